What follows belongs to an exercise in optimizing a design on an open flow for small area, a short achievable clock period and few clock cycles; a production flow would make more cautious choices.
RTL that was checked went through simulation tests only; none was proved equivalent to the original.
Order is by start time. A run may have started before the one above it ended, and the first run may already hold edits.
The series may have gaps, and a smaller design here may also do less where the tests do not look.
The RTL of runs 3, 4, 7, 12, 15 to 17 and 23 to 28 was laid out without a check of its function.
No activity file was given, so power comes from the tool's default toggle rates.

==> design/flow/design.v <==
`timescale 1ns / 1ps
module projectCPU2020(
  clk,
  rst,
  wrEn,
  data_fromRAM,
  addr_toRAM,
  data_toRAM,
  PC,
  W
);
input clk, rst;
input wire[15:0] data_fromRAM;
output reg [15:0] data_toRAM;
output reg wrEn;
output reg [12:0] addr_toRAM;
output reg [12:0] PC;  
output reg [15:0] W;  
reg [2:0] state, stateNext;
reg [12:0] PCNext;
reg [2:0] inst, instNext;
reg [15:0] WNext;
always @(posedge clk) begin
	state <= stateNext;
	PC    <= PCNext;
	inst  <= instNext;
	W     <= WNext;
end
always @(*) begin
		stateNext  = state;
		PCNext     = PC;
		instNext   = inst;
		WNext      = W;
		wrEn       = 0;
		addr_toRAM = 0;
		data_toRAM = 0;
	if (rst) begin
		stateNext  = 0;
		PCNext     = 0;
		instNext   = 0;
		WNext      = 0;
		wrEn       = 0;
		addr_toRAM = 0;
		data_toRAM = 0;
	end else begin
		case (state)
			0: begin
				PCNext     = PC;
				instNext   = inst;
				addr_toRAM = PC;
				WNext      = W;
				wrEn       = 0;
				data_toRAM = 0;
				stateNext  = 1;
			end
			1: begin
				instNext   = data_fromRAM[15:13];
				addr_toRAM = data_fromRAM[12:0];
				WNext      = W;
				if (data_fromRAM[12:0] == 13'b0000000000000) begin
					addr_toRAM = 13'b0000000000010;
					data_toRAM = 0;
					wrEn       = 0;
					PCNext     = PC;
					stateNext  = 3;
				end else begin
					if (instNext == 3'b110) begin
						data_toRAM = W;
						wrEn       = 1;
						PCNext     = PC + 1;
						stateNext  = 0;
					end else begin
						data_toRAM = 0;
						wrEn       = 0;
						PCNext     = PC;
						stateNext  = 2;
					end
				end
			end
			2: begin
				stateNext  = 0;
				wrEn       = 0;
				data_toRAM = 0;
				addr_toRAM = 0;
				instNext   = inst;
				if (instNext == 3'b000) begin
					WNext      = W + data_fromRAM;
					PCNext     = PC + 1;
				end else if (instNext == 3'b001) begin
					WNext      = (~( W | data_fromRAM));
					PCNext     = PC + 1;
				end else if (instNext == 3'b010) begin
					if (data_fromRAM < 16) begin
						WNext = W >> data_fromRAM;
					end else if (data_fromRAM < 32) begin
						WNext = W << (data_fromRAM[3:0]);
					end else if (data_fromRAM < 48) begin
							WNext = ((W >> data_fromRAM[3:0]) | (W << (16- data_fromRAM[3:0])));
					end else begin
						WNext = ((W << data_fromRAM[3:0]) | (W >> (16- data_fromRAM[3:0])));
					end
					PCNext     = PC + 1;
				end else if (instNext == 3'b011) begin
					WNext  = (W > data_fromRAM) ? 1 : 0;
					PCNext = PC + 1;
				end else if (instNext == 3'b100) begin
					PCNext = (data_fromRAM == 0) ? (PC+2) : (PC+1);
					WNext  = W;
				end else if (instNext == 3'b101) begin
					WNext  = data_fromRAM;
					PCNext = PC + 1;
				end else if (instNext == 3'b111) begin
					PCNext = data_fromRAM[12:0];
					WNext  = W;
				end
			end
			3: begin
				addr_toRAM = data_fromRAM;
				instNext   = inst;
				WNext      = W;
				if (instNext == 3'b110) begin
					data_toRAM = W;
					wrEn       = 1;
					PCNext     = PC + 1;
					stateNext  = 0;
				end else begin
					PCNext     = PC;
					data_toRAM = 0;
					wrEn       = 0;
					stateNext = 2;
				end
			end
		endcase
end
end
endmodule
==> design/flow/run.sh <==
#!/bin/bash
# synth_recipe.tcl (not shown) runs the flow's synth.tcl, then flattens the netlist and writes it again
# the make line also repeats each setting of config.mk as NAME=value (left out here)
make -C /OpenROAD-flow-scripts/flow DESIGN_CONFIG=/design/flow/config.mk WORK_HOME=/design/flow/orfs CLKGATE_MAP_FILE= SYNTH_SCRIPT=/design/flow/synth_recipe.tcl finish
==> design/flow/config.mk <==
export PLATFORM = sky130hd
export DESIGN_NAME = projectCPU2020
export DESIGN_NICKNAME = projectCPU2020
export VERILOG_FILES = /design/flow/design.v
export SDC_FILE = /design/flow/constraint.sdc
export NUM_CORES = 4
export LEC_CHECK = 0
export CAP_MARGIN = 20
export CORE_MARGIN = 2
export CORE_UTILIZATION = 40
export PLACE_DENSITY = 0.6
export SLEW_MARGIN = 20
==> design/flow/constraint.sdc <==
create_clock -name core_clock -period 5.5 [get_ports {clk}]
set_input_delay 1.1000 -clock core_clock [delete_from_list [all_inputs] [get_ports {clk}]]
set_output_delay 1.1000 -clock core_clock [all_outputs]
set_load 0.01 [all_outputs]
==> impl_metrics.tcl, run 1 <==
set metrics [dict create \
    synth-seq-area-share_pct 9.86 \
    multiInputGateArea_mm2 0.00564 \
    synth_top_family_by_area "compound AO/OA/AOI/OAI gates" \
    power_frac_seq_pct 24.2 \
    yosys_register_bits 34 \
    ant_nets 0 \
    h-tree-depth 2 \
    cp_max_fo 17 \
    post-dp-hpwl_um 21300 \
    rsz0062_at_grt "false" \
    fin_util_pct 47.1 \
    tightest_slew_ns 1.11 \
    clock_latency_ns 0.30 \
    p_leak_nw 2.92 \
    core_mm2 0.0171 \
    r2r_end "W[12]" \
    setup_tns_ns 0 \
    die-width_um 135 \
    worstPathCellList "clkdlybuf4s50_1 -> inv_2 -> ha_1 -> nor3b_1 -> buf_4 -> nand4_1 -> nand3_1 -> o21ai_0 -> and3b_1 -> and2_1 -> clkdlybuf4s50_1" \
    netSwitchingFraction_pct 40.5 \
    rr_startpoint "W[5]" \
    clockBufferDepth 2 \
    netlist_area_mm2 0.00691 \
    yosys_warnings 1 \
    wl_per_cell_um 24.9 \
    status "finished clean" \
    synth-compound-area-share_pct 27.5 \
    antenna_cells 0 \
    synth_cell_types 81 \
    p_int_w 0.000747 \
    placementRows 48 \
    cpPeakStageDelay_ns 0.62 \
    hold_buffers 0 \
    stdcell_area_mm2 0.00803 \
    synth_ff_type "dfxtp_1" \
    syn_area_per_cell_um2 7.59 \
    relSlewSlack_pct 26.2 \
    endpoint "data_toRAM[6]" \
    drtPass1Iterations 6 \
    min_period_ns 5.05 \
    gr-total-overflow 0 \
    layout.nets 1018 \
    num_vias 7787 \
    synth_fa_ha_area_share_pct 9.53 \
    crit_path_frequent_cell "clkdlybuf4s50_1" \
    synthCells 910 \
    synth-xor-area-share_pct 2.55 \
    min_period_over_period_pct 91.8 \
    grt_pass1_wl_um 44700 \
    start_kind "input port" \
    synthArstFlopShare_pct 0 \
    crit_type "in2out" \
    p_comb_share_pct 44.7 \
    grt_max_degree 45 \
    reg2reg_slack_ns 1.93 \
    syn_to_final_growth_pct 16.3 \
    die_height_um 135 \
    clkPwrFrac_pct 31.1 \
    clock_skew_ns 0.00974 \
    cts_resized 0 \
    syn-num-nets 980 \
    finalHoldViolCount 0 \
    crit_slowest_cell "and3b_1" \
    vias_per_cell 6.63 \
    numCtsBuffers 5 \
    clk_pin_slew_worst_paths_ns 0.07 \
    power_density_mw_per_mm2 156 \
    io_pins 77 \
    r2r_cells 9 \
    cts.sinks 34 \
    end_kind "output pin" \
    setup_ws_ns 0.453 \
    io_buffer_count 76 \
    gp_congestion 1.01 \
    peakVddDrop_v 0.000103 \
    synth_area_leader_cell "dfxtp_1" \
    max-cap-violations 0 \
    drive_gt1_share_pct 11.3 \
    synth.area.mux_share_pct 20.9 \
    crit_required_ns 4.40 \
    switchingPower_w 0.000507 \
    antenna_found_initial 0 \
    place_ws_ns 0.492 \
    start_util_pct 40.5 \
    routed_wl_um 29300 \
    drt_iter0_markers 953 \
    setup_viol 0 \
    crit_start "data_fromRAM[1]" \
    worstPathArrival_ns 3.95 \
    grt_pass1_vias 7475 \
    root_buffer "clkbuf_16" \
    regArea_um2 681 \
    synthSimpleGateAreaFrac_pct 21.1 \
    hold_path.class "reg2reg" \
    synthTopCellsByArea "dfxtp_1 9.9%, mux4_2 9.5%, ha_1 9.2%, mux2i_1 7.8%, nor2_1 4.9%" \
    drc 0 \
    tritoncts "built" \
    track_usage_pct 31.7 \
    dieArea_mm2 0.0183 \
    post-cts-setup-buffers 0 \
    max_freq_ghz 0.198 \
    drv_slew 0 \
    synth_edf_count 0 \
    synth.top_cell.area_share_pct 9.86 \
    placed_area_mm2 0.00784 \
    nFillCells 1792 \
]
## state kept, by name, indices dropped and copies added (netlist names)
signal / flops
inst: 3
PC: 13
W: 16
state: 2
## worst max-delay path: cells and delay by family
| family | cells | cell delay [ns] |
|---|---|---|
| fa+ha+maj | 1 | 0.18 |
| compound gates | 1 | 0.12 |
| simple gates | 5 | 1.31 |
| buf+inv | 4 | 1.24 |
## cells by family after synthesis
logic type / count (synthesis)
adder cells (fa/ha/maj): 52
flip-flops: 34
multiplexers: 104
buffers and inverters: 134
AND/OR/NAND/NOR: 295
AO/OA/AOI/OAI: 273
XOR/XNOR: 18
## per-layer routing
metal | vias to the layer above | global-route usage, % | part of all wire (%)
li1 | 3511 | - | -
met1 | 3767 | 40.0 | 41
met2 | 411 | 54.3 | 47
met3 | 98 | 4.12 | 6.7
met4 | 0 | 13.4 | 4.9
met5 | - | 0 | 0
## power by group through the flow
stage	combinational [W]	sequential [W]	clock, W
after floorplan	0.000378	0.000284	0
after global placement	0.000548	0.000308	0
after detailed placement	0.000544	0.000308	0
after CTS	0.000548	0.000302	0.000394
after global routing	0.000599	0.000307	0.000398
final	0.000560	0.000304	0.000390
## layout make-up
type                            instances  area share [%]
Clock buffer                            5            1.56
Timing Repair Buffer                  114            13.0
Tap cell                              225            3.51
Clock inverter                          3           0.857
Sequential cell                        34            8.47
Multi-Input combinational cell        742            70.2
Inverter                               51            2.38
## cells in the mapped netlist, types with 5 or more instances
| cell | number |
|---|---|
| or3_1 | 5 |
| a22oi_1 | 18 |
| a221o_1 | 7 |
| o21ai_0 | 32 |
| a311oi_1 | 8 |
| nor2_1 | 91 |
| nor3b_1 | 7 |
| ha_1 | 51 |
| buf_2 | 10 |
| buf_1 | 8 |
| nand3_1 | 18 |
| dfxtp_1 | 34 |
| a2111oi_0 | 5 |
| o211ai_1 | 10 |
| mux2i_1 | 54 |
| nand4_1 | 9 |
| a31oi_1 | 19 |
| clkbuf_1 | 56 |
| nor3_1 | 26 |
| and3_1 | 7 |
| o31ai_1 | 5 |
| a221oi_1 | 10 |
| mux4_2 | 29 |
| a21oi_1 | 58 |
| nor4_1 | 15 |
| o221ai_1 | 11 |
| a21o_1 | 5 |
| a211oi_1 | 14 |
| o21ai_1 | 9 |
| o21a_1 | 9 |
| inv_1 | 49 |
| nand2b_1 | 6 |
| nand2_1 | 66 |
| o22ai_1 | 12 |
| xnor2_1 | 15 |
| mux2_2 | 13 |
| and2_1 | 18 |
| nor2b_1 | 10 |
## through the flow
| step | instances | hold WS, ns | power (W) |
|---|---|---|---|
| 4_1_cts | 1174 | 0.547 | 0.00124 |
| 3_5_place_dp | 1166 | 0.536 | 0.000851 |
| 5_1_grt | 1174 | 0.610 | 0.00130 |
| 3_3_place_gp | 1166 | 0.545 | 0.000856 |
| 2_1_floorplan | 910 | 0.533 | 0.000662 |
| 6_report | 1174 | 0.549 | 0.00125 |
## worst min path at each step
stage / startpoint / endpoint / cells after the start
after floorplan: PC[12] / PC[12] / 2
after global placement: PC[12] / PC[12] / 2
after detailed placement: PC[12] / PC[12] / 2
after CTS: PC[12] / PC[12] / 2
after global routing: PC[12] / PC[12] / 2
final: PC[12] / PC[12] / 2
## cell usage in the layout, fill, tap and decap left out, types with 5 or more instances in the layout
cell,instances
nor2b_1,10
dfxtp_1,34
or3_1,5
a21o_1,5
a221o_1,7
and2_1,18
o31ai_1,5
nand2_1,66
o211ai_1,10
o21ai_1,9
nor2_1,91
a31oi_1,19
o21a_1,9
and3_1,7
clkbuf_16,5
a211oi_1,14
a21oi_1,58
mux4_2,29
a311oi_1,8
nor3b_1,7
buf_4,39
o221ai_1,11
nand2b_1,6
clkdlybuf4s50_1,75
a221oi_1,10
nor3_1,25
mux2_2,13
o22ai_1,12
nor4_1,15
o21ai_0,32
a2111oi_0,5
nand3_1,18
nand4_1,9
xnor2_1,15
ha_1,51
mux2i_1,54
a22oi_1,18
inv_1,49
Testbench counts, summed over its fixed seeds: cycles 88,614.
==> run 2: changes to the inputs <==
==> design/flow/design.v (replaced) <==
`timescale 1ns / 1ps
module projectCPU2020(
  clk,
  rst,
  wrEn,
  data_fromRAM,
  addr_toRAM,
  data_toRAM,
  PC,
  W
);
input clk, rst;
input wire [15:0] data_fromRAM;
output reg [15:0] data_toRAM;
output reg wrEn;
output reg [12:0] addr_toRAM;
output reg [12:0] PC;
output reg [15:0] W;
localparam S_F = 2'd0;    
localparam S_D = 2'd1;    
localparam S_I = 2'd2;    
reg [1:0] state, stateNext;
reg [2:0] inst, instNext;
reg       pend, pendNext;      
reg [12:0] ind, indNext;       
reg       indV, indVNext;
reg [12:0] PCNext;
reg [15:0] WNext;
reg [12:0] ea;
reg [15:0] sh;
always @(posedge clk) begin
  state <= stateNext;
  inst  <= instNext;
  pend  <= pendNext;
  ind   <= indNext;
  indV  <= indVNext;
  PC    <= PCNext;
  W     <= WNext;
end
always @(*) begin
  case (data_fromRAM[15:4] == 12'd0 ? 2'd0 :
        data_fromRAM[15:4] == 12'd1 ? 2'd1 :
        data_fromRAM[15:4] == 12'd2 ? 2'd2 : 2'd3)
    2'd0: sh = W >> data_fromRAM[3:0];
    2'd1: sh = W << data_fromRAM[3:0];
    2'd2: sh = ({W, W} >> data_fromRAM[3:0]);
    default: sh = ({W, W} << data_fromRAM[3:0]) >> 16;
  endcase
end
always @(*) begin
  stateNext  = state;
  instNext   = inst;
  pendNext   = pend;
  indNext    = ind;
  indVNext   = indV;
  PCNext     = PC;
  WNext      = W;
  wrEn       = 1'b0;
  addr_toRAM = PC;
  data_toRAM = W;
  ea         = data_fromRAM[12:0];
  if (rst) begin
    stateNext = S_F;
    instNext  = 3'd0;
    pendNext  = 1'b0;
    indVNext  = 1'b0;
    PCNext    = 13'd0;
    WNext     = 16'd0;
  end else begin
    case (state)
      S_F: begin
        if (pend) begin
          case (inst)
            3'd0: WNext = W + data_fromRAM;
            3'd1: WNext = ~(W | data_fromRAM);
            3'd2: WNext = sh;
            3'd3: WNext = (W > data_fromRAM) ? 16'd1 : 16'd0;
            3'd5: WNext = data_fromRAM;
            default: WNext = W;
          endcase
          if (inst == 3'd7)
            PCNext = data_fromRAM[12:0];
          else if (inst == 3'd4 && data_fromRAM == 16'd0)
            PCNext = PC + 13'd2;
          else
            PCNext = PC + 13'd1;
        end
        addr_toRAM = PCNext;
        pendNext   = 1'b0;
        stateNext  = S_D;
      end
      default: begin  
        if (state == S_D) begin
          instNext = data_fromRAM[15:13];
          ea = (data_fromRAM[12:0] == 13'd0) ? ind : data_fromRAM[12:0];
        end else begin
          ea = data_fromRAM[12:0];
          indNext  = data_fromRAM[12:0];
          indVNext = 1'b1;
        end
        addr_toRAM = ea;
        if (state == S_D && data_fromRAM[12:0] == 13'd0 && !indV) begin
          addr_toRAM = 13'd2;
          stateNext  = S_I;
        end else if (instNext == 3'd6) begin
          wrEn      = 1'b1;
          PCNext    = PC + 13'd1;
          stateNext = S_F;
          if (ea == 13'd2) begin
            indNext  = W[12:0];
            indVNext = 1'b1;
          end
        end else begin
          pendNext  = 1'b1;
          stateNext = S_F;
        end
      end
    endcase
  end
end
endmodule
==> run 2 against run 1 <==
Clock skew fell by 0.0031 ns. Largest power group unchanged. Core utilization fell by 1.7 points. Synthesized area rose by 8.6%. Register-to-register slack improved by 0.03 ns.
==> impl_metrics.tcl, run 2 <==
set metrics [dict create \
    status "finished clean" \
    tightest_slew_ns 1.08 \
    track_usage_pct 29.4 \
    worstPathCellList "clkdlybuf4s50_1 -> nor4_4 -> nand4_4 -> buf_4 -> nor3_4 -> o22ai_4 -> a41o_1 -> a211oi_2 -> o22a_1 -> clkdlybuf4s50_1" \
    cpPeakStageDelay_ns 0.53 \
    cts.sinks 49 \
    synth-seq-area-share_pct 14.8 \
    synth.area.mux_share_pct 11.4 \
    start_kind "input port" \
    synth_area_leader_cell "dfxtp_1" \
    peakVddDrop_v 0.000107 \
    synthSimpleGateAreaFrac_pct 22.9 \
    synthCells 1033 \
    synthArstFlopShare_pct 0 \
    layout_common_cells "117 x nor2_1, 104 x a21oi_1, 75 x o21ai_0" \
    yosys_register_bits 49 \
    grt_pass1_vias 7467 \
    synth_fa_ha_area_share_pct 8.61 \
    whs_path_depth 2 \
    drt_iter0_markers 991 \
    die_height_um 141 \
    drc 0 \
    gr-total-overflow 0 \
    min_period_ns 5.25 \
    numCtsBuffers 5 \
    crit_required_ns 4.40 \
    layout.nets 1118 \
    largestRegisters "W x16, PC x13, ind x13" \
    post-cts-setup-buffers 0 \
    post-dp-hpwl_um 21300 \
    nFillCells 1897 \
    start_util_pct 40.4 \
    yosys-top-cells-count "118 x nor2_1, 104 x a21oi_1, 75 x o21ai_0" \
    largest_reg_flops 16 \
    antenna_cells 0 \
    netlist_area_mm2 0.00750 \
    setup_viol 0 \
    drive_gt1_share_pct 11.2 \
    dieArea_mm2 0.0199 \
    io_buffer_count 76 \
    root_buffer "clkbuf_16" \
    crit_slowest_cell "clkdlybuf4s50_1" \
    setup_tns_ns 0 \
    min_period_over_period_pct 95.5 \
    gp_congestion 0.988 \
    worstPathArrival_ns 4.15 \
    num_vias 8471 \
    io_pins 77 \
    top_register "W" \
    synth.top_cell.area_share_pct 9.61 \
    post-synth-top-count-cell "nor2_1" \
    syn-num-nets 1102 \
    max-cap-violations 0 \
    clk_pin_slew_worst_paths_ns 0.08 \
    vias_per_cell 6.60 \
    synth_ff_type "dfxtp_1" \
    h-tree-depth 2 \
    core_mm2 0.0186 \
    p_leak_nw 3.16 \
    synth_top_family_by_area "compound AO/OA/AOI/OAI gates" \
    power_density_mw_per_mm2 162 \
    drtPass1Iterations 5 \
    placementRows 50 \
    clockBufferDepth 2 \
    finalHoldViolCount 0 \
    clock_latency_ns 0.31 \
    r2r_cells 9 \
    clock_skew_ns 0.00666 \
    stdcell_area_mm2 0.00843 \
    max_freq_ghz 0.190 \
    grt_max_degree 56 \
    cts_resized 0 \
    drv_slew 0 \
    syn_area_per_cell_um2 7.26 \
    synth_edf_count 13 \
    die-width_um 141 \
    crit_type "in2out" \
    hold_path.class "reg2reg" \
    final_common_cell "nor2_1" \
    cp_max_fo 6 \
    end_kind "output pin" \
    crit_path_frequent_cell "clkdlybuf4s50_1" \
    yosys_warnings 1 \
    synth_cell_types 91 \
    placed_area_mm2 0.00825 \
    relSlewSlack_pct 27.9 \
    grt_pass1_wl_um 45600 \
    antenna_found_initial 0 \
    tritoncts "built" \
    synthTopCellsByArea "dfxtp_1 9.6%, ha_1 8.3%, a21oi_1 6.9%, nor2_1 5.9%, edfxtp_1 5.2%" \
    synth-compound-area-share_pct 30.5 \
    wl_per_cell_um 23.2 \
    syn_to_final_growth_pct 12.4 \
    routed_wl_um 29800 \
    synth-xor-area-share_pct 1.17 \
    ant_nets 0 \
    rsz0062_at_grt "false" \
    hold_buffers 0 \
]
run 2: cell count changes after synthesis, sizes merged, moves of 14 or more:
| cell | change |
|---|---|
| a21oi | +46 |
| a22oi | -16 |
| mux2i | -26 |
| mux4 | -15 |
| nand3 | +14 |
| nor2 | +27 |
| o21ai | +36 |
run 2: cells by family after synthesis:
logic type	Yosys count
buffers and inverters	162
and+or+nand+nor	345
xor gates and xnor gates	10
AOI/OAI and AO/OA	351
DFF	49
muxes	65
adders and majority gates	51
run 2: metrics by stage:
stage,power (W),instances,util [%],setup slack [ns],hold WS (ns)
finish,0.00137,1284,45.4,0.247,0.557
detailed placement,0.000969,1276,44.4,0.251,0.523
floorplan,0.000782,1033,-,1.32,0.483
CTS,0.00136,1284,45.3,0.243,0.542
global route,0.00143,1284,45.4,0.0800,0.590
global placement,0.000969,1276,44.4,0.296,0.517
run 2: final timing paths:
path                                       from        endpoint  slack, ns
worst min register to register             indV            indV       0.56
worst max-delay path            data_fromRAM[9]  addr_toRAM[12]       0.25
worst min-delay path                       indV            indV       0.56
worst max register to register             W[1]           W[15]       1.96
run 2: layer usage:
layer,vias up,track usage [%],part of all wire (%)
met3,63,4.42,9.7
met4,0,8.32,2.6
met1,4035,42.8,44
met2,509,44.9,44
met5,-,0,0
li1,3864,-,-
run 2: area by class of cell:
cell class | count | area [um^2] | share of cell area [%]
flip-flops and latches | 49 | 1110 | 13.2
clock buffers | 5 | 125 | 1.48
well taps | 234 | 293 | 3.47
multi-input cells | 822 | 5600 | 66.5
repair buffers | 116 | 1050 | 12.4
clock inverters | 3 | 43.8 | 0.520
inverters | 55 | 206 | 2.45
run 2: report_power, final:
group          leakage (nW)  switching (W)  total [W]  internal [W]
combinational          2.66       0.000311   0.000531      0.000220
clock                0.0842       0.000172   0.000389      0.000217
sequential            0.414      0.0000577   0.000447      0.000389
run 2: worst max-delay path: cells and delay by family:
kind	cells	cell delay (ns)
buffers and inverters	3	1.23
and+or+nand+nor	3	1.00
AOI/OAI and AO/OA	4	0.82
Testbench counts for the RTL of run 2, summed over its fixed seeds: cycles 62,260.
==> run 3: changes to the inputs <==
==> design/flow/design.v (replaced) <==
`timescale 1ns / 1ps
module projectCPU2020(
  clk,
  rst,
  wrEn,
  data_fromRAM,
  addr_toRAM,
  data_toRAM,
  PC,
  W
);
input clk, rst;
input wire [15:0] data_fromRAM;
output reg [15:0] data_toRAM;
output reg wrEn;
output reg [12:0] addr_toRAM;
output reg [12:0] PC;
output reg [15:0] W;
localparam S_F = 2'd0;    
localparam S_D = 2'd1;    
localparam S_I = 2'd2;    
reg [1:0] state, stateNext;
reg [2:0] inst, instNext;
reg       pend, pendNext;      
reg [12:0] PCNext;
reg [15:0] WNext;
wire [15:0] D = data_fromRAM;
wire        hi   = |D[15:6];
wire        left = hi | D[4];           
wire        rot  = hi | D[5];           
wire [3:0]  s    = D[3:0];
wire [3:0]  r    = left ? (4'd0 - s) : s;
wire [31:0] ww   = {W, W} >> r;
wire [15:0] rr   = ww[15:0];            
reg  [15:0] msk;
integer i;
always @(*)
  for (i = 0; i < 16; i = i + 1)
    msk[i] = rot | (left ? (i >= s) : (i < 16 - s));
wire [15:0] sh   = rr & msk;
wire        sub  = inst[1];             
wire [16:0] sum  = {1'b0, W ^ {16{sub}}} + {1'b0, D} + {16'd0, sub};
wire        gt   = ~sum[16];            
always @(posedge clk) begin
  state <= stateNext;
  inst  <= instNext;
  pend  <= pendNext;
  PC    <= PCNext;
  W     <= WNext;
end
always @(*) begin
  stateNext  = state;
  instNext   = inst;
  pendNext   = pend;
  PCNext     = PC;
  WNext      = W;
  wrEn       = 1'b0;
  addr_toRAM = PC;
  data_toRAM = W;
  if (rst) begin
    stateNext = S_F;
    instNext  = 3'd0;
    pendNext  = 1'b0;
    PCNext    = 13'd0;
    WNext     = 16'd0;
  end else begin
    case (state)
      S_F: begin
        if (pend) begin
          case (inst)
            3'd0: WNext = sum[15:0];
            3'd1: WNext = ~(W | D);
            3'd2: WNext = sh;
            3'd3: WNext = {15'd0, gt};
            3'd5: WNext = D;
            default: WNext = W;
          endcase
          if (inst == 3'd7)
            PCNext = D[12:0];
          else if (inst == 3'd4 && D == 16'd0)
            PCNext = PC + 13'd2;
          else
            PCNext = PC + 13'd1;
        end
        addr_toRAM = PCNext;
        pendNext   = 1'b0;
        stateNext  = S_D;
      end
      default: begin  
        if (state == S_D)
          instNext = D[15:13];
        addr_toRAM = D[12:0];
        if (state == S_D && D[12:0] == 13'd0) begin
          addr_toRAM = 13'd2;
          stateNext  = S_I;
        end else if (instNext == 3'd6) begin
          wrEn      = 1'b1;
          PCNext    = PC + 13'd1;
          stateNext = S_F;
        end else begin
          pendNext  = 1'b1;
          stateNext = S_F;
        end
      end
    endcase
  end
end
endmodule
==> run 3 against run 2 <==
Hold slack worse by 0.00093 ns. Wire length down 36%. Sequential cell count down 14. First-iteration DRC count down 41%. Largest cell class unchanged. Total power down 16%. Count of clock-buffer cells in the layout up 1. Register-to-register slack better by 0.33 ns. Synthesized area down 30%. Final area down 26%. Highest routed layer unchanged. Combinational power down 6.8%.
==> impl_metrics.tcl, run 3 <==
set metrics [dict create \
    synth-xor-area-share_pct 5.83 \
    hold_slack_ns 0.556 \
    drive_gt1_share_pct 10.3 \
    crit_required_ns 4.40 \
    die-width_um 119 \
    synth_edf_count 0 \
    r2r_end "W[14]" \
    post-synth-top-count-cell "o21ai_0" \
    synth.area.mux_share_pct 12.4 \
    worstPathArrival_ns 4.26 \
    crit_path_frequent_cell "clkdlybuf4s50_1" \
    layout_common_cells "80 x o21ai_0, 76 x a21oi_1, 73 x clkdlybuf4s50_1" \
    track_usage_pct 26.0 \
    nFillCells 1304 \
    tightest_slew_ns 0.922 \
    r2r_cells 11 \
    root_buffer "clkbuf_16" \
    end_kind "output pin" \
    numCtsBuffers 5 \
    gp_congestion 0.903 \
    io_buffer_count 76 \
    yosys-top-cells-count "81 x o21ai_0, 76 x a21oi_1, 66 x nand2_1" \
    synth_ff_type "dfxtp_1" \
    h-tree-depth 2 \
    tritoncts "built" \
    syn_to_final_growth_pct 18.9 \
    p_leak_nw 2.37 \
    antenna_found_initial 0 \
    grt_max_degree 42 \
    layout.nets 814 \
    wl_per_cell_um 20.1 \
    place_inst 938 \
    drc 0 \
    antenna_cells 0 \
    setup_viol 0 \
    yosys_warnings 1 \
    setup_tns_ns 0 \
    largestRegisters "W x16, PC x13, inst x3" \
    place_ws_ns 0.0265 \
    final_common_cell "o21ai_0" \
    synth_area_leader_cell "dfxtp_1" \
    layoutNonFillerInstCount 947 \
    synth-compound-area-share_pct 31.1 \
    status "finished clean" \
    netlist_area_mm2 0.00528 \
    num_vias 5982 \
    drtPass1Iterations 6 \
    cts.sinks 35 \
    drv_slew 0 \
    clk_pin_slew_worst_paths_ns 0.06 \
    synthCells 726 \
    routed_wl_um 19100 \
    crit_slowest_cell "clkdlybuf4s50_1" \
    grt_pass1_wl_um 29800 \
    core_mm2 0.0128 \
    relSlewSlack_pct 38.5 \
    synth-seq-area-share_pct 13.3 \
    syn_area_per_cell_um2 7.27 \
    synth_cell_types 78 \
    max-cap-violations 0 \
    cp_max_fo 5 \
    die_height_um 119 \
    gr-total-overflow 0 \
    finalHoldViolCount 0 \
    min_period_over_period_pct 97.4 \
    crit_type "in2out" \
    drt_iter0_markers 581 \
    hold_path.class "reg2reg" \
    clock_skew_ns 0.00633 \
    hold_buffers 0 \
    top_register "W" \
    io_pins 77 \
    placementRows 41 \
    syn-num-nets 766 \
    clockBufferDepth 2 \
    min_period_ns 5.36 \
    synth.top_cell.area_share_pct 13.3 \
    cpPeakStageDelay_ns 0.49 \
    synthArstFlopShare_pct 0 \
    power_density_mw_per_mm2 182 \
    vias_per_cell 6.32 \
    endpoint "addr_toRAM[12]" \
    ant_nets 0 \
    rr_startpoint "inst[1]" \
    yosys_register_bits 35 \
    crit_start "data_fromRAM[0]" \
    worstPathCellList "clkdlybuf4s50_1 -> inv_1 -> ha_1 -> or3b_1 -> nor3_2 -> nand3_2 -> a2111oi_4 -> buf_4 -> nor2b_2 -> a31oi_1 -> a221oi_2 -> o31ai_1 -> clkdlybuf4s50_1" \
    start_kind "input port" \
    grt_pass1_vias 5472 \
    dieArea_mm2 0.0141 \
    synthTopCellsByArea "dfxtp_1 13%, o21ai_0 7.7%, a21oi_1 7.2%, mux2i_1 7.0%, ha_1 5.0%" \
    synth_fa_ha_area_share_pct 5.36 \
    largest_reg_flops 16 \
    start_util_pct 41.3 \
    peakVddDrop_v 0.0000936 \
    setup_ws_ns 0.142 \
    reg2reg_slack_ns 2.29 \
    synthSimpleGateAreaFrac_pct 22.3 \
    synth_top_family_by_area "compound AO/OA/AOI/OAI gates" \
    max_freq_ghz 0.187 \
    post-dp-hpwl_um 13900 \
    clock_latency_ns 0.29 \
]
[run 3: layout make-up]
type	instances	area (um^2)	share of cell area [%]
timing repair buffer	116	1060	16.9
clock inverter	2	35.0	0.558
sequential	35	701	11.2
clock buffer	6	139	2.21
inverter	9	33.8	0.538
multi-input combinational	607	4090	65.2
tap	172	215	3.43
[run 3: repair_timing]
| item | in CTS | in global routing |
|---|---|---|
| resized for setup | 0 | 7 |
| endpoints found under the hold margin | 0 | 0 |
| endpoints found under the setup margin | 0 | 4 |
| setup buffers | 0 | 1 |
[run 3: stage by stage]
step	util [%]	area, um^2	power (W)
2_1_floorplan	-	5280	0.000633
3_3_place_gp	47.5	6060	0.000781
3_5_place_dp	47.5	6060	0.000787
4_1_cts	48.8	6240	0.00114
5_1_grt	49.1	6270	0.00120
6_report	49.1	6270	0.00114
[run 3: how the worst min path moves through the flow]
stage / cells after the start / from / end
global route: 2 / PC[4] / PC[4]
global placement: 2 / PC[11] / PC[11]
floorplan: 2 / PC[4] / PC[4]
finish: 2 / PC[4] / PC[4]
CTS: 2 / PC[4] / PC[4]
detailed placement: 2 / PC[11] / PC[11]
[run 3: cell families after synthesis]
| group | Yosys count |
|---|---|
| adders and majority gates | 22 |
| buffers and inverters | 84 |
| xor gates and xnor gates | 33 |
| muxes | 51 |
| DFF | 35 |
| and+or+nand+nor | 237 |
| AOI/OAI and AO/OA | 264 |
[run 3: layer usage]
layer | global-route usage [%] | wire, um | vias to the layer above
met1 | 37.4 | 8760 | 2869
met3 | 4.98 | 1400 | 32
met4 | 6.85 | 364 | 0
met5 | 0 | 0 | -
li1 | - | - | 2816
met2 | 39.8 | 8530 | 265
[run 3: power breakdown]
part / internal (W) / total, W / switching [W]
clock network: 0.000226 / 0.000348 / 0.000122
registers: 0.000268 / 0.000302 / 0.0000340
logic: 0.000216 / 0.000495 / 0.000278
total: 0.000710 / 0.00114 / 0.000435
[run 3: critical path: cells and delay by family]
kind,cells,cell delay (ns)
AOI/OAI and AO/OA,4,0.85
adders and majority gates,1,0.17
buffers and inverters,4,1.21
and+or+nand+nor,4,0.93
==> run 4: changes to the inputs <==
--- a/design/flow/config.mk
+++ b/design/flow/config.mk
@@ -10,3 +10,4 @@
 export CORE_UTILIZATION = 40
 export PLACE_DENSITY = 0.6
+export SETUP_SLACK_MARGIN = 2.5
 export SLEW_MARGIN = 20
==> run 4 against run 3 <==
Die area did not move. Still clean. Worst setup slack improved by 0.76 ns. Non-clock buffer count rose by 82. Critical endpoint is now wrEn. Critical path depth fell by 1. Final area rose by 22%. Largest power group unchanged. Critical path type unchanged. Sequential share of layout area fell by 2.0 points. Via count rose by 8.0%. Largest cell class unchanged.
==> impl_metrics.tcl, run 4 <==
set metrics [dict create \
    yosys_warnings 1 \
    cpPeakStageDelay_ns 0.49 \
    layout.nets 896 \
    yosys_register_bits 35 \
    synthSimpleGateAreaFrac_pct 22.3 \
    netlist_area_mm2 0.00528 \
    worst-path-buf-inv 8 \
    drv_slew 0 \
    tightest_slew_ns 0.837 \
    syn-num-nets 766 \
    rr_startpoint "inst[2]" \
    finalHoldViolCount 0 \
    syn_to_final_growth_pct 44.8 \
    setup_tns_ns 0 \
    nFillCells 1124 \
    start_util_pct 41.3 \
    wl_per_cell_um 21.1 \
    grt_pass1_vias 5829 \
    synthTopCellsByArea "dfxtp_1 13%, o21ai_0 7.7%, a21oi_1 7.2%, mux2i_1 7.0%, ha_1 5.0%" \
    drc 0 \
    crit_start "data_fromRAM[2]" \
    placementRows 41 \
    synth_edf_count 0 \
    num_vias 6462 \
    worstPathArrival_ns 3.50 \
    cts.sinks 35 \
    drt_iter0_markers 760 \
    ant_nets 0 \
    p_leak_nw 2.90 \
    track_usage_pct 29.2 \
    max-cap-violations 0 \
    setup_viol 0 \
    io_buffer_count 76 \
    synth_fa_ha_area_share_pct 5.36 \
    synth-xor-area-share_pct 5.83 \
    place_ws_ns 0.0851 \
    vias_per_cell 6.28 \
    whs_path_depth 2 \
    synth_top_family_by_area "compound AO/OA/AOI/OAI gates" \
    min_period_over_period_pct 83.6 \
    clock_skew_ns 0.00660 \
    post-synth-top-count-cell "o21ai_0" \
    top_register "W" \
    setup_ws_ns 0.901 \
    yosys-top-cells-count "81 x o21ai_0, 76 x a21oi_1, 66 x nand2_1" \
    crit_family "simple AND/OR/NAND/NOR gates" \
    synth.top_cell.area_share_pct 13.3 \
    hold_start "PC[11]" \
    max_freq_ghz 0.217 \
    antenna_found_initial 0 \
    status "finished clean" \
    drive_gt1_share_pct 33.0 \
    crit_type "in2out" \
    largest_reg_flops 16 \
    root_buffer "clkbuf_16" \
    tritoncts "built" \
    cp_max_fo 4 \
    gp_congestion 0.938 \
    core_mm2 0.0128 \
    start_kind "input port" \
    clk_pin_slew_worst_paths_ns 0.06 \
    largestRegisters "W x16, PC x13, inst x3" \
    min_period_ns 4.60 \
    reg2reg_slack_ns 1.60 \
    r2r_end "PC[2]" \
    io_pins 77 \
    end_kind "output pin" \
    routed_wl_um 21700 \
    peakVddDrop_v 0.0000978 \
    clock_latency_ns 0.28 \
    synth_cell_types 78 \
    layout_common_cells "78 x buf_4, 65 x a21oi_1, 64 x nand2_1" \
    synthArstFlopShare_pct 0 \
    synth-compound-area-share_pct 31.1 \
    post-dp-hpwl_um 14600 \
    worstPathCellList "clkdlybuf4s15_2 -> or3b_4 -> buf_4 -> buf_6 -> buf_6 -> or4_4 -> nor3_4 -> buf_4 -> buf_4 -> buf_6 -> nor4_1 -> buf_2" \
    antenna_cells 0 \
    final_common_cell "buf_4" \
    crit_slowest_cell "or4_4" \
    drtPass1Iterations 6 \
    power_density_mw_per_mm2 158 \
    multiInputGateArea_mm2 0.00474 \
    die_height_um 119 \
    grt_max_degree 42 \
    relSlewSlack_pct 43.5 \
    crit_required_ns 4.40 \
    r2r_cells 25 \
    min_to "PC[11]" \
    synth_area_leader_cell "dfxtp_1" \
    h-tree-depth 2 \
    rsz0062_at_grt "true" \
    synth-seq-area-share_pct 13.3 \
    syn_area_per_cell_um2 7.27 \
    numCtsBuffers 5 \
    synth_ff_type "dfxtp_1" \
    hold_buffers 0 \
    synth.area.mux_share_pct 12.4 \
    grt_pass1_wl_um 33300 \
    dieArea_mm2 0.0141 \
    die-width_um 119 \
    gr-total-overflow 0 \
    clockBufferDepth 2 \
    synthCells 726 \
    hold_path.class "reg2reg" \
    regArea_um2 701 \
]
## run 4: area by class of cell
cell class                      count  share of cell area, %
Clock buffer                        7                   1.74
Clock inverter                      1                 0.0655
Inverter                            9                  0.639
Multi-Input combinational cell    607                   62.1
Sequential cell                    35                   9.17
Tap cell                          172                   2.82
Timing Repair Buffer              198                   23.5
## run 4: where the power goes
| group | total, W | internal (W) | leakage, nW | switching (W) |
|---|---|---|---|---|
| registers | 0.000312 | 0.000268 | 0.286 | 0.0000442 |
| logic | 0.000609 | 0.000284 | 2.54 | 0.000325 |
| clock network | 0.000286 | 0.000168 | 0.0679 | 0.000118 |
## run 4: metal layers
metal	track usage (%)	part of all wire, %	up-vias
li1	-	-	2976
met1	42.0	44	3142
met2	45.3	46	304
met3	4.36	7.7	40
met4	8.33	2.8	0
met5	0	0	-
## run 4: through the flow
stage	area [um^2]	total power [W]	util [%]	hold WS, ns	instances
finish	7640	0.00121	59.8	0.570	1029
global route	7640	0.00127	59.8	0.592	1029
CTS	7350	0.00117	57.6	0.558	1015
floorplan	5540	0.000658	-	0.539	726
global placement	6270	0.000809	49.1	0.537	936
detailed placement	6270	0.000817	49.1	0.545	936
## run 4: kinds of logic after synthesis
family                     count (synthesis)
AOI/OAI and AO/OA                        264
and+or+nand+nor                          237
buffers and inverters                     84
muxes                                     51
DFF                                       35
xor gates and xnor gates                  33
adders and majority gates                 22
## run 4: worst max path at each step
| stage | end | slack [ns] | cells past startpoint |
|---|---|---|---|
| 2_1_floorplan | addr_toRAM[12] | 1.06 | 13 |
| 3_3_place_gp | addr_toRAM[4] | 0.14 | 11 |
| 3_5_place_dp | addr_toRAM[4] | 0.09 | 11 |
| 4_1_cts | addr_toRAM[12] | 0.94 | 13 |
| 5_1_grt | addr_toRAM[4] | 0.88 | 12 |
| 6_report | wrEn | 0.90 | 12 |
## run 4: repair_timing
action                     4_1_cts  5_1_grt
setup buffers                   70       14
resized for setup              224       54
cloned                           1        0
setup endpoints to repair       45       43
hold endpoints to repair         0        0
pin swaps                       59       34
## run 4: worst min-delay path, cell delays in order (launching register included)
cell,delay (ns)
dfxtp_1,0.36
o21ai_1,0.09
a21oi_1,0.07
==> run 5: changes to the inputs <==
==> design/flow/design.v (replaced) <==
`timescale 1ns / 1ps
module projectCPU2020(
  clk,
  rst,
  wrEn,
  data_fromRAM,
  addr_toRAM,
  data_toRAM,
  PC,
  W
);
input clk, rst;
input wire [15:0] data_fromRAM;
output wire [15:0] data_toRAM;
output wire wrEn;
output wire [12:0] addr_toRAM;
output reg [12:0] PC;
output reg [15:0] W;
wire [15:0] D = data_fromRAM;
reg        dec, ind;
reg        pend;                   
reg        isSt;                   
reg        xAdd, xNor, xShf, xGt, xLd, xSz, xJmp;   
wire       aZero = (D[12:0] == 13'd0);
wire       dZero = (D == 16'd0);
wire       opSt  = (D[15:13] == 3'd6);
wire [12:0] pc1 = PC + 13'd1;
wire [12:0] pc2 = PC + 13'd2;
wire [12:0] nxt = (xSz & dZero) ? pc2 : (pend ? pc1 : PC);
wire        useD = dec | ind | xJmp;
assign addr_toRAM = useD ? {D[12:2], D[1] | (dec & aZero), D[0]} : nxt;
assign wrEn       = (dec & opSt & ~aZero) | (ind & isSt);
assign data_toRAM = W;
wire        hi   = |D[15:6];
wire        left = hi | D[4];           
wire        rot  = hi | D[5];           
wire [3:0]  s    = D[3:0];
wire [3:0]  r    = left ? (4'd0 - s) : s;
wire [31:0] ww   = {W, W} >> r;
wire [15:0] rr   = ww[15:0];            
reg  [15:0] msk;
integer i;
always @(*)
  for (i = 0; i < 16; i = i + 1)
    msk[i] = rot | (left ? (i >= s) : (i < 16 - s));
wire [15:0] sh   = rr & msk;
wire [16:0] sum  = {1'b0, W ^ {16{xGt}}} + {1'b0, D} + {16'd0, xGt};
wire        gt   = ~sum[16];            
reg [15:0] res;
always @(*) begin
  res = W;
  case (1'b1)
    xAdd: res = sum[15:0];
    xNor: res = ~(W | D);
    xShf: res = sh;
    xGt:  res = {15'd0, gt};
    xLd:  res = D;
    default: res = W;
  endcase
end
wire goInd = dec & aZero;
wire st    = (dec & opSt & ~aZero) | (ind & isSt);
always @(posedge clk) begin
  if (rst) begin
    dec  <= 1'b0;
    ind  <= 1'b0;
    pend <= 1'b0;
    isSt <= 1'b0;
    {xAdd, xNor, xShf, xGt, xLd, xSz, xJmp} <= 7'd0;
    PC   <= 13'd0;
    W    <= 16'd0;
  end else begin
    dec  <= ~dec & ~ind;
    ind  <= goInd;
    if (dec) begin
      isSt <= opSt;
      {xAdd, xNor, xShf, xGt, xLd, xSz, xJmp} <=
        opSt ? 7'd0 :
        {D[15:13] == 3'd0, D[15:13] == 3'd1, D[15:13] == 3'd2, D[15:13] == 3'd3,
         D[15:13] == 3'd5, D[15:13] == 3'd4, D[15:13] == 3'd7};
      pend <= ~aZero & ~opSt;
    end else if (ind) begin
      {xAdd, xNor, xShf, xGt, xLd, xSz, xJmp} <=
        {xAdd, xNor, xShf, xGt, xLd, xSz, xJmp};
      pend <= ~isSt;
    end else begin
      {xAdd, xNor, xShf, xGt, xLd, xSz, xJmp} <= 7'd0;
      pend <= 1'b0;
    end
    if (st)
      PC <= pc1;
    else if (~dec & ~ind)
      PC <= addr_toRAM;
    if (pend)
      W <= res;
  end
end
endmodule
==> design/flow/flow/run.sh (new file) <==
#!/bin/bash
# Standard ORFS layout; port buffers use buf_1 instead of the default pick.
set -euo pipefail
bash standard.sh "BUFFER_PORTS_ARGS=-buffer_cell sky130_fd_sc_hd__buf_1" finish > orfs_make.log 2>&1
==> design/flow/standard.sh (new file) <==
#!/bin/bash
# synth_recipe.tcl (not shown) runs the flow's synth.tcl, then flattens the netlist and writes it again
# the make line also repeats each setting of config.mk as NAME=value (left out here)
make -C /OpenROAD-flow-scripts/flow DESIGN_CONFIG=/design/flow/config.mk WORK_HOME=/design/flow/orfs CLKGATE_MAP_FILE= SYNTH_SCRIPT=/design/flow/synth_recipe.tcl "${@:-finish}"
--- a/design/flow/config.mk
+++ b/design/flow/config.mk
@@ -10,4 +10,3 @@
 export CORE_UTILIZATION = 40
 export PLACE_DENSITY = 0.6
-export SETUP_SLACK_MARGIN = 2.5
 export SLEW_MARGIN = 20
removed: design/flow/run.sh
==> run 5 against run 4 <==
Core utilization is 15 points lower. Synthesized cell count fell by 9.9%. Sequential share of layout area is 5.3 points higher. Total power fell by 23%. Critical path depth is the same. Sequential power increased by 4%. Hold slack worse by 0.065 ns. Non-clock buffer count down 105. Critical path type unchanged. Largest cell class unchanged.
==> impl_metrics.tcl, run 5 <==
set metrics [dict create \
    synthTopCellsByArea "dfxtp_1 16%, mux4_2 5.8%, nand2_1 5.7%, ha_1 5.5%, nor2_1 5.3%" \
    status "finished clean" \
    post-cts-setup-buffers 0 \
    synth_edf_count 0 \
    cts_resized 0 \
    numCtsBuffers 5 \
    setup_ws_ns 0.854 \
    place_inst 855 \
    clockBufferDepth 2 \
    synth.top_cell.area_share_pct 15.9 \
    clock_skew_ns 0.00549 \
    root_buffer "clkbuf_16" \
    switchingPower_w 0.000319 \
    drc 0 \
    end_kind "output pin" \
    synthArstFlopShare_pct 0 \
    start_kind "input port" \
    largest_reg_flops 16 \
    synth-seq-area-share_pct 15.9 \
    post-dp-hpwl_um 13000 \
    die_height_um 116 \
    layout.nets 731 \
    rsz0062_at_grt "false" \
    min_period_ns 4.65 \
    synth_area_leader_cell "dfxtp_1" \
    post-synth-top-count-cell "nand2_1" \
    layoutNonFillerInstCount 863 \
    io_buffer_count 76 \
    antenna_cells 0 \
    yosys_register_bits 40 \
    start_util_pct 40.5 \
    grt_pass1_vias 4979 \
    max_freq_ghz 0.215 \
    place_ws_ns 0.939 \
    setup_tns_ns 0 \
    netlist_area_mm2 0.00505 \
    yosys-top-cells-count "76 x nand2_1, 71 x nor2_1, 42 x a21oi_1, 42 x o21ai_0, 40 x dfxtp_1" \
    top_register "W" \
    io_pins 77 \
    peakVddDrop_v 0.000149 \
    nFillCells 1307 \
    worstPathArrival_ns 3.55 \
    min_period_over_period_pct 84.5 \
    synth_cell_types 70 \
    syn_to_final_growth_pct 9.47 \
    final_common_cell "nand2_1" \
    die-width_um 116 \
    yosys_warnings 1 \
    clock_latency_ns 0.30 \
    cp_max_fo 6 \
    setup_viol 0 \
    drt_iter0_markers 511 \
    wl_per_cell_um 20.3 \
    clkPwrFrac_pct 38.1 \
    whs_path_depth 2 \
    core_mm2 0.0125 \
    drtPass1Iterations 5 \
    h-tree-depth 2 \
    synth_ff_type "dfxtp_1" \
    netSwitchingFraction_pct 34.3 \
    drive_gt1_share_pct 9.12 \
    num_vias 5310 \
    vias_per_cell 6.15 \
    p_int_w 0.000613 \
    tritoncts "built" \
    gp_congestion 0.907 \
    power_density_mw_per_mm2 169 \
    hold_buffers 0 \
    power_frac_seq_pct 34.9 \
    track_usage_pct 26.3 \
    antenna_found_initial 0 \
    synthCells 654 \
    dieArea_mm2 0.0135 \
    cts.sinks 40 \
    clk_pin_slew_worst_paths_ns 0.07 \
    r2r_cells 10 \
    layout_common_cells "76 x nand2_1, 74 x buf_1, 71 x nor2_1" \
    grt_max_degree 44 \
    crit_required_ns 4.40 \
    routed_wl_um 17500 \
    gr-total-overflow 0 \
    syn-num-nets 695 \
    finalHoldViolCount 0 \
    drv_slew 0 \
    largestRegisters "W x16, PC x13" \
    max-cap-violations 0 \
    relSlewSlack_pct 25.9 \
    hold_path.class "reg2reg" \
    tightest_slew_ns 1.10 \
    ant_nets 0 \
    p_comb_share_pct 27.0 \
    crit_type "in2out" \
    p_leak_nw 2.03 \
    grt_pass1_wl_um 27200 \
    syn_area_per_cell_um2 7.72 \
    placementRows 41 \
]
run 5: path summary, 6_finish.rpt:
kind	from	end	slack, ns
worst max-delay path	data_fromRAM[0]	addr_toRAM[10]	0.85
worst min-delay path	isSt	isSt	0.51
worst min register to register	isSt	isSt	0.51
worst max register to register	W[0]	W[0]	2.08
run 5: area by class of cell:
type	instances	area, um^2	share of cell area [%]
inverters	12	45.0	0.815
well taps	172	215	3.89
flip-flops and latches	40	801	14.5
clock inverters	3	47.5	0.860
multi-input cells	538	3880	70.2
clock buffers	5	125	2.26
repair buffers	93	415	7.52
run 5: through the flow:
stage | util [%] | power, W | cell area, um^2 | hold WS [ns]
floorplan | - | 0.000506 | 5050 | 0.474
global placement | 42.9 | 0.000577 | 5350 | 0.492
detailed placement | 42.9 | 0.000581 | 5350 | 0.505
CTS | 44.3 | 0.000936 | 5530 | 0.515
global route | 44.3 | 0.000976 | 5530 | 0.537
finish | 44.3 | 0.000932 | 5530 | 0.505
run 5: power groups by stage:
stage                     combinational (W)  clock (W)  sequential, W
after floorplan                    0.000184          0       0.000323
after global placement             0.000246          0       0.000331
after detailed placement           0.000249          0       0.000332
after CTS                          0.000251   0.000360       0.000325
after global routing               0.000275   0.000374       0.000327
final                              0.000252   0.000355       0.000326
run 5: layer usage:
metal,track usage [%],share of wire (%)
met5,0,0
met4,9.84,3.1
met3,3.79,7.1
met2,43.9,47
met1,34.4,43
run 5: critical path: stages:
cell	delay [ns]
clkbuf_2	0.09
inv_1	0.20
ha_1	0.36
nor3b_1	0.22
buf_4	0.17
and2_1	0.16
nand3_1	0.13
a211oi_1	0.37
nand3_1	0.14
xor2_1	0.17
o21ai_0	0.24
buf_1	0.19
run 5: cells by family (layout without fill, tap and decap cells):
family	after synthesis	in the layout	synth area share [%]
AND/OR/NAND/NOR	234	234	21.9
AO/OA/AOI/OAI	189	189	25.6
buffers and inverters	76	113	7.46
multiplexers	49	49	15.7
XOR/XNOR	43	43	7.61
flip-flops	40	40	15.9
adder cells (fa/ha/maj)	23	23	5.85
Testbench counts for the RTL of run 5, summed over its fixed seeds: cycles 64,127.
==> run 6: changes to the inputs <==
==> design/flow/run.sh (new file) <==
#!/bin/bash
# synth_recipe.tcl (not shown) runs the flow's synth.tcl, then flattens the netlist and writes it again
# the make line also repeats each setting of config.mk as NAME=value (left out here)
make -C /OpenROAD-flow-scripts/flow DESIGN_CONFIG=/design/flow/config.mk WORK_HOME=/design/flow/orfs CLKGATE_MAP_FILE= SYNTH_SCRIPT=/design/flow/synth_recipe.tcl finish
removed: design/flow/flow/run.sh
removed: design/flow/standard.sh
==> run 6 against run 5 <==
Hold slack better by 0.0048 ns. Synthesized cell count unchanged. Critical path depth down 4. Total power up 5.2%. Sequential cell count unchanged. Fmax down 11%. Global-route usage up 2.1 points. Clock power up 1%. Non-clock buffer count up 12. Count of clock-buffer cells in the layout unchanged. Core utilization up 4.5 points. Highest routed layer unchanged.
==> impl_metrics.tcl, run 6 <==
set metrics [dict create \
    fin_util_pct 48.8 \
    setup_viol 0 \
    clockBufferDepth 2 \
    post-synth-top-count-cell "nand2_1" \
    drt_iter0_markers 629 \
    num_vias 5468 \
    start_util_pct 40.5 \
    yosys_warnings 1 \
    layout.nets 743 \
    synth.top_cell.area_share_pct 15.9 \
    cts_resized 0 \
    die_height_um 116 \
    io_pins 77 \
    yosys_register_bits 40 \
    io_buffer_count 76 \
    grt_busiest_layer "met2" \
    stdcell_area_mm2 0.00609 \
    placementRows 41 \
    post-dp-hpwl_um 14000 \
    grtUsageMet2_pct 48.3 \
    routed_wl_um 18700 \
    worstPathArrival_ns 4.13 \
    relSlewSlack_pct 42.2 \
    netSwitchingFraction_pct 33.6 \
    core_mm2 0.0125 \
    dieArea_mm2 0.0135 \
    top_register "W" \
    finalHoldViolCount 0 \
    synthArstFlopShare_pct 0 \
    crit_type "in2out" \
    drive_gt1_share_pct 10.4 \
    hold_slack_ns 0.510 \
    rsz0062_at_grt "false" \
    syn_to_final_growth_pct 20.6 \
    grt_max_degree 45 \
    use_met1_pct 37.1 \
    syn-num-nets 695 \
    clock_latency_ns 0.30 \
    clk_pin_slew_worst_paths_ns 0.07 \
    p_int_w 0.000652 \
    cp_max_fo 5 \
    synth_edf_count 0 \
    synth_ff_type "dfxtp_1" \
    gp_congestion 1.00 \
    placed_area_mm2 0.00592 \
    post-cts-setup-buffers 0 \
    gr-total-overflow 0 \
    track_usage_pct 28.4 \
    tightest_slew_ns 0.845 \
    drv_slew 0 \
    grt_pass1_wl_um 29200 \
    wl_per_cell_um 21.4 \
    grt_pass1_vias 5140 \
    crit_required_ns 4.40 \
    numCtsBuffers 5 \
    clock_skew_ns 0.00592 \
    largest_reg_flops 16 \
    power_density_mw_per_mm2 161 \
    drtPass1Iterations 5 \
    drc 0 \
    min_period_over_period_pct 95.2 \
    power_frac_seq_pct 33.3 \
    p_leak_nw 2.26 \
    antenna_found_initial 0 \
    synthTopCellsByArea "dfxtp_1 16%, mux4_2 5.8%, nand2_1 5.7%, ha_1 5.5%, nor2_1 5.3%" \
    peakVddDrop_v 0.000128 \
    end_kind "output pin" \
    start_kind "input port" \
    yosys-top-cells-count "76 x nand2_1, 71 x nor2_1, 42 x a21oi_1, 42 x o21ai_0, 40 x dfxtp_1" \
    layout_common_cells "76 x nand2_1, 76 x clkdlybuf4s50_1, 71 x nor2_1" \
    root_buffer "clkbuf_16" \
    clkPwrFrac_pct 36.6 \
    switchingPower_w 0.000329 \
    min_period_ns 5.23 \
    p_comb_share_pct 30.1 \
    setup_tns_ns 0 \
    largestRegisters "W x16, PC x13" \
    nFillCells 1250 \
    status "finished clean" \
    die-width_um 116 \
    max_freq_ghz 0.191 \
    synth_cell_types 70 \
    synth-seq-area-share_pct 15.9 \
    max-cap-violations 0 \
    synthCells 654 \
    syn_area_per_cell_um2 7.72 \
    h-tree-depth 2 \
    grt_use_met3_pct 4.10 \
    synth_area_leader_cell "dfxtp_1" \
    hold_buffers 0 \
    vias_per_cell 6.25 \
    antenna_cells 0 \
    netlist_area_mm2 0.00505 \
    hold_path.class "reg2reg" \
    cts.sinks 40 \
    tritoncts "built" \
    ant_nets 0 \
]
==> run 6: layer usage <==
layer / wire, um / up-vias
met3: 1390 / 37
met2: 8960 / 253
met4: 465 / 0
li1: - / 2542
met1: 7890 / 2636
met5: 0 / -
==> run 6: final cells by class <==
class                           count  area [um^2]  share of cell area (%)
Tap cell                          172          215                    3.53
Clock buffer                        5          125                    2.06
Clock inverter                      3         46.3                   0.760
Sequential cell                    40          801                    13.2
Multi-Input combinational cell    538         3880                    63.7
Timing Repair Buffer              105          978                    16.1
Inverter                           12         45.0                   0.740
==> run 6: critical path: stages <==
cell	delay [ns]
clkdlybuf4s50_1	0.54
nor3_1	0.50
and4_1	0.33
nand3_1	0.13
a211oi_1	0.37
xnor2_1	0.10
o21ai_0	0.42
clkdlybuf4s50_1	0.64
==> run 6: logic make-up after synthesis <==
logic type,Yosys count,share of synthesized area [%]
flops,40,15.9
simple gates,234,21.9
compound gates,189,25.6
xor+xnor,43,7.61
buf+inv,76,7.46
mux,49,15.7
fa+ha+maj,23,5.85
==> run 6: worst paths after layout <==
kind,from,to,slack (ns),cells past startpoint
hold / removal,isSt,isSt,0.51,2
setup reg to reg,xGt,W[0],1.99,10
hold reg to reg,isSt,isSt,0.51,2
setup / recovery,data_fromRAM[5],addr_toRAM[8],0.27,8
==> run 6: power by group through the flow <==
stage	logic, W	registers, W	clock network (W)
2_1_floorplan	0.000184	0.000323	0
3_5_place_dp	0.000291	0.000332	0
4_1_cts	0.000293	0.000326	0.000366
3_3_place_gp	0.000289	0.000332	0
6_report	0.000295	0.000327	0.000359
5_1_grt	0.000321	0.000328	0.000378
==> run 6: stage by stage <==
stage | power, W | worst slack, ns | instances
after floorplan | 0.000506 | 1.14 | 654
after global placement | 0.000622 | 0.484 | 867
after detailed placement | 0.000623 | 0.385 | 867
after CTS | 0.000985 | 0.370 | 875
after global routing | 0.00103 | 0.106 | 875
final | 0.000981 | 0.266 | 875
==> run 7: changes to the inputs <==
--- a/design/flow/design.v
+++ b/design/flow/design.v
@@ -20,4 +20,5 @@
 reg        dec, ind;
 reg        pend;                   
+reg        skp;                    
 reg        isSt;                   
 reg        xAdd, xNor, xShf, xGt, xLd, xSz, xJmp;   
@@ -26,6 +27,5 @@
 wire       opSt  = (D[15:13] == 3'd6);
 wire [12:0] pc1 = PC + 13'd1;
-wire [12:0] pc2 = PC + 13'd2;
-wire [12:0] nxt = (xSz & dZero) ? pc2 : (pend ? pc1 : PC);
+wire [12:0] nxt = (pend | skp) ? pc1 : PC;
 wire        useD = dec | ind | xJmp;
 assign addr_toRAM = useD ? {D[12:2], D[1] | (dec & aZero), D[0]} : nxt;
@@ -36,7 +36,12 @@
 wire        rot  = hi | D[5];           
 wire [3:0]  s    = D[3:0];
-wire [3:0]  r    = left ? (4'd0 - s) : s;
-wire [31:0] ww   = {W, W} >> r;
-wire [15:0] rr   = ww[15:0];            
+wire [3:0]  t    = {s[3] ^ (left & (s[0] | s[1] | s[2])),
+                    s[2] ^ (left & (s[0] | s[1])),
+                    s[1] ^ (left & s[0]),
+                    s[0]};
+wire [15:0] r0   = t[0] ? {W[0],     W[15:1]}  : W;
+wire [15:0] r1   = t[1] ? {r0[1:0],  r0[15:2]} : r0;
+wire [15:0] r2   = t[2] ? {r1[3:0],  r1[15:4]} : r1;
+wire [15:0] rr   = t[3] ? {r2[7:0],  r2[15:8]} : r2;
 reg  [15:0] msk;
 integer i;
@@ -60,4 +65,5 @@
 end
 wire goInd = dec & aZero;
+wire tk    = pend & xSz & dZero;      
 wire st    = (dec & opSt & ~aZero) | (ind & isSt);
 always @(posedge clk) begin
@@ -65,4 +71,5 @@
     dec  <= 1'b0;
     ind  <= 1'b0;
+    skp  <= 1'b0;
     pend <= 1'b0;
     isSt <= 1'b0;
@@ -71,6 +78,7 @@
     W    <= 16'd0;
   end else begin
-    dec  <= ~dec & ~ind;
+    dec  <= ~dec & ~ind & ~tk;
     ind  <= goInd;
+    skp  <= tk;
     if (dec) begin
       isSt <= opSt;
@@ -91,5 +99,5 @@
       PC <= pc1;
     else if (~dec & ~ind)
-      PC <= addr_toRAM;
+      PC <= addr_toRAM;    
     if (pend)
       W <= res;
==> design/flow/flow/run.sh (new file) <==
#!/bin/bash
# Standard ORFS layout; port buffers use buf_1 instead of the default pick.
set -euo pipefail
bash standard.sh "BUFFER_PORTS_ARGS=-buffer_cell sky130_fd_sc_hd__buf_1" finish > orfs_make.log 2>&1
==> design/flow/standard.sh (new file) <==
#!/bin/bash
# synth_recipe.tcl (not shown) runs the flow's synth.tcl, then flattens the netlist and writes it again
# the make line also repeats each setting of config.mk as NAME=value (left out here)
make -C /OpenROAD-flow-scripts/flow DESIGN_CONFIG=/design/flow/config.mk WORK_HOME=/design/flow/orfs CLKGATE_MAP_FILE= SYNTH_SCRIPT=/design/flow/synth_recipe.tcl "${@:-finish}"
removed: design/flow/run.sh
==> run 7 against run 6 <==
Critical path depth grew 1. Still clean on timing, DRC and antenna. Count of clock-buffer cells in the layout is the same. Clock skew grew 0.0012 ns. Largest power group unchanged. Largest cell class unchanged.
==> impl_metrics.tcl, run 7 <==
set metrics [dict create \
    switchingPower_w 0.000359 \
    clock_latency_ns 0.30 \
    syn_to_final_growth_pct 5.48 \
    start_kind "input port" \
    antenna_cells 0 \
    nFillCells 1471 \
    r2r_cells 10 \
    drt_iter0_markers 738 \
    p_int_w 0.000682 \
    layoutNonFillerInstCount 938 \
    hold_path.class "reg2reg" \
    dieArea_mm2 0.0150 \
    max-cap-violations 0 \
    power_frac_seq_pct 32.0 \
    post-synth-top-count-cell "nor2_1" \
    p_comb_share_pct 29.6 \
    routed_wl_um 20900 \
    crit_type "in2out" \
    grt_pass1_wl_um 32400 \
    worstPathArrival_ns 3.67 \
    synth-seq-area-share_pct 14.6 \
    clkPwrFrac_pct 38.3 \
    io_buffer_count 76 \
    largestRegisters "W x16, PC x13" \
    place_inst 930 \
    ant_nets 0 \
    track_usage_pct 28.0 \
    power_w 0.00104 \
    post-dp-hpwl_um 15100 \
    rsz0062_at_grt "false" \
    layout_common_cells "73 x buf_1, 70 x nor2_1, 62 x a21oi_1" \
    synth_ff_type "dfxtp_1" \
    r2r_end "W[15]" \
    drive_gt1_share_pct 8.97 \
    root_buffer "clkbuf_16" \
    drv_slew 0 \
    hold_buffers 0 \
    crit_required_ns 4.40 \
    clockBufferDepth 2 \
    clock_skew_ns 0.00712 \
    whs_path_depth 2 \
    grt_max_degree 47 \
    power_density_mw_per_mm2 176 \
    synth.area.mux_share_pct 5.95 \
    grt_pass1_vias 5672 \
    synth_top_family_by_area "compound AO/OA/AOI/OAI gates" \
    synth_cell_types 96 \
    syn_area_per_cell_um2 7.65 \
    min_period_over_period_pct 86.7 \
    setup_viol 0 \
    status "finished clean" \
    end_kind "output pin" \
    netlist_area_mm2 0.00562 \
    peakVddDrop_v 0.000123 \
    synthTopCellsByArea "dfxtp_1 15%, a21oi_1 5.5%, ha_1 4.9%, nor2_1 4.7%, xor2_1 4.7%" \
    yosys_warnings 1 \
    gr-total-overflow 0 \
    drc 0 \
    min_period_ns 4.77 \
    clk_pin_slew_worst_paths_ns 0.06 \
    syn-num-nets 775 \
    cpPeakStageDelay_ns 0.64 \
    setup_tns_ns 0 \
    fin_util_pct 43.0 \
    cts_resized 0 \
    synth_area_leader_cell "dfxtp_1" \
    numCtsBuffers 5 \
    finalHoldViolCount 0 \
    post-cts-setup-buffers 0 \
    die_height_um 122 \
    final_common_cell "buf_1" \
    max_freq_ghz 0.210 \
    crit_slowest_cell "or4b_2" \
    wl_per_cell_um 22.2 \
    hold_start "xJmp" \
    reg2reg_slack_ns 1.79 \
    synthSimpleGateAreaFrac_pct 23.4 \
    start_util_pct 40.8 \
    relSlewSlack_pct 30.5 \
    synth-xor-area-share_pct 7.80 \
    num_vias 6198 \
    yosys_register_bits 41 \
    cts.sinks 41 \
    worstPathCellList "clkbuf_2 -> inv_1 -> buf_4 -> ha_1 -> or4b_2 -> nor4_2 -> o21a_1 -> inv_2 -> buf_1" \
    cp_max_fo 13 \
    p_leak_nw 2.11 \
    min_to "xJmp" \
    h-tree-depth 2 \
    drtPass1Iterations 7 \
    yosys-top-cells-count "70 x nor2_1, 62 x a21oi_1, 52 x nand2_1" \
    antenna_found_initial 0 \
    die-width_um 122 \
    placementRows 43 \
    synthArstFlopShare_pct 0 \
    synth_edf_count 0 \
    tritoncts "built" \
    largest_reg_flops 16 \
    synth-compound-area-share_pct 32.5 \
    rr_startpoint "xGt" \
    layout.nets 798 \
    vias_per_cell 6.61 \
    gp_congestion 0.935 \
    top_register "W" \
    synth.top_cell.area_share_pct 14.6 \
    io_pins 77 \
    tightest_slew_ns 1.04 \
    hold_slack_ns 0.457 \
    synthCells 734 \
    core_mm2 0.0138 \
    netSwitchingFraction_pct 34.5 \
    synth_fa_ha_area_share_pct 5.26 \
]
-- run 7: worst max-delay path by stage --
stage                    start    to  slack, ns  cells past startpoint
3_3_place_gp   data_fromRAM[0]  wrEn       0.77                      9
3_5_place_dp   data_fromRAM[0]  wrEn       0.79                      9
5_1_grt        data_fromRAM[0]  wrEn       0.56                      9
4_1_cts        data_fromRAM[0]  wrEn       0.76                      9
6_report       data_fromRAM[0]  wrEn       0.73                      9
2_1_floorplan  data_fromRAM[1]  wrEn       1.26                      9
-- run 7: critical path: cells and delay by family --
family                   cells  cell delay [ns]
buffers and inverters        5             0.68
AO/OA/AOI/OAI                1             0.41
AND/OR/NAND/NOR              2             1.04
adder cells (fa/ha/maj)      1             0.44
-- run 7: layout make-up --
| cell class | count | area [um^2] | share of cell area [%] |
|---|---|---|---|
| well taps | 180 | 225 | 3.80 |
| multi-input cells | 603 | 4220 | 71.3 |
| inverters | 14 | 52.6 | 0.887 |
| clock inverters | 3 | 68.8 | 1.16 |
| clock buffers | 5 | 125 | 2.11 |
| repair buffers | 92 | 409 | 6.91 |
| flip-flops and latches | 41 | 821 | 13.9 |
-- run 7: power groups by stage --
stage,clock [W],sequential [W],combinational (W)
finish,0.000399,0.000333,0.000309
global placement,0,0.000339,0.000298
detailed placement,0,0.000340,0.000299
CTS,0.000408,0.000333,0.000302
global route,0.000413,0.000336,0.000336
floorplan,0,0.000335,0.000219
-- run 7: through the flow --
| stage | worst slack [ns] | cell area (um^2) |
|---|---|---|
| 2_1_floorplan | 1.26 | 5620 |
| 3_3_place_gp | 0.769 | 5720 |
| 3_5_place_dp | 0.785 | 5720 |
| 4_1_cts | 0.759 | 5920 |
| 5_1_grt | 0.559 | 5920 |
| 6_report | 0.734 | 5920 |
-- run 7: routing by layer --
metal  part of all wire [%]  global-route usage [%]  up-vias
li1                       -                       -     2832
met1                     44                    39.4     2985
met2                     44                    42.8      331
met3                    8.9                    4.60       50
met4                    3.4                    10.5        0
met5                      0                       0        -
-- run 7: kinds of logic after synthesis --
kind of cell	Yosys count
compound gates	261
xor+xnor	50
fa+ha+maj	23
buf+inv	90
flops	41
mux	19
simple gates	250
==> run 8: changes to the inputs <==
--- a/design/flow/design.v
+++ b/design/flow/design.v
@@ -20,5 +20,4 @@
 reg        dec, ind;
 reg        pend;                   
-reg        skp;                    
 reg        isSt;                   
 reg        xAdd, xNor, xShf, xGt, xLd, xSz, xJmp;   
@@ -27,5 +26,6 @@
 wire       opSt  = (D[15:13] == 3'd6);
 wire [12:0] pc1 = PC + 13'd1;
-wire [12:0] nxt = (pend | skp) ? pc1 : PC;
+wire [12:0] pc2 = PC + 13'd2;
+wire [12:0] nxt = (xSz & dZero) ? pc2 : (pend ? pc1 : PC);
 wire        useD = dec | ind | xJmp;
 assign addr_toRAM = useD ? {D[12:2], D[1] | (dec & aZero), D[0]} : nxt;
@@ -36,12 +36,7 @@
 wire        rot  = hi | D[5];           
 wire [3:0]  s    = D[3:0];
-wire [3:0]  t    = {s[3] ^ (left & (s[0] | s[1] | s[2])),
-                    s[2] ^ (left & (s[0] | s[1])),
-                    s[1] ^ (left & s[0]),
-                    s[0]};
-wire [15:0] r0   = t[0] ? {W[0],     W[15:1]}  : W;
-wire [15:0] r1   = t[1] ? {r0[1:0],  r0[15:2]} : r0;
-wire [15:0] r2   = t[2] ? {r1[3:0],  r1[15:4]} : r1;
-wire [15:0] rr   = t[3] ? {r2[7:0],  r2[15:8]} : r2;
+wire [3:0]  r    = left ? (4'd0 - s) : s;
+wire [31:0] ww   = {W, W} >> r;
+wire [15:0] rr   = ww[15:0];            
 reg  [15:0] msk;
 integer i;
@@ -65,5 +60,4 @@
 end
 wire goInd = dec & aZero;
-wire tk    = pend & xSz & dZero;      
 wire st    = (dec & opSt & ~aZero) | (ind & isSt);
 always @(posedge clk) begin
@@ -71,5 +65,4 @@
     dec  <= 1'b0;
     ind  <= 1'b0;
-    skp  <= 1'b0;
     pend <= 1'b0;
     isSt <= 1'b0;
@@ -78,7 +71,6 @@
     W    <= 16'd0;
   end else begin
-    dec  <= ~dec & ~ind & ~tk;
+    dec  <= ~dec & ~ind;
     ind  <= goInd;
-    skp  <= tk;
     if (dec) begin
       isSt <= opSt;
@@ -99,5 +91,5 @@
       PC <= pc1;
     else if (~dec & ~ind)
-      PC <= addr_toRAM;    
+      PC <= addr_toRAM;
     if (pend)
       W <= res;
--- a/design/flow/config.mk
+++ b/design/flow/config.mk
@@ -6,7 +6,9 @@
 export NUM_CORES = 4
 export LEC_CHECK = 0
+export ABC_AREA = 1
 export CAP_MARGIN = 20
 export CORE_MARGIN = 2
 export CORE_UTILIZATION = 40
 export PLACE_DENSITY = 0.6
+export SETUP_SLACK_MARGIN = 2.4
 export SLEW_MARGIN = 20
==> run 8 against run 7 <==
Still clean on timing, DRC and antenna. Count of clock-buffer cells in the layout increased by 2. Critical path type unchanged. Wire length decreased by 7.8%. Cell count increased by 20%. Synthesized cell count increased by 19%. Worst setup slack improved by 1.2 ns. Combinational power increased by 18%. Highest routed layer unchanged.
==> impl_metrics.tcl, run 8 <==
set metrics [dict create \
    synth_edf_count 0 \
    drt_iter0_markers 516 \
    crit_type "in2out" \
    setup_viol 0 \
    top_register "W" \
    start_kind "input port" \
    hold_path.class "reg2reg" \
    drtPass1Iterations 5 \
    routed_wl_um 19200 \
    end_kind "output pin" \
    clock_latency_ns 0.30 \
    syn_area_per_cell_um2 5.80 \
    crit_required_ns 4.40 \
    synthCells 875 \
    worstPathCellList "buf_8 -> nor2_4 -> nand3_2 -> nor2_4 -> buf_4 -> nand3_2 -> nand2_1 -> a21oi_1 -> a21oi_2 -> buf_1" \
    synth_area_leader_cell "dfxtp_1" \
    yosys_warnings 1 \
    die_height_um 117 \
    final_common_cell "nand2_1" \
    hold_start "xLd" \
    syn_to_final_growth_pct 21.0 \
    worstPathArrival_ns 2.51 \
    crit_slowest_cell "nor2_4" \
    cpPeakStageDelay_ns 0.22 \
    root_buffer "clkbuf_16" \
    synthArstFlopShare_pct 0 \
    tightest_slew_ns 0.548 \
    min_to "xLd" \
    finalHoldViolCount 0 \
    dieArea_mm2 0.0136 \
    grt_pass1_wl_um 29500 \
    max-cap-violations 0 \
    placementRows 41 \
    clock_skew_ns 0.00660 \
    relSlewSlack_pct 63.4 \
    syn-num-nets 916 \
    start_util_pct 40.5 \
    cts.sinks 40 \
    status "finished clean" \
    largest_reg_flops 16 \
    drv_slew 0 \
    synthTopCellsByArea "dfxtp_1 16%, nand2_1 14%, nand3_1 10%, o21ai_0 8.0%, inv_1 7.5%" \
    post-synth-top-count-cell "nand2_1" \
    whs_path_depth 2 \
    crit_family "simple AND/OR/NAND/NOR gates" \
    io_buffer_count 76 \
    multiInputGateArea_mm2 0.00383 \
    yosys-top-cells-count "193 x nand2_1, 105 x nand3_1, 102 x inv_1" \
    ant_nets 0 \
    regArea_um2 801 \
    p_leak_nw 2.80 \
    synth.top_cell.area_share_pct 15.8 \
    tritoncts "built" \
    peakVddDrop_v 0.000105 \
    cp_max_fo 4 \
    yosys_register_bits 40 \
    vias_per_cell 5.62 \
    core_mm2 0.0125 \
    h-tree-depth 2 \
    layout_common_cells "182 x nand2_1, 101 x nand3_1, 94 x inv_1" \
    hold_buffers 0 \
    antenna_found_initial 0 \
    power_density_mw_per_mm2 163 \
    worst-path-buf-inv 3 \
    setup_tns_ns 0 \
    num_vias 6327 \
    min_period_ns 3.61 \
    drive_gt1_share_pct 14.5 \
    grt_max_degree 32 \
    drc 0 \
    io_pins 77 \
    rsz0062_at_grt "true" \
    hold_slack_ns 0.459 \
    post-dp-hpwl_um 14100 \
    die-width_um 117 \
    synth_ff_type "dfxtp_1" \
    gp_congestion 0.959 \
    gr-total-overflow 0 \
    synth-seq-area-share_pct 15.8 \
    nFillCells 1388 \
    min_period_over_period_pct 65.5 \
    rr_startpoint "xGt" \
    r2r_cells 19 \
    reg2reg_slack_ns 2.87 \
    grt_pass1_vias 5559 \
    wl_per_cell_um 17.1 \
    r2r_end "W[12]" \
    netlist_area_mm2 0.00507 \
    clockBufferDepth 2 \
    largestRegisters "W x16, PC x13" \
    max_freq_ghz 0.277 \
    track_usage_pct 28.1 \
    numCtsBuffers 5 \
    layout.nets 993 \
    synth_cell_types 44 \
    antenna_cells 0 \
    clk_pin_slew_worst_paths_ns 0.06 \
]
-- run 8: changes by cell type after synthesis, sizes merged, moves of 10 or more --
cell / change
nor2: +10
a311oi: -10
inv: +90
nand3: +86
clkbuf: -29
nor3: -10
a211oi: -15
nor2b: -10
nand2: +141
and2: -12
nor4: -10
xnor2: -19
o21ai: +45
mux4: -10
-- run 8: report_power, final --
group | total, W | leakage (nW) | switching [W] | internal [W]
registers | 0.000325 | 0.326 | 0.0000230 | 0.000302
logic | 0.000364 | 2.40 | 0.000237 | 0.000127
clock network | 0.000312 | 0.0701 | 0.000131 | 0.000181
total | 0.00100 | 2.80 | 0.000391 | 0.000611
-- run 8: through the flow --
| step | total power [W] | setup slack [ns] | cells | instance area [um^2] | util [%] |
|---|---|---|---|---|---|
| after floorplan | 0.000561 | 2.11 | 875 | 5180 | - |
| after global placement | 0.000650 | 1.25 | 1083 | 5430 | 43.4 |
| after detailed placement | 0.000648 | 1.17 | 1083 | 5430 | 43.4 |
| after CTS | 0.000985 | 1.95 | 1112 | 5880 | 47.0 |
| after global routing | 0.00106 | 1.83 | 1125 | 6140 | 49.0 |
| final | 0.00100 | 1.89 | 1125 | 6140 | 49.0 |
-- run 8: cell type report --
class / instances / area share, %
multi-input combinational: 683 / 62.5
sequential: 40 / 13.0
timing repair buffer: 113 / 11.5
inverter: 108 / 6.97
tap: 172 / 3.51
clock buffer: 7 / 2.32
clock inverter: 1 / 0.122
timing repair inverter: 1 / 0.0611
-- run 8: kinds of logic after synthesis --
logic type,after synthesis,synth area share [%]
and+or+nand+nor,414,35.5
AOI/OAI and AO/OA,214,24.4
buffers and inverters,155,13.5
DFF,40,15.8
xor gates and xnor gates,29,5.01
adders and majority gates,23,5.82
-- run 8: metal layers --
layer / share of wire (%) / global-route usage (%) / up-vias
met5: 0 / 0 / -
met1: 43 / 36.9 / 2852
met3: 8.2 / 5.97 / 43
li1: - / - / 3119
met2: 45 / 45.8 / 313
met4: 3.5 / 9.96 / 0
-- run 8: how the worst max path moves through the flow --
stage	startpoint	endpoint	slack, ns	depth (start not counted)
after floorplan	data_fromRAM[1]	addr_toRAM[4]	2.11	11
after global placement	data_fromRAM[1]	addr_toRAM[4]	1.25	12
after detailed placement	data_fromRAM[1]	addr_toRAM[4]	1.17	12
after CTS	data_fromRAM[15]	addr_toRAM[12]	1.95	13
after global routing	data_fromRAM[6]	addr_toRAM[12]	1.83	12
final	data_fromRAM[6]	addr_toRAM[0]	1.89	10
-- run 8: what timing repair did --
item | CTS | global route
endpoints found under the setup margin | 43 | 38
setup buffers | 17 | 12
hold endpoints to repair | 0 | 0
gates cloned | 4 | 1
resized for setup | 58 | 39
pin swaps | 15 | 22
-- run 8: worst reg2reg max path, delay by kind of cell, from the launching register on --
family / cells / cell delay, ns
AND/OR/NAND/NOR: 8 / 0.64
buffers and inverters: 5 / 0.62
AO/OA/AOI/OAI: 5 / 0.64
adder cells (fa/ha/maj): 1 / 0.34
flip-flops: 1 / 0.30
Testbench counts for the RTL of run 8, summed over its fixed seeds: cycles 64,127.
==> run 9: changes to the inputs <==
--- a/design/flow/design.v
+++ b/design/flow/design.v
@@ -20,4 +20,5 @@
 reg        dec, ind;
 reg        pend;                   
+reg        skp;                    
 reg        isSt;                   
 reg        xAdd, xNor, xShf, xGt, xLd, xSz, xJmp;   
@@ -25,7 +26,10 @@
 wire       dZero = (D == 16'd0);
 wire       opSt  = (D[15:13] == 3'd6);
-wire [12:0] pc1 = PC + 13'd1;
-wire [12:0] pc2 = PC + 13'd2;
-wire [12:0] nxt = (xSz & dZero) ? pc2 : (pend ? pc1 : PC);
+reg  [12:0] pc1;
+integer k;
+always @(*)
+  for (k = 0; k < 13; k = k + 1)
+    pc1[k] = PC[k] ^ ((PC & ((13'd1 << k) - 13'd1)) == ((13'd1 << k) - 13'd1));
+wire [12:0] nxt = (pend | skp) ? pc1 : PC;
 wire        useD = dec | ind | xJmp;
 assign addr_toRAM = useD ? {D[12:2], D[1] | (dec & aZero), D[0]} : nxt;
@@ -36,12 +40,14 @@
 wire        rot  = hi | D[5];           
 wire [3:0]  s    = D[3:0];
-wire [3:0]  r    = left ? (4'd0 - s) : s;
-wire [31:0] ww   = {W, W} >> r;
-wire [15:0] rr   = ww[15:0];            
-reg  [15:0] msk;
-integer i;
-always @(*)
-  for (i = 0; i < 16; i = i + 1)
-    msk[i] = rot | (left ? (i >= s) : (i < 16 - s));
+wire [3:0]  t    = {s[3] ^ (left & (s[0] | s[1] | s[2])),
+                    s[2] ^ (left & (s[0] | s[1])),
+                    s[1] ^ (left & s[0]),
+                    s[0]};
+wire [15:0] r0   = t[0] ? {W[0],     W[15:1]}  : W;
+wire [15:0] r1   = t[1] ? {r0[1:0],  r0[15:2]} : r0;
+wire [15:0] r2   = t[2] ? {r1[3:0],  r1[15:4]} : r1;
+wire [15:0] rr   = t[3] ? {r2[7:0],  r2[15:8]} : r2;
+wire [15:0] msk  = rot  ? 16'hFFFF :
+                   left ? (16'hFFFF << s) : (16'hFFFF >> s);
 wire [15:0] sh   = rr & msk;
 wire [16:0] sum  = {1'b0, W ^ {16{xGt}}} + {1'b0, D} + {16'd0, xGt};
@@ -60,4 +66,5 @@
 end
 wire goInd = dec & aZero;
+wire tk    = pend & xSz & dZero;      
 wire st    = (dec & opSt & ~aZero) | (ind & isSt);
 always @(posedge clk) begin
@@ -65,4 +72,5 @@
     dec  <= 1'b0;
     ind  <= 1'b0;
+    skp  <= 1'b0;
     pend <= 1'b0;
     isSt <= 1'b0;
@@ -71,6 +79,7 @@
     W    <= 16'd0;
   end else begin
-    dec  <= ~dec & ~ind;
+    dec  <= ~dec & ~ind & ~tk;
     ind  <= goInd;
+    skp  <= tk;
     if (dec) begin
       isSt <= opSt;
@@ -91,5 +100,5 @@
       PC <= pc1;
     else if (~dec & ~ind)
-      PC <= addr_toRAM;
+      PC <= addr_toRAM;    
     if (pend)
       W <= res;
--- a/design/flow/config.mk
+++ b/design/flow/config.mk
@@ -11,4 +11,4 @@
 export CORE_UTILIZATION = 40
 export PLACE_DENSITY = 0.6
-export SETUP_SLACK_MARGIN = 2.4
+export SETUP_SLACK_MARGIN = 2.3
 export SLEW_MARGIN = 20
==> run 9 against run 8 <==
Critical path depth stayed put. Cell count is 10% lower. Register-to-register slack got worse by 0.19 ns. Clock skew decreased by 0.00099 ns. Count of clock-buffer cells in the layout is 2 lower. Wire length is 9.7% lower. Largest cell class unchanged. Global-route usage shrank 1.7 points.
==> impl_metrics.tcl, run 9 <==
set metrics [dict create \
    status "finished clean" \
    setup_ws_ns 2.18 \
    largest_reg_flops 16 \
    setup_viol 0 \
    clock_skew_ns 0.00561 \
    synthArstFlopShare_pct 0 \
    cpPeakStageDelay_ns 0.18 \
    nFillCells 1156 \
    use_met1_pct 33.7 \
    grt_max_degree 28 \
    layout.nets 905 \
    root_buffer "clkbuf_16" \
    synth_ff_type "dfxtp_1" \
    track_usage_pct 26.4 \
    crit_slowest_cell "a31oi_4" \
    synth_area_leader_cell "dfxtp_1" \
    netlist_area_mm2 0.00463 \
    grt_use_met3_pct 3.70 \
    post-synth-top-count-cell "nand2_1" \
    clock_latency_ns 0.29 \
    yosys_register_bits 41 \
    ant_nets 0 \
    p_leak_nw 2.73 \
    finalHoldViolCount 0 \
    grt_busiest_layer "met2" \
    worstPathArrival_ns 2.22 \
    core_mm2 0.0114 \
    grt_pass1_wl_um 26500 \
    gr-total-overflow 0 \
    rsz0062_at_grt "true" \
    synth_edf_count 0 \
    tightest_slew_ns 0.807 \
    start_kind "input port" \
    crit_family "buffers and inverters" \
    dieArea_mm2 0.0124 \
    min_period_over_period_pct 60.4 \
    syn_to_final_growth_pct 24.6 \
    die-width_um 112 \
    synthTopCellsByArea "dfxtp_1 18%, nand2_1 14%, nand3_1 10%, a21oi_1 7.5%, o21ai_0 6.9%" \
    routed_wl_um 17400 \
    num_vias 5759 \
    wl_per_cell_um 17.2 \
    drive_gt1_share_pct 16.1 \
    max-cap-violations 0 \
    cts.sinks 41 \
    clockBufferDepth 2 \
    place_ws_ns 1.53 \
    antenna_found_initial 0 \
    io_buffer_count 76 \
    peakVddDrop_v 0.000148 \
    gp_congestion 0.944 \
    vias_per_cell 5.70 \
    power_density_mw_per_mm2 179 \
    end_kind "output pin" \
    clk_pin_slew_worst_paths_ns 0.07 \
    placementRows 39 \
    syn-num-nets 809 \
    hold_buffers 0 \
    h-tree-depth 2 \
    start_util_pct 40.7 \
    synth_cell_types 43 \
    antenna_cells 0 \
    min_period_ns 3.32 \
    grtUsageMet2_pct 45.0 \
    synthCells 771 \
    setup_tns_ns 0 \
    layout_common_cells "174 x nand2_1, 89 x nand3_1, 76 x inv_1" \
    largestRegisters "W x16, PC x13" \
    cp_max_fo 4 \
    synth.top_cell.area_share_pct 17.7 \
    worst-path-buf-inv 5 \
    syn_area_per_cell_um2 6.00 \
    yosys-top-cells-count "176 x nand2_1, 96 x nand3_1, 80 x inv_1" \
    crit_required_ns 4.40 \
    grt_pass1_vias 5133 \
    io_pins 77 \
    tritoncts "built" \
    drt_iter0_markers 516 \
    top_register "W" \
    drv_slew 0 \
    yosys_warnings 1 \
    numCtsBuffers 5 \
    die_height_um 112 \
    worstPathCellList "buf_8 -> buf_12 -> nor2_4 -> inv_2 -> nor2_2 -> inv_2 -> nor2_4 -> nand3_2 -> a31oi_4 -> buf_6" \
    synth-seq-area-share_pct 17.7 \
    hold_path.class "reg2reg" \
    drc 0 \
    final_common_cell "nand2_1" \
    relSlewSlack_pct 46.1 \
    drtPass1Iterations 5 \
    crit_type "in2out" \
    max_freq_ghz 0.301 \
    post-dp-hpwl_um 12400 \
]
==> run 9: worst register-to-register path, cell delays in order, from the launching register on <==
cell and delay, ns:
dfxtp_1 0.30, buf_4 0.23, nor2_1 0.49, nand2_1 0.29, o21ai_4 0.56, inv_1 0.44
o21ai_0 0.19, inv_1 0.05, nand2_1 0.08, a21oi_1 0.06
==> run 9: final cells by class <==
cell class / instances / area [um^2] / area share [%]
clock buffers: 5 / 125 / 2.17
clock inverters: 3 / 46.3 / 0.803
inverters: 88 / 369 / 6.40
multi-input cells: 597 / 3390 / 58.8
flip-flops and latches: 41 / 828 / 14.4
well taps: 143 / 179 / 3.10
repair buffers: 134 / 827 / 14.4
==> run 9: kinds of logic after synthesis <==
kind of cell	share of synthesized area, %
adders and majority gates	5.57
buffers and inverters	13.5
AOI/OAI and AO/OA	23.6
xor gates and xnor gates	6.08
and+or+nand+nor	33.6
DFF	17.7
==> run 9: timing repair <==
action / in CTS / in global routing
resized for setup: 44 / 34
hold endpoints to repair: 0 / 0
setup endpoints to repair: 22 / 30
pin swaps: 11 / 7
setup buffers: 25 / 26
cloned: 1 / 0
==> run 9: metal layers <==
metal / vias to the layer above / routed length, um
met2: 253 / 8340
met4: 0 / 616
met5: - / 0
met3: 43 / 1250
li1: 2776 / -
met1: 2687 / 7170
==> run 9: power breakdown <==
group,internal [W],leakage (nW),switching (W),total [W]
combinational,0.000134,2.31,0.000218,0.000352
sequential,0.000310,0.336,0.0000173,0.000327
clock,0.000215,0.0800,0.000138,0.000353
==> run 9: worst paths after layout <==
path                    from       endpoint  slack (ns)  depth (start not counted)
min                     xJmp           xJmp        0.49                          2
min reg2reg             xJmp           xJmp        0.49                          2
max reg2reg              xGt           W[6]        2.68                          9
max          data_fromRAM[0]  addr_toRAM[1]        2.18                         10
==> run 9: per-stage QoR <==
| step | instance area (um^2) | power (W) | hold slack, ns | util, % | instances |
|---|---|---|---|---|---|
| 6_report | 5760 | 0.00103 | 0.486 | 50.7 | 1011 |
| 5_1_grt | 5760 | 0.00108 | 0.523 | 50.7 | 1011 |
| 4_1_cts | 5420 | 0.000999 | 0.477 | 47.7 | 985 |
| 3_5_place_dp | 4900 | 0.000619 | 0.467 | 43.1 | 951 |
| 3_3_place_gp | 4900 | 0.000618 | 0.472 | 43.1 | 951 |
| 2_1_floorplan | 4700 | 0.000546 | 0.441 | - | 771 |
Testbench counts for the RTL of run 9, summed over its fixed seeds: cycles 64,920.
==> run 10: changes to the inputs <==
--- a/design/flow/design.v
+++ b/design/flow/design.v
@@ -20,5 +20,4 @@
 reg        dec, ind;
 reg        pend;                   
-reg        skp;                    
 reg        isSt;                   
 reg        xAdd, xNor, xShf, xGt, xLd, xSz, xJmp;   
@@ -26,10 +25,7 @@
 wire       dZero = (D == 16'd0);
 wire       opSt  = (D[15:13] == 3'd6);
-reg  [12:0] pc1;
-integer k;
-always @(*)
-  for (k = 0; k < 13; k = k + 1)
-    pc1[k] = PC[k] ^ ((PC & ((13'd1 << k) - 13'd1)) == ((13'd1 << k) - 13'd1));
-wire [12:0] nxt = (pend | skp) ? pc1 : PC;
+wire [12:0] pc1 = PC + 13'd1;
+wire [12:0] pc2 = PC + 13'd2;
+wire [12:0] nxt = (xSz & dZero) ? pc2 : (pend ? pc1 : PC);
 wire        useD = dec | ind | xJmp;
 assign addr_toRAM = useD ? {D[12:2], D[1] | (dec & aZero), D[0]} : nxt;
@@ -40,14 +36,12 @@
 wire        rot  = hi | D[5];           
 wire [3:0]  s    = D[3:0];
-wire [3:0]  t    = {s[3] ^ (left & (s[0] | s[1] | s[2])),
-                    s[2] ^ (left & (s[0] | s[1])),
-                    s[1] ^ (left & s[0]),
-                    s[0]};
-wire [15:0] r0   = t[0] ? {W[0],     W[15:1]}  : W;
-wire [15:0] r1   = t[1] ? {r0[1:0],  r0[15:2]} : r0;
-wire [15:0] r2   = t[2] ? {r1[3:0],  r1[15:4]} : r1;
-wire [15:0] rr   = t[3] ? {r2[7:0],  r2[15:8]} : r2;
-wire [15:0] msk  = rot  ? 16'hFFFF :
-                   left ? (16'hFFFF << s) : (16'hFFFF >> s);
+wire [3:0]  r    = left ? (4'd0 - s) : s;
+wire [31:0] ww   = {W, W} >> r;
+wire [15:0] rr   = ww[15:0];            
+reg  [15:0] msk;
+integer i;
+always @(*)
+  for (i = 0; i < 16; i = i + 1)
+    msk[i] = rot | (left ? (i >= s) : (i < 16 - s));
 wire [15:0] sh   = rr & msk;
 wire [16:0] sum  = {1'b0, W ^ {16{xGt}}} + {1'b0, D} + {16'd0, xGt};
@@ -66,5 +60,4 @@
 end
 wire goInd = dec & aZero;
-wire tk    = pend & xSz & dZero;      
 wire st    = (dec & opSt & ~aZero) | (ind & isSt);
 always @(posedge clk) begin
@@ -72,5 +65,4 @@
     dec  <= 1'b0;
     ind  <= 1'b0;
-    skp  <= 1'b0;
     pend <= 1'b0;
     isSt <= 1'b0;
@@ -79,7 +71,6 @@
     W    <= 16'd0;
   end else begin
-    dec  <= ~dec & ~ind & ~tk;
+    dec  <= ~dec & ~ind;
     ind  <= goInd;
-    skp  <= tk;
     if (dec) begin
       isSt <= opSt;
@@ -100,5 +91,5 @@
       PC <= pc1;
     else if (~dec & ~ind)
-      PC <= addr_toRAM;    
+      PC <= addr_toRAM;
     if (pend)
       W <= res;
--- a/design/flow/config.mk
+++ b/design/flow/config.mk
@@ -11,4 +11,4 @@
 export CORE_UTILIZATION = 40
 export PLACE_DENSITY = 0.6
-export SETUP_SLACK_MARGIN = 2.3
+export SETUP_SLACK_MARGIN = 2.0
 export SLEW_MARGIN = 20
==> run 10 against run 9 <==
Still clean. Clock power shrank 13%. Sequential power about the same. Fmax down 6.5%. Wire length is 9.6% higher. First-iteration DRC count grew 35%. Register-to-register slack worse by 0.64 ns. Hold slack lost 0.0077 ns. Critical path type unchanged. Largest cell class unchanged.
==> impl_metrics.tcl, run 10 <==
set metrics [dict create \
    die_height_um 117 \
    p_int_w 0.000602 \
    min_period_ns 3.55 \
    drtPass1Iterations 10 \
    largestRegisters "W x16, PC x13" \
    crit_required_ns 4.40 \
    grt_max_degree 32 \
    clock_latency_ns 0.30 \
    clkPwrFrac_pct 30.6 \
    endpoint "addr_toRAM[8]" \
    synth_edf_count 0 \
    end_kind "output pin" \
    start_util_pct 40.5 \
    crit_start "data_fromRAM[13]" \
    rsz0062_at_grt "true" \
    synth.area.mux_share_pct 0 \
    vias_per_cell 5.60 \
    track_usage_pct 27.7 \
    top_register "W" \
    cp_max_fo 13 \
    synthSimpleGateAreaFrac_pct 35.5 \
    syn_area_per_cell_um2 5.80 \
    layout.nets 995 \
    drc 0 \
    synth_ff_type "dfxtp_1" \
    synth-xor-area-share_pct 5.01 \
    peakVddDrop_v 0.000123 \
    gr-total-overflow 0 \
    tightest_slew_ns 0.719 \
    switchingPower_w 0.000398 \
    reg2reg_slack_ns 2.04 \
    root_buffer "clkbuf_16" \
    die-width_um 117 \
    drv_slew 0 \
    largest_reg_flops 16 \
    r2r_cells 20 \
    antenna_found_initial 0 \
    netSwitchingFraction_pct 39.8 \
    max_freq_ghz 0.282 \
    synth.top_cell.area_share_pct 15.8 \
    relSlewSlack_pct 51.9 \
    hold_path.class "reg2reg" \
    start_kind "input port" \
    synthArstFlopShare_pct 0 \
    synth-compound-area-share_pct 24.4 \
    clk_pin_slew_worst_paths_ns 0.06 \
    routed_wl_um 19000 \
    cts.sinks 40 \
    numCtsBuffers 5 \
    yosys_register_bits 40 \
    power_frac_seq_pct 32.5 \
    gp_congestion 0.956 \
    power_density_mw_per_mm2 166 \
    p_leak_nw 2.80 \
    setup_ws_ns 1.95 \
    post-synth-top-count-cell "nand2_1" \
    tritoncts "built" \
    max-cap-violations 0 \
    netlist_area_mm2 0.00507 \
    drt_iter0_markers 698 \
    syn-num-nets 916 \
    antenna_cells 0 \
    clock_skew_ns 0.00658 \
    grt_pass1_vias 5462 \
    dieArea_mm2 0.0136 \
    io_buffer_count 76 \
    synth_fa_ha_area_share_pct 5.82 \
    core_mm2 0.0125 \
    synthTopCellsByArea "dfxtp_1 16%, nand2_1 14%, nand3_1 10%, o21ai_0 8.0%, inv_1 7.5%" \
    r2r_end "PC[12]" \
    status "finished clean" \
    placementRows 41 \
    hold_buffers 0 \
    drive_gt1_share_pct 13.1 \
    finalHoldViolCount 0 \
    synthCells 875 \
    rr_startpoint "PC[0]" \
    yosys-top-cells-count "193 x nand2_1, 105 x nand3_1, 102 x inv_1" \
    yosys_warnings 1 \
    post-dp-hpwl_um 14000 \
    min_period_over_period_pct 64.5 \
    synth_top_family_by_area "simple AND/OR/NAND/NOR gates" \
    setup_tns_ns 0 \
    h-tree-depth 2 \
    ant_nets 0 \
    synth_area_leader_cell "dfxtp_1" \
    setup_viol 0 \
    syn_to_final_growth_pct 19.0 \
    crit_type "in2out" \
    wl_per_cell_um 16.9 \
    clockBufferDepth 2 \
    place_ws_ns 0.928 \
    p_comb_share_pct 36.9 \
    layout_common_cells "190 x nand2_1, 104 x nand3_1, 98 x inv_1" \
    grt_pass1_wl_um 29100 \
    io_pins 77 \
    num_vias 6308 \
    final_common_cell "nand2_1" \
    synth-seq-area-share_pct 15.8 \
    worstPathArrival_ns 2.45 \
    synth_cell_types 44 \
]
[run 10: layer usage]
| layer | vias up | wire length, um | global-route usage [%] |
|---|---|---|---|
| met4 | 0 | 410 | 5.49 |
| met2 | 323 | 8920 | 48.0 |
| met3 | 43 | 1750 | 5.92 |
| li1 | 3095 | - | - |
| met5 | - | 0 | 0 |
| met1 | 2847 | 7970 | 35.6 |
[run 10: worst min-delay path by stage]
stage | from | endpoint | slack (ns) | depth (start not counted)
global placement | xLd | xLd | 0.47 | 2
finish | xLd | xLd | 0.48 | 2
CTS | xLd | xLd | 0.49 | 2
floorplan | xLd | xLd | 0.44 | 2
detailed placement | xLd | xLd | 0.48 | 2
global route | xLd | xLd | 0.53 | 2
[run 10: stage by stage]
stage	cell area, um^2	hold WS [ns]	utilization [%]	instances	power [W]
6_report	6040	0.478	48.2	1126	0.00100
5_1_grt	6040	0.528	48.2	1126	0.00106
4_1_cts	5830	0.485	46.5	1115	0.000975
3_5_place_dp	5340	0.476	42.7	1081	0.000636
3_3_place_gp	5340	0.471	42.7	1081	0.000638
2_1_floorplan	5080	0.441	-	875	0.000553
[run 10: critical path, stage by stage]
cell and delay, ns:
clkbuf_4 0.18, nor2_4 0.10, nand2_2 0.08, nor2_4 0.12, nand3_4 0.11, buf_8 0.17
a21oi_2 0.11, o21ai_1 0.08, a31oi_1 0.22, buf_2 0.17
[run 10: area by class of cell]
class                      instances  area (um^2)
clock inverter                     2         12.5
timing repair buffer             119          728
fill                            1357         6480
multi-input combinational        680         3730
sequential                        40          801
clock buffer                       5          125
inverter                         108          420
tap                              172          215
[run 10: power by group through the flow]
stage | registers (W) | logic [W] | clock network [W]
final | 0.000325 | 0.000369 | 0.000306
after global routing | 0.000327 | 0.000406 | 0.000322
after CTS | 0.000324 | 0.000343 | 0.000309
after detailed placement | 0.000330 | 0.000306 | 0
after global placement | 0.000331 | 0.000307 | 0
after floorplan | 0.000327 | 0.000226 | 0
[run 10: logic make-up (layout without fill, tap and decap cells)]
group	count (synthesis)	count (layout)
compound gates	214	214
xor+xnor	29	29
fa+ha+maj	23	23
buf+inv	155	234
flops	40	40
simple gates	414	414
[run 10: repair_timing]
| item | in CTS | in global routing |
|---|---|---|
| resized for setup | 62 | 55 |
| endpoints found under the setup margin | 24 | 18 |
| pin swaps | 13 | 17 |
| gates cloned | 0 | 0 |
| setup buffers | 27 | 11 |
Testbench counts for the RTL of run 10, summed over its fixed seeds: cycles 64,127.
==> run 11: changes to the inputs <==
--- a/design/flow/design.v
+++ b/design/flow/design.v
@@ -20,4 +20,5 @@
 reg        dec, ind;
 reg        pend;                   
+reg        skp;                    
 reg        isSt;                   
 reg        xAdd, xNor, xShf, xGt, xLd, xSz, xJmp;   
@@ -25,7 +26,10 @@
 wire       dZero = (D == 16'd0);
 wire       opSt  = (D[15:13] == 3'd6);
-wire [12:0] pc1 = PC + 13'd1;
-wire [12:0] pc2 = PC + 13'd2;
-wire [12:0] nxt = (xSz & dZero) ? pc2 : (pend ? pc1 : PC);
+reg  [12:0] pc1;
+integer k;
+always @(*)
+  for (k = 0; k < 13; k = k + 1)
+    pc1[k] = PC[k] ^ ((PC & ((13'd1 << k) - 13'd1)) == ((13'd1 << k) - 13'd1));
+wire [12:0] nxt = (pend | skp) ? pc1 : PC;
 wire        useD = dec | ind | xJmp;
 assign addr_toRAM = useD ? {D[12:2], D[1] | (dec & aZero), D[0]} : nxt;
@@ -36,12 +40,14 @@
 wire        rot  = hi | D[5];           
 wire [3:0]  s    = D[3:0];
-wire [3:0]  r    = left ? (4'd0 - s) : s;
-wire [31:0] ww   = {W, W} >> r;
-wire [15:0] rr   = ww[15:0];            
-reg  [15:0] msk;
-integer i;
-always @(*)
-  for (i = 0; i < 16; i = i + 1)
-    msk[i] = rot | (left ? (i >= s) : (i < 16 - s));
+wire [3:0]  t    = {s[3] ^ (left & (s[0] | s[1] | s[2])),
+                    s[2] ^ (left & (s[0] | s[1])),
+                    s[1] ^ (left & s[0]),
+                    s[0]};
+wire [15:0] r0   = t[0] ? {W[0],     W[15:1]}  : W;
+wire [15:0] r1   = t[1] ? {r0[1:0],  r0[15:2]} : r0;
+wire [15:0] r2   = t[2] ? {r1[3:0],  r1[15:4]} : r1;
+wire [15:0] rr   = t[3] ? {r2[7:0],  r2[15:8]} : r2;
+wire [15:0] msk  = rot  ? 16'hFFFF :
+                   left ? (16'hFFFF << s) : (16'hFFFF >> s);
 wire [15:0] sh   = rr & msk;
 wire [16:0] sum  = {1'b0, W ^ {16{xGt}}} + {1'b0, D} + {16'd0, xGt};
@@ -60,4 +66,5 @@
 end
 wire goInd = dec & aZero;
+wire tk    = pend & xSz & dZero;      
 wire st    = (dec & opSt & ~aZero) | (ind & isSt);
 always @(posedge clk) begin
@@ -65,4 +72,5 @@
     dec  <= 1'b0;
     ind  <= 1'b0;
+    skp  <= 1'b0;
     pend <= 1'b0;
     isSt <= 1'b0;
@@ -71,6 +79,7 @@
     W    <= 16'd0;
   end else begin
-    dec  <= ~dec & ~ind;
+    dec  <= ~dec & ~ind & ~tk;
     ind  <= goInd;
+    skp  <= tk;
     if (dec) begin
       isSt <= opSt;
@@ -91,5 +100,5 @@
       PC <= pc1;
     else if (~dec & ~ind)
-      PC <= addr_toRAM;
+      PC <= addr_toRAM;    
     if (pend)
       W <= res;
--- a/design/flow/config.mk
+++ b/design/flow/config.mk
@@ -6,9 +6,8 @@
 export NUM_CORES = 4
 export LEC_CHECK = 0
-export ABC_AREA = 1
 export CAP_MARGIN = 20
 export CORE_MARGIN = 2
 export CORE_UTILIZATION = 40
 export PLACE_DENSITY = 0.6
-export SETUP_SLACK_MARGIN = 2.0
+export SETUP_SLACK_MARGIN = 2.3
 export SLEW_MARGIN = 20
==> run 11 against run 10 <==
Register-to-register slack worse by 0.05 ns. Synthesized cell count decreased by 23%. Hold slack worse by 0.018 ns. Core utilization increased by 3.9 points. Total power increased by 2.5%. Critical path type unchanged. Critical endpoint is now wrEn. Largest cell class unchanged.
==> impl_metrics.tcl, run 11 <==
set metrics [dict create \
    start_util_pct 41.3 \
    cp_max_fo 3 \
    use_met1_pct 38.2 \
    rsz0062_at_grt "true" \
    synthSimpleGateAreaFrac_pct 22.7 \
    clock_latency_ns 0.29 \
    vias_per_cell 6.39 \
    h-tree-depth 2 \
    relSlewSlack_pct 30.6 \
    worstPathCellList "buf_8 -> or2_4 -> or3_4 -> or4_4 -> a32oi_4 -> clkinvlp_4 -> buf_1" \
    die_height_um 116 \
    multiInputGateArea_mm2 0.00415 \
    layout_common_cells "63 x nand2_1, 62 x a21oi_1, 62 x buf_1" \
    synth_fa_ha_area_share_pct 5.15 \
    routed_wl_um 19500 \
    synth-seq-area-share_pct 16.4 \
    status "finished clean" \
    hold_slack_ns 0.460 \
    synth_area_leader_cell "dfxtp_1" \
    drive_gt1_share_pct 23.6 \
    grt_busiest_layer "met2" \
    hold_path.class "reg2reg" \
    num_vias 5865 \
    largestRegisters "W x16, PC x13" \
    top_register "W" \
    regArea_um2 826 \
    core_mm2 0.0121 \
    cpPeakStageDelay_ns 0.47 \
    antenna_cells 0 \
    yosys-top-cells-count "70 x nand2_1, 68 x a21oi_1, 61 x nor2_1" \
    finalHoldViolCount 0 \
    grt_pass1_vias 5320 \
    numCtsBuffers 5 \
    drtPass1Iterations 6 \
    synth.top_cell.area_share_pct 16.4 \
    die-width_um 116 \
    power_density_mw_per_mm2 162 \
    track_usage_pct 28.0 \
    syn_area_per_cell_um2 7.47 \
    nFillCells 1166 \
    synth_top_family_by_area "compound AO/OA/AOI/OAI gates" \
    yosys_warnings 1 \
    gp_congestion 0.944 \
    io_pins 77 \
    clk_pin_slew_worst_paths_ns 0.06 \
    worst-path-buf-inv 3 \
    crit_required_ns 4.40 \
    drt_iter0_markers 611 \
    grt_pass1_wl_um 29300 \
    syn-num-nets 708 \
    synth_cell_types 65 \
    p_leak_nw 2.44 \
    clockBufferDepth 2 \
    root_buffer "clkbuf_16" \
    grtUsageMet2_pct 43.5 \
    min_period_ns 4.02 \
    start_kind "input port" \
    yosys_register_bits 41 \
    grt_use_met3_pct 6.22 \
    post-dp-hpwl_um 12900 \
    setup_tns_ns 0 \
    crit_family "simple AND/OR/NAND/NOR gates" \
    hold_buffers 0 \
    drc 0 \
    layout.nets 787 \
    wl_per_cell_um 21.2 \
    syn_to_final_growth_pct 26.3 \
    io_buffer_count 76 \
    post-synth-top-count-cell "nand2_1" \
    synthArstFlopShare_pct 0 \
    end_kind "output pin" \
    synth_edf_count 0 \
    antenna_found_initial 0 \
    synthCells 670 \
    crit_slowest_cell "or4_4" \
    peakVddDrop_v 0.000103 \
    dieArea_mm2 0.0134 \
    worstPathArrival_ns 2.92 \
    cts.sinks 41 \
    grt_max_degree 34 \
    synth_ff_type "dfxtp_1" \
    placementRows 40 \
    tightest_slew_ns 1.03 \
    drv_slew 0 \
    clock_skew_ns 0.00521 \
    synthTopCellsByArea "dfxtp_1 16%, mux4_2 8.1%, a21oi_1 6.8%, nand2_1 5.3%, mux2i_1 5.0%" \
    max-cap-violations 0 \
    tritoncts "built" \
    min_period_over_period_pct 73.1 \
    ant_nets 0 \
    synth-compound-area-share_pct 27.4 \
    crit_type "in2out" \
    max_freq_ghz 0.249 \
    final_common_cell "nand2_1" \
    synth.area.mux_share_pct 14.2 \
    synth-xor-area-share_pct 6.30 \
    gr-total-overflow 0 \
    netlist_area_mm2 0.00500 \
    place_ws_ns 0.795 \
    power_w 0.00103 \
    setup_ws_ns 1.48 \
    setup_viol 0 \
    largest_reg_flops 16 \
]
run 11: cell families (layout without fill, tap and decap cells):
| kind of cell | count (synthesis) | count (layout) |
|---|---|---|
| AOI/OAI and AO/OA | 213 | 216 |
| xor gates and xnor gates | 36 | 36 |
| adders and majority gates | 20 | 20 |
| buffers and inverters | 82 | 158 |
| DFF | 41 | 41 |
| muxes | 48 | 48 |
| and+or+nand+nor | 230 | 231 |
run 11: repair_timing:
item	4_1_cts	5_1_grt
endpoints found under the setup margin	36	37
gates resized for setup	52	66
pin swaps	16	19
cloned	4	0
setup buffers	29	20
run 11: layout make-up:
class                   count  area share (%)
clock buffers               6            2.20
clock inverters             2           0.594
inverters                  12           0.832
multi-input cells         551            65.7
flip-flops and latches     41            13.1
well taps                 168            3.33
repair buffers            138            14.3
run 11: final timing paths:
check | cells after the start | slack (ns) | from | end
worst min register to register | 2 | 0.46 | xJmp | xJmp
worst min-delay path | 2 | 0.46 | xJmp | xJmp
worst max-delay path | 7 | 1.48 | data_fromRAM[0] | wrEn
worst max register to register | 11 | 1.99 | xGt | W[0]
run 11: through the flow:
step	util [%]	area, um^2	cells
6_report	52.2	6320	918
3_5_place_dp	43.7	5290	857
4_1_cts	48.8	5920	898
5_1_grt	52.2	6320	918
2_1_floorplan	-	5060	670
3_3_place_gp	43.7	5290	857
run 11: routing by layer:
layer  vias to the layer above  wire length [um]
li1                       2646                 -
met1                      2787              7970
met2                       376              8930
met3                        56              2000
met4                         0               585
met5                         -                 0
run 11: where the power goes:
part | total, W | internal (W) | switching (W)
Combinational | 0.000332 | 0.000140 | 0.000192
Sequential | 0.000335 | 0.000310 | 0.0000250
Clock | 0.000359 | 0.000227 | 0.000132
Total | 0.00103 | 0.000676 | 0.000349
run 11: worst register-to-register path, cell delays in order (launching register included):
cell and delay [ns]:
dfxtp_1 0.57, buf_4 0.33, xor2_1 0.27, fa_2 0.29
a211o_1 0.13, o211ai_1 0.17, a2111o_1 0.49, a31oi_2 0.28
a21oi_1 0.13, nand4b_1 0.20, a221oi_1 0.38, o21ai_0 0.16
Testbench counts for the RTL of run 11, summed over its fixed seeds: cycles 64,920.
==> run 12: changes to the inputs <==
--- a/design/flow/design.v
+++ b/design/flow/design.v
@@ -32,7 +32,7 @@
     pc1[k] = PC[k] ^ ((PC & ((13'd1 << k) - 13'd1)) == ((13'd1 << k) - 13'd1));
 wire [12:0] nxt = (pend | skp) ? pc1 : PC;
-wire        useD = dec | ind | xJmp;
-assign addr_toRAM = useD ? {D[12:2], D[1] | (dec & aZero), D[0]} : nxt;
-assign wrEn       = (dec & opSt & ~aZero) | (ind & isSt);
+cpu_bus u_bus(
+  .d(D), .dec(dec), .useD(dec | ind | xJmp), .indSt(ind & isSt), .p(nxt),
+  .addr(addr_toRAM), .wrEn(wrEn));
 assign data_toRAM = W;
 wire        hi   = |D[15:6];
@@ -100,5 +100,5 @@
       PC <= pc1;
     else if (~dec & ~ind)
-      PC <= addr_toRAM;    
+      PC <= xJmp ? D[12:0] : nxt;    
     if (pend)
       W <= res;
@@ -106,2 +106,12 @@
 end
 endmodule
+module cpu_bus(d, dec, useD, indSt, p, addr, wrEn);
+input  [15:0] d;
+input  [12:0] p;
+input         dec, useD, indSt;
+output [12:0] addr;
+output        wrEn;
+wire   aZero = (d[12:0] == 13'd0);
+assign addr = useD ? {d[12:2], d[1] | (dec & aZero), d[0]} : p;
+assign wrEn = (dec & (d[15:13] == 3'd6) & ~aZero) | indSt;
+endmodule
--- a/design/flow/config.mk
+++ b/design/flow/config.mk
@@ -6,8 +6,12 @@
 export NUM_CORES = 4
 export LEC_CHECK = 0
+export ABC_AREA = 1
 export CAP_MARGIN = 20
 export CORE_MARGIN = 2
 export CORE_UTILIZATION = 40
 export PLACE_DENSITY = 0.6
-export SETUP_SLACK_MARGIN = 2.3
+export SETUP_SLACK_MARGIN = 2.4
 export SLEW_MARGIN = 20
+export SYNTH_HIERARCHICAL = 1
+export SYNTH_MINIMUM_KEEP_SIZE = 0
+export TNS_END_PERCENT = 0
==> run 12 against run 11 <==
Synthesized cell count up 31%. Synthesized area about the same. Cell count up 19%. Clock skew up 0.00059 ns. Hold slack better by 0.0066 ns. Wire length down 9.4%. Total power down 9.4%. Sequential share of layout area up 2.0 points. Combinational power down 14%. Critical endpoint is now addr_toRAM[12].
==> impl_metrics.tcl, run 12 <==
set metrics [dict create \
    synthTopCellsByArea "nand2_1 21%, dfxtp_1 16%, nand3_1 11%, o21ai_0 7.2%, a21oi_1 7.0%" \
    max-cap-violations 0 \
    die_height_um 116 \
    cpPeakStageDelay_ns 0.36 \
    synth_top_family_by_area "simple AND/OR/NAND/NOR gates" \
    yosys_register_bits 41 \
    cts.sinks 41 \
    core_mm2 0.0121 \
    layout_common_cells "281 x nand2_1, 108 x nand3_1, 73 x inv_1" \
    crit_path_frequent_cell "nand2_1" \
    synthSimpleGateAreaFrac_pct 39.9 \
    rsz0062_at_grt "true" \
    syn_area_per_cell_um2 5.69 \
    fin_util_pct 45.3 \
    post-dp-hpwl_um 13400 \
    layout.nets 958 \
    wl_per_cell_um 16.2 \
    synth-seq-area-share_pct 16.4 \
    multiInputGateArea_mm2 0.00359 \
    worst-path-buf-inv 1 \
    hold_buffers 0 \
    nFillCells 1408 \
    synth.area.mux_share_pct 0 \
    drv_slew 0 \
    post-synth-top-count-cell "nand2_1" \
    routed_wl_um 17700 \
    end_kind "output pin" \
    crit_slowest_cell "dfxtp_4" \
    synth.top_cell.area_share_pct 21.2 \
    antenna_found_initial 0 \
    min_period_ns 3.29 \
    largest_reg_flops 16 \
    crit_family "simple AND/OR/NAND/NOR gates" \
    start_kind "flop" \
    yosys-top-cells-count "283 x nand2_1, 109 x nand3_1, 74 x inv_1" \
    clk_pin_slew_worst_paths_ns 0.07 \
    drt_iter0_markers 590 \
    tightest_slew_ns 0.922 \
    synth-compound-area-share_pct 20.0 \
    synth-xor-area-share_pct 5.80 \
    worstPathArrival_ns 2.19 \
    gp_congestion 0.992 \
    h-tree-depth 2 \
    antenna_cells 0 \
    dieArea_mm2 0.0134 \
    power_w 0.000929 \
    status "finished clean" \
    gr-total-overflow 0 \
    clock_latency_ns 0.30 \
    min_period_over_period_pct 59.8 \
    crit_required_ns 4.40 \
    vias_per_cell 5.37 \
    synth_area_leader_cell "nand2_1" \
    drive_gt1_share_pct 7.27 \
    largestRegisters "W x16, PC x13" \
    die-width_um 116 \
    synthCells 879 \
    max_freq_ghz 0.304 \
    synth_cell_types 40 \
    ant_nets 0 \
    clock_skew_ns 0.00580 \
    clockBufferDepth 2 \
    root_buffer "clkbuf_16" \
    grt_pass1_wl_um 28100 \
    crit_type "reg2out" \
    hold_path.class "reg2reg" \
    final_common_cell "nand2_1" \
    synthArstFlopShare_pct 0 \
    netlist_area_mm2 0.00500 \
    track_usage_pct 26.7 \
    worstPathCellList "ha_4 -> nand3_4 -> nor2_4 -> nand2_2 -> nor2_2 -> nand4_1 -> nor2_1 -> xor2_1 -> nand2_1 -> nand2_1 -> nand2_1 -> nand2_1 -> buf_2" \
    setup_tns_ns 0 \
    grt_pass1_vias 5201 \
    grt_max_degree 27 \
    io_pins 77 \
    syn-num-nets 917 \
    synth_fa_ha_area_share_pct 5.15 \
    tritoncts "built" \
    regArea_um2 826 \
    cp_max_fo 3 \
    numCtsBuffers 5 \
    synth_ff_type "dfxtp_1" \
    setup_viol 0 \
    power_density_mw_per_mm2 169 \
    peakVddDrop_v 0.0000984 \
    relSlewSlack_pct 38.3 \
    io_buffer_count 76 \
    synth_edf_count 0 \
    start_util_pct 41.3 \
    drc 0 \
    yosys_warnings 7 \
    placementRows 40 \
    top_register "W" \
    num_vias 5849 \
    drtPass1Iterations 5 \
    p_leak_nw 2.64 \
    finalHoldViolCount 0 \
    syn_to_final_growth_pct 9.70 \
]
==> run 12: cell types whose count changed in the layout (fill, tap and decap cells not counted), sizes merged, moves of 10 or more <==
cell | previous run | this run
o21ai | 46 | 79
nand2 | 70 | 293
nor3b | 13 | 0
buf | 137 | 88
mux2i | 25 | 0
inv | 10 | 83
o211ai | 13 | 3
mux4 | 18 | 0
xnor2 | 13 | 3
nand3 | 22 | 111
==> run 12: timing repair <==
| action | CTS | global route |
|---|---|---|
| gates resized for setup | 22 | 3 |
| setup buffers | 5 | 3 |
| cloned | 0 | 0 |
| endpoints found under the setup margin | 35 | 35 |
| pin swaps | 5 | 4 |
==> run 12: cells by family (layout without fill, tap and decap cells) <==
group                      count (synthesis)  in the layout
AOI/OAI and AO/OA                        184            184
buffers and inverters                    137            179
and+or+nand+nor                          466            466
xor gates and xnor gates                  31             31
adders and majority gates                 20             20
DFF                                       41             41
==> run 12: cell type report <==
cell class,count,area share [%]
timing repair buffer,88,6.95
sequential,41,15.0
clock inverter,3,0.524
clock buffer,5,2.28
inverter,83,5.91
multi-input combinational,701,65.5
tap,168,3.83
==> run 12: power breakdown <==
group / internal, W / switching (W)
Sequential: 0.000305 / 0.0000123
Combinational: 0.0000889 / 0.000196
Clock: 0.000175 / 0.000151
==> run 12: stage by stage <==
step                      instances  hold slack [ns]  worst slack (ns)  cell area, um^2
final                          1089            0.467              2.21             5490
after global routing           1089            0.483              2.02             5490
after CTS                      1086            0.464              2.17             5460
after detailed placement       1073            0.453              1.77             5200
after global placement         1073            0.453              1.83             5200
after floorplan                 879            0.441              2.43             5000
==> run 12: modules after synthesis, one instance, submodules excluded <==
| module | copies in the design | flops+latches | area, um^2 | cells inside |
|---|---|---|---|---|
| projectCPU2020 | 1 | 41 | 4740 | 820 |
| cpu_bus | 1 | 0 | 265 | 59 |
==> run 12: worst reg2reg max path: stages, from the launching register on <==
cell,delay (ns)
dfxtp_1,0.84
clkinvlp_4,0.59
nand3_1,0.22
nand2_1,0.35
inv_1,0.64
o21ai_0,0.23
inv_1,0.09
nand2_1,0.05
a21oi_1,0.10
==> run 12: layer usage <==
layer  part of all wire [%]  track usage, %  vias up
met5                      0               0        -
met4                    2.4            7.54        0
met3                    5.8            2.51       34
met2                     45            41.1      214
met1                     47            39.6     2641
li1                       -               -     2960
==> run 12: path summary, 6_finish.rpt <==
| check | startpoint | end | slack (ns) | cells past startpoint |
|---|---|---|---|---|
| worst min-delay path | xLd | xLd | 0.47 | 2 |
| worst max-delay path | PC[0] | addr_toRAM[12] | 2.21 | 13 |
| worst min register to register | xLd | xLd | 0.47 | 2 |
| worst max register to register | xNor | W[3] | 2.31 | 8 |
==> run 13: changes to the inputs <==
--- a/design/flow/design.v
+++ b/design/flow/design.v
@@ -32,7 +32,7 @@
     pc1[k] = PC[k] ^ ((PC & ((13'd1 << k) - 13'd1)) == ((13'd1 << k) - 13'd1));
 wire [12:0] nxt = (pend | skp) ? pc1 : PC;
-cpu_bus u_bus(
-  .d(D), .dec(dec), .useD(dec | ind | xJmp), .indSt(ind & isSt), .p(nxt),
-  .addr(addr_toRAM), .wrEn(wrEn));
+wire        useD = dec | ind | xJmp;
+assign addr_toRAM = useD ? {D[12:2], D[1] | (dec & aZero), D[0]} : nxt;
+assign wrEn       = (dec & opSt & ~aZero) | (ind & isSt);
 assign data_toRAM = W;
 wire        hi   = |D[15:6];
@@ -100,5 +100,5 @@
       PC <= pc1;
     else if (~dec & ~ind)
-      PC <= xJmp ? D[12:0] : nxt;    
+      PC <= addr_toRAM;    
     if (pend)
       W <= res;
@@ -106,12 +106,2 @@
 end
 endmodule
-module cpu_bus(d, dec, useD, indSt, p, addr, wrEn);
-input  [15:0] d;
-input  [12:0] p;
-input         dec, useD, indSt;
-output [12:0] addr;
-output        wrEn;
-wire   aZero = (d[12:0] == 13'd0);
-assign addr = useD ? {d[12:2], d[1] | (dec & aZero), d[0]} : p;
-assign wrEn = (dec & (d[15:13] == 3'd6) & ~aZero) | indSt;
-endmodule
--- a/design/flow/config.mk
+++ b/design/flow/config.mk
@@ -11,7 +11,5 @@
 export CORE_UTILIZATION = 40
 export PLACE_DENSITY = 0.6
-export SETUP_SLACK_MARGIN = 2.4
+export SETUP_SLACK_MARGIN = 2.3
 export SLEW_MARGIN = 20
-export SYNTH_HIERARCHICAL = 1
-export SYNTH_MINIMUM_KEEP_SIZE = 0
 export TNS_END_PERCENT = 0
==> run 13 against run 12 <==
Sequential power increased by 3%. Wire length decreased by 3.0%. Fmax decreased by 0.70%. Largest cell class unchanged. Sequential cell count unchanged. Register-to-register slack improved by 0.13 ns. Critical path type is now in2out. Die area decreased by 7.3%.
==> impl_metrics.tcl, run 13 <==
set metrics [dict create \
    grt_pass1_wl_um 26900 \
    max-cap-violations 0 \
    rr_startpoint "xGt" \
    crit_slowest_cell "a31oi_4" \
    final_common_cell "nand2_1" \
    clkPwrFrac_pct 31.6 \
    antenna_found_initial 0 \
    multiInputGateArea_mm2 0.00332 \
    routed_wl_um 17100 \
    clk_pin_slew_worst_paths_ns 0.06 \
    clock_skew_ns 0.00865 \
    r2r_cells 9 \
    start_kind "input port" \
    yosys_warnings 1 \
    netSwitchingFraction_pct 37.8 \
    ant_nets 0 \
    top_register "W" \
    worstPathArrival_ns 2.21 \
    layoutNonFillerInstCount 977 \
    setup_tns_ns 0 \
    synthCells 771 \
    whs_path_depth 2 \
    worst-path-buf-inv 5 \
    max_freq_ghz 0.302 \
    synthTopCellsByArea "dfxtp_1 18%, nand2_1 14%, nand3_1 10%, a21oi_1 7.5%, o21ai_0 6.9%" \
    p_leak_nw 2.49 \
    switchingPower_w 0.000356 \
    cpPeakStageDelay_ns 0.18 \
    nFillCells 1215 \
    syn_to_final_growth_pct 14.9 \
    grt_busiest_layer "met2" \
    synth.top_cell.area_share_pct 17.7 \
    min_to "xSz" \
    yosys-top-cells-count "176 x nand2_1, 96 x nand3_1, 80 x inv_1" \
    synth_edf_count 0 \
    layout.nets 872 \
    cts.sinks 41 \
    hold_path.class "reg2reg" \
    synth_area_leader_cell "dfxtp_1" \
    end_kind "output pin" \
    vias_per_cell 5.70 \
    grt_pass1_vias 5067 \
    tightest_slew_ns 0.923 \
    h-tree-depth 2 \
    min_period_ns 3.31 \
    r2r_end "W[6]" \
    grtUsageMet2_pct 47.1 \
    place_ws_ns 1.50 \
    root_buffer "clkbuf_16" \
    die-width_um 112 \
    hold_slack_ns 0.483 \
    grt_max_degree 28 \
    layout_common_cells "175 x nand2_1, 92 x nand3_1, 79 x inv_1" \
    track_usage_pct 26.8 \
    dieArea_mm2 0.0124 \
    clockBufferDepth 2 \
    start_util_pct 40.7 \
    synth_cell_types 43 \
    clock_latency_ns 0.29 \
    worstPathCellList "buf_6 -> clkinv_8 -> nand2_2 -> nor2_4 -> inv_2 -> nor2_2 -> inv_2 -> nor2_4 -> nand3_2 -> a31oi_4 -> buf_6" \
    num_vias 5570 \
    status "finished clean" \
    drtPass1Iterations 6 \
    crit_family "simple AND/OR/NAND/NOR gates" \
    post-synth-top-count-cell "nand2_1" \
    gp_congestion 1.00 \
    power_frac_seq_pct 34.6 \
    place_inst 951 \
    p_int_w 0.000586 \
    hold_buffers 0 \
    die_height_um 112 \
    drv_slew 0 \
    setup_viol 0 \
    drc 0 \
    syn-num-nets 809 \
    largest_reg_flops 16 \
    numCtsBuffers 5 \
    antenna_cells 0 \
    post-dp-hpwl_um 13000 \
    netlist_area_mm2 0.00463 \
    grt_use_met3_pct 4.03 \
    yosys_register_bits 41 \
    drive_gt1_share_pct 10.4 \
    p_comb_share_pct 33.8 \
    crit_type "in2out" \
    min_period_over_period_pct 60.2 \
    synth_ff_type "dfxtp_1" \
    use_met1_pct 34.2 \
    placementRows 39 \
    peakVddDrop_v 0.000109 \
    drt_iter0_markers 465 \
    tritoncts "built" \
    power_density_mw_per_mm2 177 \
    regArea_um2 823 \
    core_mm2 0.0114 \
    cp_max_fo 9 \
    io_buffer_count 76 \
    synthArstFlopShare_pct 0 \
    reg2reg_slack_ns 2.44 \
    finalHoldViolCount 0 \
    crit_required_ns 4.40 \
    largestRegisters "W x16, PC x13" \
    setup_ws_ns 2.19 \
    relSlewSlack_pct 38.5 \
    gr-total-overflow 0 \
    synth-seq-area-share_pct 17.7 \
    hold_start "xSz" \
    wl_per_cell_um 17.5 \
    rsz0062_at_grt "true" \
    syn_area_per_cell_um2 6.00 \
    io_pins 77 \
]
-- run 13: cell types whose count changed in the layout (fill, tap and decap cells not counted), sizes merged, moves of 3 or more --
| cell | before | now |
|---|---|---|
| nor2 | 55 | 69 |
| nor3 | 2 | 5 |
| o22ai | 0 | 3 |
| buf | 88 | 100 |
| xor2 | 28 | 25 |
| a221oi | 0 | 9 |
| a211oi | 2 | 5 |
| nand2 | 293 | 182 |
| o21ai | 79 | 68 |
| nand3 | 111 | 98 |
| o211ai | 3 | 10 |
-- run 13: final cells by class --
type                    instances  share of cell area (%)
flip-flops and latches         41                    15.5
repair buffers                100                    9.39
inverters                      88                    6.76
clock inverters                 1                   0.165
well taps                     143                    3.37
multi-input cells             598                    62.4
clock buffers                   6                    2.42
-- run 13: routing by layer --
| metal | wire length [um] | part of all wire (%) |
|---|---|---|
| met5 | 0 | 0 |
| met1 | 7290 | 43 |
| met2 | 8280 | 48 |
| met3 | 1180 | 6.9 |
| met4 | 371 | 2.2 |
-- run 13: cells by family after synthesis --
logic type,Yosys count,synth area share (%)
buf+inv,133,13.5
simple gates,356,33.6
flops,41,17.7
fa+ha+maj,20,5.57
xor+xnor,30,6.08
compound gates,191,23.6
-- run 13: tightest hold or removal path, delay by kind of cell (launching register included) --
family	cells	cell delay, ns
DFF	1	0.32
and+or+nand+nor	1	0.06
AOI/OAI and AO/OA	1	0.05
-- run 13: metrics by stage --
| stage | instance area [um^2] | power, W | util (%) |
|---|---|---|---|
| 6_report | 5320 | 0.000942 | 46.7 |
| 4_1_cts | 5200 | 0.000926 | 45.7 |
| 5_1_grt | 5320 | 0.000992 | 46.7 |
| 3_3_place_gp | 4890 | 0.000619 | 43.0 |
| 2_1_floorplan | 4690 | 0.000546 | - |
| 3_5_place_dp | 4890 | 0.000620 | 43.0 |
-- run 13: what timing repair did --
| item | CTS | global route |
|---|---|---|
| pin swaps | 8 | 6 |
| endpoints found under the setup margin | 25 | 29 |
| gates resized for setup | 31 | 14 |
| setup buffers | 12 | 6 |
| gates cloned | 0 | 1 |
-- run 13: worst max-delay path by stage --
stage | cells after the start | from | to
after floorplan | 10 | data_fromRAM[2] | addr_toRAM[1]
after global placement | 12 | data_fromRAM[1] | wrEn
after detailed placement | 12 | data_fromRAM[1] | wrEn
after CTS | 11 | data_fromRAM[2] | addr_toRAM[1]
after global routing | 11 | data_fromRAM[2] | addr_toRAM[1]
final | 11 | data_fromRAM[2] | addr_toRAM[1]
-- run 13: power by group through the flow --
| stage | clock network (W) | registers, W | logic, W |
|---|---|---|---|
| after global routing | 0.000310 | 0.000327 | 0.000354 |
| final | 0.000298 | 0.000325 | 0.000319 |
| after detailed placement | 0 | 0.000332 | 0.000288 |
| after CTS | 0.000298 | 0.000325 | 0.000303 |
| after floorplan | 0 | 0.000332 | 0.000214 |
| after global placement | 0 | 0.000331 | 0.000287 |
Testbench counts for the RTL of run 13, summed over its fixed seeds: cycles 64,920.
==> run 14: changes to the inputs <==
--- a/design/flow/config.mk
+++ b/design/flow/config.mk
@@ -11,5 +11,5 @@
 export CORE_UTILIZATION = 40
 export PLACE_DENSITY = 0.6
-export SETUP_SLACK_MARGIN = 2.3
+export SETUP_SLACK_MARGIN = 2.6
 export SLEW_MARGIN = 20
 export TNS_END_PERCENT = 0
==> run 14 against run 13 <==
Die area unchanged. Clock skew is 0.00091 ns lower. Final area up 2.1%. Sequential cell count is the same. Count of clock-buffer cells in the layout unchanged. Sequential share of layout area shrank 0.31 points. Register-to-register slack barely moved. Worst setup slack improved by 0.040 ns. Sequential power about the same. Still clean.
==> impl_metrics.tcl, run 14 <==
set metrics [dict create \
    gr-total-overflow 0 \
    drt_iter0_markers 458 \
    synth_area_leader_cell "dfxtp_1" \
    synth.top_cell.area_share_pct 17.7 \
    layout.nets 879 \
    synth_edf_count 0 \
    syn_to_final_growth_pct 17.3 \
    routed_wl_um 17200 \
    synth-xor-area-share_pct 6.08 \
    tritoncts "built" \
    synthTopCellsByArea "dfxtp_1 18%, nand2_1 14%, nand3_1 10%, a21oi_1 7.5%, o21ai_0 6.9%" \
    crit_slowest_cell "a31oi_4" \
    synth-compound-area-share_pct 23.6 \
    start_kind "input port" \
    start_util_pct 40.7 \
    status "finished clean" \
    cp_max_fo 4 \
    relSlewSlack_pct 39.3 \
    drtPass1Iterations 6 \
    io_pins 77 \
    drv_slew 0 \
    crit_required_ns 4.40 \
    yosys-top-cells-count "176 x nand2_1, 96 x nand3_1, 80 x inv_1" \
    dieArea_mm2 0.0124 \
    synth.area.mux_share_pct 0 \
    top_register "W" \
    finalHoldViolCount 0 \
    synth_fa_ha_area_share_pct 5.57 \
    setup_tns_ns 0 \
    yosys_warnings 1 \
    die_height_um 112 \
    worstPathCellList "buf_12 -> inv_6 -> nand2_4 -> nor2_4 -> inv_2 -> nor2_2 -> inv_2 -> nor2_4 -> nand3_2 -> a31oi_4 -> buf_6" \
    cts.sinks 41 \
    syn-num-nets 809 \
    io_buffer_count 76 \
    setup_viol 0 \
    hold_buffers 0 \
    grt_pass1_wl_um 27100 \
    clockBufferDepth 2 \
    peakVddDrop_v 0.000110 \
    max_freq_ghz 0.305 \
    min_period_ns 3.27 \
    drc 0 \
    final_common_cell "nand2_1" \
    nFillCells 1210 \
    syn_area_per_cell_um2 6.00 \
    yosys_register_bits 41 \
    max-cap-violations 0 \
    rsz0062_at_grt "true" \
    synthCells 771 \
    cpPeakStageDelay_ns 0.18 \
    clk_pin_slew_worst_paths_ns 0.06 \
    vias_per_cell 5.70 \
    antenna_found_initial 0 \
    synth_ff_type "dfxtp_1" \
    synth-seq-area-share_pct 17.7 \
    core_mm2 0.0114 \
    min_period_over_period_pct 59.5 \
    gp_congestion 1.00 \
    netlist_area_mm2 0.00463 \
    rr_startpoint "xGt" \
    wl_per_cell_um 17.5 \
    post-synth-top-count-cell "nand2_1" \
    track_usage_pct 27.0 \
    worstPathArrival_ns 2.17 \
    synthArstFlopShare_pct 0 \
    synth_cell_types 43 \
    drive_gt1_share_pct 11.8 \
    h-tree-depth 2 \
    synthSimpleGateAreaFrac_pct 33.6 \
    largest_reg_flops 16 \
    fin_util_pct 47.7 \
    placementRows 39 \
    grt_pass1_vias 5124 \
    die-width_um 112 \
    num_vias 5605 \
    clock_skew_ns 0.00774 \
    worst-path-buf-inv 5 \
    root_buffer "clkbuf_16" \
    hold_path.class "reg2reg" \
    numCtsBuffers 5 \
    crit_start "data_fromRAM[1]" \
    power_density_mw_per_mm2 175 \
    largestRegisters "W x16, PC x13" \
    end_kind "output pin" \
    p_leak_nw 2.54 \
    crit_type "in2out" \
    ant_nets 0 \
    crit_family "simple AND/OR/NAND/NOR gates" \
    antenna_cells 0 \
    layout_common_cells "175 x nand2_1, 91 x nand3_1, 78 x inv_1" \
    hold_start "xSz" \
    tightest_slew_ns 0.911 \
    synth_top_family_by_area "simple AND/OR/NAND/NOR gates" \
    clock_latency_ns 0.29 \
    grt_max_degree 28 \
    post-dp-hpwl_um 13000 \
]
[run 14: repair_timing]
action                                  CTS  global route
gates cloned                              0             1
gates resized for setup                  42            19
hold endpoints to repair                  0             0
endpoints found under the setup margin   43            30
setup buffers                            20             5
pin swaps                                10             5
[run 14: power breakdown]
group / switching (W) / internal (W) / total (W)
sequential: 0.0000164 / 0.000310 / 0.000326
clock: 0.000132 / 0.000167 / 0.000299
combinational: 0.000212 / 0.000115 / 0.000327
[run 14: logic make-up after synthesis]
group / Yosys count
xor+xnor: 30
fa+ha+maj: 20
compound gates: 191
simple gates: 356
buf+inv: 133
flops: 41
[run 14: layout make-up]
type	count	area [um^2]	share of cell area, %
tap	143	179	3.30
multi-input combinational	598	3350	61.7
inverter	88	362	6.67
sequential	41	823	15.2
clock buffer	6	129	2.38
clock inverter	1	8.76	0.161
timing repair buffer	107	574	10.6
[run 14: worst paths after layout]
check | end | slack [ns] | cells past startpoint
worst max register to register | W[6] | 2.43 | 9
worst max-delay path | addr_toRAM[1] | 2.23 | 11
worst min-delay path | xSz | 0.48 | 2
worst min register to register | xSz | 0.48 | 2
[run 14: layer usage]
| layer | track usage (%) | vias to the layer above | part of all wire, % |
|---|---|---|---|
| met5 | 0 | - | 0 |
| met4 | 7.90 | 0 | 2.1 |
| met3 | 4.19 | 25 | 7.1 |
| met2 | 47.5 | 237 | 48 |
| met1 | 34.2 | 2617 | 43 |
| li1 | - | 2726 | - |
[run 14: per-stage QoR]
| step | cells | setup WS [ns] | hold WS [ns] | total power, W | area [um^2] |
|---|---|---|---|---|---|
| after floorplan | 771 | 2.29 | 0.441 | 0.000546 | 4690 |
| after global placement | 951 | 1.54 | 0.474 | 0.000619 | 4890 |
| after detailed placement | 951 | 1.50 | 0.476 | 0.000620 | 4890 |
| after CTS | 978 | 2.23 | 0.486 | 0.000935 | 5300 |
| after global routing | 984 | 2.16 | 0.510 | 0.00100 | 5430 |
| final | 984 | 2.23 | 0.481 | 0.000952 | 5430 |
[run 14: worst min-delay path: cells and delay by family, from the launching register on]
family / cells / cell delay (ns)
simple gates: 1 / 0.06
compound gates: 1 / 0.05
flops: 1 / 0.32
==> run 15: changes to the inputs <==
--- a/design/flow/design.v
+++ b/design/flow/design.v
@@ -53,16 +53,16 @@
 wire [16:0] sum  = {1'b0, W ^ {16{xGt}}} + {1'b0, D} + {16'd0, xGt};
 wire        gt   = ~sum[16];            
-reg [15:0] res;
-always @(*) begin
-  res = W;
-  case (1'b1)
-    xAdd: res = sum[15:0];
-    xNor: res = ~(W | D);
-    xShf: res = sh;
-    xGt:  res = {15'd0, gt};
-    xLd:  res = D;
-    default: res = W;
-  endcase
-end
+wire        sAdd  = pend & xAdd;
+wire        sNor  = pend & xNor;
+wire        sShf  = pend & xShf;
+wire        sGt   = pend & xGt;
+wire        sLd   = pend & xLd;
+wire        sKeep = ~(sAdd | sNor | sShf | sGt | sLd);
+wire [15:0] res   = ({16{sAdd}}  & sum[15:0]) |
+                    ({16{sNor}}  & ~(W | D)) |
+                    ({16{sShf}}  & sh) |
+                    ({16{sGt}}   & {15'd0, gt}) |
+                    ({16{sLd}}   & D) |
+                    ({16{sKeep}} & W);
 wire goInd = dec & aZero;
 wire tk    = pend & xSz & dZero;      
@@ -101,6 +101,5 @@
     else if (~dec & ~ind)
       PC <= addr_toRAM;    
-    if (pend)
-      W <= res;
+    W <= res;
   end
 end
==> run 15 against run 14 <==
Final area is 2.5% higher. Non-clock buffer count up 4. Synthesized area is 2.2% higher. Total power increased by 0.94%. Clock skew is 0.0020 ns lower. First-iteration DRC count is 37% higher. Largest power group is now clock. Critical path depth shrank 1. Hold slack worse by 0.0064 ns. Sequential power barely moved.
==> impl_metrics.tcl, run 15 <==
set metrics [dict create \
    gr-total-overflow 0 \
    yosys-top-cells-count "150 x nand2_1, 116 x nand3_1, 87 x inv_1" \
    tritoncts "built" \
    drt_iter0_markers 627 \
    synthTopCellsByArea "dfxtp_1 17%, nand3_1 12%, nand2_1 12%, a21oi_1 7.8%, inv_1 6.9%" \
    start_util_pct 41.2 \
    synth.top_cell.area_share_pct 17.4 \
    drc 0 \
    clock_skew_ns 0.00574 \
    dieArea_mm2 0.0127 \
    routed_wl_um 17600 \
    yosys_register_bits 41 \
    crit_type "in2out" \
    max-cap-violations 0 \
    largest_reg_flops 16 \
    power_density_mw_per_mm2 173 \
    io_buffer_count 76 \
    antenna_cells 0 \
    layout_common_cells "147 x nand2_1, 113 x nand3_1, 83 x inv_1" \
    synth_ff_type "dfxtp_1" \
    clock_latency_ns 0.30 \
    gp_congestion 0.986 \
    final_common_cell "nand2_1" \
    numCtsBuffers 5 \
    clockBufferDepth 2 \
    relSlewSlack_pct 57.6 \
    post-dp-hpwl_um 13100 \
    cp_max_fo 2 \
    synth_edf_count 0 \
    netlist_area_mm2 0.00473 \
    synthArstFlopShare_pct 0 \
    ant_nets 0 \
    yosys_warnings 1 \
    drv_slew 0 \
    drive_gt1_share_pct 15.0 \
    nFillCells 1183 \
    syn_to_final_growth_pct 17.7 \
    wl_per_cell_um 17.7 \
    synth_area_leader_cell "dfxtp_1" \
    max_freq_ghz 0.314 \
    synth_cell_types 50 \
    syn_area_per_cell_um2 6.09 \
    power_w 0.000961 \
    post-synth-top-count-cell "nand2_1" \
    rsz0062_at_grt "true" \
    crit_required_ns 4.40 \
    cts.sinks 41 \
    antenna_found_initial 0 \
    setup_tns_ns 0 \
    peakVddDrop_v 0.000114 \
    end_kind "output pin" \
    synth-seq-area-share_pct 17.4 \
    synthCells 776 \
    tightest_slew_ns 0.634 \
    root_buffer "clkbuf_16" \
    layoutNonFillerInstCount 994 \
    die-width_um 113 \
    core_mm2 0.0115 \
    h-tree-depth 2 \
    finalHoldViolCount 0 \
    worstPathArrival_ns 2.08 \
    place_inst 956 \
    largestRegisters "W x16, PC x13" \
    fin_util_pct 48.5 \
    drtPass1Iterations 8 \
    grt_pass1_vias 5211 \
    status "finished clean" \
    start_kind "input port" \
    io_pins 77 \
    top_register "W" \
    hold_buffers 0 \
    layout.nets 888 \
    clk_pin_slew_worst_paths_ns 0.07 \
    syn-num-nets 814 \
    grt_max_degree 37 \
    grt_pass1_wl_um 27400 \
    num_vias 5703 \
    setup_viol 0 \
    vias_per_cell 5.74 \
    p_leak_nw 2.54 \
    track_usage_pct 27.0 \
    min_period_over_period_pct 57.8 \
    hold_path.class "reg2reg" \
    die_height_um 113 \
    placementRows 39 \
    min_period_ns 3.18 \
]
run 15: final cells by class:
| class | instances | area, um^2 | share of cell area [%] |
|---|---|---|---|
| Inverter | 95 | 383 | 6.88 |
| Clock buffer | 5 | 125 | 2.25 |
| Timing Repair Buffer | 111 | 627 | 11.3 |
| Sequential cell | 41 | 825 | 14.8 |
| Tap cell | 143 | 179 | 3.22 |
| Clock inverter | 3 | 25.0 | 0.450 |
| Multi-Input combinational cell | 596 | 3400 | 61.1 |
run 15: power breakdown:
part	leakage, nW	total [W]	switching (W)	internal, W
clock network	0.0708	0.000325	0.000153	0.000172
logic	2.13	0.000312	0.000204	0.000108
registers	0.335	0.000324	0.0000155	0.000308
total	2.54	0.000961	0.000372	0.000589
run 15: worst max-delay path, stage by stage:
cell     delay (ns)
buf_12         0.11
inv_8          0.06
nand2_8        0.05
nor2_4         0.09
nand2_2        0.08
nor2_4         0.10
nand3_2        0.10
a31o_4         0.24
inv_2          0.05
buf_6          0.09
run 15: metal layers:
metal / wire, um / vias to the layer above / track usage (%)
met2: 8130 / 270 / 43.1
met5: 0 / - / 0
met3: 1370 / 41 / 2.79
li1: - / 2751 / -
met1: 7670 / 2641 / 38.6
met4: 443 / 0 / 7.72
run 15: final timing paths:
kind              startpoint             to  slack [ns]  cells after the start
max          data_fromRAM[1]  addr_toRAM[1]        2.32                     10
min                      xLd            xLd        0.47                      2
max reg2reg              xGt          W[15]        2.81                     14
min reg2reg              xLd            xLd        0.47                      2
run 15: logic make-up (layout without fill, tap and decap cells):
kind of cell,after synthesis,after routing,share of synthesized area (%)
flops,41,41,17.4
xor+xnor,23,23,4.66
simple gates,379,379,37.5
fa+ha+maj,20,20,5.45
buf+inv,139,214,13.5
compound gates,174,174,21.5
run 15: what timing repair did:
action / 4_1_cts / 5_1_grt
setup endpoints to repair: 40 / 30
buffers inserted: 21 / 9
pin swaps: 9 / 16
gates resized for setup: 47 / 27
run 15: stage by stage:
stage                     hold slack (ns)  cell area, um^2  setup WS, ns
after floorplan                     0.441             4730          2.36
after global placement              0.454             4950          1.55
after detailed placement            0.458             4950          1.50
after CTS                           0.469             5420          2.28
after global routing                0.500             5560          2.24
final                               0.475             5560          2.32
==> run 16: changes to the inputs <==
--- a/design/flow/config.mk
+++ b/design/flow/config.mk
@@ -9,6 +9,6 @@
 export CAP_MARGIN = 20
 export CORE_MARGIN = 2
-export CORE_UTILIZATION = 40
-export PLACE_DENSITY = 0.6
+export CORE_UTILIZATION = 60
+export PLACE_DENSITY = 0.75
 export SETUP_SLACK_MARGIN = 2.6
 export SLEW_MARGIN = 20
==> run 16 against run 15 <==
Clock skew up 0.0040 ns. Register-to-register slack worse by 0.22 ns. Global-route usage up 12 points. Die area down 32%. Worst setup slack worse by 0.11 ns. Via count up 3.6%. Wire length down 2.7%. Sequential share of layout area up 0.55 points.
==> impl_metrics.tcl, run 16 <==
set metrics [dict create \
    clockBufferDepth 2 \
    hold_slack_ns 0.471 \
    finalHoldViolCount 0 \
    setup_tns_ns 0 \
    dieArea_mm2 0.00861 \
    power_w 0.000894 \
    synthTopCellsByArea "dfxtp_1 17%, nand3_1 12%, nand2_1 12%, a21oi_1 7.8%, inv_1 6.9%" \
    yosys-top-cells-count "150 x nand2_1, 116 x nand3_1, 87 x inv_1" \
    worstPathCellList "buf_6 -> buf_12 -> clkinv_8 -> nand2_8 -> nor2_4 -> nand2_2 -> nor2_4 -> nand3_2 -> a31o_4 -> inv_2 -> buf_6" \
    nFillCells 734 \
    max_freq_ghz 0.304 \
    syn-num-nets 814 \
    grtUsageMet2_pct 65.0 \
    place_inst 915 \
    p_leak_nw 2.46 \
    drive_gt1_share_pct 12.8 \
    layoutNonFillerInstCount 945 \
    yosys_warnings 1 \
    die_height_um 92.8 \
    synth_cell_types 50 \
    whs_path_depth 2 \
    largestRegisters "W x16, PC x13" \
    ant_nets 0 \
    antenna_cells 0 \
    synth.top_cell.area_share_pct 17.4 \
    largest_reg_flops 16 \
    placementRows 32 \
    grt_pass1_wl_um 26000 \
    r2r_cells 14 \
    drt_iter0_markers 554 \
    grt_pass1_vias 5186 \
    end_kind "output pin" \
    core_mm2 0.00769 \
    crit_type "in2out" \
    setup_viol 0 \
    track_usage_pct 38.5 \
    tightest_slew_ns 0.654 \
    min_period_ns 3.29 \
    clock_latency_ns 0.31 \
    io_buffer_count 76 \
    synth_area_leader_cell "dfxtp_1" \
    routed_wl_um 17100 \
    hold_path.class "reg2reg" \
    synth_ff_type "dfxtp_1" \
    relSlewSlack_pct 56.3 \
    root_buffer "clkbuf_8" \
    drtPass1Iterations 8 \
    layout.nets 880 \
    post-synth-top-count-cell "nand2_1" \
    antenna_found_initial 0 \
    grt_busiest_layer "met2" \
    synth_edf_count 0 \
    wl_per_cell_um 18.1 \
    start_util_pct 61.5 \
    grt_use_met3_pct 6.51 \
    clk_pin_slew_worst_paths_ns 0.08 \
    synthCells 776 \
    final_common_cell "nand2_1" \
    syn_to_final_growth_pct 13.6 \
    cpPeakStageDelay_ns 0.25 \
    h-tree-depth 2 \
    start_kind "input port" \
    synth-seq-area-share_pct 17.4 \
    place_ws_ns 1.78 \
    die-width_um 92.8 \
    vias_per_cell 6.25 \
    cts.sinks 41 \
    drc 0 \
    layout_common_cells "148 x nand2_1, 113 x nand3_1, 83 x inv_1" \
    cp_max_fo 3 \
    clock_skew_ns 0.00975 \
    tritoncts "built" \
    gr-total-overflow 0 \
    max-cap-violations 0 \
    netlist_area_mm2 0.00473 \
    grt_max_degree 37 \
    status "finished clean" \
    hold_buffers 0 \
    use_met1_pct 47.8 \
    crit_required_ns 4.40 \
    yosys_register_bits 41 \
    io_pins 77 \
    reg2reg_slack_ns 2.59 \
    power_density_mw_per_mm2 166 \
    num_vias 5906 \
    synthArstFlopShare_pct 0 \
    post-dp-hpwl_um 12600 \
    worstPathArrival_ns 2.19 \
    gp_congestion 1.05 \
    crit_slowest_cell "a31o_4" \
    setup_ws_ns 2.21 \
    syn_area_per_cell_um2 6.09 \
    peakVddDrop_v 0.000201 \
    rsz0062_at_grt "true" \
    min_period_over_period_pct 59.9 \
    drv_slew 0 \
    top_register "W" \
    numCtsBuffers 5 \
]
[run 16: cells by family (layout without fill, tap and decap cells)]
logic type                 Yosys count  in the layout  share of synthesized area [%]
AOI/OAI and AO/OA                  174            174                           21.5
and+or+nand+nor                    379            379                           37.5
DFF                                 41             41                           17.4
adders and majority gates           20             20                           5.45
xor gates and xnor gates            23             23                           4.66
buffers and inverters              139            206                           13.5
[run 16: final timing paths]
path | endpoint | startpoint
min reg2reg | xAdd | xAdd
max | addr_toRAM[1] | data_fromRAM[0]
min | xAdd | xAdd
max reg2reg | W[11] | xGt
[run 16: metal layers]
layer / routed length, um / vias up / part of all wire (%)
li1: - / 2744 / -
met1: 6520 / 2695 / 38
met2: 7990 / 407 / 47
met3: 1830 / 60 / 11
met4: 787 / 0 / 4.6
met5: 0 / - / 0
[run 16: stage by stage]
| step | utilization (%) | cell area, um^2 |
|---|---|---|
| 3_5_place_dp | 63.8 | 4900 |
| 4_1_cts | 68.0 | 5230 |
| 3_3_place_gp | 63.8 | 4900 |
| 2_1_floorplan | - | 4730 |
| 6_report | 69.9 | 5370 |
| 5_1_grt | 69.9 | 5370 |
[run 16: power by group]
group          leakage, nW  total, W  switching, W  internal, W
Combinational         2.07  0.000310      0.000203     0.000107
Clock               0.0543  0.000260      0.000123     0.000136
Sequential           0.334  0.000325     0.0000164     0.000308
Total                 2.46  0.000894      0.000343     0.000551
[run 16: area by class of cell]
cell class	instances	area [um^2]	share of cell area [%]
repair buffers	103	558	10.4
flip-flops and latches	41	826	15.4
clock inverters	3	46.3	0.862
inverters	95	380	7.08
multi-input cells	596	3360	62.6
clock buffers	5	68.8	1.28
well taps	102	128	2.38
[run 16: critical path, delay by kind of cell]
family,cells,cell delay [ns]
AND/OR/NAND/NOR,5,0.43
buffers and inverters,5,0.41
AO/OA/AOI/OAI,1,0.25
[run 16: repair_timing]
item                                    4_1_cts  5_1_grt
endpoints found under the hold margin         0        0
buffers inserted                             11       10
resized for setup                            24       26
endpoints found under the setup margin       30       30
pin swaps                                     7       10
cloned                                        1        0
==> run 17: changes to the inputs <==
--- a/design/flow/design.v
+++ b/design/flow/design.v
@@ -31,7 +31,6 @@
   for (k = 0; k < 13; k = k + 1)
     pc1[k] = PC[k] ^ ((PC & ((13'd1 << k) - 13'd1)) == ((13'd1 << k) - 13'd1));
-wire [12:0] nxt = (pend | skp) ? pc1 : PC;
 wire        useD = dec | ind | xJmp;
-assign addr_toRAM = useD ? {D[12:2], D[1] | (dec & aZero), D[0]} : nxt;
+assign addr_toRAM = useD ? {D[12:2], D[1] | (dec & aZero), D[0]} : pc1;
 assign wrEn       = (dec & opSt & ~aZero) | (ind & isSt);
 assign data_toRAM = W;
@@ -67,5 +66,4 @@
 wire goInd = dec & aZero;
 wire tk    = pend & xSz & dZero;      
-wire st    = (dec & opSt & ~aZero) | (ind & isSt);
 always @(posedge clk) begin
   if (rst) begin
@@ -76,5 +74,5 @@
     isSt <= 1'b0;
     {xAdd, xNor, xShf, xGt, xLd, xSz, xJmp} <= 7'd0;
-    PC   <= 13'd0;
+    PC   <= 13'h1FFF;    
     W    <= 16'd0;
   end else begin
@@ -97,8 +95,6 @@
       pend <= 1'b0;
     end
-    if (st)
-      PC <= pc1;
-    else if (~dec & ~ind)
-      PC <= addr_toRAM;    
+    if (~dec & ~ind)
+      PC <= xJmp ? D[12:0] : pc1;    
     W <= res;
   end
--- a/design/flow/config.mk
+++ b/design/flow/config.mk
@@ -9,6 +9,6 @@
 export CAP_MARGIN = 20
 export CORE_MARGIN = 2
-export CORE_UTILIZATION = 60
-export PLACE_DENSITY = 0.75
+export CORE_UTILIZATION = 40
+export PLACE_DENSITY = 0.6
 export SETUP_SLACK_MARGIN = 2.6
 export SLEW_MARGIN = 20
==> run 17 against run 16 <==
Fmax hardly changed. Sequential cell count decreased by 1. Clock skew rose by 0.0042 ns. Register-to-register slack worse by 0.23 ns. Critical endpoint unchanged. Die area grew 38%. Still clean. Non-clock buffer count is 14 lower. Critical path type unchanged. First-iteration DRC count is 23% lower.
==> impl_metrics.tcl, run 17 <==
set metrics [dict create \
    synth_area_leader_cell "dfxtp_1" \
    synthCells 719 \
    max_freq_ghz 0.303 \
    tightest_slew_ns 0.767 \
    setup_viol 0 \
    rr_startpoint "xGt" \
    routed_wl_um 16300 \
    clkPwrFrac_pct 27.8 \
    layout_common_cells "142 x nand2_1, 120 x nand3_1, 79 x a21oi_1" \
    synth_ff_type "dfxtp_1" \
    synth_fa_ha_area_share_pct 5.87 \
    gp_congestion 0.976 \
    synth_top_family_by_area "simple AND/OR/NAND/NOR gates" \
    min_period_over_period_pct 59.9 \
    antenna_cells 0 \
    netSwitchingFraction_pct 39.1 \
    synth-seq-area-share_pct 18.2 \
    numCtsBuffers 5 \
    layout.nets 811 \
    grt_pass1_wl_um 25000 \
    relSlewSlack_pct 48.8 \
    drtPass1Iterations 6 \
    wl_per_cell_um 17.9 \
    tritoncts "built" \
    ant_nets 0 \
    track_usage_pct 27.6 \
    gr-total-overflow 0 \
    min_to "xNor" \
    die-width_um 109 \
    grt_use_met3_pct 2.75 \
    worstPathCellList "buf_8 -> nor2_4 -> nand3_2 -> nor4_4 -> nand2_1 -> nand2_1 -> nand2_1 -> nand2_2 -> buf_6" \
    p_leak_nw 2.27 \
    cpPeakStageDelay_ns 0.30 \
    start_kind "input port" \
    crit_slowest_cell "nor4_4" \
    die_height_um 109 \
    yosys-top-cells-count "145 x nand2_1, 124 x nand3_1, 81 x inv_1" \
    hold_path.class "reg2reg" \
    switchingPower_w 0.000357 \
    drc 0 \
    grt_pass1_vias 4626 \
    power_frac_seq_pct 35.6 \
    synth_cell_types 40 \
    crit_path_frequent_cell "nand2_1" \
    vias_per_cell 5.72 \
    grt_max_degree 42 \
    clockBufferDepth 2 \
    max-cap-violations 0 \
    dieArea_mm2 0.0118 \
    crit_required_ns 4.40 \
    syn-num-nets 757 \
    finalHoldViolCount 0 \
    p_int_w 0.000557 \
    setup_ws_ns 2.20 \
    synthSimpleGateAreaFrac_pct 36.0 \
    r2r_end "W[15]" \
    place_inst 895 \
    core_mm2 0.0108 \
    synth-compound-area-share_pct 21.9 \
    synth-xor-area-share_pct 4.81 \
    io_pins 77 \
    final_common_cell "nand2_1" \
    p_comb_share_pct 36.6 \
    netlist_area_mm2 0.00439 \
    grt_busiest_layer "met2" \
    drt_iter0_markers 425 \
    grtUsageMet2_pct 48.2 \
    clock_latency_ns 0.31 \
    status "finished clean" \
    crit_type "in2out" \
    r2r_cells 14 \
    syn_area_per_cell_um2 6.11 \
    synthTopCellsByArea "dfxtp_1 18%, nand3_1 14%, nand2_1 12%, a21oi_1 9.1%, inv_1 6.9%" \
    synth.area.mux_share_pct 0 \
    io_buffer_count 76 \
    clock_skew_ns 0.0139 \
    synth.top_cell.area_share_pct 18.2 \
    end_kind "output pin" \
    power_density_mw_per_mm2 184 \
    yosys_register_bits 40 \
    antenna_found_initial 0 \
    cts.sinks 40 \
    stdcell_area_mm2 0.00497 \
    start_util_pct 40.7 \
    place_ws_ns 1.69 \
    cp_max_fo 2 \
    root_buffer "clkbuf_8" \
    largest_reg_flops 16 \
    clk_pin_slew_worst_paths_ns 0.10 \
    rsz0062_at_grt "true" \
    num_vias 5232 \
    post-synth-top-count-cell "nand2_1" \
    yosys_warnings 1 \
    placementRows 38 \
    crit_family "simple AND/OR/NAND/NOR gates" \
    hold_start "xNor" \
    post-dp-hpwl_um 12600 \
    setup_tns_ns 0 \
    top_register "W" \
    drv_slew 0 \
    peakVddDrop_v 0.000103 \
    layoutNonFillerInstCount 914 \
    h-tree-depth 2 \
    min_period_ns 3.30 \
    use_met1_pct 36.3 \
    worstPathArrival_ns 2.20 \
    drive_gt1_share_pct 9.95 \
    largestRegisters "W x16, PC x13" \
    synthArstFlopShare_pct 0 \
    synth_edf_count 0 \
    worst-path-buf-inv 2 \
    placed_area_mm2 0.00464 \
    reg2reg_slack_ns 2.36 \
    syn_to_final_growth_pct 13.2 \
    whs_path_depth 2 \
]
run 17: cell count changes after synthesis, moves of 4 or more:
cell / change
inv_2: -5
nand2_1: -5
nor2_1: -24
a21oi_1: +6
a31oi_1: -5
o22ai_1: -5
nand2_2: -6
nand3_1: +8
nor3_1: -4
inv_1: -6
o211ai_1: +11
run 17: cells by family (layout without fill, tap and decap cells):
logic type	after synthesis	after routing
AOI/OAI and AO/OA	169	169
xor gates and xnor gates	22	22
adders and majority gates	20	20
buffers and inverters	126	181
DFF	40	40
and+or+nand+nor	342	342
run 17: stage by stage:
stage          util [%]  hold slack [ns]  total power [W]
4_1_cts            45.5            0.476         0.000898
5_1_grt            46.1            0.497         0.000968
6_report           46.1            0.477         0.000914
3_3_place_gp       43.0            0.453         0.000623
2_1_floorplan         -            0.441         0.000545
3_5_place_dp       43.0            0.462         0.000628
run 17: repair_timing:
action	in CTS	in global routing
setup buffers	6	5
hold buffers	0	0
resized for setup	37	8
pin swaps	6	5
setup endpoints to repair	30	30
run 17: routing by layer:
layer | up-vias | share of wire (%) | wire length, um
met5 | - | 0 | 0
met4 | 0 | 2.1 | 341
met3 | 25 | 6.0 | 981
met2 | 204 | 49 | 7950
met1 | 2461 | 43 | 7060
li1 | 2542 | - | -
run 17: worst max-delay path by stage:
stage                          startpoint        endpoint  slack [ns]  depth (start not counted)
final                     data_fromRAM[6]   addr_toRAM[1]        2.20                          9
after global routing                PC[1]  addr_toRAM[12]        2.09                         14
after CTS                 data_fromRAM[6]   addr_toRAM[1]        2.23                          9
after detailed placement  data_fromRAM[0]   addr_toRAM[1]        1.69                          9
after global placement    data_fromRAM[0]   addr_toRAM[1]        1.71                          9
after floorplan           data_fromRAM[2]   addr_toRAM[1]        2.42                          8
run 17: area by class of cell:
type                    instances  area [um^2]
well taps                     140          175
clock inverters                 3         42.5
flip-flops and latches         40          806
multi-input cells             553         3120
fillers                      1201         5820
repair buffers                 89          439
clock buffers                   5         68.8
inverters                      84          324
run 17: power by group through the flow:
stage	clock, W	combinational, W	sequential (W)
final	0.000254	0.000334	0.000326
after floorplan	0	0.000212	0.000333
after CTS	0.000256	0.000317	0.000324
after global routing	0.000269	0.000371	0.000328
after detailed placement	0	0.000298	0.000330
after global placement	0	0.000293	0.000329
run 17: worst reg2reg max path, stage by stage, from the launching register on:
cell and delay (ns):
dfxtp_1 0.83, buf_4 0.32, xor2_1 0.09, ha_1 0.38, nand2_1 0.11, o21ai_0 0.26
a21oi_1 0.09, o21ai_0 0.35, nand3_1 0.16, nand2_1 0.10, nand2_1 0.05, nand3_1 0.12
nand3_1 0.10, nand2_1 0.06, inv_1 0.04
==> run 18: changes to the inputs <==
--- a/design/flow/design.v
+++ b/design/flow/design.v
@@ -21,6 +21,13 @@
 reg        pend;                   
 reg        skp;                    
-reg        isSt;                   
-reg        xAdd, xNor, xShf, xGt, xLd, xSz, xJmp;   
+reg  [2:0] inst;                   
+wire       xAdd = pend & (inst == 3'd0);
+wire       xNor = pend & (inst == 3'd1);
+wire       xShf = pend & (inst == 3'd2);
+wire       xGt  = pend & (inst == 3'd3);
+wire       xSz  = pend & (inst == 3'd4);
+wire       xLd  = pend & (inst == 3'd5);
+wire       xJmp = pend & (inst == 3'd7);
+wire       isSt = (inst == 3'd6);
 wire       aZero = (D[12:0] == 13'd0);
 wire       dZero = (D == 16'd0);
@@ -72,6 +79,4 @@
     skp  <= 1'b0;
     pend <= 1'b0;
-    isSt <= 1'b0;
-    {xAdd, xNor, xShf, xGt, xLd, xSz, xJmp} <= 7'd0;
     PC   <= 13'h1FFF;    
     W    <= 16'd0;
@@ -80,19 +85,7 @@
     ind  <= goInd;
     skp  <= tk;
-    if (dec) begin
-      isSt <= opSt;
-      {xAdd, xNor, xShf, xGt, xLd, xSz, xJmp} <=
-        opSt ? 7'd0 :
-        {D[15:13] == 3'd0, D[15:13] == 3'd1, D[15:13] == 3'd2, D[15:13] == 3'd3,
-         D[15:13] == 3'd5, D[15:13] == 3'd4, D[15:13] == 3'd7};
-      pend <= ~aZero & ~opSt;
-    end else if (ind) begin
-      {xAdd, xNor, xShf, xGt, xLd, xSz, xJmp} <=
-        {xAdd, xNor, xShf, xGt, xLd, xSz, xJmp};
-      pend <= ~isSt;
-    end else begin
-      {xAdd, xNor, xShf, xGt, xLd, xSz, xJmp} <= 7'd0;
-      pend <= 1'b0;
-    end
+    if (dec)
+      inst <= D[15:13];
+    pend <= (dec & ~aZero & ~opSt) | (ind & ~isSt);
     if (~dec & ~ind)
       PC <= xJmp ? D[12:0] : pc1;    
==> run 18 against run 17 <==
Register-to-register slack gained 0.19 ns. Critical path type unchanged. Core utilization grew 1.0 points. Clock power grew 6%. Die area shrank 4.3%. Still clean on timing, DRC and antenna. Largest cell class unchanged.
==> impl_metrics.tcl, run 18 <==
set metrics [dict create \
    clock_skew_ns 0.0183 \
    nFillCells 1104 \
    synth.top_cell.area_share_pct 16.8 \
    layout.nets 795 \
    synthArstFlopShare_pct 0 \
    status "finished clean" \
    crit_type "in2out" \
    layoutNonFillerInstCount 891 \
    setup_viol 0 \
    cts.sinks 35 \
    yosys-top-cells-count "141 x nand2_1, 141 x nand3_1, 68 x inv_1" \
    layout_common_cells "138 x nand2_1, 138 x nand3_1, 65 x inv_1" \
    crit_slowest_cell "buf_2" \
    worstPathCellList "buf_2 -> nor2_4 -> nand3_2 -> nor2_4 -> nand4_1 -> o21ai_1 -> o21ai_1 -> nand2_1 -> buf_2" \
    grt_pass1_vias 4761 \
    multiInputGateArea_mm2 0.00307 \
    crit_start "data_fromRAM[6]" \
    max-cap-violations 0 \
    crit_required_ns 4.40 \
    setup_tns_ns 0 \
    yosys_warnings 1 \
    grt_pass1_wl_um 25600 \
    placementRows 37 \
    synth_edf_count 3 \
    tightest_slew_ns 0.757 \
    gp_congestion 0.974 \
    r2r_cells 13 \
    top_register "W" \
    io_pins 77 \
    numCtsBuffers 5 \
    start_kind "input port" \
    relSlewSlack_pct 49.3 \
    largestRegisters "W x16, PC x13, inst x3" \
    reg2reg_slack_ns 2.55 \
    drv_slew 0 \
    core_mm2 0.0103 \
    die-width_um 106 \
    root_buffer "clkbuf_8" \
    dieArea_mm2 0.0113 \
    synthTopCellsByArea "nand3_1 17%, dfxtp_1 15%, nand2_1 13%, a21oi_1 7.4%, ha_1 6.9%" \
    synth_cell_types 41 \
    worstPathArrival_ns 2.11 \
    syn-num-nets 734 \
    power_density_mw_per_mm2 197 \
    start_util_pct 40.9 \
    place_inst 865 \
    netlist_area_mm2 0.00420 \
    worst-path-buf-inv 2 \
    grt_max_degree 36 \
    fin_util_pct 47.1 \
    routed_wl_um 16500 \
    end_kind "output pin" \
    post-dp-hpwl_um 12700 \
    rsz0062_at_grt "true" \
    track_usage_pct 29.1 \
    drtPass1Iterations 6 \
    tritoncts "built" \
    regArea_um2 736 \
    cp_max_fo 5 \
    cpPeakStageDelay_ns 0.14 \
    largest_reg_flops 16 \
    io_buffer_count 76 \
    drt_iter0_markers 537 \
    h-tree-depth 2 \
    clk_pin_slew_worst_paths_ns 0.09 \
    crit_cells 9 \
    die_height_um 106 \
    clock_latency_ns 0.33 \
    crit_family "simple AND/OR/NAND/NOR gates" \
    syn_to_final_growth_pct 15.2 \
    r2r_end "W[10]" \
    endpoint "addr_toRAM[1]" \
    num_vias 5257 \
    min_period_ns 3.21 \
    yosys_register_bits 35 \
    syn_area_per_cell_um2 6.07 \
    vias_per_cell 5.90 \
    rr_startpoint "inst[2]" \
    finalHoldViolCount 0 \
    synth-seq-area-share_pct 17.4 \
    drive_gt1_share_pct 10.7 \
    peakVddDrop_v 0.0000797 \
    min_period_over_period_pct 58.3 \
    clockBufferDepth 2 \
    gr-total-overflow 0 \
    drc 0 \
    power_w 0.000954 \
    synthCells 692 \
    synth_ff_type "dfxtp_1" \
    antenna_found_initial 2 \
    hold_path.class "reg2reg" \
    max_freq_ghz 0.312 \
    synth_area_leader_cell "nand3_1" \
    wl_per_cell_um 18.5 \
    p_leak_nw 2.15 \
    ant_nets 0 \
]
## run 18: tightest hold or removal path, cell delays in order (launching register included)
cell and delay (ns):
dfxtp_1 0.34, nand2_1 0.07, a21oi_1 0.06
## run 18: area by class of cell
type | instances | share of cell area, %
multi-input combinational | 544 | 63.4
sequential | 35 | 15.2
timing repair buffer | 94 | 9.70
inverter | 73 | 5.74
tap | 136 | 3.52
clock buffer | 5 | 1.42
clock inverter | 3 | 0.983
antenna | 1 | 0.0517
## run 18: per-layer routing
layer / wire (um) / part of all wire [%] / GRT usage [%] / up-vias
li1: - / - / - / 2490
met1: 7300 / 44 / 39.5 / 2452
met2: 7240 / 44 / 46.4 / 280
met3: 1390 / 8.4 / 5.03 / 33
met4: 542 / 3.3 / 10.2 / 2
met5: 13 / 0.079 / 0 / -
## run 18: power by group
group | internal, W | switching (W) | total (W) | leakage (nW)
Combinational | 0.000133 | 0.000249 | 0.000382 | 1.80
Clock | 0.000138 | 0.000131 | 0.000269 | 0.0587
Sequential | 0.000277 | 0.0000257 | 0.000302 | 0.291
Total | 0.000548 | 0.000406 | 0.000954 | 2.15
## run 18: worst min path at each step
stage	startpoint	end	cells after the start
after floorplan	ind	pend	2
after global placement	ind	pend	2
after detailed placement	ind	pend	2
after CTS	ind	pend	2
after global routing	ind	pend	2
final	ind	pend	2
## run 18: what timing repair did
| item | in CTS | in global routing |
|---|---|---|
| endpoints found under the setup margin | 30 | 30 |
| pin swaps | 13 | 2 |
| gates resized for setup | 43 | 5 |
| buffers inserted | 12 | 4 |
| cloned | 1 | 0 |
| hold buffers | 0 | 0 |
## run 18: logic make-up (layout without fill, tap and decap cells)
family                   after synthesis  in the layout  share of synthesized area (%)
buffers and inverters                114            175                           12.5
other                                  0              1                              0
flip-flops                            35             35                           17.4
XOR/XNOR                              21             21                           4.38
adder cells (fa/ha/maj)               24             24                           7.33
AO/OA/AOI/OAI                        151            151                           20.3
AND/OR/NAND/NOR                      347            348                           38.1
## run 18: per-stage QoR
step | cell area [um^2] | setup WS (ns) | hold slack (ns)
2_1_floorplan | 4250 | 2.44 | 0.458
4_1_cts | 4790 | 2.32 | 0.496
6_report | 4840 | 2.29 | 0.506
5_1_grt | 4840 | 2.20 | 0.531
3_5_place_dp | 4450 | 1.91 | 0.481
3_3_place_gp | 4450 | 1.95 | 0.478
Testbench counts for the RTL of run 18, summed over its fixed seeds: cycles 64,920.
==> run 19: changes to the inputs <==
--- a/design/flow/config.mk
+++ b/design/flow/config.mk
@@ -11,5 +11,5 @@
 export CORE_UTILIZATION = 40
 export PLACE_DENSITY = 0.6
-export SETUP_SLACK_MARGIN = 2.6
+export SETUP_SLACK_MARGIN = 2.9
 export SLEW_MARGIN = 20
 export TNS_END_PERCENT = 0
==> run 19 against run 18 <==
Largest cell class unchanged. Synthesized cell count stayed put. Core utilization stayed put. Combinational power barely moved. Clock power about the same. Clock skew did not move. Cell count is the same.
==> impl_metrics.tcl, run 19 <==
set metrics [dict create \
    wl_per_cell_um 18.5 \
    drv_slew 0 \
    rsz0062_at_grt "true" \
    clockBufferDepth 2 \
    power_density_mw_per_mm2 197 \
    routed_wl_um 16500 \
    vias_per_cell 5.90 \
    crit_required_ns 4.40 \
    cp_max_fo 5 \
    yosys-top-cells-count "141 x nand2_1, 141 x nand3_1, 68 x inv_1" \
    synth_top_family_by_area "simple AND/OR/NAND/NOR gates" \
    netSwitchingFraction_pct 42.6 \
    max-cap-violations 0 \
    drtPass1Iterations 6 \
    syn-num-nets 734 \
    regArea_um2 736 \
    antenna_found_initial 2 \
    cts.sinks 35 \
    gp_congestion 0.974 \
    status "finished clean" \
    track_usage_pct 29.1 \
    h-tree-depth 2 \
    clock_skew_ns 0.0183 \
    io_buffer_count 76 \
    die-width_um 106 \
    synthCells 692 \
    setup_tns_ns 0 \
    synthTopCellsByArea "nand3_1 17%, dfxtp_1 15%, nand2_1 13%, a21oi_1 7.4%, ha_1 6.9%" \
    switchingPower_w 0.000406 \
    p_int_w 0.000548 \
    clk_pin_slew_worst_paths_ns 0.09 \
    finalHoldViolCount 0 \
    yosys_register_bits 35 \
    grt_pass1_vias 4761 \
    setup_viol 0 \
    clkPwrFrac_pct 28.2 \
    worstPathArrival_ns 2.11 \
    synth_cell_types 41 \
    synth_ff_type "dfxtp_1" \
    hold_buffers 0 \
    placementRows 37 \
    relSlewSlack_pct 49.3 \
    grt_pass1_wl_um 25600 \
    yosys_warnings 1 \
    peakVddDrop_v 0.0000797 \
    layout.nets 795 \
    layout_common_cells "138 x nand2_1, 138 x nand3_1, 65 x inv_1" \
    largestRegisters "W x16, PC x13, inst x3" \
    num_vias 5257 \
    synth-xor-area-share_pct 4.38 \
    synth_edf_count 3 \
    synth_fa_ha_area_share_pct 7.33 \
    tritoncts "built" \
    hold_slack_ns 0.506 \
    multiInputGateArea_mm2 0.00307 \
    gr-total-overflow 0 \
    start_util_pct 40.9 \
    layoutNonFillerInstCount 891 \
    synth-seq-area-share_pct 17.4 \
    syn_area_per_cell_um2 6.07 \
    core_mm2 0.0103 \
    clock_latency_ns 0.33 \
    fin_util_pct 47.1 \
    numCtsBuffers 5 \
    place_inst 865 \
    synthArstFlopShare_pct 0 \
    p_comb_share_pct 40.1 \
    p_leak_nw 2.15 \
    drt_iter0_markers 537 \
    start_kind "input port" \
    end_kind "output pin" \
    die_height_um 106 \
    synth-compound-area-share_pct 20.3 \
    power_frac_seq_pct 31.7 \
    crit_type "in2out" \
    synth.top_cell.area_share_pct 16.8 \
    root_buffer "clkbuf_8" \
    dieArea_mm2 0.0113 \
    nFillCells 1104 \
    max_freq_ghz 0.312 \
    drc 0 \
    synth_area_leader_cell "nand3_1" \
    io_pins 77 \
    tightest_slew_ns 0.757 \
    min_period_over_period_pct 58.3 \
    synth.area.mux_share_pct 0 \
    netlist_area_mm2 0.00420 \
    syn_to_final_growth_pct 15.2 \
    post-dp-hpwl_um 12700 \
    synthSimpleGateAreaFrac_pct 38.1 \
    drive_gt1_share_pct 10.7 \
    hold_path.class "reg2reg" \
    top_register "W" \
    largest_reg_flops 16 \
    ant_nets 0 \
    grt_max_degree 36 \
    min_period_ns 3.21 \
]
==> run 19: critical path, cell delays in order <==
cell     delay (ns)
buf_2          0.14
nor2_4         0.10
nand3_2        0.10
nor2_4         0.11
nand4_1        0.10
o21ai_1        0.13
o21ai_1        0.09
nand2_1        0.09
buf_2          0.13
==> run 19: what timing repair did <==
| item | in CTS | in global routing |
|---|---|---|
| pin swaps | 13 | 2 |
| cloned | 1 | 0 |
| resized for setup | 43 | 5 |
| endpoints found under the setup margin | 30 | 30 |
| buffers inserted | 12 | 4 |
==> run 19: metal layers <==
layer | share of wire, % | global-route usage (%) | vias up
li1 | - | - | 2490
met1 | 44 | 39.5 | 2452
met2 | 44 | 46.4 | 280
met3 | 8.4 | 5.03 | 33
met4 | 3.3 | 10.2 | 2
met5 | 0.079 | 0 | -
==> run 19: path summary, 6_finish.rpt <==
path / startpoint / end / slack (ns) / cells past startpoint
min: ind / pend / 0.51 / 2
min reg2reg: ind / pend / 0.51 / 2
max: data_fromRAM[6] / addr_toRAM[1] / 2.29 / 9
max reg2reg: inst[2] / W[10] / 2.55 / 13
==> run 19: cell type report <==
| class | instances | area share [%] |
|---|---|---|
| Multi-Input combinational cell | 544 | 63.4 |
| Sequential cell | 35 | 15.2 |
| Timing Repair Buffer | 94 | 9.70 |
| Inverter | 73 | 5.74 |
| Tap cell | 136 | 3.52 |
| Clock buffer | 5 | 1.42 |
| Clock inverter | 3 | 0.983 |
| Antenna cell | 1 | 0.0517 |
==> run 19: through the flow <==
stage	setup WS, ns	total power [W]	cell area (um^2)
2_1_floorplan	2.44	0.000551	4250
6_report	2.29	0.000954	4840
5_1_grt	2.20	0.00101	4840
3_5_place_dp	1.91	0.000646	4450
3_3_place_gp	1.95	0.000643	4450
4_1_cts	2.32	0.000944	4790
==> run 19: power by group through the flow <==
stage / sequential, W / combinational, W / clock (W)
2_1_floorplan: 0.000307 / 0.000244 / 0
3_3_place_gp: 0.000304 / 0.000339 / 0
3_5_place_dp: 0.000305 / 0.000341 / 0
4_1_cts: 0.000301 / 0.000369 / 0.000273
5_1_grt: 0.000305 / 0.000422 / 0.000284
6_report: 0.000302 / 0.000382 / 0.000269
==> run 19: cells by family after synthesis <==
logic type / after synthesis
xor+xnor: 21
buf+inv: 114
compound gates: 151
simple gates: 347
flops: 35
fa+ha+maj: 24
==> run 20: changes to the inputs <==
==> design/flow/flow/run.sh (replaced) <==
#!/bin/bash
# Standard ORFS layout; port buffers use buf_1 instead of the default pick,
# and non-critical gates are downsized after global routing.
set -euo pipefail
bash standard.sh "BUFFER_PORTS_ARGS=-buffer_cell sky130_fd_sc_hd__buf_1" "RECOVER_POWER=50" finish > orfs_make.log 2>&1
--- a/design/flow/config.mk
+++ b/design/flow/config.mk
@@ -11,5 +11,5 @@
 export CORE_UTILIZATION = 40
 export PLACE_DENSITY = 0.6
-export SETUP_SLACK_MARGIN = 2.9
+export SETUP_SLACK_MARGIN = 2.6
 export SLEW_MARGIN = 20
 export TNS_END_PERCENT = 0
==> run 20 against run 19 <==
Register-to-register slack worse by 0.06 ns. Global-route usage did not move. Critical endpoint is now addr_toRAM[11]. Core utilization shrank 0.23 points.
==> impl_metrics.tcl, run 20 <==
set metrics [dict create \
    h-tree-depth 2 \
    grt_max_degree 36 \
    drt_iter0_markers 527 \
    cp_max_fo 11 \
    wl_met3_um 1310 \
    io_buffer_count 76 \
    synth-seq-area-share_pct 17.4 \
    clockBufferDepth 2 \
    setup_viol 0 \
    wl_met2_um 7220 \
    setup_ws_ns 2.14 \
    gp_congestion 0.974 \
    nFillCells 1112 \
    antenna_found_initial 2 \
    core_mm2 0.0103 \
    largestRegisters "W x16, PC x13, inst x3" \
    rsz0062_at_grt "true" \
    min_period_over_period_pct 61.0 \
    drc 0 \
    syn-num-nets 734 \
    whs_path_depth 2 \
    tightest_slew_ns 1.32 \
    synthCells 692 \
    crit_required_ns 4.40 \
    synth_cell_types 41 \
    max_freq_ghz 0.298 \
    synth_ff_type "dfxtp_1" \
    netlist_area_mm2 0.00420 \
    cts.sinks 35 \
    synth.top_cell.area_share_pct 16.8 \
    io_pins 77 \
    status "finished clean" \
    synth_area_leader_cell "nand3_1" \
    start_kind "flop" \
    yosys_warnings 1 \
    synthTopCellsByArea "nand3_1 17%, dfxtp_1 15%, nand2_1 13%, a21oi_1 7.4%, ha_1 6.9%" \
    layout_common_cells "138 x nand2_1, 138 x nand3_1, 65 x inv_1" \
    crit_type "reg2out" \
    numCtsBuffers 5 \
    start_util_pct 40.9 \
    power_density_mw_per_mm2 198 \
    ant_nets 0 \
    drive_gt1_share_pct 9.81 \
    routed_wl_um 16600 \
    syn_to_final_growth_pct 14.6 \
    tritoncts "built" \
    root_buffer "clkbuf_8" \
    post-dp-hpwl_um 12700 \
    min_period_ns 3.36 \
    wl_per_cell_um 18.6 \
    p_leak_nw 2.14 \
    yosys-top-cells-count "141 x nand2_1, 141 x nand3_1, 68 x inv_1" \
    multiInputGateArea_mm2 0.00306 \
    regArea_um2 731 \
    grt_pass1_wl_um 25600 \
    routed.top_layer "met5" \
    layout.nets 795 \
    drv_slew 0 \
    met1Wirelength_um 7500 \
    die-width_um 106 \
    worstPathArrival_ns 2.26 \
    setup_tns_ns 0 \
    hold_buffers 0 \
    grt_pass1_vias 4761 \
    track_usage_pct 29.1 \
    clock_skew_ns 0.0194 \
    hold_path.class "reg2reg" \
    vias_per_cell 5.83 \
    relSlewSlack_pct 11.5 \
    r2r_cells 13 \
    largest_reg_flops 16 \
    finalHoldViolCount 0 \
    dieArea_mm2 0.0113 \
    top_register "W" \
    synth_edf_count 3 \
    synthArstFlopShare_pct 0 \
    placementRows 37 \
    gr-total-overflow 0 \
    drtPass1Iterations 5 \
    yosys_register_bits 35 \
    syn_area_per_cell_um2 6.07 \
    power_w 0.000954 \
    clk_pin_slew_worst_paths_ns 0.09 \
    clock_latency_ns 0.33 \
    end_kind "output pin" \
    die_height_um 106 \
    place_ws_ns 1.91 \
    num_vias 5196 \
    max-cap-violations 0 \
    peakVddDrop_v 0.0000797 \
]
run 20: cell types whose count changed in the layout (fill, tap and decap cells not counted), sizes merged:
cell and change:
buf -7, clkbuf +7
run 20: report_power, final:
group          switching [W]  internal [W]
Combinational       0.000250      0.000132
Clock               0.000132      0.000138
Sequential         0.0000258      0.000276
Total               0.000407      0.000546
run 20: cells by family (layout without fill, tap and decap cells):
logic type,count (synthesis),after routing,synth area share (%)
xor+xnor,21,21,4.38
flops,35,35,17.4
other cells,0,1,0
buf+inv,114,175,12.5
compound gates,151,151,20.3
simple gates,347,348,38.1
fa+ha+maj,24,24,7.33
run 20: through the flow:
stage | cells | hold WS (ns) | util, % | instance area (um^2)
global placement | 865 | 0.478 | 43.3 | 4450
detailed placement | 865 | 0.481 | 43.3 | 4450
global route | 890 | 0.527 | 46.8 | 4810
floorplan | 692 | 0.458 | - | 4250
CTS | 886 | 0.496 | 46.6 | 4790
finish | 891 | 0.496 | 46.8 | 4810
run 20: final cells by class:
cell class	count	area share [%]
multi-input combinational	544	63.5
timing repair buffer	94	9.51
clock buffer	5	1.43
tap	136	3.53
inverter	73	5.77
sequential	35	15.2
clock inverter	3	0.988
antenna	1	0.0520
run 20: final timing paths:
path | start | end | slack [ns]
worst min-delay path | ind | pend | 0.50
worst max register to register | inst[2] | W[10] | 2.49
worst max-delay path | dec | addr_toRAM[11] | 2.14
worst min register to register | ind | pend | 0.50
run 20: timing repair:
item / 4_1_cts / 5_1_grt
resized for setup: 43 / 5
pin swaps: 13 / 2
setup endpoints to repair: 30 / 30
cloned: 1 / 0
buffers inserted: 12 / 4
run 20: critical path, stage by stage (launching register included):
cell	delay, ns
dfxtp_1	0.34
nor2_1	0.36
clkinvlp_4	0.17
clkbuf_1	0.27
nor2_4	0.31
o21a_1	0.17
nand2_1	0.07
o21ai_0	0.08
buf_1	0.17
run 20: metal layers:
layer,global-route usage [%],vias to the layer above
li1,-,2485
met1,39.5,2432
met2,46.4,246
met3,5.03,31
met4,10.2,2
met5,0,-
==> run 21: changes to the inputs <==
==> design/flow/flow/run.sh (replaced) <==
#!/bin/bash
# Standard ORFS layout; port buffers use buf_1 instead of the default pick.
set -euo pipefail
bash standard.sh "BUFFER_PORTS_ARGS=-buffer_cell sky130_fd_sc_hd__buf_1" finish > orfs_make.log 2>&1
--- a/design/flow/config.mk
+++ b/design/flow/config.mk
@@ -7,9 +7,9 @@
 export LEC_CHECK = 0
 export ABC_AREA = 1
-export CAP_MARGIN = 20
+export CAP_MARGIN = 0
 export CORE_MARGIN = 2
 export CORE_UTILIZATION = 40
 export PLACE_DENSITY = 0.6
 export SETUP_SLACK_MARGIN = 2.6
-export SLEW_MARGIN = 20
+export SLEW_MARGIN = 0
 export TNS_END_PERCENT = 0
==> run 21 against run 20 <==
Hold slack better by 0.0098 ns. Wire length down 0.42%. Clock power barely moved. Synthesized cell count unchanged. First-iteration DRC count up 1.9%.
==> impl_metrics.tcl, run 21 <==
set metrics [dict create \
    status "finished clean" \
    drtPass1Iterations 6 \
    power_density_mw_per_mm2 197 \
    vias_per_cell 5.90 \
    routed_wl_um 16500 \
    crit_family "simple AND/OR/NAND/NOR gates" \
    top_register "W" \
    finalHoldViolCount 0 \
    setup_viol 0 \
    grt_busiest_layer "met2" \
    layout.nets 795 \
    peakVddDrop_v 0.0000797 \
    h-tree-depth 2 \
    synth_edf_count 3 \
    r2r_end "W[10]" \
    max-cap-violations 0 \
    dieArea_mm2 0.0113 \
    crit_start "data_fromRAM[6]" \
    rr_startpoint "inst[2]" \
    gp_congestion 0.974 \
    netlist_area_mm2 0.00420 \
    end_kind "output pin" \
    hold_start "ind" \
    wl_per_cell_um 18.5 \
    reg2reg_slack_ns 2.55 \
    regArea_um2 736 \
    drc 0 \
    rsz0062_at_grt "true" \
    cts.sinks 35 \
    drv_slew 0 \
    ant_nets 0 \
    stdcell_area_mm2 0.00484 \
    use_met1_pct 39.5 \
    synthArstFlopShare_pct 0 \
    grt_pass1_vias 4761 \
    synth-seq-area-share_pct 17.4 \
    antenna_found_initial 2 \
    grt_pass1_wl_um 25600 \
    cpPeakStageDelay_ns 0.14 \
    io_buffer_count 76 \
    whs_path_depth 2 \
    numCtsBuffers 5 \
    synth_cell_types 41 \
    die-width_um 106 \
    largest_reg_flops 16 \
    largestRegisters "W x16, PC x13, inst x3" \
    worstPathArrival_ns 2.11 \
    tritoncts "built" \
    track_usage_pct 29.1 \
    syn-num-nets 734 \
    min_period_ns 3.21 \
    syn_to_final_growth_pct 15.2 \
    min_to "pend" \
    hold_path.class "reg2reg" \
    grt_use_met3_pct 5.03 \
    grtUsageMet2_pct 46.4 \
    yosys-top-cells-count "141 x nand2_1, 141 x nand3_1, 68 x inv_1" \
    crit_type "in2out" \
    io_pins 77 \
    drive_gt1_share_pct 10.7 \
    crit_required_ns 4.40 \
    nFillCells 1104 \
    root_buffer "clkbuf_8" \
    synth_area_leader_cell "nand3_1" \
    clk_pin_slew_worst_paths_ns 0.09 \
    hold_buffers 0 \
    die_height_um 106 \
    synth_ff_type "dfxtp_1" \
    power_w 0.000954 \
    r2r_cells 13 \
    multiInputGateArea_mm2 0.00307 \
    synthTopCellsByArea "nand3_1 17%, dfxtp_1 15%, nand2_1 13%, a21oi_1 7.4%, ha_1 6.9%" \
    synth.top_cell.area_share_pct 16.8 \
    syn_area_per_cell_um2 6.07 \
    synthCells 692 \
    cp_max_fo 5 \
    grt_max_degree 36 \
    clock_latency_ns 0.33 \
    placementRows 37 \
    core_mm2 0.0103 \
    start_util_pct 40.9 \
    clockBufferDepth 2 \
    min_period_over_period_pct 58.3 \
    yosys_warnings 1 \
    num_vias 5257 \
    post-dp-hpwl_um 12700 \
    tightest_slew_ns 0.757 \
    clock_skew_ns 0.0183 \
    yosys_register_bits 35 \
    crit_slowest_cell "buf_2" \
    worst-path-buf-inv 2 \
    gr-total-overflow 0 \
    layout_common_cells "138 x nand2_1, 138 x nand3_1, 65 x inv_1" \
    drt_iter0_markers 537 \
    setup_tns_ns 0 \
    relSlewSlack_pct 49.3 \
    p_leak_nw 2.15 \
    worstPathCellList "buf_2 -> nor2_4 -> nand3_2 -> nor2_4 -> nand4_1 -> o21ai_1 -> o21ai_1 -> nand2_1 -> buf_2" \
    placed_area_mm2 0.00445 \
    max_freq_ghz 0.312 \
    start_kind "input port" \
]
## run 21: tightest hold or removal path: stages (launching register included)
cell and delay [ns]:
dfxtp_1 0.34, nand2_1 0.07, a21oi_1 0.06
## run 21: cells by family (layout without fill, tap and decap cells)
logic type | Yosys count | count (layout) | synth area share, %
compound gates | 151 | 151 | 20.3
xor+xnor | 21 | 21 | 4.38
fa+ha+maj | 24 | 24 | 7.33
buf+inv | 114 | 175 | 12.5
flops | 35 | 35 | 17.4
other cells | 0 | 1 | 0
simple gates | 347 | 348 | 38.1
## run 21: through the flow
step / std cells / hold slack [ns] / utilization (%) / worst slack (ns)
floorplan: 692 / 0.458 / - / 2.44
global placement: 865 / 0.478 / 43.3 / 1.95
detailed placement: 865 / 0.481 / 43.3 / 1.91
CTS: 886 / 0.496 / 46.6 / 2.32
global route: 890 / 0.531 / 47.1 / 2.20
finish: 891 / 0.506 / 47.1 / 2.29
## run 21: area by class of cell
class / instances / share of cell area [%]
antenna: 1 / 0.0517
clock buffer: 5 / 1.42
clock inverter: 3 / 0.983
inverter: 73 / 5.74
multi-input combinational: 544 / 63.4
sequential: 35 / 15.2
tap: 136 / 3.52
timing repair buffer: 94 / 9.70
## run 21: metal layers
| layer | share of wire, % | wire, um |
|---|---|---|
| met1 | 44 | 7300 |
| met4 | 3.3 | 542 |
| met5 | 0.079 | 13 |
| met2 | 44 | 7240 |
| met3 | 8.4 | 1390 |
## run 21: how the worst max path moves through the flow
stage / end / slack, ns / cells after the start
2_1_floorplan: addr_toRAM[1] / 2.44 / 8
3_3_place_gp: addr_toRAM[1] / 1.95 / 9
3_5_place_dp: addr_toRAM[1] / 1.91 / 9
4_1_cts: addr_toRAM[12] / 2.32 / 12
5_1_grt: addr_toRAM[1] / 2.20 / 9
6_report: addr_toRAM[1] / 2.29 / 9
## run 21: power by group
| part | switching, W | internal, W | total, W |
|---|---|---|---|
| Combinational | 0.000249 | 0.000133 | 0.000382 |
| Clock | 0.000131 | 0.000138 | 0.000269 |
| Sequential | 0.0000257 | 0.000277 | 0.000302 |
| Total | 0.000406 | 0.000548 | 0.000954 |
## run 21: timing repair
item,CTS,global route
setup endpoints to repair,30,30
pin swaps,13,2
gates resized for setup,43,5
cloned,1,0
setup buffers,12,4
==> run 22: changes to the inputs <==
--- a/design/flow/config.mk
+++ b/design/flow/config.mk
@@ -7,9 +7,9 @@
 export LEC_CHECK = 0
 export ABC_AREA = 1
-export CAP_MARGIN = 0
+export CAP_MARGIN = 20
 export CORE_MARGIN = 2
 export CORE_UTILIZATION = 40
 export PLACE_DENSITY = 0.6
-export SETUP_SLACK_MARGIN = 2.6
-export SLEW_MARGIN = 0
+export SETUP_SLACK_MARGIN = 2.2
+export SLEW_MARGIN = 20
 export TNS_END_PERCENT = 0
==> run 22 against run 21 <==
First-iteration DRC count rose by 3.2%. Synthesized area did not move. Core utilization hardly changed. Critical endpoint unchanged. Largest cell class unchanged.
==> impl_metrics.tcl, run 22 <==
set metrics [dict create \
    worst-path-buf-inv 3 \
    clock_latency_ns 0.30 \
    synthTopCellsByArea "nand3_1 17%, dfxtp_1 15%, nand2_1 13%, a21oi_1 7.4%, ha_1 6.9%" \
    synth-seq-area-share_pct 17.4 \
    clk_pin_slew_worst_paths_ns 0.09 \
    gp_congestion 0.985 \
    routed_wl_um 16100 \
    layout.nets 796 \
    min_period_ns 3.28 \
    peakVddDrop_v 0.000111 \
    crit_slowest_cell "o21ai_1" \
    placed_area_mm2 0.00443 \
    grt_max_degree 27 \
    synth_edf_count 3 \
    yosys_register_bits 35 \
    h-tree-depth 2 \
    crit_required_ns 4.40 \
    yosys_warnings 1 \
    grt_pass1_vias 4649 \
    status "finished clean" \
    crit_family "simple AND/OR/NAND/NOR gates" \
    hold_path.class "reg2reg" \
    post-dp-hpwl_um 12200 \
    fin_util_pct 47.1 \
    top_register "W" \
    numCtsBuffers 5 \
    largestRegisters "W x16, PC x13, inst x3" \
    clock_skew_ns 0.0127 \
    p_int_w 0.000500 \
    ant_nets 0 \
    cts.sinks 35 \
    die_height_um 106 \
    placementRows 37 \
    drive_gt1_share_pct 10.6 \
    max_freq_ghz 0.305 \
    crit_type "in2out" \
    netlist_area_mm2 0.00420 \
    clkPwrFrac_pct 22.7 \
    io_buffer_count 76 \
    setup_viol 0 \
    p_comb_share_pct 43.3 \
    vias_per_cell 5.96 \
    gr-total-overflow 0 \
    synth.top_cell.area_share_pct 16.8 \
    power_w 0.000884 \
    wl_per_cell_um 18.0 \
    core_mm2 0.0103 \
    setup_tns_ns 0 \
    min_period_over_period_pct 59.7 \
    track_usage_pct 27.5 \
    num_vias 5310 \
    hold_buffers 0 \
    power_frac_seq_pct 34.0 \
    finalHoldViolCount 0 \
    synthArstFlopShare_pct 0 \
    tritoncts "built" \
    reg2reg_slack_ns 2.50 \
    tightest_slew_ns 0.775 \
    layout_common_cells "138 x nand2_1, 138 x nand3_1, 66 x buf_1" \
    grt_pass1_wl_um 24700 \
    syn-num-nets 734 \
    worstPathCellList "buf_8 -> buf_12 -> nor2_4 -> nand2_4 -> nor2_4 -> nand4_1 -> o21ai_1 -> o21ai_1 -> nand2_1 -> buf_2" \
    power_density_mw_per_mm2 183 \
    worstPathArrival_ns 2.18 \
    synth_area_leader_cell "nand3_1" \
    cpPeakStageDelay_ns 0.15 \
    antenna_found_initial 0 \
    syn_area_per_cell_um2 6.07 \
    synth_cell_types 41 \
    switchingPower_w 0.000384 \
    yosys-top-cells-count "141 x nand2_1, 141 x nand3_1, 68 x inv_1" \
    cp_max_fo 2 \
    start_kind "input port" \
    hold_slack_ns 0.498 \
    p_leak_nw 2.16 \
    synthCells 692 \
    antenna_cells 0 \
    relSlewSlack_pct 48.1 \
    dieArea_mm2 0.0113 \
    die-width_um 106 \
    drv_slew 0 \
    rsz0062_at_grt "true" \
    syn_to_final_growth_pct 15.3 \
    start_util_pct 40.9 \
    netSwitchingFraction_pct 43.5 \
    synth_ff_type "dfxtp_1" \
    clockBufferDepth 2 \
    stdcell_area_mm2 0.00484 \
    drc 0 \
    drtPass1Iterations 5 \
    root_buffer "clkbuf_8" \
    max-cap-violations 0 \
    largest_reg_flops 16 \
    end_kind "output pin" \
    drt_iter0_markers 554 \
    io_pins 77 \
]
run 22: cell counts after synthesis:
No cell type changed its count.
run 22: what timing repair did:
action / CTS / global route
setup endpoints to repair: 14 / 16
setup buffers: 7 / 9
cloned: 2 / 0
gates resized for setup: 28 / 36
pin swaps: 7 / 11
run 22: metrics by stage:
| step | setup slack, ns | std cells |
|---|---|---|
| floorplan | 2.26 | 692 |
| global placement | 1.72 | 865 |
| detailed placement | 1.65 | 865 |
| CTS | 2.17 | 882 |
| global route | 2.14 | 891 |
| finish | 2.22 | 891 |
run 22: power groups by stage:
stage	clock network [W]	registers, W	logic (W)
final	0.000201	0.000301	0.000383
after global routing	0.000211	0.000303	0.000421
after CTS	0.000197	0.000298	0.000354
after detailed placement	0	0.000304	0.000338
after global placement	0	0.000303	0.000334
after floorplan	0	0.000307	0.000240
run 22: layout make-up:
class | instances | area (um^2)
sequential | 35 | 733
tap | 136 | 170
inverter | 73 | 278
timing repair buffer | 95 | 508
clock inverter | 3 | 20.0
fill | 1133 | 5430
multi-input combinational | 544 | 3070
clock buffer | 5 | 68.8
run 22: layer usage:
| layer | part of all wire [%] | vias to the layer above | routed length, um | global-route usage, % |
|---|---|---|---|---|
| li1 | - | 2502 | - | - |
| met1 | 44 | 2469 | 7070 | 39.1 |
| met2 | 43 | 303 | 6960 | 42.4 |
| met3 | 9.3 | 36 | 1500 | 4.29 |
| met4 | 3.5 | 0 | 559 | 9.18 |
| met5 | 0 | - | 0 | 0 |
run 22: worst reg2reg max path, stage by stage (launching register included):
cell and delay, ns:
edfxtp_1 0.44, nor2_2 0.31, nand2_4 0.26, xor2_1 0.23
ha_1 0.38, a21oi_1 0.09, o21ai_1 0.35, nand3_1 0.13
nand2_1 0.14, nand3_1 0.08, nand2_1 0.12, nand3_1 0.09
nand4_1 0.10, nand3_1 0.09, nand2_1 0.07, inv_1 0.04
run 22: worst paths after layout:
path                                 startpoint            end  depth (start not counted)
worst max-delay path            data_fromRAM[0]  addr_toRAM[1]                         10
worst min-delay path                        ind           pend                          2
worst max register to register          inst[2]           W[0]                         15
worst min register to register              ind           pend                          2
run 22: logic make-up (layout without fill, tap and decap cells):
group	count (synthesis)	in the layout	synth area share, %
buffers and inverters	114	176	12.5
adders and majority gates	24	24	7.33
AOI/OAI and AO/OA	151	151	20.3
and+or+nand+nor	347	348	38.1
xor gates and xnor gates	21	21	4.38
DFF	35	35	17.4
==> run 23: changes to the inputs <==
--- a/design/flow/design.v
+++ b/design/flow/design.v
@@ -20,5 +20,4 @@
 reg        dec, ind;
 reg        pend;                   
-reg        skp;                    
 reg  [2:0] inst;                   
 wire       xAdd = pend & (inst == 3'd0);
@@ -77,5 +76,4 @@
     dec  <= 1'b0;
     ind  <= 1'b0;
-    skp  <= 1'b0;
     pend <= 1'b0;
     PC   <= 13'h1FFF;    
@@ -84,5 +82,4 @@
     dec  <= ~dec & ~ind & ~tk;
     ind  <= goInd;
-    skp  <= tk;
     if (dec)
       inst <= D[15:13];
==> design/flow/flow/run.sh (replaced) <==
#!/bin/bash
# Standard ORFS layout; port buffers use buf_1 instead of the default pick,
# and clock tree synthesis adds no dummy loads.
set -euo pipefail
bash standard.sh "BUFFER_PORTS_ARGS=-buffer_cell sky130_fd_sc_hd__buf_1" \
  "CTS_ARGS=-sink_clustering_enable -repair_clock_nets -dont_use_dummy_load" \
  finish > orfs_make.log 2>&1
--- a/design/flow/config.mk
+++ b/design/flow/config.mk
@@ -11,5 +11,5 @@
 export CORE_UTILIZATION = 40
 export PLACE_DENSITY = 0.6
-export SETUP_SLACK_MARGIN = 2.2
+export SETUP_SLACK_MARGIN = 2.6
 export SLEW_MARGIN = 20
 export TNS_END_PERCENT = 0
==> run 23 against run 22 <==
Fmax grew 2.6%. Clock skew grew 0.0093 ns. Non-clock buffer count grew 6. Largest cell class unchanged. Die area is the same. Still clean on timing, DRC and antenna. Wire length grew 3.2%. Largest power group unchanged. Core utilization grew 0.37 points. First-iteration DRC count grew 2.3%.
==> impl_metrics.tcl, run 23 <==
set metrics [dict create \
    status "finished clean" \
    synthArstFlopShare_pct 0 \
    ant_nets 0 \
    syn-num-nets 734 \
    stdcell_area_mm2 0.00488 \
    post-dp-hpwl_um 12700 \
    largest_reg_flops 16 \
    grt_max_degree 36 \
    cp_max_fo 4 \
    worstPathArrival_ns 2.10 \
    drv_slew 0 \
    die-width_um 106 \
    max-cap-violations 0 \
    setup_viol 0 \
    routed_wl_um 16600 \
    cts.sinks 35 \
    end_kind "output pin" \
    synth_ff_type "dfxtp_1" \
    num_vias 5196 \
    yosys_warnings 1 \
    io_buffer_count 76 \
    core_mm2 0.0103 \
    power_w 0.000891 \
    top_register "W" \
    drt_iter0_markers 567 \
    yosys-top-cells-count "141 x nand2_1, 141 x nand3_1, 68 x inv_1" \
    layout.nets 802 \
    power_density_mw_per_mm2 183 \
    setup_ws_ns 2.30 \
    tightest_slew_ns 0.753 \
    gp_congestion 0.974 \
    yosys_register_bits 35 \
    synthTopCellsByArea "nand3_1 17%, dfxtp_1 15%, nand2_1 13%, a21oi_1 7.4%, ha_1 6.9%" \
    grt_pass1_wl_um 25800 \
    synth.top_cell.area_share_pct 16.8 \
    peakVddDrop_v 0.0000758 \
    start_kind "input port" \
    drc 0 \
    syn_area_per_cell_um2 6.07 \
    final_common_cell "nand2_1" \
    tritoncts "built" \
    min_period_over_period_pct 58.2 \
    finalHoldViolCount 0 \
    synth_cell_types 41 \
    dieArea_mm2 0.0113 \
    drtPass1Iterations 5 \
    max_freq_ghz 0.312 \
    start_util_pct 40.9 \
    drive_gt1_share_pct 11.1 \
    rsz0062_at_grt "true" \
    root_buffer "clkbuf_8" \
    reg2reg_slack_ns 2.55 \
    grt_pass1_vias 4750 \
    relSlewSlack_pct 49.5 \
    clock_skew_ns 0.0219 \
    vias_per_cell 5.81 \
    syn_to_final_growth_pct 16.2 \
    synth_area_leader_cell "nand3_1" \
    hold_slack_ns 0.489 \
    clockBufferDepth 2 \
    track_usage_pct 29.4 \
    synth-seq-area-share_pct 17.4 \
    synth_edf_count 3 \
    die_height_um 106 \
    netlist_area_mm2 0.00420 \
    crit_type "in2out" \
    layout_common_cells "139 x nand2_1, 138 x nand3_1, 65 x inv_1" \
    hold_path.class "reg2reg" \
    place_ws_ns 1.91 \
    min_period_ns 3.20 \
    placed_area_mm2 0.00445 \
    h-tree-depth 2 \
    io_pins 77 \
    clk_pin_slew_worst_paths_ns 0.09 \
    gr-total-overflow 0 \
    setup_tns_ns 0 \
    clock_latency_ns 0.32 \
    crit_required_ns 4.40 \
    nFillCells 1089 \
    p_leak_nw 2.18 \
    largestRegisters "W x16, PC x13, inst x3" \
    antenna_found_initial 2 \
    synthCells 692 \
    numCtsBuffers 5 \
    wl_per_cell_um 18.5 \
    placementRows 37 \
]
[run 23: changes by cell type in the layout (fill, tap and decap cells not counted), moves of 2 or more]
cell / change
buf_1: -2
buf_12: +3
buf_2: +2
buf_4: +4
clkinvlp_4: -2
[run 23: timing repair]
action / CTS / global route
buffers inserted: 19 / 4
pin swaps: 14 / 2
gates cloned: 1 / 0
hold buffers: 0 / 0
setup endpoints to repair: 30 / 30
gates resized for setup: 54 / 4
hold endpoints to repair: 0 / 0
[run 23: per-layer routing]
| metal | GRT usage, % | part of all wire, % | vias up |
|---|---|---|---|
| li1 | - | - | 2498 |
| met2 | 46.6 | 44 | 261 |
| met4 | 10.2 | 3.1 | 2 |
| met3 | 5.03 | 8.3 | 34 |
| met5 | 0 | 0.078 | - |
| met1 | 40.4 | 45 | 2401 |
[run 23: final cells by class]
class,instances,area [um^2],area share [%]
sequential,35,733,15.0
antenna,1,2.50,0.0513
inverter,73,278,5.69
tap,136,170,3.49
multi-input combinational,544,3060,62.8
clock buffer,5,68.8,1.41
timing repair buffer,101,564,11.6
[run 23: cell families after synthesis]
| group | synth area share (%) |
|---|---|
| AOI/OAI and AO/OA | 20.3 |
| xor gates and xnor gates | 4.38 |
| adders and majority gates | 7.33 |
| buffers and inverters | 12.5 |
| DFF | 17.4 |
| and+or+nand+nor | 38.1 |
[run 23: worst max-delay path, stage by stage]
cell and delay, ns:
buf_2 0.15, inv_2 0.08, nand3_2 0.11, nor2_4 0.11, nand4_1 0.10, o21ai_1 0.13, o21ai_1 0.09, nand2_1 0.10
buf_2 0.13
[run 23: report_power, final]
part | switching, W | internal (W) | leakage (nW) | total (W)
sequential | 0.0000254 | 0.000277 | 0.290 | 0.000302
combinational | 0.000251 | 0.000142 | 1.85 | 0.000393
clock | 0.000113 | 0.0000822 | 0.0360 | 0.000196
total | 0.000390 | 0.000501 | 2.18 | 0.000891
[run 23: stage by stage]
stage,instances,util [%]
after floorplan,692,-
after global placement,865,43.3
after detailed placement,865,43.3
after CTS,890,47.1
after global routing,894,47.5
final,895,47.5
[run 23: final timing paths]
check	start	end	cells past startpoint
hold / removal	ind	pend	2
setup reg to reg	inst[2]	W[10]	13
hold reg to reg	ind	pend	2
setup / recovery	data_fromRAM[5]	addr_toRAM[1]	9
==> run 24: changes to the inputs <==
--- a/design/flow/design.v
+++ b/design/flow/design.v
@@ -20,4 +20,5 @@
 reg        dec, ind;
 reg        pend;                   
+reg        skp;                    
 reg  [2:0] inst;                   
 wire       xAdd = pend & (inst == 3'd0);
@@ -38,6 +39,7 @@
     pc1[k] = PC[k] ^ ((PC & ((13'd1 << k) - 13'd1)) == ((13'd1 << k) - 13'd1));
 wire        useD = dec | ind | xJmp;
-assign addr_toRAM = useD ? {D[12:2], D[1] | (dec & aZero), D[0]} : pc1;
-assign wrEn       = (dec & opSt & ~aZero) | (ind & isSt);
+cpu_bus u_bus(
+  .d(D), .dec(dec), .useD(useD), .indSt(ind & isSt), .p(pc1),
+  .addr(addr_toRAM), .wrEn(wrEn));
 assign data_toRAM = W;
 wire        hi   = |D[15:6];
@@ -76,4 +78,5 @@
     dec  <= 1'b0;
     ind  <= 1'b0;
+    skp  <= 1'b0;
     pend <= 1'b0;
     PC   <= 13'h1FFF;    
@@ -82,4 +85,5 @@
     dec  <= ~dec & ~ind & ~tk;
     ind  <= goInd;
+    skp  <= tk;
     if (dec)
       inst <= D[15:13];
@@ -91,2 +95,12 @@
 end
 endmodule
+module cpu_bus(d, dec, useD, indSt, p, addr, wrEn);
+input  [15:0] d;
+input  [12:0] p;
+input         dec, useD, indSt;
+output [12:0] addr;
+output        wrEn;
+wire   aZero = (d[12:0] == 13'd0);
+assign addr = useD ? {d[12:2], d[1] | (dec & aZero), d[0]} : p;
+assign wrEn = (dec & (d[15:13] == 3'd6) & ~aZero) | indSt;
+endmodule
==> design/flow/flow/run.sh (replaced) <==
#!/bin/bash
# Standard ORFS layout; port buffers use buf_1 instead of the default pick.
set -euo pipefail
bash standard.sh "BUFFER_PORTS_ARGS=-buffer_cell sky130_fd_sc_hd__buf_1" finish > orfs_make.log 2>&1
--- a/design/flow/config.mk
+++ b/design/flow/config.mk
@@ -13,3 +13,5 @@
 export SETUP_SLACK_MARGIN = 2.6
 export SLEW_MARGIN = 20
+export SYNTH_HIERARCHICAL = 1
+export SYNTH_MINIMUM_KEEP_SIZE = 0
 export TNS_END_PERCENT = 0
==> run 24 against run 23 <==
Final area increased by 10%. Synthesized area increased by 9.1%. First-iteration DRC count is 5.6% higher. Non-clock buffer count increased by 1. Clock power increased by 43%. Sequential power barely moved. Via count is 5.2% higher. Core utilization hardly changed. Largest cell class unchanged. Highest routed layer is now met4.
==> impl_metrics.tcl, run 24 <==
set metrics [dict create \
    regArea_um2 738 \
    synthCells 751 \
    relSlewSlack_pct 61.1 \
    worstPathArrival_ns 1.93 \
    peakVddDrop_v 0.000191 \
    synth_area_leader_cell "dfxtp_1" \
    synth_ff_type "dfxtp_1" \
    io_pins 77 \
    syn-num-nets 793 \
    top_register "W" \
    hold_buffers 0 \
    stdcell_area_mm2 0.00538 \
    num_vias 5467 \
    grt_pass1_wl_um 25800 \
    yosys_warnings 7 \
    p_int_w 0.000606 \
    crit_type "reg2out" \
    power_w 0.00101 \
    min_period_ns 3.03 \
    clock_skew_ns 0.00407 \
    switchingPower_w 0.000406 \
    tritoncts "built" \
    drtPass1Iterations 5 \
    track_usage_pct 25.7 \
    placementRows 39 \
    ant_nets 0 \
    drive_gt1_share_pct 13.9 \
    clock_latency_ns 0.28 \
    numCtsBuffers 5 \
    die_height_um 111 \
    routed_wl_um 16300 \
    vias_per_cell 5.69 \
    clockBufferDepth 2 \
    tightest_slew_ns 0.582 \
    root_buffer "clkbuf_16" \
    drt_iter0_markers 599 \
    cts.sinks 35 \
    layout.nets 859 \
    core_mm2 0.0113 \
    post-synth-top-count-cell "nand2_1" \
    largestRegisters "W x16, PC x13, inst x3" \
    dieArea_mm2 0.0123 \
    synthArstFlopShare_pct 0 \
    max-cap-violations 0 \
    rr_startpoint "inst[2]" \
    end_kind "output pin" \
    clk_pin_slew_worst_paths_ns 0.06 \
    largest_reg_flops 16 \
    drc 0 \
    finalHoldViolCount 0 \
    p_comb_share_pct 42.2 \
    synth_edf_count 3 \
    synthTopCellsByArea "dfxtp_1 14%, nand3_1 14%, nand2_1 13%, a21oi_1 7.2%, o21ai_0 6.9%" \
    netSwitchingFraction_pct 40.1 \
    final_common_cell "nand2_1" \
    nFillCells 1204 \
    syn_area_per_cell_um2 6.10 \
    placed_area_mm2 0.00479 \
    hold_path.class "reg2reg" \
    p_leak_nw 2.61 \
    clkPwrFrac_pct 27.8 \
    synth.top_cell.area_share_pct 14.0 \
    min_period_over_period_pct 55.1 \
    yosys-top-cells-count "153 x nand2_1, 127 x nand3_1, 81 x inv_1" \
    cp_max_fo 3 \
    max_freq_ghz 0.330 \
    grt_pass1_vias 4958 \
    antenna_found_initial 0 \
    gr-total-overflow 0 \
    io_buffer_count 76 \
    crit_start "PC[1]" \
    synth_cell_types 46 \
    antenna_cells 0 \
    netlist_area_mm2 0.00458 \
    status "finished clean" \
    gp_congestion 0.957 \
    power_density_mw_per_mm2 188 \
    layout_common_cells "144 x nand2_1, 123 x nand3_1, 78 x inv_1" \
    rsz0062_at_grt "true" \
    syn_to_final_growth_pct 17.3 \
    crit_required_ns 4.40 \
    setup_tns_ns 0 \
    setup_viol 0 \
    multiInputGateArea_mm2 0.00341 \
    start_kind "flop" \
    grt_max_degree 28 \
    power_frac_seq_pct 30.1 \
    start_util_pct 40.5 \
    hold_start "PC[1]" \
    drv_slew 0 \
    h-tree-depth 2 \
    yosys_register_bits 35 \
    post-dp-hpwl_um 11900 \
    wl_per_cell_um 17.0 \
    die-width_um 111 \
    synth-seq-area-share_pct 15.9 \
]
==> run 24: area by class of cell <==
cell class | count | share of cell area (%)
inverters | 86 | 6.21
repair buffers | 102 | 10.8
clock inverters | 1 | 0.0931
multi-input cells | 587 | 63.4
flip-flops and latches | 35 | 13.7
well taps | 143 | 3.33
clock buffers | 7 | 2.47
==> run 24: worst paths after layout <==
| path | end | slack, ns | cells past startpoint |
|---|---|---|---|
| min reg2reg | PC[1] | 0.52 | 2 |
| max reg2reg | W[9] | 2.70 | 15 |
| max | addr_toRAM[9] | 2.47 | 11 |
| min | PC[1] | 0.52 | 2 |
==> run 24: stage by stage <==
step                hold WS [ns]  cells  worst slack (ns)  util (%)
floorplan                  0.458    751              2.67         -
global placement           0.483    931              2.02      42.4
detailed placement         0.497    931              2.00      42.4
CTS                        0.520    954              2.46      46.2
global route               0.551    961              2.37      47.5
finish                     0.522    961              2.47      47.5
==> run 24: modules after synthesis, one instance, submodules excluded <==
module | area (um^2) | copies in the design | flip-flops and latches
cpu_bus | 265 | 1 | 0
projectCPU2020 | 4320 | 1 | 35
==> run 24: cells by family (layout without fill, tap and decap cells) <==
kind of cell / count (synthesis) / count (layout) / synth area share (%)
and+or+nand+nor: 383 / 383 / 39.5
AOI/OAI and AO/OA: 151 / 151 / 18.1
buffers and inverters: 129 / 196 / 13.4
DFF: 35 / 35 / 15.9
xor gates and xnor gates: 26 / 26 / 5.79
adders and majority gates: 24 / 24 / 6.72
muxes: 3 / 3 / 0.655
==> run 24: timing repair <==
action,4_1_cts,5_1_grt
resized for setup,57,31
endpoints found under the setup margin,29,26
cloned,1,0
pin swaps,13,11
buffers inserted,14,7
==> run 24: layer usage <==
metal / routed length (um) / track usage, %
met4: 418 / 7.98
met2: 7490 / 41.2
met1: 7200 / 35.2
met3: 1230 / 4.81
met5: 0 / 0
==> run 24: worst max-delay path, stage by stage, from the launching register on <==
cell     delay [ns]
dfxtp_4        0.36
ha_4           0.15
nand3_4        0.09
nor2_4         0.13
nand2_4        0.08
nor2_4         0.11
buf_4          0.14
ha_4           0.13
xor2_2         0.17
nand2_1        0.08
nand2_1        0.07
buf_2          0.12
==> run 24: power by group through the flow <==
| stage | Clock (W) | Combinational, W | Sequential, W |
|---|---|---|---|
| finish | 0.000281 | 0.000427 | 0.000304 |
| global route | 0.000296 | 0.000472 | 0.000307 |
| CTS | 0.000286 | 0.000397 | 0.000302 |
| detailed placement | 0 | 0.000357 | 0.000305 |
| global placement | 0 | 0.000352 | 0.000304 |
| floorplan | 0 | 0.000259 | 0.000308 |
==> run 25: changes to the inputs <==
--- a/design/flow/design.v
+++ b/design/flow/design.v
@@ -90,5 +90,5 @@
     pend <= (dec & ~aZero & ~opSt) | (ind & ~isSt);
     if (~dec & ~ind)
-      PC <= xJmp ? D[12:0] : pc1;    
+      PC <= addr_toRAM;    
     W <= res;
   end
==> run 25 against run 24 <==
Still clean. Total power down 13%. Register-to-register slack worse by 0.05 ns. Clock power down 31%. Core utilization down 0.71 points. Count of clock-buffer cells in the layout down 1. Critical endpoint is now addr_toRAM[1]. Highest routed layer unchanged.
==> impl_metrics.tcl, run 25 <==
set metrics [dict create \
    p_leak_nw 2.38 \
    start_kind "input port" \
    place_inst 926 \
    crit_required_ns 4.40 \
    io_pins 77 \
    synth.top_cell.area_share_pct 14.8 \
    synth_cell_types 48 \
    synth_edf_count 3 \
    syn_to_final_growth_pct 13.2 \
    drc 0 \
    rsz0062_at_grt "true" \
    p_comb_share_pct 44.3 \
    synthCells 745 \
    p_int_w 0.000496 \
    synthTopCellsByArea "nand2_1 15%, dfxtp_1 14%, nand3_1 13%, inv_1 6.5%, ha_1 6.4%" \
    whs_path_depth 2 \
    fin_util_pct 46.8 \
    antenna_found_initial 0 \
    die_height_um 110 \
    switchingPower_w 0.000384 \
    min_period_over_period_pct 56.5 \
    synth_ff_type "dfxtp_1" \
    synth-seq-area-share_pct 16.2 \
    grt_pass1_wl_um 25400 \
    max_freq_ghz 0.322 \
    min_period_ns 3.11 \
    clk_pin_slew_worst_paths_ns 0.08 \
    vias_per_cell 5.62 \
    h-tree-depth 2 \
    root_buffer "clkbuf_8" \
    power_w 0.000880 \
    largest_reg_flops 16 \
    clockBufferDepth 2 \
    synth_area_leader_cell "nand2_1" \
    layoutNonFillerInstCount 952 \
    status "finished clean" \
    reg2reg_slack_ns 2.65 \
    netSwitchingFraction_pct 43.6 \
    end_kind "output pin" \
    cp_max_fo 4 \
    top_register "W" \
    final_common_cell "nand2_1" \
    start_util_pct 41.3 \
    setup_viol 0 \
    gp_congestion 1.02 \
    max-cap-violations 0 \
    peakVddDrop_v 0.000107 \
    drive_gt1_share_pct 12.7 \
    stdcell_area_mm2 0.00509 \
    dieArea_mm2 0.0121 \
    wl_per_cell_um 17.0 \
    io_buffer_count 76 \
    yosys-top-cells-count "177 x nand2_1, 117 x nand3_1, 78 x inv_1" \
    drt_iter0_markers 612 \
    ant_nets 0 \
    num_vias 5353 \
    power_frac_seq_pct 33.8 \
    synthArstFlopShare_pct 0 \
    post-dp-hpwl_um 12800 \
    core_mm2 0.0109 \
    routed_wl_um 16200 \
    syn-num-nets 787 \
    clock_latency_ns 0.30 \
    regArea_um2 733 \
    clkPwrFrac_pct 21.9 \
    layout.nets 853 \
    drtPass1Iterations 7 \
    yosys_register_bits 35 \
    placementRows 38 \
    worstPathArrival_ns 2.01 \
    yosys_warnings 7 \
    syn_area_per_cell_um2 6.04 \
    crit_type "in2out" \
    r2r_cells 15 \
    finalHoldViolCount 0 \
    grt_max_degree 23 \
    multiInputGateArea_mm2 0.00328 \
    layout_common_cells "176 x nand2_1, 114 x nand3_1, 74 x inv_1" \
    nFillCells 1132 \
    largestRegisters "W x16, PC x13, inst x3" \
    gr-total-overflow 0 \
    power_density_mw_per_mm2 173 \
    hold_path.class "reg2reg" \
    grt_pass1_vias 4962 \
    post-synth-top-count-cell "nand2_1" \
    track_usage_pct 27.4 \
    clock_skew_ns 0.00999 \
    numCtsBuffers 5 \
    tightest_slew_ns 0.588 \
    cts.sinks 35 \
    setup_tns_ns 0 \
    antenna_cells 0 \
    tritoncts "built" \
    die-width_um 110 \
    placed_area_mm2 0.00475 \
    relSlewSlack_pct 60.4 \
    drv_slew 0 \
    netlist_area_mm2 0.00450 \
]
==> run 25: cell types whose count changed after synthesis, sizes merged, moves of 3 or more <==
cell	previous run	this run
nand2	161	183
o21ai	63	49
a21oi	66	55
a221oi	10	6
a21o	1	4
mux2i	3	0
o211ai	3	0
o22ai	0	3
==> run 25: routing by layer <==
layer	vias up	share of wire [%]	track usage [%]
met5	-	0	0
met4	0	3.6	11.0
met3	37	7.0	4.00
met2	250	45	44.3
met1	2456	45	36.6
li1	2610	-	-
==> run 25: path summary, 6_finish.rpt <==
check                  start             to
max          data_fromRAM[6]  addr_toRAM[1]
min                      ind           pend
max reg2reg          inst[2]          W[13]
min reg2reg              ind           pend
==> run 25: critical path, stage by stage <==
cell     delay [ns]
buf_1          0.17
inv_2          0.13
nand2_1        0.07
nor2_2         0.11
nand3_1        0.10
a21oi_2        0.17
buf_2          0.15
==> run 25: cell families (layout without fill, tap and decap cells) <==
group,after synthesis,after routing,share of synthesized area (%)
and+or+nand+nor,404,404,42.1
AOI/OAI and AO/OA,131,131,16.6
buffers and inverters,126,193,12.9
DFF,35,35,16.2
xor gates and xnor gates,25,25,5.29
adders and majority gates,24,24,6.84
==> run 25: power by group through the flow <==
stage / sequential, W / clock [W] / combinational, W
2_1_floorplan: 0.000303 / 0 / 0.000251
3_3_place_gp: 0.000300 / 0 / 0.000347
3_5_place_dp: 0.000301 / 0 / 0.000349
4_1_cts: 0.000297 / 0.000197 / 0.000369
5_1_grt: 0.000299 / 0.000205 / 0.000435
6_report: 0.000297 / 0.000193 / 0.000390
==> run 25: modules after synthesis, one instance, submodules excluded <==
module,area (um^2),copies in the design,flops+latches,cells inside
projectCPU2020,4230,1,35,686
cpu_bus,265,1,0,59
==> run 25: stage by stage <==
step | worst slack (ns) | hold slack (ns)
after global routing | 2.35 | 0.514
after global placement | 1.90 | 0.474
after detailed placement | 1.84 | 0.484
after CTS | 2.39 | 0.488
after floorplan | 2.63 | 0.458
final | 2.39 | 0.489
==> run 25: area by class of cell <==
| cell class | instances | area share, % |
|---|---|---|
| Clock buffer | 6 | 1.42 |
| Clock inverter | 2 | 0.147 |
| Inverter | 87 | 6.61 |
| Multi-Input combinational cell | 584 | 64.3 |
| Sequential cell | 35 | 14.4 |
| Tap cell | 140 | 3.44 |
| Timing Repair Buffer | 98 | 9.68 |
==> run 25: what timing repair did <==
item                                    4_1_cts  5_1_grt
gates cloned                                  0        0
endpoints found under the setup margin       30       30
gates resized for setup                      35       18
pin swaps                                     6        5
hold buffers                                  0        0
setup buffers                                 4       14
==> run 26: changes to the inputs <==
--- a/design/flow/design.v
+++ b/design/flow/design.v
@@ -20,5 +20,4 @@
 reg        dec, ind;
 reg        pend;                   
-reg        skp;                    
 reg  [2:0] inst;                   
 wire       xAdd = pend & (inst == 3'd0);
@@ -39,7 +38,6 @@
     pc1[k] = PC[k] ^ ((PC & ((13'd1 << k) - 13'd1)) == ((13'd1 << k) - 13'd1));
 wire        useD = dec | ind | xJmp;
-cpu_bus u_bus(
-  .d(D), .dec(dec), .useD(useD), .indSt(ind & isSt), .p(pc1),
-  .addr(addr_toRAM), .wrEn(wrEn));
+assign addr_toRAM = useD ? {D[12:2], D[1] | (dec & aZero), D[0]} : pc1;
+assign wrEn       = (dec & opSt & ~aZero) | (ind & isSt);
 assign data_toRAM = W;
 wire        hi   = |D[15:6];
@@ -78,5 +76,4 @@
     dec  <= 1'b0;
     ind  <= 1'b0;
-    skp  <= 1'b0;
     pend <= 1'b0;
     PC   <= 13'h1FFF;    
@@ -85,22 +82,11 @@
     dec  <= ~dec & ~ind & ~tk;
     ind  <= goInd;
-    skp  <= tk;
     if (dec)
       inst <= D[15:13];
     pend <= (dec & ~aZero & ~opSt) | (ind & ~isSt);
     if (~dec & ~ind)
-      PC <= addr_toRAM;    
+      PC <= xJmp ? D[12:0] : pc1;    
     W <= res;
   end
 end
 endmodule
-module cpu_bus(d, dec, useD, indSt, p, addr, wrEn);
-input  [15:0] d;
-input  [12:0] p;
-input         dec, useD, indSt;
-output [12:0] addr;
-output        wrEn;
-wire   aZero = (d[12:0] == 13'd0);
-assign addr = useD ? {d[12:2], d[1] | (dec & aZero), d[0]} : p;
-assign wrEn = (dec & (d[15:13] == 3'd6) & ~aZero) | indSt;
-endmodule
--- a/design/flow/config.mk
+++ b/design/flow/config.mk
@@ -10,8 +10,7 @@
 export CORE_MARGIN = 2
 export CORE_UTILIZATION = 40
+export GPL_ROUTABILITY_DRIVEN = 0
 export PLACE_DENSITY = 0.6
 export SETUP_SLACK_MARGIN = 2.6
 export SLEW_MARGIN = 20
-export SYNTH_HIERARCHICAL = 1
-export SYNTH_MINIMUM_KEEP_SIZE = 0
 export TNS_END_PERCENT = 0
==> run 26 against run 25 <==
Wire length rose by 1.5%. Clock power rose by 36%. Combinational power rose by 3%. Critical path depth rose by 2. Critical endpoint unchanged. Highest routed layer unchanged.
==> impl_metrics.tcl, run 26 <==
set metrics [dict create \
    status "finished clean" \
    cts.sinks 35 \
    synth_ff_type "dfxtp_1" \
    drtPass1Iterations 5 \
    antenna_cells 0 \
    track_usage_pct 29.2 \
    grt_busiest_layer "met2" \
    worstPathCellList "buf_8 -> nor2_4 -> nand3_2 -> nor2_4 -> nand4_1 -> o21ai_1 -> o21ai_1 -> nand2_1 -> buf_2" \
    numCtsBuffers 5 \
    netlist_area_mm2 0.00420 \
    crit_type "in2out" \
    cp_max_fo 7 \
    dieArea_mm2 0.0113 \
    place_inst 866 \
    die-width_um 106 \
    clk_pin_slew_worst_paths_ns 0.09 \
    syn_to_final_growth_pct 20.3 \
    min_period_ns 3.18 \
    synthCells 692 \
    worstPathArrival_ns 2.08 \
    start_util_pct 40.9 \
    synthTopCellsByArea "nand3_1 17%, dfxtp_1 15%, nand2_1 13%, a21oi_1 7.4%, ha_1 6.9%" \
    die_height_um 106 \
    hold_buffers 0 \
    grt_max_degree 31 \
    h-tree-depth 2 \
    place_ws_ns 1.90 \
    max_freq_ghz 0.315 \
    ant_nets 0 \
    min_period_over_period_pct 57.8 \
    drive_gt1_share_pct 13.5 \
    io_pins 77 \
    cpPeakStageDelay_ns 0.14 \
    antenna_found_initial 0 \
    start_kind "input port" \
    p_leak_nw 2.28 \
    use_met1_pct 40.3 \
    hold_path.class "reg2reg" \
    clock_skew_ns 0.0165 \
    yosys-top-cells-count "141 x nand2_1, 141 x nand3_1, 68 x inv_1" \
    setup_viol 0 \
    grtUsageMet2_pct 45.6 \
    relSlewSlack_pct 55.5 \
    drc 0 \
    tightest_slew_ns 0.665 \
    routed_wl_um 16400 \
    syn_area_per_cell_um2 6.07 \
    synthArstFlopShare_pct 0 \
    io_buffer_count 76 \
    wl_per_cell_um 18.0 \
    syn-num-nets 734 \
    num_vias 5355 \
    synth_edf_count 3 \
    core_mm2 0.0103 \
    clockBufferDepth 2 \
    crit_slowest_cell "o21ai_1" \
    largestRegisters "W x16, PC x13, inst x3" \
    vias_per_cell 5.87 \
    power_w 0.000964 \
    peakVddDrop_v 0.0000969 \
    max-cap-violations 0 \
    grt_use_met3_pct 3.99 \
    placementRows 37 \
    synth.top_cell.area_share_pct 16.8 \
    setup_tns_ns 0 \
    top_register "W" \
    gr-total-overflow 0 \
    tritoncts "built" \
    largest_reg_flops 16 \
    layoutNonFillerInstCount 913 \
    placed_area_mm2 0.00446 \
    layout_common_cells "138 x nand2_1, 138 x nand3_1, 65 x inv_1" \
    power_density_mw_per_mm2 191 \
    finalHoldViolCount 0 \
    yosys_register_bits 35 \
    rsz0062_at_grt "true" \
    nFillCells 1093 \
    clock_latency_ns 0.32 \
    stdcell_area_mm2 0.00505 \
    setup_ws_ns 2.32 \
    end_kind "output pin" \
    yosys_warnings 1 \
    synth-seq-area-share_pct 17.4 \
    post-dp-hpwl_um 12100 \
    layout.nets 818 \
    grt_pass1_vias 4880 \
    synth_area_leader_cell "nand3_1" \
    synth_cell_types 41 \
    grt_pass1_wl_um 25800 \
    drv_slew 0 \
    root_buffer "clkbuf_8" \
    drt_iter0_markers 520 \
    crit_required_ns 4.40 \
]
[run 26: final timing paths]
check | start | end | slack (ns) | cells past startpoint
max | data_fromRAM[7] | addr_toRAM[1] | 2.32 | 9
max reg2reg | inst[2] | W[10] | 2.55 | 13
min | ind | pend | 0.52 | 2
min reg2reg | ind | pend | 0.52 | 2
[run 26: stage by stage]
stage               utilization (%)  hold slack, ns
floorplan                         -           0.458
global placement               43.4           0.479
detailed placement             43.4           0.500
CTS                            48.4           0.513
global route                   49.1           0.567
finish                         49.1           0.520
[run 26: layout make-up]
| class | instances | area, um^2 | share of cell area, % |
|---|---|---|---|
| clock buffers | 5 | 68.8 | 1.36 |
| clock inverters | 3 | 47.5 | 0.941 |
| inverters | 73 | 275 | 5.45 |
| multi-input cells | 544 | 3080 | 61.0 |
| flip-flops and latches | 35 | 733 | 14.5 |
| well taps | 136 | 170 | 3.37 |
| repair buffers | 117 | 673 | 13.3 |
[run 26: repair_timing]
action / in CTS / in global routing
setup endpoints to repair: 29 / 30
resized for setup: 50 / 13
cloned: 1 / 0
pin swaps: 12 / 5
buffers inserted: 34 / 4
[run 26: report_power, final]
group	leakage [nW]	internal, W	switching [W]
sequential	0.290	0.000277	0.0000254
clock	0.0587	0.000138	0.000124
combinational	1.94	0.000146	0.000254
[run 26: worst max-delay path, delay by kind of cell]
family,cells,cell delay (ns)
buf+inv,2,0.25
simple gates,5,0.51
compound gates,2,0.23
[run 26: metal layers]
| layer | vias up | wire length [um] | share of wire (%) |
|---|---|---|---|
| met5 | - | 0 | 0 |
| met2 | 334 | 7120 | 43 |
| met1 | 2458 | 7090 | 43 |
| met3 | 30 | 1660 | 10 |
| li1 | 2533 | - | - |
| met4 | 0 | 566 | 3.4 |
[run 26: cell families after synthesis]
group                      after synthesis  share of synthesized area, %
AOI/OAI and AO/OA                      151                          20.3
adders and majority gates               24                          7.33
buffers and inverters                  114                          12.5
DFF                                     35                          17.4
and+or+nand+nor                        347                          38.1
xor gates and xnor gates                21                          4.38
==> run 27: changes to the inputs <==
--- a/design/flow/config.mk
+++ b/design/flow/config.mk
@@ -10,6 +10,5 @@
 export CORE_MARGIN = 2
 export CORE_UTILIZATION = 40
-export GPL_ROUTABILITY_DRIVEN = 0
-export PLACE_DENSITY = 0.6
+export PLACE_DENSITY = 0.75
 export SETUP_SLACK_MARGIN = 2.6
 export SLEW_MARGIN = 20
==> run 27 against run 26 <==
Total power down 3.3%. Register-to-register slack got worse by 0.05 ns. Synthesized area unchanged. Cell count decreased by 2.2%. Non-clock buffer count is 19 lower. Clock skew fell by 0.0063 ns. Combinational power is 4% lower. Fmax is 3.6% lower. Global-route usage down 3.0 points. First-iteration DRC count grew 18%. Still clean. Worst setup slack got worse by 0.12 ns. Hold slack worse by 0.012 ns.
==> impl_metrics.tcl, run 27 <==
set metrics [dict create \
    status "finished clean" \
    ant_nets 0 \
    end_kind "output pin" \
    crit_path_frequent_cell "o21ai_1" \
    synth.top_cell.area_share_pct 16.8 \
    max-cap-violations 0 \
    start_kind "input port" \
    yosys_warnings 1 \
    antenna_found_initial 0 \
    placed_area_mm2 0.00446 \
    grt_pass1_wl_um 23500 \
    drtPass1Iterations 6 \
    synthCells 692 \
    syn_area_per_cell_um2 6.07 \
    cpPeakStageDelay_ns 0.17 \
    io_buffer_count 76 \
    synth-seq-area-share_pct 17.4 \
    clock_skew_ns 0.0102 \
    clock_latency_ns 0.30 \
    worstPathArrival_ns 2.20 \
    rsz0062_at_grt "true" \
    finalHoldViolCount 0 \
    hold_path.class "reg2reg" \
    wl_per_cell_um 17.2 \
    synth_ff_type "dfxtp_1" \
    synthArstFlopShare_pct 0 \
    largest_reg_flops 16 \
    grt_max_degree 27 \
    max_freq_ghz 0.303 \
    drt_iter0_markers 614 \
    placementRows 37 \
    dieArea_mm2 0.0113 \
    crit_slowest_cell "clkbuf_2" \
    start_util_pct 40.9 \
    cts.sinks 35 \
    power_density_mw_per_mm2 191 \
    drv_slew 0 \
    layout.nets 798 \
    crit_required_ns 4.40 \
    syn-num-nets 734 \
    antenna_cells 0 \
    tritoncts "built" \
    p_leak_nw 2.19 \
    syn_to_final_growth_pct 15.9 \
    final_common_cell "nand2_1" \
    yosys-top-cells-count "141 x nand2_1, 141 x nand3_1, 68 x inv_1" \
    yosys_register_bits 35 \
    setup_viol 0 \
    post-dp-hpwl_um 11400 \
    stdcell_area_mm2 0.00487 \
    power_w 0.000932 \
    track_usage_pct 26.2 \
    peakVddDrop_v 0.0000917 \
    hold_buffers 0 \
    h-tree-depth 2 \
    gp_congestion 0.998 \
    synthTopCellsByArea "nand3_1 17%, dfxtp_1 15%, nand2_1 13%, a21oi_1 7.4%, ha_1 6.9%" \
    core_mm2 0.0103 \
    root_buffer "clkbuf_8" \
    synth_area_leader_cell "nand3_1" \
    drive_gt1_share_pct 11.0 \
    grt_pass1_vias 4463 \
    tightest_slew_ns 0.675 \
    numCtsBuffers 5 \
    setup_tns_ns 0 \
    layout_common_cells "139 x nand2_1, 138 x nand3_1, 65 x inv_1, 65 x buf_1, 62 x a21oi_1" \
    clockBufferDepth 2 \
    clk_pin_slew_worst_paths_ns 0.08 \
    num_vias 5262 \
    min_period_over_period_pct 59.9 \
    die_height_um 106 \
    netlist_area_mm2 0.00420 \
    crit_type "in2out" \
    cp_max_fo 5 \
    drc 0 \
    worstPathCellList "clkbuf_2 -> inv_2 -> nand3_4 -> nor2_4 -> nand4_1 -> o21ai_1 -> o21ai_1 -> nand2_1 -> buf_2" \
    routed_wl_um 15400 \
    relSlewSlack_pct 54.9 \
    synth_cell_types 41 \
    synth_edf_count 3 \
    io_pins 77 \
    die-width_um 106 \
    vias_per_cell 5.89 \
    min_period_ns 3.30 \
    largestRegisters "W x16, PC x13, inst x3" \
    top_register "W" \
    gr-total-overflow 0 \
]
run 27: cell counts after synthesis:
No cell type changed its count.
run 27: layer usage:
| layer | vias up | wire [um] | track usage (%) |
|---|---|---|---|
| met5 | - | 0 | 0 |
| met4 | 0 | 444 | 7.24 |
| met3 | 49 | 1960 | 4.05 |
| met2 | 375 | 6610 | 40.8 |
| met1 | 2346 | 6390 | 37.5 |
| li1 | 2492 | - | - |
run 27: logic make-up (layout without fill, tap and decap cells):
kind of cell | after synthesis | after routing | synth area share, %
adder cells (fa/ha/maj) | 24 | 24 | 7.33
buffers and inverters | 114 | 179 | 12.5
flip-flops | 35 | 35 | 17.4
AO/OA/AOI/OAI | 151 | 151 | 20.3
AND/OR/NAND/NOR | 347 | 347 | 38.1
XOR/XNOR | 21 | 21 | 4.38
run 27: area by class of cell:
cell class	count	area (um^2)
Timing Repair Buffer	98	532
Clock inverter	3	43.8
Clock buffer	5	68.8
Inverter	73	278
Sequential cell	35	733
Multi-Input combinational cell	543	3040
Tap cell	136	170
Fill cell	1108	5410
run 27: final timing paths:
kind / start / endpoint / slack [ns] / depth (start not counted)
worst min-delay path: ind / pend / 0.51 / 2
worst min register to register: ind / pend / 0.51 / 2
worst max-delay path: data_fromRAM[4] / addr_toRAM[1] / 2.20 / 9
worst max register to register: inst[2] / W[10] / 2.50 / 13
run 27: repair_timing:
action                                  CTS  global route
setup buffers                            14             3
endpoints found under the setup margin   26            30
pin swaps                                13            11
resized for setup                        32            21
cloned                                    1             0
run 27: worst max-delay path, delay by kind of cell:
kind	cells	cell delay (ns)
AO/OA/AOI/OAI	2	0.23
buffers and inverters	3	0.42
AND/OR/NAND/NOR	4	0.44
run 27: report_power, final:
part	switching, W	internal, W
Sequential	0.0000232	0.000277
Combinational	0.000250	0.000136
Clock	0.000112	0.000135
Total	0.000385	0.000548
run 27: stage by stage:
| stage | utilization [%] | cells | hold slack [ns] | setup slack [ns] |
|---|---|---|---|---|
| 3_3_place_gp | 43.4 | 867 | 0.478 | 1.86 |
| 3_5_place_dp | 43.4 | 867 | 0.489 | 1.85 |
| 6_report | 47.4 | 893 | 0.508 | 2.20 |
| 2_1_floorplan | - | 692 | 0.458 | 2.44 |
| 4_1_cts | 46.5 | 890 | 0.507 | 2.26 |
| 5_1_grt | 47.4 | 893 | 0.528 | 2.14 |
==> run 28: changes to the inputs <==
==> design/flow/flow/run.sh (replaced) <==
#!/bin/bash
# Standard ORFS layout; port buffers use buf_1 instead of the default pick,
# and timing is repaired after global routing only (not after CTS).
set -euo pipefail
bash standard.sh "BUFFER_PORTS_ARGS=-buffer_cell sky130_fd_sc_hd__buf_1" \
  "SKIP_CTS_REPAIR_TIMING=1" finish > orfs_make.log 2>&1
--- a/design/flow/config.mk
+++ b/design/flow/config.mk
@@ -10,5 +10,5 @@
 export CORE_MARGIN = 2
 export CORE_UTILIZATION = 40
-export PLACE_DENSITY = 0.75
+export PLACE_DENSITY = 0.6
 export SETUP_SLACK_MARGIN = 2.6
 export SLEW_MARGIN = 20
==> run 28 against run 27 <==
Still clean. Sequential share of layout area decreased by 0.29 points. Sequential cell count unchanged. Total power increased by 4.2%. Sequential power about the same. Largest power group unchanged. Non-clock buffer count increased by 9. Highest routed layer is now met5.
==> impl_metrics.tcl, run 28 <==
set metrics [dict create \
    status "finished clean" \
    crit_start "PC[1]" \
    grt_pass1_vias 4619 \
    relSlewSlack_pct 48.1 \
    drive_gt1_share_pct 12.4 \
    dieArea_mm2 0.0113 \
    syn-num-nets 734 \
    synthTopCellsByArea "nand3_1 17%, dfxtp_1 15%, nand2_1 13%, a21oi_1 7.4%, ha_1 6.9%" \
    drc 0 \
    layout.nets 808 \
    synth_cell_types 41 \
    hold_slack_ns 0.508 \
    largestRegisters "W x16, PC x13, inst x3" \
    ant_nets 0 \
    setup_tns_ns 0 \
    yosys_register_bits 35 \
    clkPwrFrac_pct 28.0 \
    largest_reg_flops 16 \
    antenna_found_initial 1 \
    gr-total-overflow 0 \
    root_buffer "clkbuf_8" \
    stdcell_area_mm2 0.00500 \
    synth_area_leader_cell "nand3_1" \
    grt_max_degree 36 \
    nFillCells 1092 \
    syn_to_final_growth_pct 19.0 \
    synth.top_cell.area_share_pct 16.8 \
    core_mm2 0.0103 \
    rr_startpoint "inst[2]" \
    tightest_slew_ns 0.774 \
    vias_per_cell 5.91 \
    io_buffer_count 76 \
    numCtsBuffers 5 \
    drtPass1Iterations 6 \
    hold_start "ind" \
    num_vias 5337 \
    die_height_um 106 \
    io_pins 77 \
    drt_iter0_markers 479 \
    placementRows 37 \
    worstPathCellList "ha_4 -> nand3_4 -> nor2_4 -> nand2_4 -> nor2_4 -> nand3_2 -> nor2_4 -> nand2_2 -> xnor2_1 -> nand2_1 -> o21ai_1 -> buf_2" \
    setup_ws_ns 2.28 \
    regArea_um2 738 \
    synth_ff_type "dfxtp_1" \
    switchingPower_w 0.000412 \
    drv_slew 0 \
    tritoncts "built" \
    max-cap-violations 0 \
    cpPeakStageDelay_ns 0.39 \
    crit_path_frequent_cell "nor2_4" \
    finalHoldViolCount 0 \
    cp_max_fo 3 \
    max_freq_ghz 0.310 \
    crit_family "simple AND/OR/NAND/NOR gates" \
    crit_type "reg2out" \
    grt_pass1_wl_um 25000 \
    p_int_w 0.000559 \
    track_usage_pct 28.4 \
    power_density_mw_per_mm2 194 \
    crit_slowest_cell "dfxtp_4" \
    p_leak_nw 2.24 \
    placed_area_mm2 0.00445 \
    yosys_warnings 1 \
    h-tree-depth 2 \
    layout_common_cells "138 x nand2_1, 138 x nand3_1, 65 x inv_1" \
    start_kind "flop" \
    worst-path-buf-inv 1 \
    netSwitchingFraction_pct 42.4 \
    crit_required_ns 4.40 \
    netlist_area_mm2 0.00420 \
    antenna_cells 0 \
    power_frac_seq_pct 31.2 \
    synth-seq-area-share_pct 17.4 \
    clockBufferDepth 2 \
    multiInputGateArea_mm2 0.00309 \
    rsz0062_at_grt "true" \
    wl_per_cell_um 18.3 \
    die-width_um 106 \
    clock_latency_ns 0.34 \
    setup_viol 0 \
    min_period_over_period_pct 58.6 \
    fin_util_pct 48.6 \
    cts.sinks 35 \
    worstPathArrival_ns 2.12 \
    synthCells 692 \
    yosys-top-cells-count "141 x nand2_1, 141 x nand3_1, 68 x inv_1" \
    peakVddDrop_v 0.0000803 \
    top_register "W" \
    syn_area_per_cell_um2 6.07 \
    min_period_ns 3.22 \
    p_comb_share_pct 40.8 \
    start_util_pct 40.9 \
    synth_edf_count 3 \
    clock_skew_ns 0.0260 \
    synthArstFlopShare_pct 0 \
    hold_path.class "reg2reg" \
    clk_pin_slew_worst_paths_ns 0.12 \
    routed_wl_um 16600 \
    end_kind "output pin" \
    gp_congestion 0.974 \
    place_ws_ns 1.91 \
    post-dp-hpwl_um 12700 \
]
run 28: cell counts after synthesis:
Identical to the previous run, type by type.
run 28: cell type report:
class	count	share of cell area (%)
Clock buffer	5	1.38
Clock inverter	3	0.951
Inverter	73	5.71
Multi-Input combinational cell	544	61.9
Sequential cell	35	14.8
Tap cell	136	3.40
Timing Repair Buffer	107	11.9
run 28: logic make-up after synthesis:
| family | synth area share [%] |
|---|---|
| xor gates and xnor gates | 4.38 |
| DFF | 17.4 |
| and+or+nand+nor | 38.1 |
| AOI/OAI and AO/OA | 20.3 |
| buffers and inverters | 12.5 |
| adders and majority gates | 7.33 |
run 28: metrics by stage:
step	power, W	std cells
2_1_floorplan	0.000551	692
3_3_place_gp	0.000643	865
3_5_place_dp	0.000646	865
4_1_cts	0.000915	873
5_1_grt	0.00103	903
6_report	0.000972	903
run 28: per-layer routing:
layer,share of wire [%],up-vias,global-route usage (%)
met4,3.2,2,9.55
met5,0.078,-,0
met1,44,2497,39.2
met2,44,288,45.0
li1,-,2521,-
met3,8.8,29,4.60
run 28: worst reg2reg max path, delay by kind of cell (launching register included):
kind / cells / cell delay, ns
AND/OR/NAND/NOR: 5 / 0.98
adder cells (fa/ha/maj): 1 / 0.43
buffers and inverters: 1 / 0.05
flip-flops: 1 / 0.43
XOR/XNOR: 1 / 0.25
AO/OA/AOI/OAI: 5 / 0.69
run 28: final timing paths:
check / cells after the start / slack (ns) / end
min reg2reg: 2 / 0.51 / pend
min: 2 / 0.51 / pend
max: 12 / 2.28 / addr_toRAM[12]
max reg2reg: 13 / 2.55 / W[10]
run 28: power by group through the flow:
stage               clock network (W)  registers (W)  logic, W
finish                       0.000273       0.000303  0.000396
global route                 0.000284       0.000306  0.000438
CTS                          0.000273       0.000299  0.000342
detailed placement                  0       0.000305  0.000341
global placement                    0       0.000304  0.000339
floorplan                           0       0.000307  0.000244

## afterwards: timing with drivers on the ports
How much do the figures lean on ideal ports? The routed layouts below were timed once more, with nothing changed but the port constraints. Step 1 (the two cells are an assumption about what drives the block):
set clk [get_ports {clk}]
set_driving_cell -lib_cell sky130_fd_sc_hd__clkbuf_16 $clk
set_driving_cell -lib_cell sky130_fd_sc_hd__buf_2 [delete_from_list [all_inputs] $clk]
Step 2 times the ports against the registers' clock, not the clock port: input delays grow and output delays shrink by t, the midpoint of the rising clock arrivals with the driver on. Three values: ideal, step 1, step 2; two values: the first two.
run	t, ns	setup WS [ns]	worst register clock-pin slew, ns	cell pins on the clock port's net
run 1	0.335	0.453 / 0.431 / 0.431	0.07 / 0.07	1
run 2	0.353	0.247 / 0.222 / 0.222	0.08 / 0.08	1
run 3	0.330	0.142 / 0.121 / 0.121	0.06 / 0.06	1
run 4	0.314	0.901 / 0.852 / 0.852	0.06 / 0.06	1
run 5	0.334	0.854 / 0.834 / 0.834	0.07 / 0.07	1
run 6	0.337	0.266 / 0.244 / 0.244	0.07 / 0.07	1
run 7	0.330	0.734 / 0.714 / 0.714	0.07 / 0.07	1
run 8	0.337	1.895 / 1.854 / 1.854	0.06 / 0.06	1
run 9	0.330	2.181 / 2.138 / 2.058	0.07 / 0.07	1
run 10	0.337	1.950 / 1.918 / 1.673	0.07 / 0.07	1
run 11	0.327	1.479 / 1.438 / 1.154	0.07 / 0.07	1
run 12	0.333	2.210 / 2.171 / 1.943	0.07 / 0.07	1
run 13	0.328	2.186 / 2.149 / 2.010	0.07 / 0.07	1
run 14	0.328	2.226 / 2.176 / 2.044	0.07 / 0.07	1
run 15	0.332	2.320 / 2.273 / 2.114	0.08 / 0.08	1
run 16	0.335	2.207 / 2.170 / 1.946	0.09 / 0.09	1
run 17	0.339	2.205 / 2.167 / 2.110	0.10 / 0.10	1
run 18	0.352	2.291 / 2.267 / 2.050	0.11 / 0.11	1
run 19	0.352	2.291 / 2.267 / 2.050	0.11 / 0.11	1
run 20	0.353	2.143 / 2.109 / 2.079	0.11 / 0.11	1
run 21	0.352	2.291 / 2.267 / 2.050	0.11 / 0.11	1
run 22	0.326	2.217 / 2.175 / 2.021	0.09 / 0.09	1
run 23	0.341	2.299 / 2.255 / 2.045	0.09 / 0.09	1
run 24	0.318	2.468 / 2.428 / 2.269	0.06 / 0.06	1
run 25	0.332	2.395 / 2.375 / 2.246	0.08 / 0.08	1
run 26	0.341	2.322 / 2.271 / 2.022	0.09 / 0.09	1
run 27	0.334	2.204 / 2.174 / 2.005	0.08 / 0.08	1
run 28	0.358	2.278 / 2.242 / 2.098	0.12 / 0.12	1
After both steps every run listed still meets setup and hold. For run 11, which loses most, drivers alone change the setup slack by -0.041 ns; drivers and shift together by -0.325 ns.
